Source: an optimization exercise on an open RTL-to-GDS flow (aim: small area). Production flows keep margins and buffers that such runs may drop.
Where RTL was checked, it was by simulation tests only, not by an equivalence proof against the original.
The runs stand in the order in which they began. Some may have run side by side, so a run need not build on the results above it, and the first need not be the original design.
Not every run is shown, and edits may drop behaviour that the tests do not exercise.
Only the layout flow was run in runs 3 and 4; the RTL was not checked for function there.
No activity file was given, so power comes from the tool's default toggle rates.

==> design.v <==
`timescale 1ns / 1ps
module decoder_3_8(
    a,
    b,
    c,
    out
   );
   input a;
   input b;
   input c;
   output [7:0]out;
   reg[7:0]out;
   always@(*)begin
        case({a,b,c})
            3'b000:out=8'b11111110;
            3'b001:out=8'b11111101;
            3'b010:out=8'b11111011;
            3'b011:out=8'b11110111;
            3'b100:out=8'b11101111;
            3'b101:out=8'b11011111;
            3'b110:out=8'b10111111;
            3'b111:out=8'b01111111;
        endcase         
   end
endmodule
`timescale 1ns / 1ps
module hex8(
    Clk,
    Reset_n,
    Disp_Data,
    SEL,
    SEG
    );
    input Clk;
    input Reset_n;
    input [31:0]Disp_Data;
    output wire[7:0]SEL;
    output reg[7:0]SEG;
    reg [29:0]cnt;
    reg [2:0]cnt_sel;
    reg [3:0]data_temp;
    parameter MCNT=1-1;  
    parameter MCNT_sel=8-1;
    always@(posedge Clk or negedge Reset_n)
    if(!Reset_n)
        cnt<=0;
    else if(cnt==MCNT)
        cnt<=0;
    else 
        cnt<=cnt+1'b1;
    always@(posedge Clk or negedge Reset_n)
    if(!Reset_n)
        cnt_sel<=0;
    else if(cnt==MCNT)begin
        if(cnt_sel==MCNT_sel)
            cnt_sel<=0;
        else
            cnt_sel<=cnt_sel+1'b1;
        end
    decoder_3_8 decoder_3_8_inst(
    .a(cnt_sel[2]),
    .b(cnt_sel[1]),
    .c(cnt_sel[0]),
    .out(SEL)
   );
    always@(posedge Clk)
    case(data_temp)
        0:SEG<=8'b1100_0000;
        1:SEG<=8'b1111_1001;
        2:SEG<=8'b1010_0100;            
        3:SEG<=8'b1011_0000;
        4:SEG<=8'b1001_1001;
        5:SEG<=8'b1001_0010;
        6:SEG<=8'b1000_0010;
        7:SEG<=8'b1111_1000;
        8:SEG<=8'b1000_0000;
        9:SEG<=8'b1001_0000;
        10:SEG<=8'b1011_1111;
        11:SEG<=8'b1111_1111;
        default:SEG<=8'b0000_0000;
    endcase
    always@(*)
    case(cnt_sel)
        0:data_temp<=Disp_Data[3:0];
        1:data_temp<=Disp_Data[7:4];
        2:data_temp<=Disp_Data[11:8];
        3:data_temp<=Disp_Data[15:12];
        4:data_temp<=Disp_Data[19:16];
        5:data_temp<=Disp_Data[23:20];
        6:data_temp<=Disp_Data[27:24];
        7:data_temp<=Disp_Data[31:28];
    endcase
endmodule
`timescale 1ns / 1ps
module key_filter(
    Clk,
    Reset_n,
    Key,
    Key_P_flag,
    Key_R_flag
    );
    input Clk;
    input Reset_n;
    input Key;
    output reg Key_P_flag;
    output reg Key_R_flag;
    reg sync_d0_Key;
    reg sync_d1_Key;
    reg Key_r;
    reg [1:0]state;
    reg [29:0]cnt;
    wire Key_pedge;
    wire Key_nedge;
    wire timewait_20ms;
    parameter MCNT=20;  
    localparam IDLE=0;
    localparam P_FILTER=1;
    localparam WAIT_R=2;
    localparam R_FILTER=3;
    always@(posedge Clk)
        sync_d0_Key<=Key;
    always@(posedge Clk)
        sync_d1_Key<=sync_d0_Key;
    always@(posedge Clk)
        Key_r<=sync_d1_Key;
    assign Key_pedge=(Key_r==0)&&(sync_d1_Key==1);
    assign Key_nedge=(Key_r==1)&&(sync_d1_Key==0);
    always@(posedge Clk or negedge Reset_n)
    if(!Reset_n)
        cnt<=0;
    else if((state==P_FILTER)||(state==R_FILTER))
        cnt<=cnt+1'b1;
    else
        cnt<=0;
    assign timewait_20ms=cnt>=MCNT;
    always@(posedge Clk or negedge Reset_n)
    if(!Reset_n)begin
        state<=0;
        Key_P_flag<=0;
        Key_R_flag<=0;
    end
    else 
        case(state)
            IDLE:begin
                Key_R_flag<=0;
                if(Key_nedge==1)begin
                    state<=P_FILTER;
                end
            end
            P_FILTER:begin
                if(timewait_20ms)begin
                    Key_P_flag<=1;
                    state<=WAIT_R;
                end
                else if(Key_pedge==1)
                    state<=IDLE;
                else 
                    state<=state;
            end
            WAIT_R:begin
                Key_P_flag<=0;
                if(Key_pedge==1)begin
                    state<=R_FILTER;
                end
            end
            R_FILTER:begin
                if(timewait_20ms)begin
                    Key_R_flag<=1;
                    state<=IDLE;
                end
                else if(Key_nedge==1)
                    state<=WAIT_R;
                else 
                    state<=state;
            end
            endcase
endmodule
`timescale 1ns / 1ps
module calendar(
    Clk,
    Reset_n,
    cnt_inc,
    cnt_dec,
    full_flag,
    Data
    );
    input Clk;
    input Reset_n;
    input [2:0]cnt_inc;
    input [2:0]cnt_dec;
    input full_flag;
    output reg[31:0]Data;
    reg [3:0]cnt_0;
    reg [3:0]cnt_1;
    reg [3:0]cnt_2;
    reg [3:0]cnt_3;
    reg [3:0]cnt_4;
    reg [3:0]cnt_5;
    reg month_b; 
    reg leap_year; 
    reg year_full;
    reg month_full;
    reg day_full;
    always @(*) begin
        month_b=0;  
        if(cnt_3==0)
            case(cnt_2)
                1,3,5,7,8:month_b=1; 
                default:month_b=0; 
            endcase
        else if(cnt_3==1)
            case(cnt_2)
                0,2:month_b=1; 
                default:month_b=0; 
            endcase
    end
    always @(*) begin
        if((cnt_4+cnt_5*10)%4==0)
            leap_year=1; 
        else
            leap_year=0; 
    end
    always @(*) begin
        day_full=0;  
        if((cnt_5==9)&&(cnt_4==9))
            year_full=1;
        else
            year_full=0;
        if ((cnt_3==1)&&(cnt_2==2)) 
            month_full=1;
        else
            month_full=0;
        if(month_b==1) begin
            if((cnt_1==3)&&(cnt_0==1))
                day_full=1;
            else
                day_full=0;
        end
        else if((month_b==0)&&(cnt_2==2))begin
            if(leap_year==1) begin
                if(((cnt_1==2)&&(cnt_0==9))||(cnt_1==3))
                    day_full=1;
                else
                    day_full=0;
            end
            else if(leap_year==0) begin
                if(((cnt_1==2)&&(cnt_0>=8))||(cnt_1==3))
                    day_full=1;
                else
                    day_full=0;
            end
        end
        else if(month_b==0) begin
            if(cnt_1==3)
                day_full=1;
            else
                day_full=0;
        end
    end
    always @(posedge Clk or negedge Reset_n) begin
        if(!Reset_n)begin
            cnt_0<=4'b0001;
            cnt_1<=4'b0000;
            cnt_2<=4'b0001;
            cnt_3<=4'b0000;
            cnt_4<=4'b0000;
            cnt_5<=4'b0000;
        end
        else begin
            if (cnt_inc[0]==1)
                if(day_full==1) begin
                    cnt_0<=1;
                    cnt_1<=0;
                end
                else if(cnt_0==9) begin
                    cnt_0<=0;
                    cnt_1<=cnt_1+1;
                end
                else
                    cnt_0<=cnt_0+1;
            else if (cnt_dec[0]==1)
                if(cnt_0==1&&cnt_1==0) begin
                    if(month_b==1)begin
                        cnt_0<=1;
                        cnt_1<=3;
                    end
                    else if(month_b==0&&cnt_2==2) begin
                        if(leap_year==1) begin
                            cnt_0<=9;
                            cnt_1<=2;
                        end
                        else if(leap_year==0) begin
                            cnt_0<=8;
                            cnt_1<=2;
                        end
                    end
                    else begin
                        cnt_0<=0;
                        cnt_1<=3;
                    end
                end
                else if(cnt_0==0) begin
                    cnt_0<=9;
                    cnt_1<=cnt_1-1;
                end
                else
                    cnt_0<=cnt_0-1;
            if(cnt_inc[1]==1)
                if(month_full==1)begin
                    cnt_2<=1;
                    cnt_3<=0;
                end
                else if((cnt_2==9))begin
                    cnt_2<=0;
                    cnt_3<=cnt_3+1;
                end
                else
                    cnt_2<=cnt_2+1;
            else if(cnt_dec[1]==1)
                if(cnt_2==1&&cnt_3==0)begin
                    cnt_2<=2;
                    cnt_3<=1;
                end
                else if(cnt_2==0)begin
                    cnt_2<=9;
                    cnt_3<=cnt_3-1;
                end
                else
                    cnt_2<=cnt_2-1;
            if(cnt_inc[2]==1)
                if((year_full==1)) begin
                    cnt_4<=0;
                    cnt_5<=0;
                end
                else if((cnt_4==9))begin
                    cnt_4<=0;
                    cnt_5<=cnt_5+1;
                end
                else
                    cnt_4<=cnt_4+1;
            else if(cnt_dec[2]==1)
                if(cnt_4==0&&cnt_5==0)begin
                    cnt_4<=9;
                    cnt_5<=9;
                end
                else if(cnt_4==0)begin
                    cnt_4<=9;
                    cnt_5<=cnt_5-1;
                end
                else
                    cnt_4<=cnt_4-1;
            if(full_flag==1) begin
                if(day_full==1)begin
                    cnt_0<=1;
                    cnt_1<=0;
                    if(month_full==1)begin
                        cnt_2<=1;
                        cnt_3<=0;
                        if(year_full==1) begin
                            cnt_4<=0;
                            cnt_5<=0;
                        end
                        else if((cnt_4==9))begin
                            cnt_4<=0;
                            cnt_5<=cnt_5+1;
                        end
                        else
                            cnt_4<=cnt_4+1;
                    end
                    else if((cnt_2==9))begin
                        cnt_2<=0;
                        cnt_3<=cnt_3+1;
                    end
                    else
                        cnt_2<=cnt_2+1;
                end
                else if(cnt_0==9) begin
                    cnt_0<=0;
                    cnt_1<=cnt_1+1;
                end
                else
                    cnt_0<=cnt_0+1;
            end
        end
    end
    always@(posedge Clk)begin
        Data<={cnt_0,cnt_1,cnt_2,cnt_3,cnt_4,cnt_5,4'b0000,4'b0010};
    end
endmodule
`timescale 1ns / 1ps
module alarm(
    Clk,
    Reset_n,
    cnt_inc,
    cnt_dec,
    Data
    );
    input Clk;
    input Reset_n;
    input [2:0]cnt_inc;
    input [2:0]cnt_dec;
    output reg[31:0]Data;
    reg [3:0]cnt_0;
    reg [3:0]cnt_1;
    reg [3:0]cnt_2;
    reg [3:0]cnt_3;
    reg [3:0]cnt_4;
    reg [3:0]cnt_5;
    always @(posedge Clk or negedge Reset_n) begin
        if (!Reset_n) begin
            cnt_0 <= 0;
            cnt_1 <= 0;
            cnt_2 <= 0;
            cnt_3 <= 0;
            cnt_4 <= 0;
            cnt_5 <= 0;
        end else begin
            if(cnt_inc[0]==1)
                if(cnt_0==9)begin
                    cnt_0<=0;
                    if(cnt_1==5)begin
                        cnt_1<=0;
                    end
                    else
                        cnt_1<=cnt_1+1;
                end
                else
                    cnt_0<=cnt_0+1;
            else if(cnt_dec[0]==1)
                if(cnt_0==0)begin
                    cnt_0<=9;
                    if(cnt_1==0)begin
                        cnt_1<=5;
                    end
                    else
                        cnt_1<=cnt_1-1;
                end
                else
                    cnt_0<=cnt_0-1;
            if(cnt_inc[1]==1)
                if(cnt_2==9)begin
                    cnt_2<=0;
                    if(cnt_3==5)begin
                        cnt_3<=0;
                    end
                    else
                        cnt_3<=cnt_3+1;
                end
                else
                    cnt_2<=cnt_2+1;
            else if(cnt_dec[1]==1)
                if(cnt_2==0)begin
                    cnt_2<=9;
                    if(cnt_3==0)begin
                        cnt_3<=5;
                    end
                    else
                        cnt_3<=cnt_3-1;
                end
                else
                    cnt_2<=cnt_2-1;
            if(cnt_inc[2]==1)
                if(cnt_4==3&&cnt_5==2)begin
                    cnt_4<=0;
                    cnt_5<=0;
                end
                else if(cnt_4==9)begin
                    cnt_4<=0;
                    cnt_5<=cnt_5+1;
                end
                else
                    cnt_4<=cnt_4+1;
            else if(cnt_dec[2]==1)
                if(cnt_4==0)begin
                    if(cnt_5==0)begin
                        cnt_4<=3;
                        cnt_5<=2;
                    end
                    else begin
                        cnt_4<=9;
                        cnt_5<=cnt_5-1;
                    end
                end
                else
                    cnt_4<=cnt_4-1;
        end
    end
    always@(*) begin
        Data={cnt_0,cnt_1,4'hA,cnt_2,cnt_3,4'hA,cnt_4,cnt_5};
    end
endmodule
`timescale 1ns / 1ps
module counter_down(
    Clk,
    Reset_n,
    cnt_inc,
    cnt_dec,
    cnt_down,
    Data,
    start_flag,
    reset_flag
    );
    input Clk;
    input Reset_n;
    input [2:0] cnt_inc;
    input [2:0] cnt_dec;
    input cnt_down;
    input start_flag;
    input reset_flag;
    output reg [31:0] Data;
    reg [31:0] Data_last;
    reg start_flag_r;
    reg [3:0]cnt_0;
    reg [3:0]cnt_1;
    reg [3:0]cnt_2;
    reg [3:0]cnt_3;
    reg [3:0]cnt_4;
    reg [3:0]cnt_5;
    always @(posedge Clk or negedge Reset_n) begin
        if(!Reset_n)begin
            cnt_0 <= 4'd0;
            cnt_1 <= 4'd0;
            cnt_2 <= 4'd0;
            cnt_3 <= 4'd0;
            cnt_4 <= 4'd0;  
            cnt_5 <= 4'd0;
        end
        else if(reset_flag==1)begin
            cnt_0 <= Data_last[31:28];
            cnt_1 <= Data_last[27:24];
            cnt_2 <= Data_last[19:16];
            cnt_3 <= Data_last[15:12];
            cnt_4 <= Data_last[7:4];
            cnt_5 <= Data_last[3:0];
        end
        else begin
            if(cnt_inc[0]==1)begin
                if(cnt_0==9)begin
                    cnt_0<=0;
                    if(cnt_1==5)
                        cnt_1<=0;
                    else
                        cnt_1<=cnt_1+1;
                end
                else
                    cnt_0<=cnt_0+1;
            end
            else if(cnt_dec[0]==1)begin
                if(cnt_0==0)begin
                    cnt_0<=9;
                    if(cnt_1==0)
                        cnt_1<=5;
                    else
                        cnt_1<=cnt_1-1;
                end
                else
                    cnt_0<=cnt_0-1;
            end
            if(cnt_inc[1]==1)begin
                if(cnt_2==9)begin
                    cnt_2<=0;
                    if(cnt_3==5)
                        cnt_3<=0;
                    else
                        cnt_3<=cnt_3+1;
                end
                else
                    cnt_2<=cnt_2+1;
            end
            else if(cnt_dec[1]==1)begin
                if(cnt_2==0)begin
                    cnt_2<=9;
                    if(cnt_3==0)
                        cnt_3<=5;
                    else
                        cnt_3<=cnt_3-1;
                end
                else
                    cnt_2<=cnt_2-1;
            end
            if(cnt_inc[2]==1)begin
                if(cnt_4==3&&cnt_5==2)begin
                    cnt_4<=0;
                    cnt_5<=0;
                end
                else if(cnt_4==9)begin
                    cnt_4<=0;
                    cnt_5<=cnt_5+1;
                end
                else
                    cnt_4<=cnt_4+1;
            end
            else if(cnt_dec[2]==1)begin
                if(cnt_4==0)begin
                    if(cnt_5==0)begin
                        cnt_4<=3;
                        cnt_5<=2;
                    end
                    else begin
                            cnt_4<=9;
                            cnt_5<=cnt_5-1;
                        end
                end
                else
                    cnt_4<=cnt_4-1;
            end
            if(cnt_down==1)begin
                if(cnt_0==0)begin
                    cnt_0<=9;
                    if(cnt_1==0)begin
                        cnt_1<=5;
                        if(cnt_2==0)begin
                            cnt_2<=9;
                            if(cnt_3==0)begin
                                cnt_3<=5;
                                if(cnt_4==0)begin
                                    if(cnt_5==0)begin
                                        cnt_5<=2;
                                        cnt_4<=3;
                                    end
                                    else begin
                                        cnt_4<=9;
                                        cnt_5<=cnt_5-1;
                                    end
                                end
                                else
                                    cnt_4<=cnt_4-1;
                            end
                            else
                                cnt_3<=cnt_3-1;
                        end
                        else begin
                            cnt_2<=cnt_2-1;
                        end
                    end
                    else
                        cnt_1<=cnt_1-1;
                end
                else
                    cnt_0<=cnt_0-1;
            end
        end
    end
    always @(posedge Clk) begin
        start_flag_r<=start_flag;
    end
    always @(posedge Clk or negedge Reset_n) begin
        if(!Reset_n) begin
            Data<=0;
            Data_last<=0;
        end
        else if(start_flag_r==1) begin
            Data_last<={cnt_0,cnt_1,4'hA,cnt_2,cnt_3,4'hA,cnt_4,cnt_5};
        end
        else begin
            Data<={cnt_0,cnt_1,4'hA,cnt_2,cnt_3,4'hA,cnt_4,cnt_5};
        end
    end
endmodule
`timescale 1ns / 1ps
module electric_clock(
    Clk,
    Reset_n,
    Key,
    LED,
    SEL,
    SEG
    );
    input Clk;
    input Reset_n;
    input [3:0]Key;
    output [3:0]LED;
    reg LED_3;  
    output [7:0]SEL;
    output [7:0]SEG;
    reg [31:0]Data;
    wire [31:0]Data_clock;
    wire [31:0]Data_calendar;
    wire [31:0]Data_alarm;
    reg [31:0]Data_alarm_s1;
    reg [31:0]Data_alarm_s2;
    reg [31:0]Data_alarm_s3;
    wire [31:0]Data_counter_down;
    reg [2:0]state1;
    reg [2:0]state2;
    reg[1:0]key_state;
    reg[1:0]alarm_state;
    wire[3:0]Point;
    wire [3:0]Key_P_flag;
    wire [3:0]Key_R_flag;
    assign Point=4'hA;
    reg[29:0]cnt_s;
    reg[29:0]cnt_flash; 
    reg[29:0]cnt_key_time;
    reg[29:0]cnt_alarm_time;
    reg[29:0]cnt_counter_down_flash;
    reg[3:0]cnt_0;
    reg[3:0]cnt_1;
    reg[3:0]cnt_2;
    reg[3:0]cnt_3;
    reg[3:0]cnt_4;
    reg[3:0]cnt_5;
    reg[5:0]cnt_inc; 
    reg[5:0]cnt_dec; 
    reg[2:0]cnt_inc_c;
    reg[2:0]cnt_dec_c;
    reg[2:0]cnt_inc_a;
    reg[2:0]cnt_dec_a;
    reg[2:0]cnt_inc_d;
    reg[2:0]cnt_dec_d;
    reg f_clear;
    reg [2:0]alarm_set;
    reg [29:0]cnt_down;
    reg count_d;
    reg start_flag;
    reg reset_flag;
    parameter MCNT_F=500-1;  
    parameter MCNT_S=1000-1;
    parameter MCNT_2S =2000-1;
    parameter MCNT_5S =5000-1;
    parameter MCNT_10S=10000-1;
    localparam CLOCK=0;
    localparam CLOCK_C=1;
    localparam CALENDAR=2;
    localparam CALENDAR_C=3;
    localparam ALARM=4;
    localparam COUNTER_D_SET=5;
    localparam COUNTER_D_START=6;
    hex8 hex8_inst(
    .Clk(Clk),
    .Reset_n(Reset_n),
    .Disp_Data(Data),
    .SEL(SEL),
    .SEG(SEG)
    );
    key_filter key_filter_inst0( 
    .Clk(Clk),
    .Reset_n(Reset_n),
    .Key(Key[0]),
    .Key_P_flag(Key_P_flag[0]),
    .Key_R_flag(Key_R_flag[0])
    );
    key_filter key_filter_inst1( 
    .Clk(Clk),
    .Reset_n(Reset_n),
    .Key(Key[1]),
    .Key_P_flag(Key_P_flag[1]),
    .Key_R_flag(Key_R_flag[1])
    );
    key_filter key_filter_inst2( 
    .Clk(Clk),
    .Reset_n(Reset_n),
    .Key(Key[2]),
    .Key_P_flag(Key_P_flag[2]),
    .Key_R_flag(Key_R_flag[2])
    );
    key_filter key_filter_inst3( 
    .Clk(Clk),
    .Reset_n(Reset_n),
    .Key(Key[3]),
    .Key_P_flag(Key_P_flag[3]),
    .Key_R_flag(Key_R_flag[3])
    );
    always@(posedge Clk or negedge Reset_n)begin
        if(!Reset_n) begin
            cnt_s<=0;
            cnt_0<=0;
            cnt_1<=0;
            cnt_2<=0;
            cnt_3<=0;
            cnt_4<=0;
            cnt_5<=0;
            f_clear<=0;
            cnt_inc[1]<=0;
            cnt_inc[3]<=0;
            cnt_inc[5]<=0;
            cnt_dec[1]<=0;
            cnt_dec[3]<=0;
            cnt_dec[5]<=0;
        end
        else begin
            if(cnt_s==MCNT_S)
                cnt_s<=0;
            else 
                cnt_s<=cnt_s+1'b1;
            if(cnt_inc[0]==1)
                if(cnt_0==9)begin
                    cnt_0<=0;
                    cnt_inc[1]<=1;
                end
                else 
                    cnt_0<=cnt_0+1'b1;
            else if (cnt_dec[0]==1)
                if(cnt_0==0)begin
                    cnt_0<=9;
                    cnt_dec[1]<=1;
                end
                else 
                    cnt_0<=cnt_0-1'b1;
            else if (cnt_inc[1]==1)
                cnt_inc[1]<=0;
            else if (cnt_dec[1]==1)
                cnt_dec[1]<=0; 
            else if(cnt_s==MCNT_S)
                if(cnt_0==9)
                    cnt_0<=0;
                else
                    cnt_0<=cnt_0+1'b1;
            if(cnt_inc[1]==1)
                if(cnt_1==5)
                    cnt_1<=0;
                else
                    cnt_1<=cnt_1+1'b1;
            else if (cnt_dec[1]==1)
                if(cnt_1==0)
                    cnt_1<=5;
                else 
                    cnt_1<=cnt_1-1'b1;
            else if((cnt_0==9)&&(cnt_s==MCNT_S))begin
                if(cnt_1==5)
                    cnt_1<=0;
                else
                    cnt_1<=cnt_1+1'b1;
            end   
            if(cnt_inc[2]==1)
                if(cnt_2==9)begin
                    cnt_2<=0;
                    cnt_inc[3]<=1;
                end
                else 
                    cnt_2<=cnt_2+1'b1;
            else if (cnt_dec[2]==1)
                if(cnt_2==0)begin
                    cnt_2<=9;
                    cnt_dec[3]<=1;
                end
                else 
                    cnt_2<=cnt_2-1'b1;
            else if (cnt_dec[3]==1)
                cnt_dec[3]<=0; 
            else if (cnt_inc[3]==1)
                cnt_inc[3]<=0;  
            else if((cnt_1==5)&&(cnt_0==9)&&(cnt_s==MCNT_S))
                if(cnt_2==9)
                    cnt_2<=0;
                else
                    cnt_2<=cnt_2+1'b1;
            if(cnt_inc[3]==1)
                if(cnt_3==5)
                    cnt_3<=0;
                else
                    cnt_3<=cnt_3+1'b1;
            else if (cnt_dec[3]==1)
                if(cnt_3==0)
                    cnt_3<=5;
                else 
                    cnt_3<=cnt_3-1'b1;
            else if((cnt_1==5)&&(cnt_0==9)&&(cnt_s==MCNT_S)&&(cnt_2==9))
                if(cnt_3==5)
                    cnt_3<=0;
                else
                    cnt_3<=cnt_3+1'b1; 
            if(cnt_inc[4]==1)
                if((cnt_5==2)&&(cnt_4==3))begin
                    cnt_4<=0;
                    f_clear<=1;
                end
                else if(cnt_4==9)begin
                    cnt_4<=0;
                    cnt_inc[5]<=1;
                end
                else 
                    cnt_4<=cnt_4+1'b1;
            else if (cnt_dec[4]==1)
                if(cnt_4==0)begin
                    if(cnt_5==0)
                        cnt_4<=3;
                    else 
                        cnt_4<=9;
                    cnt_dec[5]<=1;
                end
                else 
                    cnt_4<=cnt_4-1'b1;
            else if (cnt_dec[5]==1)
                cnt_dec[5]<=0; 
            else if (cnt_inc[5]==1)
                cnt_inc[5]<=0;
            else if (f_clear==1)
                f_clear<=0;
            else if((cnt_1==5)&&(cnt_0==9)&&(cnt_s==MCNT_S)&&(cnt_2==9)&&(cnt_3==5)&&(cnt_4==3)&&(cnt_5==2))begin
                f_clear<=1;
                cnt_4<=0;
            end  
            else if((cnt_1==5)&&(cnt_0==9)&&(cnt_s==MCNT_S)&&(cnt_2==9)&&(cnt_3==5))
                if(cnt_4==9)
                    cnt_4<=0;
                else
                    cnt_4<=cnt_4+1'b1;
            if(f_clear==1)
                cnt_5<=0;
            else if(cnt_inc[5]==1)
                cnt_5<=cnt_5+1'b1;
            else if (cnt_dec[5]==1)
                if(cnt_5==0)
                    cnt_5<=2;
                else 
                    cnt_5<=cnt_5-1'b1;
            else if((cnt_1==5)&&(cnt_0==9)&&(cnt_s==MCNT_S)&&(cnt_2==9)&&(cnt_3==5)&&(cnt_4==9))
                    cnt_5<=cnt_5+1'b1;
        end
    end 
    calendar calendar_inst(
    .Clk(Clk),
    .Reset_n(Reset_n),
    .cnt_inc(cnt_inc_c),
    .cnt_dec(cnt_dec_c),
    .full_flag(f_clear),
    .Data(Data_calendar)
    );
    alarm alarm_inst1(
    .Clk(Clk),
    .Reset_n(Reset_n),
    .cnt_inc(cnt_inc_a),
    .cnt_dec(cnt_dec_a),
    .Data(Data_alarm)
    );
    counter_down counter_down_inst(
    .Clk(Clk),
    .Reset_n(Reset_n),
    .cnt_inc(cnt_inc_d),
    .cnt_dec(cnt_dec_d),
    .cnt_down(count_d),
    .start_flag(start_flag),
    .reset_flag(reset_flag),
    .Data(Data_counter_down)
    );
    always@(posedge Clk or negedge Reset_n)begin
    if(!Reset_n)begin
        state1<=0;
        state2<=0;
        alarm_set<=0;
        Data_alarm_s1<=32'hffff_ffff;
        Data_alarm_s2<=32'hffff_ffff;
        Data_alarm_s3<=32'hffff_ffff;
        count_d<=0;
        cnt_down<=0;
        start_flag<=0;
        reset_flag<=0;
        cnt_inc[0]<=0;
        cnt_inc[2]<=0;
        cnt_inc[4]<=0;
        cnt_dec[0]<=0;
        cnt_dec[2]<=0;
        cnt_dec[4]<=0;
        cnt_inc_c<=0;
        cnt_dec_c<=0;
        cnt_inc_a<=0;
        cnt_dec_a<=0;
        cnt_inc_d<=0;
        cnt_dec_d<=0;
        cnt_counter_down_flash<=0;
    end
    else if(cnt_inc[0]==1)
        cnt_inc[0]<=0;
    else if(cnt_inc[2]==1)
        cnt_inc[2]<=0;
    else if(cnt_inc[4]==1)
        cnt_inc[4]<=0;
    else if(cnt_dec[0]==1)
        cnt_dec[0]<=0;
    else if(cnt_dec[2]==1)
        cnt_dec[2]<=0;
    else if(cnt_dec[4]==1)
        cnt_dec[4]<=0;
    else if(cnt_inc_c[0]==1)
        cnt_inc_c[0]<=0;
    else if(cnt_inc_c[1]==1)
        cnt_inc_c[1]<=0;
    else if(cnt_inc_c[2]==1)
        cnt_inc_c[2]<=0;
    else if(cnt_dec_c[0]==1)
        cnt_dec_c[0]<=0;
    else if(cnt_dec_c[1]==1)
        cnt_dec_c[1]<=0;
    else if(cnt_dec_c[2]==1)
        cnt_dec_c[2]<=0;
    else if(cnt_inc_a[0]==1)
        cnt_inc_a[0]<=0;
    else if(cnt_inc_a[1]==1)
        cnt_inc_a[1]<=0;
    else if(cnt_inc_a[2]==1)
        cnt_inc_a[2]<=0;
    else if(cnt_dec_a[0]==1)
        cnt_dec_a[0]<=0;
    else if(cnt_dec_a[1]==1)
        cnt_dec_a[1]<=0;
    else if(cnt_dec_a[2]==1)
        cnt_dec_a[2]<=0;
    else if(cnt_inc_d[0]==1)
        cnt_inc_d[0]<=0;
    else if(cnt_inc_d[1]==1)
        cnt_inc_d[1]<=0;
    else if(cnt_inc_d[2]==1)
        cnt_inc_d[2]<=0;
    else if(cnt_dec_d[0]==1)
        cnt_dec_d[0]<=0;
    else if(cnt_dec_d[1]==1)
        cnt_dec_d[1]<=0;
    else if(cnt_dec_d[2]==1)
        cnt_dec_d[2]<=0;
    else case(state1)
            CLOCK:begin
                state2<=0;
                if(Key_P_flag[3]==1)
                    state1<=CLOCK_C;
            end
            CLOCK_C:begin
                if(Key_P_flag[3]==1)
                    state1<=CALENDAR;
                else if(cnt_s!=MCNT_S)
                    case(state2)
                        0:
                            if(Key_P_flag[2]==1)
                                state2<=1;
                            else if(Key_P_flag[1]==1)
                                cnt_inc[0]<=1; 
                            else if(Key_P_flag[0]==1)
                                cnt_dec[0]<=1; 
                        1:
                            if(Key_P_flag[2]==1)
                                state2<=2;
                            else if(Key_P_flag[1]==1)
                                cnt_inc[2]<=1;
                            else if(Key_P_flag[0]==1)
                                cnt_dec[2]<=1;
                        2:
                            if(Key_P_flag[2]==1)
                                state2<=0;
                            else if(Key_P_flag[1]==1)
                                cnt_inc[4]<=1;
                            else if(Key_P_flag[0]==1)   
                                cnt_dec[4]<=1;
                        default:
                            state2<=0;
                    endcase
            end
            CALENDAR:begin  
                state2<=0;
                if(Key_P_flag[3]==1)
                    state1<=CALENDAR_C;
            end
            CALENDAR_C:begin
                if(Key_P_flag[3]==1)
                    state1<=ALARM;
                else
                    case(state2)
                            0:
                                if(Key_P_flag[2]==1)
                                    state2<=1;
                                else if(Key_P_flag[1]==1)
                                    cnt_inc_c[0]<=1;
                                else if(Key_P_flag[0]==1)
                                    cnt_dec_c[0]<=1;
                            1:
                                if(Key_P_flag[2]==1)
                                    state2<=2;
                                else if(Key_P_flag[1]==1)
                                    cnt_inc_c[1]<=1;
                                else if(Key_P_flag[0]==1)
                                    cnt_dec_c[1]<=1;
                            2:
                                if(Key_P_flag[2]==1)
                                    state2<=0;
                                else if(Key_P_flag[1]==1)
                                    cnt_inc_c[2]<=1;
                                else if(Key_P_flag[0]==1)
                                    cnt_dec_c[2]<=1;
                            default:
                                state2<=0;
                endcase
            end
            ALARM:begin
                if(Key_P_flag[3]==1)begin
                    state1<=COUNTER_D_SET;
                    state2<=0;
                end
                else if(key_state==3)begin
                    if(alarm_set[0]==0)begin
                        alarm_set[0]<=1;
                        Data_alarm_s1<=Data_alarm;
                    end
                    else if(alarm_set[1]==0)begin
                        alarm_set[1]<=1;
                        Data_alarm_s2<=Data_alarm;
                    end
                    else if(alarm_set[2]==0)begin
                        alarm_set[2]<=1;
                        Data_alarm_s3<=Data_alarm;
                    end
                    else begin
                        Data_alarm_s1<=32'hffff_ffff;
                        Data_alarm_s2<=32'hffff_ffff;
                        Data_alarm_s3<=32'hffff_ffff;
                        alarm_set<=0;
                    end    
                end   
                else
                    case(state2)
                        0:
                            if(key_state==2)
                                state2<=1;
                            else if(Key_P_flag[1]==1)
                                cnt_inc_a[0]<=1;
                            else if(Key_P_flag[0]==1)
                                cnt_dec_a[0]<=1;
                        1:
                            if(key_state==2)
                                state2<=2;
                            else if(Key_P_flag[1]==1)
                                cnt_inc_a[1]<=1;
                            else if(Key_P_flag[0]==1)
                                cnt_dec_a[1]<=1;
                        2:
                            if(key_state==2)
                                state2<=0;
                            else if(Key_P_flag[1]==1)
                                cnt_inc_a[2]<=1;
                            else if(Key_P_flag[0]==1)   
                                cnt_dec_a[2]<=1;
                        default:
                            state2<=0;
                    endcase
            end
            COUNTER_D_SET:begin
                reset_flag<=0;
                if(Key_P_flag[3]==1)
                    state1<=CLOCK;
                else if(key_state==3)begin
                    state1<=COUNTER_D_START;
                    start_flag<=1;
                    state2<=0;
                end
                else
                    case(state2)
                        0:
                            if(key_state==2)
                                state2<=1;
                            else if(Key_P_flag[1]==1)
                                cnt_inc_d[0]<=1;
                            else if(Key_P_flag[0]==1)
                                cnt_dec_d[0]<=1;
                        1:
                            if(key_state==2)
                                state2<=2;
                            else if(Key_P_flag[1]==1)
                                cnt_inc_d[1]<=1;
                            else if(Key_P_flag[0]==1)
                                cnt_dec_d[1]<=1;
                        2:
                            if(key_state==2)
                                state2<=0;
                            else if(Key_P_flag[1]==1)
                                cnt_inc_d[2]<=1;
                            else if(Key_P_flag[0]==1)   
                                cnt_dec_d[2]<=1;
                        default:
                            state2<=0;
                    endcase
            end
            COUNTER_D_START:begin
                start_flag<=0;
                case(state2)
                    0:begin
                        if(key_state==2)begin
                            state2<=1;
                            cnt_down<=0;
                        end
                        else if(Key_P_flag[3]==1)begin
                            state1<=CLOCK;
                            state2<=0;
                            cnt_down<=0;
                        end
                        else if(Data_counter_down=={4'h0,4'h0,4'hA,4'h0,4'h0,4'hA,4'h0,4'h0})begin
                            count_d<=0;
                            cnt_down<=0;
                            state2<=2;
                        end
                        else if(cnt_down==MCNT_S)begin
                            cnt_down<=0;
                            count_d<=1;
                        end
                        else begin
                            count_d<=0;
                            cnt_down<=cnt_down+1'b1;
                        end
                    end
                    1:begin
                        count_d<=0;
                        if(key_state==2)
                            state2<=0;
                        else if(key_state==3)begin
                            reset_flag<=1;
                            cnt_down<=0;
                            state2<=0;
                            state1<=COUNTER_D_SET;
                        end
                        else if(Key_P_flag[3]==1)begin
                            state1<=CLOCK;
                            state2<=0;
                            cnt_down<=0;
                        end
                    end
                    2:begin
                        cnt_counter_down_flash<=cnt_counter_down_flash+1'b1;
                        if(cnt_counter_down_flash==MCNT_5S)begin
                            cnt_counter_down_flash<=0;
                            state2<=0;
                            state1<=CLOCK;
                        end
                        if(Key_P_flag[3]==1)begin
                            state1<=CLOCK;
                            state2<=0;
                            cnt_counter_down_flash<=0;
                        end
                    end
                    default:begin
                        state2<=0;
                        count_d<=0;
                    end
                endcase
            end
            default:
                state1<=CLOCK;
        endcase
    end
    always@(posedge Clk or negedge Reset_n)begin
        if(!Reset_n)begin
            key_state<=0;
            cnt_key_time<=0;
        end
        else begin
            case(key_state)
                0:
                    if(Key_P_flag[2]==1)begin
                        key_state<=1;
                        cnt_key_time<=0;
                    end
                1:
                    if(Key_R_flag[2]==1)begin
                        key_state<=2;
                        cnt_key_time<=0;
                    end
                    else if(cnt_key_time==MCNT_2S)begin
                        key_state<=3;
                        cnt_key_time<=0;
                    end
                    else begin
                        cnt_key_time<=cnt_key_time+1;
                    end
                default:
                    key_state<=0;
            endcase
        end
    end
    always@(posedge Clk or negedge Reset_n)begin
        if(!Reset_n)
            cnt_flash<=0;
        else
            if(cnt_flash==MCNT_F)
                cnt_flash<=0;
            else
                cnt_flash<=cnt_flash+1;
    end
    always@(posedge Clk)begin
        case(state1)
            CLOCK:
                Data<={cnt_0,cnt_1,Point,cnt_2,cnt_3,Point,cnt_4,cnt_5};
            CLOCK_C:
                if(cnt_flash<MCNT_F/2)
                    Data<={cnt_0,cnt_1,Point,cnt_2,cnt_3,Point,cnt_4,cnt_5};
                else if(state2==0)
                    Data<={4'hB,4'hB,Point,cnt_2,cnt_3,Point,cnt_4,cnt_5};
                else if(state2==1)
                    Data<={cnt_0,cnt_1,Point,4'hB,4'hB,Point,cnt_4,cnt_5};
                else if(state2==2)
                    Data<={cnt_0,cnt_1,Point,cnt_2,cnt_3,Point,4'hB,4'hB};
                else
                    Data<={cnt_0,cnt_1,Point,cnt_2,cnt_3,Point,cnt_4,cnt_5};
            CALENDAR:
                Data<=Data_calendar;
            CALENDAR_C:
                if(cnt_flash<MCNT_F/2)
                    Data<=Data_calendar;
                else if(state2==0)
                    Data<={4'hB,4'hB,Data_calendar[23:20],Data_calendar[19:16],Data_calendar[15:12],Data_calendar[11:8],Data_calendar[7:4],Data_calendar[3:0]};
                else if(state2==1)
                    Data<={Data_calendar[31:28],Data_calendar[27:24],4'hB,4'hB,Data_calendar[15:12],Data_calendar[11:8],Data_calendar[7:4],Data_calendar[3:0]};
                else if(state2==2)
                    Data<={Data_calendar[31:28],Data_calendar[27:24],Data_calendar[23:20],Data_calendar[19:16],4'hB,4'hB,4'hB,4'hB};
                else
                    Data<=Data_calendar;
            ALARM:
                if(cnt_flash<MCNT_F/2)
                    Data<=Data_alarm;
                else if(state2==0)
                    Data<={4'hB,4'hB,Data_alarm[23:20],Data_alarm[19:16],Data_alarm[15:12],Data_alarm[11:8],Data_alarm[7:4],Data_alarm[3:0]};
                else if(state2==1) 
                    Data<={Data_alarm[31:28],Data_alarm[27:24],Data_alarm[23:20],4'hB,4'hB,Data_alarm[11:8],Data_alarm[7:4],Data_alarm[3:0]};
                else if(state2==2)
                    Data<={Data_alarm[31:28],Data_alarm[27:24],Data_alarm[23:20],Data_alarm[19:16],Data_alarm[15:12],Data_alarm[11:8],4'hB,4'hB};
                else
                    Data<=Data_alarm;
            COUNTER_D_SET:
                if(cnt_flash<MCNT_F/2)
                    Data<=Data_counter_down;
                else if(state2==0)
                    Data<={4'hB,4'hB,Data_counter_down[23:20],Data_counter_down[19:16],Data_counter_down[15:12],Data_counter_down[11:8],Data_counter_down[7:4],Data_counter_down[3:0]};
                else if(state2==1) 
                    Data<={Data_counter_down[31:28],Data_counter_down[27:24],Data_counter_down[23:20],4'hB,4'hB,Data_counter_down[11:8],Data_counter_down[7:4],Data_counter_down[3:0]};
                else if(state2==2)
                    Data<={Data_counter_down[31:28],Data_counter_down[27:24],Data_counter_down[23:20],Data_counter_down[19:16],Data_counter_down[15:12],Data_counter_down[11:8],4'hB,4'hB};
                else
                    Data<=Data_counter_down;
            COUNTER_D_START:
                Data<=Data_counter_down;
            default:
                Data<={cnt_0,cnt_1,Point,cnt_2,cnt_3,Point,cnt_4,cnt_5};
        endcase
    end
    assign LED={LED_3,alarm_set};
    assign Data_clock={cnt_0,cnt_1,Point,cnt_2,cnt_3,Point,cnt_4,cnt_5};
    always@(posedge Clk or negedge Reset_n)begin
        if(!Reset_n)begin
            LED_3<=0;
            alarm_state<=0;
            cnt_alarm_time<=0;
        end
        else if(state1==COUNTER_D_START&&state2==2)
            if(cnt_flash<MCNT_F/2)
                LED_3<=1;
            else
                LED_3<=0;
        else
            case(alarm_state)
                0:begin
                    LED_3<=0;
                    cnt_alarm_time<=0;
                    if(Data_clock==Data_alarm_s1||Data_clock==Data_alarm_s2||Data_clock==Data_alarm_s3)
                        alarm_state<=1;
                end
                1:begin
                    cnt_alarm_time<=cnt_alarm_time+1'b1;
                    if(Key_P_flag[2]==1)
                        alarm_state<=0;
                    else if(cnt_alarm_time==MCNT_5S)begin
                        alarm_state<=2;
                        cnt_alarm_time<=0;
                    end
                    if(cnt_flash<MCNT_F/2)
                        LED_3<=1;
                    else
                        LED_3<=0;
                end
                2:begin
                    cnt_alarm_time<=cnt_alarm_time+1'b1;
                    if(Key_P_flag[2]==1)
                        alarm_state<=0;
                    else if(cnt_alarm_time==MCNT_10S)begin
                        alarm_state<=3;
                        cnt_alarm_time<=0;
                    end
                    LED_3<=0;
                end
                3:begin
                    cnt_alarm_time<=cnt_alarm_time+1'b1;
                    if(Key_P_flag[2]==1)
                        alarm_state<=0;
                    else if(cnt_alarm_time==MCNT_5S)begin
                        alarm_state<=0;
                        cnt_alarm_time<=0;
                    end
                    if(cnt_flash<MCNT_F/2)
                        LED_3<=1;
                    else
                        LED_3<=0;
                end
                default:
                    alarm_state<=0;
            endcase
    end
endmodule
==> run.sh <==
#!/bin/bash
# synth_recipe.tcl (not shown) runs the flow's synth.tcl, then flattens the netlist and writes it again
# the make line also repeats each setting of config.mk as NAME=value (left out here)
make -C /OpenROAD-flow-scripts/flow DESIGN_CONFIG=/design/flow/config.mk WORK_HOME=/design/flow/orfs CLKGATE_MAP_FILE= SYNTH_SCRIPT=/design/flow/synth_recipe.tcl finish
==> config.mk <==
export PLATFORM = sky130hd
export DESIGN_NAME = electric_clock
export DESIGN_NICKNAME = electric_clock
export VERILOG_FILES = /design/flow/design.v
export SDC_FILE = /design/flow/constraint.sdc
export NUM_CORES = 4
export LEC_CHECK = 0
export CAP_MARGIN = 20
export CORE_MARGIN = 2
export CORE_UTILIZATION = 40
export PLACE_DENSITY = 0.6
export SLEW_MARGIN = 20
==> constraint.sdc <==
create_clock -name core_clock -period 20.0 [get_ports {Clk}]
set_input_delay 4.0000 -clock core_clock [delete_from_list [all_inputs] [get_ports {Clk}]]
set_output_delay 4.0000 -clock core_clock [all_outputs]
set_load 0.01 [all_outputs]
==> results of run 1 <==
routing by layer:
layer  part of all wire  global-route usage  wire, um
met1               0.48               0.281     44700
met2               0.44               0.296     41000
met3              0.049              0.0313      4570
met4              0.026              0.0554      2450
met5                  0                   0         0
critical path, cell delays in order:
cell and delay [ps]:
buf_8 510, buf_12 550, buf_4 850, buf_4 820
cell usage after synthesis (10+ instances only):
| library cell | instances |
|---|---|
| inv_1 | 107 |
| nand2_1 | 353 |
| or4_1 | 17 |
| a22oi_1 | 31 |
| or2_2 | 14 |
| mux2_2 | 62 |
| xor2_1 | 157 |
| xnor2_1 | 216 |
| dfstp_2 | 77 |
| buf_2 | 37 |
| nand3b_1 | 12 |
| buf_1 | 16 |
| o22a_1 | 27 |
| nor3b_1 | 12 |
| nor2b_1 | 38 |
| nand3_1 | 188 |
| o21a_1 | 10 |
| and4_1 | 28 |
| or3_1 | 31 |
| o22ai_1 | 23 |
| nor4_1 | 105 |
| nand4_1 | 115 |
| a21o_1 | 12 |
| dfrtp_1 | 537 |
| nand2b_1 | 30 |
| a21boi_0 | 14 |
| and2_1 | 125 |
| dfxtp_1 | 77 |
| o31ai_1 | 51 |
| mux2i_1 | 49 |
| o21ai_0 | 264 |
| ha_1 | 62 |
| o211ai_1 | 19 |
| a22o_1 | 16 |
| a21oi_1 | 148 |
| nor4b_1 | 10 |
| nor3_1 | 107 |
| a31oi_1 | 41 |
| clkbuf_1 | 169 |
| o221ai_1 | 17 |
| nor2_1 | 385 |
| a221oi_1 | 10 |
| and3_1 | 57 |
| o32ai_1 | 14 |
final cells by class:
| class | instances | area (um^2) | share of cell area |
|---|---|---|---|
| multi-input combinational | 3027 | 19200 | 0.464 |
| sequential | 691 | 17000 | 0.412 |
| clock buffer | 122 | 2420 | 0.0586 |
| tap | 1254 | 1570 | 0.0380 |
| timing repair buffer | 50 | 477 | 0.0115 |
| inverter | 111 | 417 | 0.0101 |
| clock inverter | 22 | 263 | 0.00636 |
worst paths after layout:
check / endpoint / slack (ps) / cells past startpoint
worst max-delay path: cnt_dec_d[0]$_DFFE_PN0P_ / 13490 / 4
max in group core_clock: SEL[1] / 13620 / 4
worst max register to register: cnt_inc_d[2]$_DFFE_PN0P_ / 16500 / 7
worst min-delay path: key_filter_inst1.sync_d1_Key$_DFF_P_ / 340 / 0
worst min register to register: key_filter_inst1.sync_d1_Key$_DFF_P_ / 340 / 0
min in group asynchronous: cnt_s[16]$_DFF_PN0_ / 3390 / 1
state kept, by name, indices dropped and copies added (netlist names), 8 cells and up:
name / flops
Data_alarm_s3: 25
hex8_inst.SEG: 8
counter_down_inst.Data_last: 24
cnt_counter_down_flash: 30
cnt_key_time: 30
counter_down_inst.Data: 25
Data_alarm_s2: 25
key_filter_inst1.cnt: 30
cnt_down: 30
key_filter_inst2.cnt: 30
cnt_flash: 30
Data_alarm_s1: 25
calendar_inst.Data: 24
key_filter_inst0.cnt: 30
cnt_alarm_time: 30
Data: 32
key_filter_inst3.cnt: 30
cnt_s: 30
hex8_inst.cnt: 30
logic make-up (layout without fill, tap and decap cells):
family | count (synthesis) | in the layout | synth area share
and+or+nand+nor | 1676 | 1676 | 0.230
AOI/OAI and AO/OA | 804 | 804 | 0.140
DFF | 691 | 691 | 0.454
xor gates and xnor gates | 373 | 373 | 0.0872
buffers and inverters | 340 | 305 | 0.0358
muxes | 111 | 111 | 0.0317
adders and majority gates | 63 | 63 | 0.0210
report_power, final:
part	internal (mW)	switching, mW	total [mW]	leakage [nW]
Clock	0.898	0.592	1.49	1.32
Combinational	0.0361	0.0696	0.106	7.25
Sequential	1.41	0.0321	1.45	8.84
==> results.txt, run 1 <==
- sum of negative setup slack: 0 ps
- clock tree from TritonCTS: built
- cell at the root of the clock tree: clkbuf_16
- Worst Path Arrival: 7150 ps
- startpoint of the most critical setup path: Reset_n
- area of the core: 93000 um^2
- top achievable clock speed: 154 MHz
- Area after DPL: 38600 um^2
- leakage power: 17.4 nW
- Crit Reg-Reg Startpoint: state1[0]$_DFFE_PN0P_
- worst relative slew slack: 0.311
- largest area contributor in the netlist: dfrtp_1
- GRT Residual Overflow: 0
- setup ws final: 13490 ps
- gate count of the mapped netlist: 4058
- number of antenna violations at the first check in global routing: 0
- Fillers: 9079
- Post-Route WL: 92600 um
- worst min path class: flip-flop to flip-flop
- starting density of the core: 0.403
- run status: finished clean
- most common cell after layout, fill and taps aside: dfrtp_1
- total number of placement rows: 112
- CTS max path bufs: 3
- Max VDD drop: 0.0000523 V
- Post-synth top flop: dfrtp_1
- clock-pin transition on the worst setup and hold timing paths: 60 ps
- sum of net half-perimeters after detailed placement: 62400 um
- number of H-tree branching levels: 3
- first-pass GRT wire length: 152000 um
- Final Power: 3.04 mW
- worst hold start: key_filter_inst1.sync_d0_Key$_DFF_P_
- post-route cell area: 41300 um^2
- Num CTS Buffers: 80
- Maximum Capacitance Violations: 0
- Max FO, Critical Path: 155
- final hold slack: 345 ps
- Top-Level Pins: 26
- post-synth cell types: 105
- start-to-end type of the worst setup path: input pin to asynchronous set/reset pin
- Area contributors post-synth: dfrtp_1, dfstp_2, xnor2_1
- post-route minimum period: 6510 ps
- number of DRC markers in iteration 0: 2385
- post-route insts no fill: 5277
- pre-CTS setup slack: 12660 ps
- clock latency reported for the late side of the worst-skew pair: 650 ps
- antenna cells: 0
- antenna-violating nets left: 0
- first-pass detailed-route iteration total: 6
- max-slew violation count: 0
- pin count of the biggest net entering global routing: 156
- RSZ-0062 raised after global routing: false
- post-CTS sizing: 0
- count of endpoints failing hold in the final timing report: 0
- proportion of layout cells with a drive suffix above 1: 0.0887
- count of vias placed by the detailed router: 29400
- GP Congestion: 0.875
- Layout Area Growth over Synthesis: 10.3%
- synthesized area per cell: 9.23 um^2
- commonest non-fill, non-tap cells in the layout: dfrtp_1, nor2_1, nand2_1
- Synth Register Bits: 691
- synthesized net count: 4126
- Slew @ Worst Pin: 1030 ps
- number of nets in the layout: 4029
- Die Y: 310 um
- required time reported for the critical path endpoint: 20630 ps
- fraction of synthesis flops using an asynchronous set or reset pin: 0.889
- sinks on the clock net: 691
- share of the synthesized area in the top cell type: 0.359
- worst clock skew: 31.7 ps
- width of the die: 310 um
- Power per Cell Area: 73.6 nW/um^2
- global routing usage summed across all routing layers: 0.193
- EDFF count, synth: 0
- Worst setup EP type: asynchronous set/reset pin
- synth warn: 7
- DRC violation count after routing: 0
- proportion of synthesized chip area in sequential cells: 0.454
- Vias/cell: 5.58
- hold-fix buffers at CTS: 0
- Final setup viols: 0
- via count of the first global-routing pass: 27800
- IO Port Bufs: 25
- ratio of final minimum period to clock period: 0.326
- average wire per standard cell: 17.6 um
- cell area after technology mapping: 37500 um^2
- buffer count from post-CTS setup fixing: 0
- post-route core utilization: 0.444
- type of origin of the critical path: input pin
- die area: 96100 um^2
- number of instances in the placed design: 5132
==> inputs of run 2 (changes only) <==
==> design.v (replaced) <==
module key_filter #(parameter KF = 20) (
    input  Clk,
    input  Reset_n,
    input  Key,
    output P,
    output R
);
    reg s0, s1, kr;
    always @(posedge Clk) begin
        s0 <= Key;
        s1 <= s0;
        kr <= s1;
    end
    reg [1:0] st;
    reg [4:0] cnt;
    wire tw = (cnt & KF) == KF;
    wire abort = s1 ^ st[1];
    wire trig = st[1] ? (s1 & ~kr) : (kr & ~s1);
    always @(posedge Clk or negedge Reset_n)
        if (!Reset_n)
            st <= 2'b00;
        else if (st[0]) begin
            if (tw)
                st <= {~st[1], 1'b0};
            else if (abort)
                st <= {st[1], 1'b0};
        end else if (trig)
            st <= {st[1], 1'b1};
    always @(posedge Clk)
        cnt <= st[0] ? cnt + 1'b1 : 5'd0;
    wire done = (cnt & (KF + 1)) == (KF + 1);
    assign P = (st == 2'b10) & done;
    assign R = (st == 2'b00) & done;
endmodule
`timescale 1ns / 1ps
module electric_clock(
    Clk,
    Reset_n,
    Key,
    LED,
    SEL,
    SEG
    );
    input Clk;
    input Reset_n;
    input [3:0]Key;
    output [3:0]LED;
    output [7:0]SEL;
    output [7:0]SEG;
    localparam KF   = 20;
    localparam NF   = 500;
    localparam FH   = 249;
    localparam NS   = 1000;
    localparam N2S  = 2000;
    localparam N5S  = 5000;
    localparam N10S = 10000;
    localparam FW   = 9;      
    localparam FOFF = 7;      
    localparam CLOCK=0;
    localparam CLOCK_C=1;
    localparam CALENDAR=2;
    localparam CALENDAR_C=3;
    localparam ALARM=4;
    localparam COUNTER_D_SET=5;
    localparam COUNTER_D_START=6;
    wire [3:0] P;
    wire [3:0] R;
    key_filter #(.KF(KF)) key_filter_inst0(.Clk(Clk), .Reset_n(Reset_n), .Key(Key[0]), .P(P[0]), .R(R[0]));
    key_filter #(.KF(KF)) key_filter_inst1(.Clk(Clk), .Reset_n(Reset_n), .Key(Key[1]), .P(P[1]), .R(R[1]));
    key_filter #(.KF(KF)) key_filter_inst2(.Clk(Clk), .Reset_n(Reset_n), .Key(Key[2]), .P(P[2]), .R(R[2]));
    key_filter #(.KF(KF)) key_filter_inst3(.Clk(Clk), .Reset_n(Reset_n), .Key(Key[3]), .P(P[3]), .R(R[3]));
    reg half;
    reg [FW-1:0] cf;
    wire cf_end = (cf & (NF - 1 + FOFF)) == (NF - 1 + FOFF);
    wire tick = half & cf_end;
    wire flash_on = cf < (FH + FOFF);
    always @(posedge Clk or negedge Reset_n)
        if (!Reset_n) begin
            half <= 1'b0;
            cf <= FOFF;
        end else begin
            half <= half ^ cf_end;
            cf <= cf_end ? FOFF : cf + 1'b1;
        end
    reg [2:0] state1;
    reg [1:0] state2;
    reg [1:0] key_state;
    reg adj;             
    reg inc;             
    reg adj_d, inc_d;    
    reg [2:0] alarm_set;
    reg count_d, start_flag, reset_flag;
    reg start_flag_r, count_d_d, reset_flag_d;
    wire s2_0 = state2 == 2'd0;
    wire s2_1 = state2 == 2'd1;
    wire s2_2 = state2 == 2'd2;
    wire in_clock_c = state1 == CLOCK_C;
    wire in_cal_c   = state1 == CALENDAR_C;
    wire in_alarm   = state1 == ALARM;
    wire in_set     = state1 == COUNTER_D_SET;
    wire in_start   = state1 == COUNTER_D_START;
    wire ci0 = adj &  inc & in_clock_c & s2_0;
    wire cd0 = adj & ~inc & in_clock_c & s2_0;
    wire ci2 = adj &  inc & in_clock_c & s2_1;
    wire cd2 = adj & ~inc & in_clock_c & s2_1;
    wire ci4 = adj &  inc & in_clock_c & s2_2;
    wire cd4 = adj & ~inc & in_clock_c & s2_2;
    wire ai0 = adj &  inc & in_alarm & s2_0;
    wire ad0 = adj & ~inc & in_alarm & s2_0;
    wire ai1 = adj &  inc & in_alarm & s2_1;
    wire ad1 = adj & ~inc & in_alarm & s2_1;
    wire ai2 = adj &  inc & in_alarm & s2_2;
    wire ad2 = adj & ~inc & in_alarm & s2_2;
    wire ki0 = adj_d &  inc_d & in_cal_c & s2_0;
    wire kd0 = adj_d & ~inc_d & in_cal_c & s2_0;
    wire ki1 = adj_d &  inc_d & in_cal_c & s2_1;
    wire kd1 = adj_d & ~inc_d & in_cal_c & s2_1;
    wire ki2 = adj_d &  inc_d & in_cal_c & s2_2;
    wire kd2 = adj_d & ~inc_d & in_cal_c & s2_2;
    wire di0 = adj_d &  inc_d & in_set & s2_0;
    wire dd0 = adj_d & ~inc_d & in_set & s2_0;
    wire di1 = adj_d &  inc_d & in_set & s2_1;
    wire dd1 = adj_d & ~inc_d & in_set & s2_1;
    wire di2 = adj_d &  inc_d & in_set & s2_2;
    wire dd2 = adj_d & ~inc_d & in_set & s2_2;
    reg [3:0] c0;    
    reg [2:0] c1;
    reg [3:0] c2;    
    reg [2:0] c3;
    reg [3:0] c4;    
    reg [3:0] c5;
    reg ci1, cd1, ci3, cd3, ci5, cd5, f_clear;
    wire t1 = (c0 == 9) & tick;
    wire t2 = t1 & (c1 == 5);
    wire t3 = t2 & (c2 == 9);
    wire t4 = t3 & (c3 == 5);
    always @(posedge Clk or negedge Reset_n)
        if (!Reset_n) begin
            c0 <= 0; c1 <= 0; c2 <= 0; c3 <= 0; c4 <= 0; c5 <= 0;
            ci1 <= 0; cd1 <= 0; ci3 <= 0; cd3 <= 0; ci5 <= 0; cd5 <= 0;
            f_clear <= 0;
        end else begin
            if (ci0) begin
                if (c0 == 9) begin c0 <= 0; ci1 <= 1; end
                else c0 <= c0 + 1'b1;
            end else if (cd0) begin
                if (c0 == 0) begin c0 <= 9; cd1 <= 1; end
                else c0 <= c0 - 1'b1;
            end else if (ci1)
                ci1 <= 0;
            else if (cd1)
                cd1 <= 0;
            else if (tick)
                c0 <= (c0 == 9) ? 4'd0 : c0 + 1'b1;
            if (ci1)
                c1 <= (c1 == 5) ? 3'd0 : c1 + 1'b1;
            else if (cd1)
                c1 <= (c1 == 0) ? 3'd5 : c1 - 1'b1;
            else if (t1)
                c1 <= (c1 == 5) ? 3'd0 : c1 + 1'b1;
            if (ci2) begin
                if (c2 == 9) begin c2 <= 0; ci3 <= 1; end
                else c2 <= c2 + 1'b1;
            end else if (cd2) begin
                if (c2 == 0) begin c2 <= 9; cd3 <= 1; end
                else c2 <= c2 - 1'b1;
            end else if (cd3)
                cd3 <= 0;
            else if (ci3)
                ci3 <= 0;
            else if (t2)
                c2 <= (c2 == 9) ? 4'd0 : c2 + 1'b1;
            if (ci3)
                c3 <= (c3 == 5) ? 3'd0 : c3 + 1'b1;
            else if (cd3)
                c3 <= (c3 == 0) ? 3'd5 : c3 - 1'b1;
            else if (t3)
                c3 <= (c3 == 5) ? 3'd0 : c3 + 1'b1;
            if (ci4) begin
                if (c5 == 2 && c4 == 3) begin c4 <= 0; f_clear <= 1; end
                else if (c4 == 9) begin c4 <= 0; ci5 <= 1; end
                else c4 <= c4 + 1'b1;
            end else if (cd4) begin
                if (c4 == 0) begin
                    c4 <= (c5 == 0) ? 4'd3 : 4'd9;
                    cd5 <= 1;
                end else
                    c4 <= c4 - 1'b1;
            end else if (cd5)
                cd5 <= 0;
            else if (ci5)
                ci5 <= 0;
            else if (f_clear)
                f_clear <= 0;
            else if (t4 && c4 == 3 && c5 == 2) begin
                f_clear <= 1;
                c4 <= 0;
            end else if (t4)
                c4 <= (c4 == 9) ? 4'd0 : c4 + 1'b1;
            if (f_clear)
                c5 <= 0;
            else if (ci5)
                c5 <= c5 + 1'b1;
            else if (cd5)
                c5 <= (c5 == 0) ? 4'd2 : c5 - 1'b1;
            else if (t4 && c4 == 9)
                c5 <= c5 + 1'b1;
        end
    reg f_clear_d;
    reg [3:0] k0;    
    reg [1:0] k1;
    reg [3:0] k2;    
    reg       k3;
    reg [3:0] k4;    
    reg [3:0] k5;
    wire month_b = k3 ? (k2 == 0 || k2 == 2)
                      : (k2 == 1 || k2 == 3 || k2 == 5 || k2 == 7 || k2 == 8);
    wire leap_year = ~k4[0] & ~(k4[1] ^ k5[0]);
    wire year_full = (k5 == 9) && (k4 == 9);
    wire month_full = k3 && (k2 == 2);
    wire day_full = month_b ? (k1 == 3 && k0 == 1)
                  : (k2 == 2) ? ((k1 == 2 && (leap_year ? k0 == 9 : k0 >= 8)) || k1 == 3)
                  : (k1 == 3);
    always @(posedge Clk or negedge Reset_n)
        if (!Reset_n) begin
            k0 <= 1; k1 <= 0; k2 <= 1; k3 <= 0; k4 <= 0; k5 <= 0;
        end else begin
            if (ki0)
                if (day_full) begin k0 <= 1; k1 <= 0; end
                else if (k0 == 9) begin k0 <= 0; k1 <= k1 + 1'b1; end
                else k0 <= k0 + 1'b1;
            else if (kd0)
                if (k0 == 1 && k1 == 0) begin
                    if (month_b) begin k0 <= 1; k1 <= 3; end
                    else if (k2 == 2) begin k0 <= leap_year ? 4'd9 : 4'd8; k1 <= 2; end
                    else begin k0 <= 0; k1 <= 3; end
                end
                else if (k0 == 0) begin k0 <= 9; k1 <= k1 - 1'b1; end
                else k0 <= k0 - 1'b1;
            if (ki1)
                if (month_full) begin k2 <= 1; k3 <= 0; end
                else if (k2 == 9) begin k2 <= 0; k3 <= 1; end
                else k2 <= k2 + 1'b1;
            else if (kd1)
                if (k2 == 1 && k3 == 0) begin k2 <= 2; k3 <= 1; end
                else if (k2 == 0) begin k2 <= 9; k3 <= 0; end
                else k2 <= k2 - 1'b1;
            if (ki2)
                if (year_full) begin k4 <= 0; k5 <= 0; end
                else if (k4 == 9) begin k4 <= 0; k5 <= k5 + 1'b1; end
                else k4 <= k4 + 1'b1;
            else if (kd2)
                if (k4 == 0 && k5 == 0) begin k4 <= 9; k5 <= 9; end
                else if (k4 == 0) begin k4 <= 9; k5 <= k5 - 1'b1; end
                else k4 <= k4 - 1'b1;
            if (f_clear_d) begin
                if (day_full) begin
                    k0 <= 1; k1 <= 0;
                    if (month_full) begin
                        k2 <= 1; k3 <= 0;
                        if (year_full) begin k4 <= 0; k5 <= 0; end
                        else if (k4 == 9) begin k4 <= 0; k5 <= k5 + 1'b1; end
                        else k4 <= k4 + 1'b1;
                    end
                    else if (k2 == 9) begin k2 <= 0; k3 <= 1; end
                    else k2 <= k2 + 1'b1;
                end
                else if (k0 == 9) begin k0 <= 0; k1 <= k1 + 1'b1; end
                else k0 <= k0 + 1'b1;
            end
        end
    reg [3:0] a0;
    reg [2:0] a1;
    reg [3:0] a2;
    reg [2:0] a3;
    reg [3:0] a4;
    reg [1:0] a5;
    always @(posedge Clk or negedge Reset_n)
        if (!Reset_n) begin
            a0 <= 0; a1 <= 0; a2 <= 0; a3 <= 0; a4 <= 0; a5 <= 0;
        end else begin
            if (ai0)
                if (a0 == 9) begin a0 <= 0; a1 <= (a1 == 5) ? 3'd0 : a1 + 1'b1; end
                else a0 <= a0 + 1'b1;
            else if (ad0)
                if (a0 == 0) begin a0 <= 9; a1 <= (a1 == 0) ? 3'd5 : a1 - 1'b1; end
                else a0 <= a0 - 1'b1;
            if (ai1)
                if (a2 == 9) begin a2 <= 0; a3 <= (a3 == 5) ? 3'd0 : a3 + 1'b1; end
                else a2 <= a2 + 1'b1;
            else if (ad1)
                if (a2 == 0) begin a2 <= 9; a3 <= (a3 == 0) ? 3'd5 : a3 - 1'b1; end
                else a2 <= a2 - 1'b1;
            if (ai2)
                if (a4 == 3 && a5 == 2) begin a4 <= 0; a5 <= 0; end
                else if (a4 == 9) begin a4 <= 0; a5 <= a5 + 1'b1; end
                else a4 <= a4 + 1'b1;
            else if (ad2)
                if (a4 == 0) begin
                    if (a5 == 0) begin a4 <= 3; a5 <= 2; end
                    else begin a4 <= 9; a5 <= a5 - 1'b1; end
                end
                else a4 <= a4 - 1'b1;
        end
    reg [3:0] d0;
    reg [2:0] d1;
    reg [3:0] d2;
    reg [2:0] d3;
    reg [3:0] d4;
    reg [1:0] d5;
    reg [3:0] l0;    
    reg [2:0] l1;
    reg [3:0] l2;
    reg [2:0] l3;
    reg [3:0] l4;
    reg [1:0] l5;
    reg [3:0] n0;
    reg [2:0] n1;
    reg [3:0] n2;
    reg [2:0] n3;
    reg [3:0] n4;
    reg [1:0] n5;
    always @(*) begin
        n0 = d0; n1 = d1; n2 = d2; n3 = d3; n4 = d4; n5 = d5;
        if (reset_flag_d) begin
            n0 = l0; n1 = l1; n2 = l2; n3 = l3; n4 = l4; n5 = l5;
        end else begin
            if (di0)
                if (d0 == 9) begin n0 = 0; n1 = (d1 == 5) ? 3'd0 : d1 + 1'b1; end
                else n0 = d0 + 1'b1;
            else if (dd0)
                if (d0 == 0) begin n0 = 9; n1 = (d1 == 0) ? 3'd5 : d1 - 1'b1; end
                else n0 = d0 - 1'b1;
            if (di1)
                if (d2 == 9) begin n2 = 0; n3 = (d3 == 5) ? 3'd0 : d3 + 1'b1; end
                else n2 = d2 + 1'b1;
            else if (dd1)
                if (d2 == 0) begin n2 = 9; n3 = (d3 == 0) ? 3'd5 : d3 - 1'b1; end
                else n2 = d2 - 1'b1;
            if (di2)
                if (d4 == 3 && d5 == 2) begin n4 = 0; n5 = 0; end
                else if (d4 == 9) begin n4 = 0; n5 = d5 + 1'b1; end
                else n4 = d4 + 1'b1;
            else if (dd2)
                if (d4 == 0) begin
                    if (d5 == 0) begin n4 = 3; n5 = 2; end
                    else begin n4 = 9; n5 = d5 - 1'b1; end
                end
                else n4 = d4 - 1'b1;
            if (count_d_d) begin
                if (d0 == 0) begin
                    n0 = 9;
                    if (d1 == 0) begin
                        n1 = 5;
                        if (d2 == 0) begin
                            n2 = 9;
                            if (d3 == 0) begin
                                n3 = 5;
                                if (d4 == 0) begin
                                    if (d5 == 0) begin n5 = 2; n4 = 3; end
                                    else begin n4 = 9; n5 = d5 - 1'b1; end
                                end else
                                    n4 = d4 - 1'b1;
                            end else
                                n3 = d3 - 1'b1;
                        end else
                            n2 = d2 - 1'b1;
                    end else
                        n1 = d1 - 1'b1;
                end else
                    n0 = d0 - 1'b1;
            end
        end
    end
    wire hold = start_flag_r & in_start;
    always @(posedge Clk or negedge Reset_n)
        if (!Reset_n) begin
            d0 <= 0; d1 <= 0; d2 <= 0; d3 <= 0; d4 <= 0; d5 <= 0;
            count_d_d <= 0;
        end else if (!hold) begin
            d0 <= n0; d1 <= n1; d2 <= n2; d3 <= n3; d4 <= n4; d5 <= n5;
            count_d_d <= count_d;
        end
    always @(posedge Clk)
        if (start_flag_r) begin
            l0 <= n0; l1 <= n1; l2 <= n2; l3 <= n3; l4 <= n4; l5 <= n5;
        end
    wire cd_zero = (d0 == 0) && (d1 == 0) && (d2 == 0) && (d3 == 0) && (d4 == 0) && (d5 == 0);
    reg [10:0] ktime;
    always @(posedge Clk or negedge Reset_n)
        if (!Reset_n)
            key_state <= 0;
        else case (key_state)
            0: if (P[2]) key_state <= 1;
            1: if (R[2]) key_state <= 2;
               else if ((ktime & (N2S - 1)) == (N2S - 1)) key_state <= 3;
            default: key_state <= 0;
        endcase
    always @(posedge Clk)
        ktime <= (key_state == 1) ? ktime + 1'b1 : 11'd0;
    reg [12:0] tcnt;
    wire t_sec = (tcnt & (NS - 1)) == (NS - 1);
    wire t_5s  = (tcnt & (N5S - 1)) == (N5S - 1);
    always @(posedge Clk or negedge Reset_n)
        if (!Reset_n) begin
            state1 <= 0;
            state2 <= 0;
            alarm_set <= 0;
            count_d <= 0;
            start_flag <= 0;
            reset_flag <= 0;
            adj <= 0;
        end else if (adj)
            adj <= 0;
        else case (state1)
            CLOCK: begin
                state2 <= 0;
                if (P[3]) state1 <= CLOCK_C;
            end
            CLOCK_C: begin
                if (P[3])
                    state1 <= CALENDAR;
                else if (!tick) begin
                    if (P[2])
                        state2 <= s2_0 ? 2'd1 : s2_1 ? 2'd2 : 2'd0;
                    else if (P[1] | P[0])
                        adj <= 1;
                end
            end
            CALENDAR: begin
                state2 <= 0;
                if (P[3]) state1 <= CALENDAR_C;
            end
            CALENDAR_C: begin
                if (P[3])
                    state1 <= ALARM;
                else if (P[2])
                    state2 <= s2_0 ? 2'd1 : s2_1 ? 2'd2 : 2'd0;
                else if (P[1] | P[0])
                    adj <= 1;
            end
            ALARM: begin
                if (P[3]) begin
                    state1 <= COUNTER_D_SET;
                    state2 <= 0;
                end else if (key_state == 3) begin
                    if (!alarm_set[0]) alarm_set[0] <= 1;
                    else if (!alarm_set[1]) alarm_set[1] <= 1;
                    else if (!alarm_set[2]) alarm_set[2] <= 1;
                    else alarm_set <= 0;
                end else if (key_state == 2)
                    state2 <= s2_0 ? 2'd1 : s2_1 ? 2'd2 : 2'd0;
                else if (P[1] | P[0])
                    adj <= 1;
            end
            COUNTER_D_SET: begin
                reset_flag <= 0;
                if (P[3])
                    state1 <= CLOCK;
                else if (key_state == 3) begin
                    state1 <= COUNTER_D_START;
                    start_flag <= 1;
                    state2 <= 0;
                end else if (key_state == 2)
                    state2 <= s2_0 ? 2'd1 : s2_1 ? 2'd2 : 2'd0;
                else if (P[1] | P[0])
                    adj <= 1;
            end
            COUNTER_D_START: begin
                start_flag <= 0;
                case (state2)
                    0: begin
                        if (key_state == 2)
                            state2 <= 1;
                        else if (P[3]) begin
                            state1 <= CLOCK;
                            state2 <= 0;
                        end else if (cd_zero) begin
                            count_d <= 0;
                            state2 <= 2;
                        end else
                            count_d <= t_sec;
                    end
                    1: begin
                        count_d <= 0;
                        if (key_state == 2)
                            state2 <= 0;
                        else if (key_state == 3) begin
                            reset_flag <= 1;
                            state2 <= 0;
                            state1 <= COUNTER_D_SET;
                        end else if (P[3]) begin
                            state1 <= CLOCK;
                            state2 <= 0;
                        end
                    end
                    2: begin
                        if (t_5s || P[3]) begin
                            state2 <= 0;
                            state1 <= CLOCK;
                        end
                    end
                    default: begin
                        state2 <= 0;
                        count_d <= 0;
                    end
                endcase
            end
            default:
                state1 <= CLOCK;
        endcase
    always @(posedge Clk)
        inc <= P[1];
    always @(posedge Clk) begin
        adj_d <= adj;
        inc_d <= inc;
        f_clear_d <= f_clear;
        reset_flag_d <= reset_flag;
        start_flag_r <= start_flag;
    end
    always @(posedge Clk)
        if (in_start && state2 == 0 && !(key_state == 2) && !P[3] && !cd_zero && !t_sec)
            tcnt <= tcnt + 1'b1;
        else if (in_start && state2 == 2 && !t_5s && !P[3])
            tcnt <= tcnt + 1'b1;
        else
            tcnt <= 0;
    reg [3:0] s0_0, s1_0, s2_0r;
    reg [2:0] s0_1, s1_1, s2_1r;
    reg [3:0] s0_2, s1_2, s2_2r;
    reg [2:0] s0_3, s1_3, s2_3r;
    reg [3:0] s0_4, s1_4, s2_4r;
    reg [1:0] s0_5, s1_5, s2_5r;
    wire store = ~adj & in_alarm & ~P[3] & (key_state == 3);
    always @(posedge Clk) begin
        if (store & ~alarm_set[0]) begin
            s0_0 <= a0; s0_1 <= a1; s0_2 <= a2; s0_3 <= a3; s0_4 <= a4; s0_5 <= a5;
        end
        if (store & alarm_set[0] & ~alarm_set[1]) begin
            s1_0 <= a0; s1_1 <= a1; s1_2 <= a2; s1_3 <= a3; s1_4 <= a4; s1_5 <= a5;
        end
        if (store & alarm_set[0] & alarm_set[1] & ~alarm_set[2]) begin
            s2_0r <= a0; s2_1r <= a1; s2_2r <= a2; s2_3r <= a3; s2_4r <= a4; s2_5r <= a5;
        end
    end
    wire hh_ok = c5[3:2] == 2'b00;
    wire m0 = alarm_set[0] && hh_ok && c0 == s0_0 && c1 == s0_1 && c2 == s0_2 && c3 == s0_3 && c4 == s0_4 && c5[1:0] == s0_5;
    wire m1 = alarm_set[1] && hh_ok && c0 == s1_0 && c1 == s1_1 && c2 == s1_2 && c3 == s1_3 && c4 == s1_4 && c5[1:0] == s1_5;
    wire m2 = alarm_set[2] && hh_ok && c0 == s2_0r && c1 == s2_1r && c2 == s2_2r && c3 == s2_3r && c4 == s2_4r && c5[1:0] == s2_5r;
    wire alarm_hit = m0 | m1 | m2;
    reg LED_3;
    reg [1:0] alarm_state;
    reg [13:0] atime;
    wire a_5s  = (atime & (N5S - 1)) == (N5S - 1);
    wire a_10s = (atime & (N10S - 1)) == (N10S - 1);
    always @(posedge Clk or negedge Reset_n)
        if (!Reset_n) begin
            LED_3 <= 0;
            alarm_state <= 0;
        end else if (in_start && state2 == 2)
            LED_3 <= flash_on;
        else case (alarm_state)
            0: begin
                LED_3 <= 0;
                if (alarm_hit) alarm_state <= 1;
            end
            1: begin
                if (P[2]) alarm_state <= 0;
                else if (a_5s) alarm_state <= 2;
                LED_3 <= flash_on;
            end
            2: begin
                if (P[2]) alarm_state <= 0;
                else if (a_10s) alarm_state <= 3;
                LED_3 <= 0;
            end
            default: begin
                if (P[2]) alarm_state <= 0;
                else if (a_5s) alarm_state <= 0;
                LED_3 <= flash_on;
            end
        endcase
    always @(posedge Clk)
        if (in_start && state2 == 2)
            atime <= atime;
        else if (alarm_state == 0)
            atime <= 0;
        else if (!P[2] && ((alarm_state == 2) ? a_10s : a_5s))
            atime <= 0;
        else
            atime <= atime + 1'b1;
    assign LED = {LED_3, alarm_set};
    localparam [3:0] PT = 4'hA;
    localparam [3:0] BL = 4'hB;
    wire [31:0] dclk = {c0, 1'b0, c1, PT, c2, 1'b0, c3, PT, c4, c5};
    wire [31:0] dcal = {k0, 2'b00, k1, k2, 3'b000, k3, k4, k5, 4'h0, 4'h2};
    wire [31:0] dal  = {a0, 1'b0, a1, PT, a2, 1'b0, a3, PT, a4, 2'b00, a5};
    wire [31:0] dcd  = {d0, 1'b0, d1, PT, d2, 1'b0, d3, PT, d4, 2'b00, d5};
    reg [31:0] M;
    always @(*) begin
        case (state1)
            CLOCK_C:
                if (flash_on) M = dclk;
                else if (s2_0) M = {BL, BL, dclk[23:0]};
                else if (s2_1) M = {dclk[31:20], BL, BL, dclk[11:0]};
                else if (s2_2) M = {dclk[31:8], BL, BL};
                else M = dclk;
            CALENDAR:
                M = dcal;
            CALENDAR_C:
                if (flash_on) M = dcal;
                else if (s2_0) M = {BL, BL, dcal[23:0]};
                else if (s2_1) M = {dcal[31:24], BL, BL, dcal[15:0]};
                else if (s2_2) M = {dcal[31:16], BL, BL, BL, BL};
                else M = dcal;
            ALARM:
                if (flash_on) M = dal;
                else if (s2_0) M = {BL, BL, dal[23:0]};
                else if (s2_1) M = {dal[31:20], BL, BL, dal[11:0]};
                else if (s2_2) M = {dal[31:8], BL, BL};
                else M = dal;
            COUNTER_D_SET:
                if (flash_on) M = dcd;
                else if (s2_0) M = {BL, BL, dcd[23:0]};
                else if (s2_1) M = {dcd[31:20], BL, BL, dcd[11:0]};
                else if (s2_2) M = {dcd[31:8], BL, BL};
                else M = dcd;
            COUNTER_D_START:
                M = dcd;
            default:
                M = dclk;
        endcase
    end
    reg [2:0] cnt_sel;
    always @(posedge Clk or negedge Reset_n)
        if (!Reset_n) cnt_sel <= 0;
        else cnt_sel <= cnt_sel + 1'b1;
    reg [3:0] nib1, nib2;
    wire [2:0] nsel = cnt_sel + 1'b1;
    always @(posedge Clk or negedge Reset_n)
        if (!Reset_n) nib1 <= 0;
        else nib1 <= M[{nsel, 2'b00} +: 4];
    always @(posedge Clk)
        nib2 <= nib1;
    assign SEL = ~(8'b1 << cnt_sel);
    reg [7:0] seg_c;
    always @(*)
        case (nib2)
            0: seg_c = 8'b1100_0000;
            1: seg_c = 8'b1111_1001;
            2: seg_c = 8'b1010_0100;
            3: seg_c = 8'b1011_0000;
            4: seg_c = 8'b1001_1001;
            5: seg_c = 8'b1001_0010;
            6: seg_c = 8'b1000_0010;
            7: seg_c = 8'b1111_1000;
            8: seg_c = 8'b1000_0000;
            9: seg_c = 8'b1001_0000;
            10: seg_c = 8'b1011_1111;
            11: seg_c = 8'b1111_1111;
            default: seg_c = 8'b0000_0000;
        endcase
    assign SEG = seg_c;
endmodule
==> run 2 against run 1 <==
Effect of this change:
- cell area fell by 52%
- cell count shrank 52%
- synthesized cell count fell by 51%
- worst hold slack lost 18 ps
- count of clock-buffer cells in the layout down 73
- critical path type is now flip-flop to output port
==> results.txt, run 2 <==
- slowest CP cell: clkdlybuf4s50_1
- EDFF count, synth: 94, +94
- number of DRC markers in iteration 0: 1536, -36%
- CTS max path bufs: 3, unchanged
- ratio of final minimum period to clock period: 0.329, +0.00339
- via count of the first global-routing pass: 14500, -48%
- first-pass GRT wire length: 79600 um, -48%
- Slew @ Worst Pin: 1020 ps, -10.9 ps
- post-CTS sizing: 0, unchanged
- sum of negative setup slack: 0 ps, unchanged
- worst min path class: flip-flop to flip-flop
- first-pass detailed-route iteration total: 6, unchanged
- type of origin of the critical path: flip-flop
- worst path cell trace: buf_4, inv_1, ha_1, nand2_1, clkdlybuf4s50_1
- post-route insts no fill: 2544, -52%
- Die Y: 216 um, -30%
- required time reported for the critical path endpoint: 16000 ps, -4630 ps
- Worst setup EP type: output port
- die area: 46700 um^2, -51%
- Layout Area Growth over Synthesis: 9.75%
- Maximum Capacitance Violations: 0, unchanged
- post-route minimum period: 6580 ps, +67.7 ps
- largest area contributor in the netlist: dfrtp_1
- worst relative slew slack: 0.318, +0.00730
- Post-Route WL: 49600 um, -46%
- Fillers: 4277, -53%
- start-to-end type of the worst setup path: flip-flop to output port
- Top-Level Pins: 26, unchanged
- sinks on the clock net: 295, -57%
- starting density of the core: 0.406, +0.00304
- average wire per standard cell: 19.5 um, +11%
- width of the die: 216 um, -30%
- fraction of synthesis flops using an asynchronous set or reset pin: 0.444, -0.444
- share of the synthesized area in the top cell type: 0.175, -0.183
- hold-fix buffers at CTS: 0, unchanged
- cell at the root of the clock tree: clkbuf_16
- flip-flop count of the largest register, all copies and words added: 14, -56%
- post-synth cell types: 99, -5.7%
- proportion of synthesized chip area in sequential cells: 0.418, -0.0362
- Crit Reg-Reg Startpoint: state2[0]$_DFFE_PN0P_
- pin count of the biggest net entering global routing: 71, -54%
- total number of placement rows: 77, -31%
- count of endpoints failing hold in the final timing report: 0, unchanged
- count of vias placed by the detailed router: 15100, -49%
- RSZ-0062 raised after global routing: false
- CP delay by family, top: buffers and inverters
- most common cell after layout, fill and taps aside: nor2_1
- area of the multi-input gates: 9600 um^2, -50%
- Num CTS Buffers: 36, -55%
- synthesized area per cell: 9.04 um^2, -2.1%
- top achievable clock speed: 152 MHz, -1.0%
- Synth Register Bits: 295, -57%
- IO Port Bufs: 25, unchanged
- max-slew violation count: 0, unchanged
- Vias/cell: 5.92, +6.2%
- Reg2Reg Setup Slack: 16500 ps, about the same
- most frequent cell after synthesis: nor2_1
- clock-pin transition on the worst setup and hold timing paths: 60 ps, about the same
- buffer count from post-CTS setup fixing: 0, unchanged
- Max FO, Critical Path: 36, -77%
- gate count of the mapped netlist: 1990, -51%
- largest reg by FF count: atime
- worst hold start: key_filter_inst0.s0$_DFF_P_
- most common library cells after synthesis: nor2_1, nand2_1, o21ai_0
- worst clock skew: 24.3 ps, -7.37 ps
- total buffers and inverters traversed by the critical path: 3, -1
- area of the core: 44300 um^2, -52%
- global routing usage summed across all routing layers: 0.211, +0.0179
- total area of sequential cells: 7510 um^2, -56%
- cell area after technology mapping: 18000 um^2, -52%
- antenna cells: 0, unchanged
- clock tree from TritonCTS: built
- final hold slack: 327 ps, -17.6 ps
- Post-synth top flop: dfrtp_1
- GRT Residual Overflow: 0, unchanged
- synthesized net count: 2055, -50%
- antenna-violating nets left: 0, unchanged
- run status: finished clean
- number of antenna violations at the first check in global routing: 1, +1
- maximum cell stage delay along the critical path: 540 ps, -310 ps
- GP Congestion: 0.919, +5.1%
- Worst Path Arrival: 2580 ps, -4570 ps
- number of H-tree branching levels: 2, -1
- startpoint of the most critical setup path: cnt_sel[0]$_DFF_PN0_
- largest registers: atime: 14 flops, tcnt: 13 flops, ktime: 11 flops
- DRC violation count after routing: 0, unchanged
- number of instances in the placed design: 2478, -52%
- commonest non-fill, non-tap cells in the layout: nor2_1, nand2_1, o21ai_0
- Area contributors post-synth: dfrtp_1, edfxtp_1, dfxtp_1
- clock latency reported for the late side of the worst-skew pair: 570 ps, -80 ps
- Final setup viols: 0, unchanged
- number of nets in the layout: 1989, -51%
- sum of net half-perimeters after detailed placement: 34300 um, -45%
- proportion of layout cells with a drive suffix above 1: 0.0681, -0.0206
- synth warn: 2, -5
==> run 2: cell count changes after synthesis, sizes merged, moves of 100 or more <==
cell and change:
nand3 -100, nor2 -214, nand2 -185, o21ai -129, xnor2 -138, dfrtp -411
==> run 2: final cells by class <==
type | instances | area share
clock buffers | 49 | 0.0523
flip-flops and latches | 295 | 0.381
inverters | 73 | 0.0139
multi-input cells | 1481 | 0.487
well taps | 592 | 0.0375
repair buffers | 37 | 0.0173
clock inverters | 17 | 0.0115
==> run 2: final timing paths <==
path | depth (start not counted) | end
setup / recovery | 5 | SEL[6]
hold / removal | 0 | key_filter_inst0.s1$_DFF_P_
setup reg to reg | 8 | state2[1]$_DFFE_PN0P_
hold reg to reg | 0 | key_filter_inst0.s1$_DFF_P_
max in group asynchronous | 2 | alarm_set[2]$_DFFE_PN0P_
min in group asynchronous | 1 | key_filter_inst1.st[0]$_DFF_PN0_
==> run 2: cell families (layout without fill, tap and decap cells) <==
kind of cell / after synthesis / in the layout / share of synthesized area
adder cells (fa/ha/maj): 61 / 61 / 0.0422
AO/OA/AOI/OAI: 492 / 492 / 0.184
XOR/XNOR: 143 / 143 / 0.0697
buffers and inverters: 214 / 176 / 0.0482
multiplexers: 43 / 43 / 0.0256
flip-flops: 295 / 295 / 0.418
AND/OR/NAND/NOR: 742 / 742 / 0.213
==> run 2: metrics by stage <==
stage	instance area, um^2	worst slack [ps]	util
after floorplan	18000	14780	-
after global placement	18500	14100	0.417
after detailed placement	18500	14030	0.417
after CTS	19700	13410	0.445
after global routing	19700	13320	0.445
final	19700	13420	0.445
==> run 2: per-layer routing <==
layer | vias up | global-route usage | share of wire
met2 | 567 | 0.336 | 0.46
met4 | 2 | 0.0833 | 0.029
li1 | 7107 | - | -
met3 | 107 | 0.0313 | 0.070
met1 | 7284 | 0.289 | 0.44
met5 | - | 0 | 0.00026
Power of run 2 is not shown: the default activity estimate is doubtful for this run.
==> inputs of run 3 (changes only) <==
--- a/design.v
+++ b/design.v
@@ -1,4 +1,4 @@
-module key_filter #(parameter KF = 20) (
+module key_filter #(parameter TW = 5'd27, parameter DONE = 5'd22) (
     input  Clk,
     input  Reset_n,
     input  Key,
@@ -13,7 +13,7 @@
     end
     reg [1:0] st;
     reg [4:0] cnt;
-    wire tw = (cnt & KF) == KF;
+    wire tw = cnt == TW;
     wire abort = s1 ^ st[1];
     wire trig = st[1] ? (s1 & ~kr) : (kr & ~s1);
     always @(posedge Clk or negedge Reset_n)
@@ -27,8 +27,8 @@
         end else if (trig)
             st <= {st[1], 1'b1};
     always @(posedge Clk)
-        cnt <= st[0] ? cnt + 1'b1 : 5'd0;
-    wire done = (cnt & (KF + 1)) == (KF + 1);
+        cnt <= st[0] ? {cnt[3:0], ~(cnt[4] ^ cnt[2])} : 5'd0;
+    wire done = cnt == DONE;
     assign P = (st == 2'b10) & done;
     assign R = (st == 2'b00) & done;
 endmodule
@@ -47,7 +47,8 @@
     output [3:0]LED;
     output [7:0]SEL;
     output [7:0]SEG;
-    localparam KF   = 20;
+    localparam KTW  = 5'd27;    
+    localparam KDONE = 5'd22;
     localparam NF   = 500;
     localparam FH   = 249;
     localparam NS   = 1000;
@@ -56,6 +57,11 @@
     localparam N10S = 10000;
     localparam FW   = 9;      
     localparam FOFF = 7;      
+    localparam [10:0] K_2S  = 11'd1491;    
+    localparam [12:0] T_1S  = 13'd8168;    
+    localparam [12:0] T_5S  = 13'd1729;    
+    localparam [13:0] A_5S  = 14'd15875;   
+    localparam [13:0] A_10S = 14'd16371;   
     localparam CLOCK=0;
     localparam CLOCK_C=1;
     localparam CALENDAR=2;
@@ -65,10 +71,10 @@
     localparam COUNTER_D_START=6;
     wire [3:0] P;
     wire [3:0] R;
-    key_filter #(.KF(KF)) key_filter_inst0(.Clk(Clk), .Reset_n(Reset_n), .Key(Key[0]), .P(P[0]), .R(R[0]));
-    key_filter #(.KF(KF)) key_filter_inst1(.Clk(Clk), .Reset_n(Reset_n), .Key(Key[1]), .P(P[1]), .R(R[1]));
-    key_filter #(.KF(KF)) key_filter_inst2(.Clk(Clk), .Reset_n(Reset_n), .Key(Key[2]), .P(P[2]), .R(R[2]));
-    key_filter #(.KF(KF)) key_filter_inst3(.Clk(Clk), .Reset_n(Reset_n), .Key(Key[3]), .P(P[3]), .R(R[3]));
+    key_filter #(.TW(KTW), .DONE(KDONE)) key_filter_inst0(.Clk(Clk), .Reset_n(Reset_n), .Key(Key[0]), .P(P[0]), .R(R[0]));
+    key_filter #(.TW(KTW), .DONE(KDONE)) key_filter_inst1(.Clk(Clk), .Reset_n(Reset_n), .Key(Key[1]), .P(P[1]), .R(R[1]));
+    key_filter #(.TW(KTW), .DONE(KDONE)) key_filter_inst2(.Clk(Clk), .Reset_n(Reset_n), .Key(Key[2]), .P(P[2]), .R(R[2]));
+    key_filter #(.TW(KTW), .DONE(KDONE)) key_filter_inst3(.Clk(Clk), .Reset_n(Reset_n), .Key(Key[3]), .P(P[3]), .R(R[3]));
     reg half;
     reg [FW-1:0] cf;
     wire cf_end = (cf & (NF - 1 + FOFF)) == (NF - 1 + FOFF);
@@ -129,7 +135,13 @@
     reg [2:0] c3;
     reg [3:0] c4;    
     reg [3:0] c5;
-    reg ci1, cd1, ci3, cd3, ci5, cd5, f_clear;
+    reg cd5, f_clear;
+    wire clk_adj_d = adj_d & in_clock_c;
+    wire ci1 = clk_adj_d &  inc_d & s2_0 & (c0 == 0);
+    wire cd1 = clk_adj_d & ~inc_d & s2_0 & (c0 == 9);
+    wire ci3 = clk_adj_d &  inc_d & s2_1 & (c2 == 0);
+    wire cd3 = clk_adj_d & ~inc_d & s2_1 & (c2 == 9);
+    wire ci5 = clk_adj_d &  inc_d & s2_2 & (c4 == 0) & ~f_clear;
     wire t1 = (c0 == 9) & tick;
     wire t2 = t1 & (c1 == 5);
     wire t3 = t2 & (c2 == 9);
@@ -137,19 +149,17 @@
     always @(posedge Clk or negedge Reset_n)
         if (!Reset_n) begin
             c0 <= 0; c1 <= 0; c2 <= 0; c3 <= 0; c4 <= 0; c5 <= 0;
-            ci1 <= 0; cd1 <= 0; ci3 <= 0; cd3 <= 0; ci5 <= 0; cd5 <= 0;
+            cd5 <= 0;
             f_clear <= 0;
         end else begin
             if (ci0) begin
-                if (c0 == 9) begin c0 <= 0; ci1 <= 1; end
+                if (c0 == 9) c0 <= 0;
                 else c0 <= c0 + 1'b1;
             end else if (cd0) begin
-                if (c0 == 0) begin c0 <= 9; cd1 <= 1; end
+                if (c0 == 0) c0 <= 9;
                 else c0 <= c0 - 1'b1;
-            end else if (ci1)
-                ci1 <= 0;
-            else if (cd1)
-                cd1 <= 0;
+            end else if (ci1 | cd1)
+                ;
             else if (tick)
                 c0 <= (c0 == 9) ? 4'd0 : c0 + 1'b1;
             if (ci1)
@@ -159,15 +169,13 @@
             else if (t1)
                 c1 <= (c1 == 5) ? 3'd0 : c1 + 1'b1;
             if (ci2) begin
-                if (c2 == 9) begin c2 <= 0; ci3 <= 1; end
+                if (c2 == 9) c2 <= 0;
                 else c2 <= c2 + 1'b1;
             end else if (cd2) begin
-                if (c2 == 0) begin c2 <= 9; cd3 <= 1; end
+                if (c2 == 0) c2 <= 9;
                 else c2 <= c2 - 1'b1;
-            end else if (cd3)
-                cd3 <= 0;
-            else if (ci3)
-                ci3 <= 0;
+            end else if (cd3 | ci3)
+                ;
             else if (t2)
                 c2 <= (c2 == 9) ? 4'd0 : c2 + 1'b1;
             if (ci3)
@@ -178,7 +186,7 @@
                 c3 <= (c3 == 5) ? 3'd0 : c3 + 1'b1;
             if (ci4) begin
                 if (c5 == 2 && c4 == 3) begin c4 <= 0; f_clear <= 1; end
-                else if (c4 == 9) begin c4 <= 0; ci5 <= 1; end
+                else if (c4 == 9) c4 <= 0;
                 else c4 <= c4 + 1'b1;
             end else if (cd4) begin
                 if (c4 == 0) begin
@@ -189,7 +197,7 @@
             end else if (cd5)
                 cd5 <= 0;
             else if (ci5)
-                ci5 <= 0;
+                ;
             else if (f_clear)
                 f_clear <= 0;
             else if (t4 && c4 == 3 && c5 == 2) begin
@@ -393,14 +401,15 @@
         else case (key_state)
             0: if (P[2]) key_state <= 1;
             1: if (R[2]) key_state <= 2;
-               else if ((ktime & (N2S - 1)) == (N2S - 1)) key_state <= 3;
+               else if (ktime == K_2S) key_state <= 3;
             default: key_state <= 0;
         endcase
     always @(posedge Clk)
-        ktime <= (key_state == 1) ? ktime + 1'b1 : 11'd0;
+        ktime <= (key_state == 1) ? {ktime[9:0], ~(ktime[10] ^ ktime[8])} : 11'd0;
     reg [12:0] tcnt;
-    wire t_sec = (tcnt & (NS - 1)) == (NS - 1);
-    wire t_5s  = (tcnt & (N5S - 1)) == (N5S - 1);
+    wire t_sec = tcnt == T_1S;
+    wire t_5s  = tcnt == T_5S;
+    wire [12:0] tcnt_n = {tcnt[11:0], ~(tcnt[12] ^ tcnt[3] ^ tcnt[2] ^ tcnt[0])};
     always @(posedge Clk or negedge Reset_n)
         if (!Reset_n) begin
             state1 <= 0;
@@ -520,9 +529,9 @@
     end
     always @(posedge Clk)
         if (in_start && state2 == 0 && !(key_state == 2) && !P[3] && !cd_zero && !t_sec)
-            tcnt <= tcnt + 1'b1;
+            tcnt <= tcnt_n;
         else if (in_start && state2 == 2 && !t_5s && !P[3])
-            tcnt <= tcnt + 1'b1;
+            tcnt <= tcnt_n;
         else
             tcnt <= 0;
     reg [3:0] s0_0, s1_0, s2_0r;
@@ -551,8 +560,8 @@
     reg LED_3;
     reg [1:0] alarm_state;
     reg [13:0] atime;
-    wire a_5s  = (atime & (N5S - 1)) == (N5S - 1);
-    wire a_10s = (atime & (N10S - 1)) == (N10S - 1);
+    wire a_5s  = atime == A_5S;
+    wire a_10s = atime == A_10S;
     always @(posedge Clk or negedge Reset_n)
         if (!Reset_n) begin
             LED_3 <= 0;
@@ -588,7 +597,7 @@
         else if (!P[2] && ((alarm_state == 2) ? a_10s : a_5s))
             atime <= 0;
         else
-            atime <= atime + 1'b1;
+            atime <= {atime[12:0], ~(atime[13] ^ atime[4] ^ atime[2] ^ atime[0])};
     assign LED = {LED_3, alarm_set};
     localparam [3:0] PT = 4'hA;
     localparam [3:0] BL = 4'hB;
@@ -643,22 +652,17 @@
     always @(posedge Clk)
         nib2 <= nib1;
     assign SEL = ~(8'b1 << cnt_sel);
-    reg [7:0] seg_c;
-    always @(*)
-        case (nib2)
-            0: seg_c = 8'b1100_0000;
-            1: seg_c = 8'b1111_1001;
-            2: seg_c = 8'b1010_0100;
-            3: seg_c = 8'b1011_0000;
-            4: seg_c = 8'b1001_1001;
-            5: seg_c = 8'b1001_0010;
-            6: seg_c = 8'b1000_0010;
-            7: seg_c = 8'b1111_1000;
-            8: seg_c = 8'b1000_0000;
-            9: seg_c = 8'b1001_0000;
-            10: seg_c = 8'b1011_1111;
-            11: seg_c = 8'b1111_1111;
-            default: seg_c = 8'b0000_0000;
-        endcase
-    assign SEG = seg_c;
+    wire [3:0] n = nib2;
+    assign SEG = (n == 0)  ? 8'b1100_0000 :
+                 (n == 1)  ? 8'b1111_1001 :
+                 (n == 2)  ? 8'b1010_0100 :
+                 (n == 3)  ? 8'b1011_0000 :
+                 (n == 4)  ? 8'b1001_1001 :
+                 (n == 5)  ? 8'b1001_0010 :
+                 (n == 6)  ? 8'b1000_0010 :
+                 (n == 7)  ? 8'b1111_1000 :
+                 (n == 8)  ? 8'b1000_0000 :
+                 (n == 9)  ? 8'b1001_0000 :
+                 (n == 10) ? 8'b1011_1111 :
+                 (n == 11) ? 8'b1111_1111 : 8'b0000_0000;
 endmodule
==> flow/run.sh (new file) <==
#!/bin/bash
# The standard layout, except that the standard synthesis maps the
# combinational logic with an area-oriented ABC script (flow/abc_area.script)
# instead of ORFS's delay-oriented one. Registers are not touched.
set -euo pipefail
HERE=$(pwd)
{
  echo 'proc abc {args} {'
  echo '  set i [lsearch $args -script]'
  echo "  set args [lreplace \$args \$i [expr {\$i+1}] -script $HERE/flow/abc_area.script]"
  echo '  set j [lsearch $args -D]'
  echo '  if {$j >= 0} { set args [lreplace $args $j [expr {$j+1}]] }'
  echo '  yosys abc {*}$args'
  echo '}'
  cat synth_recipe.tcl
} > flow_synth.tcl
sed "s#SYNTH_SCRIPT=[^ ]*#SYNTH_SCRIPT=$HERE/flow_synth.tcl#" standard.sh > flow_standard.sh
bash flow_standard.sh > flow_make.log 2>&1
==> flow/abc_area.script (new file) <==
&get -n
&st
&dch -f
&nf -R 1000 -p
&st
&syn2
&dch -f
&nf -R 1000 -p
&st
&dch -f
&nf -R 1000 -p
&put
==> standard.sh (new file) <==
#!/bin/bash
# synth_recipe.tcl (not shown) runs the flow's synth.tcl, then flattens the netlist and writes it again
# the make line also repeats each setting of config.mk as NAME=value (left out here)
make -C /OpenROAD-flow-scripts/flow DESIGN_CONFIG=/design/flow/config.mk WORK_HOME=/design/flow/orfs CLKGATE_MAP_FILE= SYNTH_SCRIPT=/design/flow/synth_recipe.tcl "${@:-finish}"
removed: run.sh
==> run 3 against run 2 <==
Effect of this change:
- still clean on timing, DRC and antenna
- fmax decreased by 10%
- utilization increased by 1.1 points
- cell count decreased by 10%
- die area decreased by 13%
- setup slack got worse by 750 ps
- global-route usage increased by 0.60 points
- critical path type unchanged
- critical endpoint is now SEL[2]
- largest cell class unchanged
==> results.txt, run 3 <==
- Area contributors post-synth: dfrtp_1, edfxtp_1, dfxtp_1
- post-route core utilization: 0.457, +0.0114
- worst clock skew: 40.2 ps, +15.9 ps
- number of DRC markers in iteration 0: 1218, -21%
- count of vias placed by the detailed router: 13400, -11%
- Levels on crit path: 4, -1
- maximum cell stage delay along the critical path: 1030 ps, +490 ps
- end point of the critical path: SEL[2]
- buffer count from post-CTS setup fixing: 0, unchanged
- proportion of layout cells with a drive suffix above 1: 0.0426, -0.0255
- number of H-tree branching levels: 1, -1
- Synth Register Bits: 286, -3.1%
- total number of placement rows: 72, -6.5%
- gate count of the mapped netlist: 1665, -16%
- pin count of the biggest net entering global routing: 66, -7.0%
- most common library cells after synthesis: nand2_1, nor2_1, o21ai_0
- first-pass GRT wire length: 70500 um, -11%
- Post-synth top flop: dfrtp_1
- clock latency reported for the late side of the worst-skew pair: 610 ps, +40 ps
- Post-Route WL: 44500 um, -10%
- RSZ-0062 raised after global routing: false
- synthesized net count: 1719, -16%
- via count of the first global-routing pass: 12700, -12%
- hold-fix buffers at CTS: 0, unchanged
- Crit Reg-Reg Startpoint: state1[2]$_DFFE_PN0P_
- Maximum Capacitance Violations: 0, unchanged
- commonest non-fill, non-tap cells in the layout: nand2_1, nor2_1, o21ai_0
- Crit Reg-Reg Endpoint: a5[1]$_DFFE_PN0P_
- Die Y: 201 um, -7.0%
- required time reported for the critical path endpoint: 16000 ps, about the same
- pre-CTS setup slack: 13310 ps, -719 ps
- average wire per standard cell: 19.5 um, +0.23%
- most frequent cell after synthesis: nand2_1
- post-route minimum period: 7330 ps, +752 ps
- setup ws final: 12670 ps, -752 ps
- IO Port Bufs: 25, unchanged
- top achievable clock speed: 136 MHz, -10%
- flip-flop count of the largest register, all copies and words added: 14, unchanged
- fraction of synthesis flops using an asynchronous set or reset pin: 0.441, -0.00351
- largest registers: atime: 14 flops, tcnt: 13 flops, ktime: 11 flops
- Max FO, Critical Path: 28, -22%
- worst path cell trace: clkinv_1, ha_1, nand2_1, clkdlybuf4s50_1
- synth warn: 2, unchanged
- Final setup viols: 0, unchanged
- die area: 40400 um^2, -13%
- synthesized area per cell: 9.32 um^2, +3.2%
- GP Congestion: 0.927, +0.90%
- Worst setup EP type: output port
- cell area after technology mapping: 15500 um^2, -14%
- total buffers and inverters traversed by the critical path: 2, -1
- CTS max path bufs: 3, unchanged
- width of the die: 201 um, -7.0%
- count of endpoints failing hold in the final timing report: 0, unchanged
- Top-Level Pins: 26, unchanged
- largest reg by FF count: atime
- worst relative slew slack: 0.295, -0.0230
- length in cells of the worst reg-to-reg path: 10, +2
- DRC violation count after routing: 0, unchanged
- EDFF count, synth: 94, unchanged
- max-slew violation count: 0, unchanged
- CP delay by family, top: buffers and inverters
- number of nets in the layout: 1790, -10%
- sum of negative setup slack: 0 ps, unchanged
- antenna cells: 0, unchanged
- antenna-violating nets left: 0, unchanged
- sum of net half-perimeters after detailed placement: 31300 um, -8.5%
- run status: finished clean
- number of antenna violations at the first check in global routing: 0, -1
- first-pass detailed-route iteration total: 7, +1
- most common cell after layout, fill and taps aside: nand2_1
- Reg2Reg Setup Slack: 16260 ps, -240 ps
- worst min path class: flip-flop to flip-flop
- proportion of synthesized chip area in sequential cells: 0.471, +0.0530
- post-CTS sizing: 0, unchanged
- Worst Path Arrival: 3330 ps, +750 ps
- starting density of the core: 0.403, -0.00231
- cell at the root of the clock tree: clkbuf_16
- global routing usage summed across all routing layers: 0.217, +0.00599
- share of the synthesized area in the top cell type: 0.195, +0.0198
- largest area contributor in the netlist: dfrtp_1
- ratio of final minimum period to clock period: 0.367, +0.0376
- GRT Residual Overflow: 0, unchanged
- sinks on the clock net: 286, -3.1%
- Vias/cell: 5.88, -0.68%
- clock-pin transition on the worst setup and hold timing paths: 60 ps, about the same
- slowest CP cell: dfrtp_1
- Layout Area Growth over Synthesis: 13.2%
- Fillers: 3686, -14%
- area of the core: 38500 um^2, -13%
- start-to-end type of the worst setup path: flip-flop to output port
- clock tree from TritonCTS: built
- Slew @ Worst Pin: 1060 ps, +34.6 ps
- post-synth cell types: 68, -31%
- startpoint of the most critical setup path: cnt_sel[0]$_DFF_PN0_
- type of origin of the critical path: flip-flop
- Num CTS Buffers: 31, -14%
## run 3: cell types whose count changed after synthesis, sizes merged, moves of 28 or more
cell    before  now
and2        36   64
inv         73    0
nand3       90   62
clkbuf      98    0
xor2        65   31
xnor2       78   39
clkinv       0   93
buf         43    1
## run 3: per-layer routing
| layer | track usage | routed length (um) |
|---|---|---|
| met1 | 0.305 | 20200 |
| met2 | 0.340 | 19900 |
| met3 | 0.0381 | 3050 |
| met4 | 0.0706 | 1410 |
| met5 | 0 | 0 |
## run 3: how the worst min path moves through the flow
stage                           startpoint                          end  slack, ps  depth (start not counted)
2_1_floorplan  key_filter_inst0.s0$_DFF_P_  key_filter_inst0.s1$_DFF_P_        310                          0
4_1_cts        key_filter_inst2.s0$_DFF_P_  key_filter_inst2.s1$_DFF_P_        330                          0
6_report       key_filter_inst1.s0$_DFF_P_  key_filter_inst1.s1$_DFF_P_        320                          0
3_5_place_dp   key_filter_inst2.s0$_DFF_P_  key_filter_inst2.s1$_DFF_P_        310                          0
3_3_place_gp   key_filter_inst2.s0$_DFF_P_  key_filter_inst2.s1$_DFF_P_        310                          0
5_1_grt        key_filter_inst1.s0$_DFF_P_  key_filter_inst1.s1$_DFF_P_        330                          0
## run 3: cell families after synthesis
| kind of cell | Yosys count | synth area share |
|---|---|---|
| fa+ha+maj | 48 | 0.0387 |
| compound gates | 471 | 0.195 |
| mux | 29 | 0.0203 |
| simple gates | 667 | 0.213 |
| flops | 286 | 0.471 |
| buf+inv | 94 | 0.0230 |
| xor+xnor | 70 | 0.0395 |
## run 3: area by class of cell
class	count	area, um^2	area share
sequential	286	7300	0.416
clock inverter	10	115	0.00655
multi-input combinational	1285	7870	0.448
inverter	93	349	0.0199
timing repair buffer	39	357	0.0203
clock buffer	48	921	0.0524
tap	518	648	0.0369
## run 3: worst register-to-register path: stages (launching register included)
cell	delay (ps)
dfrtp_1	840
nand2b_1	560
nor2_1	270
buf_4	310
and3_1	450
nand2_1	130
a31o_1	230
a31oi_1	400
nor3b_1	170
o21ai_0	110
o21ai_0	100
## run 3: through the flow
stage | instance area [um^2] | hold slack, ps | std cells
2_1_floorplan | 15500 | 310 | 1665
3_3_place_gp | 16500 | 312 | 2221
3_5_place_dp | 16500 | 312 | 2221
4_1_cts | 17600 | 326 | 2279
5_1_grt | 17600 | 334 | 2279
6_report | 17600 | 324 | 2279
Power of run 3 is not shown: the default activity estimate is doubtful for this run.
==> inputs of run 4 (changes only) <==
==> config.mk (replaced) <==
export PLATFORM = sky130hd
export DESIGN_NAME = electric_clock
export DESIGN_NICKNAME = electric_clock
export VERILOG_FILES = /design/flow/design.v
export SDC_FILE = /design/flow/constraint.sdc
export NUM_CORES = 4
export LEC_CHECK = 0
export CAP_MARGIN = 0
export CORE_MARGIN = 2
export CORE_UTILIZATION = 60
export CTS_BUF_LIST = sky130_fd_sc_hd__clkbuf_4 sky130_fd_sc_hd__clkbuf_8
export PLACE_DENSITY = 0.75
export SLEW_MARGIN = 0
==> run 4 against run 3 <==
Effect of this change:
- synthesized cell count did not move
- utilization up 23 points
- largest cell class unchanged
- critical path depth is 1 higher
- non-clock buffer count fell by 3
- critical endpoint is now SEL[7]
==> results.txt, run 4 <==
- Top-Level Pins: 26, unchanged
- Final setup viols: 0, unchanged
- startpoint of the most critical setup path: cnt_sel[0]$_DFF_PN0_
- most frequent cell after synthesis: nand2_1
- Post-synth top flop: dfrtp_1
- count of endpoints failing hold in the final timing report: 0, unchanged
- Area contributors post-synth: dfrtp_1, edfxtp_1, dfxtp_1
- share of the synthesized area in the top cell type: 0.195, unchanged
- flip-flop count of the largest register, all copies and words added: 14, unchanged
- number of nets in the layout: 1804, +0.78%
- EDFF count, synth: 94, unchanged
- routed wire length on met3: 3960 um, +30%
- first-pass GRT wire length: 69400 um, -1.7%
- post-CTS sizing: 0, unchanged
- Max FO, Critical Path: 27, -3.6%
- worst clock skew: 29.6 ps, -10.6 ps
- Slew @ Worst Pin: 1070 ps, +14.8 ps
- synthesized area per cell: 9.32 um^2, unchanged
- via count of the first global-routing pass: 12900, +1.1%
- GP Congestion: 1.00, +7.9%
- most common library cells after synthesis: nand2_1, nor2_1, o21ai_0
- total number of placement rows: 58, -19%
- Crit Reg-Reg Startpoint: state1[2]$_DFFE_PN0P_
- area of the multi-input gates: 7870 um^2, unchanged
- sum of net half-perimeters after detailed placement: 30600 um, -2.4%
- Num CTS Buffers: 48, +55%
- worst relative slew slack: 0.284, -0.0108
- most common cell after layout, fill and taps aside: nand2_1
- synthesized net count: 1719, unchanged
- number of antenna violations at the first check in global routing: 0, unchanged
- IO Port Bufs: 25, unchanged
- DRC violation count after routing: 0, unchanged
- count of vias placed by the detailed router: 13600, +1.7%
- fraction of synthesis flops using an asynchronous set or reset pin: 0.441, unchanged
- CTS max path bufs: 3, unchanged
- starting density of the core: 0.614, +0.211
- area of the core: 25300 um^2, -34%
- end point of the critical path: SEL[7]
- largest registers: atime: 14 flops, tcnt: 13 flops, ktime: 11 flops
- width of the die: 165 um, -18%
- Crit Reg-Reg Endpoint: a1[1]$_DFFE_PN0P_
- die area: 27200 um^2, -33%
- clock latency reported for the late side of the worst-skew pair: 600 ps, about the same
- type of origin of the critical path: flip-flop
- first-pass detailed-route iteration total: 6, -1
- proportion of layout cells with a drive suffix above 1: 0.0609, +0.0183
- start-to-end type of the worst setup path: flip-flop to output port
- commonest non-fill, non-tap cells in the layout: nand2_1, nor2_1, o21ai_0
- clock-pin transition on the worst setup and hold timing paths: 60 ps, about the same
- post-synth cell types: 68, unchanged
- sinks on the clock net: 286, unchanged
- post-route minimum period: 6220 ps, -1110 ps
- clock tree from TritonCTS: built
- RSZ-0062 raised after global routing: false
- sum of negative setup slack: 0 ps, unchanged
- worst min path class: flip-flop to flip-flop
- post-route cell area: 17400 um^2, -0.89%
- number of H-tree branching levels: 2, +1
- Worst Path Arrival: 2220 ps, -1110 ps
- pin count of the biggest net entering global routing: 75, +14%
- M1 WL: 18600 um, -7.8%
- average wire per standard cell: 20.8 um, +6.2%
- run status: finished clean
- worst hold start: key_filter_inst3.s0$_DFF_P_
- global routing usage summed across all routing layers: 0.328, +0.111
- cell area after technology mapping: 15500 um^2, unchanged
- max-slew violation count: 0, unchanged
- cell at the root of the clock tree: clkbuf_8
- Vias/cell: 6.43, +9.3%
- Maximum Capacitance Violations: 0, unchanged
- buffer count from post-CTS setup fixing: 0, unchanged
- Synth Register Bits: 286, unchanged
- Fillers: 2023, -45%
- largest reg by FF count: atime
- met2 WL post-DR: 19800 um, -0.43%
- Layout Area Growth over Synthesis: 12.2%
- length in cells of the worst reg-to-reg path: 9, -1
- top metal layer carrying routed signals: met4
- GRT Residual Overflow: 0, unchanged
- Area after DPL: 16300 um^2, -1.5%
- antenna-violating nets left: 0, unchanged
- top achievable clock speed: 161 MHz, +18%
- required time reported for the critical path endpoint: 16000 ps, about the same
- largest area contributor in the netlist: dfrtp_1
- number of DRC markers in iteration 0: 1514, +24%
- gate count of the mapped netlist: 1665, unchanged
- Post-Route WL: 44000 um, -1.2%
- Worst setup EP type: output port
- Die Y: 165 um, -18%
- ratio of final minimum period to clock period: 0.311, -0.0555
- hold-fix buffers at CTS: 0, unchanged
- total area of sequential cells: 7300 um^2, about the same
- proportion of synthesized chip area in sequential cells: 0.471, unchanged
- Reg2Reg Setup Slack: 15960 ps, -300 ps
- synth warn: 2, unchanged
- antenna cells: 0, unchanged
run 4: cell counts after synthesis:
No cell type changed its count.
run 4: cells by family (layout without fill, tap and decap cells):
group,Yosys count,in the layout,synth area share
flip-flops,286,286,0.471
buffers and inverters,94,219,0.0230
AND/OR/NAND/NOR,667,667,0.213
AO/OA/AOI/OAI,471,471,0.195
XOR/XNOR,70,70,0.0395
adder cells (fa/ha/maj),48,48,0.0387
multiplexers,29,29,0.0203
run 4: final cells by class:
| type | instances | area share |
|---|---|---|
| Clock buffer | 74 | 0.0535 |
| Timing Repair Buffer | 36 | 0.0192 |
| Tap cell | 330 | 0.0237 |
| Clock inverter | 16 | 0.0119 |
| Multi-Input combinational cell | 1285 | 0.452 |
| Sequential cell | 286 | 0.420 |
| Inverter | 93 | 0.0201 |
run 4: per-layer routing:
layer  GRT usage  vias to the layer above
met1       0.449                     6481
met5           0                        -
met3      0.0693                      118
met2       0.512                      645
met4       0.130                        0
li1            -                     6391
run 4: critical path, cell delays in order, from the launching register on:
cell,delay (ps)
dfrtp_1,380
buf_4,240
ha_1,260
ha_1,200
clkinv_1,40
clkdlybuf4s50_1,520
run 4: per-stage QoR:
stage | util | setup WS, ps | cells | hold WS [ps]
CTS | 0.689 | 13770 | 2120 | 327
finish | 0.689 | 13780 | 2120 | 324
global route | 0.689 | 13700 | 2120 | 333
floorplan | - | 14420 | 1665 | 310
detailed placement | 0.644 | 14400 | 2030 | 312
global placement | 0.644 | 14430 | 2030 | 311
run 4: how the worst min path moves through the flow:
stage | end | slack [ps] | depth (start not counted)
after floorplan | key_filter_inst0.s1$_DFF_P_ | 310 | 0
after global routing | key_filter_inst1.s1$_DFF_P_ | 330 | 0
after global placement | key_filter_inst1.s1$_DFF_P_ | 310 | 0
after detailed placement | key_filter_inst2.s1$_DFF_P_ | 310 | 0
final | key_filter_inst3.s1$_DFF_P_ | 320 | 0
after CTS | key_filter_inst2.s1$_DFF_P_ | 330 | 0
Power of run 4 is not shown: the default activity estimate is doubtful for this run.
==> inputs of run 5 (changes only) <==
==> design.v (replaced) <==
module key_filter #(parameter TW = 5'd27, parameter DONE = 5'd22) (
    input  Clk,
    input  Reset_n,
    input  Key,
    output P,
    output R
);
    reg s0, s1, kr;
    always @(posedge Clk) begin
        s0 <= Key;
        s1 <= s0;
        kr <= s1;
    end
    reg [1:0] st;
    reg [4:0] cnt;
    wire tw = cnt == TW;
    wire abort = s1 ^ st[1];
    wire trig = st[1] ? (s1 & ~kr) : (kr & ~s1);
    always @(posedge Clk or negedge Reset_n)
        if (!Reset_n)
            st <= 2'b00;
        else if (st[0]) begin
            if (tw)
                st <= {~st[1], 1'b0};
            else if (abort)
                st <= {st[1], 1'b0};
        end else if (trig)
            st <= {st[1], 1'b1};
    always @(posedge Clk)
        cnt <= st[0] ? {cnt[3:0], ~(cnt[4] ^ cnt[2])} : 5'd0;
    wire done = cnt == DONE;
    assign P = (st == 2'b10) & done;
    assign R = (st == 2'b00) & done;
endmodule
`timescale 1ns / 1ps
module electric_clock(
    Clk,
    Reset_n,
    Key,
    LED,
    SEL,
    SEG
    );
    input Clk;
    input Reset_n;
    input [3:0]Key;
    output [3:0]LED;
    output [7:0]SEL;
    output [7:0]SEG;
    localparam KTW  = 5'd27;    
    localparam KDONE = 5'd22;
    localparam NF   = 500;
    localparam FH   = 249;
    localparam NS   = 1000;
    localparam N2S  = 2000;
    localparam N5S  = 5000;
    localparam N10S = 10000;
    localparam FW   = 9;      
    localparam FOFF = 7;      
    localparam [10:0] K_2S  = 11'd1491;    
    localparam [12:0] T_1S  = 13'd8168;    
    localparam [12:0] T_5S  = 13'd1729;    
    localparam [13:0] A_5S  = 14'd15875;   
    localparam [13:0] A_10S = 14'd16371;   
    localparam CLOCK=0;
    localparam CLOCK_C=1;
    localparam CALENDAR=2;
    localparam CALENDAR_C=3;
    localparam ALARM=4;
    localparam COUNTER_D_SET=5;
    localparam COUNTER_D_START=6;
    function [3:0] inc10;
        input [3:0] d;
        inc10 = (d[3] & d[0]) ? 4'd0 : d + 1'b1;
    endfunction
    function [3:0] dec10;
        input [3:0] d;
        dec10 = (d == 0) ? 4'd9 : d - 1'b1;
    endfunction
    function [2:0] inc6;
        input [2:0] d;
        inc6 = (d[2] & d[0]) ? 3'd0 : d + 1'b1;
    endfunction
    function [2:0] dec6;
        input [2:0] d;
        dec6 = (d == 0) ? 3'd5 : d - 1'b1;
    endfunction
    wire [3:0] P;
    wire [3:0] R;
    key_filter #(.TW(KTW), .DONE(KDONE)) key_filter_inst0(.Clk(Clk), .Reset_n(Reset_n), .Key(Key[0]), .P(P[0]), .R(R[0]));
    key_filter #(.TW(KTW), .DONE(KDONE)) key_filter_inst1(.Clk(Clk), .Reset_n(Reset_n), .Key(Key[1]), .P(P[1]), .R(R[1]));
    key_filter #(.TW(KTW), .DONE(KDONE)) key_filter_inst2(.Clk(Clk), .Reset_n(Reset_n), .Key(Key[2]), .P(P[2]), .R(R[2]));
    key_filter #(.TW(KTW), .DONE(KDONE)) key_filter_inst3(.Clk(Clk), .Reset_n(Reset_n), .Key(Key[3]), .P(P[3]), .R(R[3]));
    reg half;
    reg [FW-1:0] cf;
    wire cf_end = (cf & (NF - 1 + FOFF)) == (NF - 1 + FOFF);
    wire tick = half & cf_end;
    wire flash_on = cf < (FH + FOFF);
    always @(posedge Clk or negedge Reset_n)
        if (!Reset_n) begin
            half <= 1'b0;
            cf <= FOFF;
        end else begin
            half <= half ^ cf_end;
            cf <= cf_end ? FOFF : cf + 1'b1;
        end
    reg [2:0] state1;
    reg [1:0] state2;
    reg [1:0] key_state;
    reg adj;             
    reg inc;             
    reg adj_d, inc_d;    
    reg [2:0] alarm_set;
    reg count_d, start_flag, reset_flag;
    reg start_flag_r, count_d_d, reset_flag_d;
    wire s2_0 = state2 == 2'd0;
    wire s2_1 = state2 == 2'd1;
    wire s2_2 = state2 == 2'd2;
    wire in_clock_c = state1 == CLOCK_C;
    wire in_cal_c   = state1 == CALENDAR_C;
    wire in_alarm   = state1 == ALARM;
    wire in_set     = state1 == COUNTER_D_SET;
    wire in_start   = state1 == COUNTER_D_START;
    wire ci0 = adj &  inc & in_clock_c & s2_0;
    wire cd0 = adj & ~inc & in_clock_c & s2_0;
    wire ci2 = adj &  inc & in_clock_c & s2_1;
    wire cd2 = adj & ~inc & in_clock_c & s2_1;
    wire ci4 = adj &  inc & in_clock_c & s2_2;
    wire cd4 = adj & ~inc & in_clock_c & s2_2;
    wire ai0 = adj &  inc & in_alarm & s2_0;
    wire ad0 = adj & ~inc & in_alarm & s2_0;
    wire ai1 = adj &  inc & in_alarm & s2_1;
    wire ad1 = adj & ~inc & in_alarm & s2_1;
    wire ai2 = adj &  inc & in_alarm & s2_2;
    wire ad2 = adj & ~inc & in_alarm & s2_2;
    wire ki0 = adj_d &  inc_d & in_cal_c & s2_0;
    wire kd0 = adj_d & ~inc_d & in_cal_c & s2_0;
    wire ki1 = adj_d &  inc_d & in_cal_c & s2_1;
    wire kd1 = adj_d & ~inc_d & in_cal_c & s2_1;
    wire ki2 = adj_d &  inc_d & in_cal_c & s2_2;
    wire kd2 = adj_d & ~inc_d & in_cal_c & s2_2;
    wire di0 = adj_d &  inc_d & in_set & s2_0;
    wire dd0 = adj_d & ~inc_d & in_set & s2_0;
    wire di1 = adj_d &  inc_d & in_set & s2_1;
    wire dd1 = adj_d & ~inc_d & in_set & s2_1;
    wire di2 = adj_d &  inc_d & in_set & s2_2;
    wire dd2 = adj_d & ~inc_d & in_set & s2_2;
    reg [3:0] c0;    
    reg [2:0] c1;
    reg [3:0] c2;    
    reg [2:0] c3;
    reg [3:0] c4;    
    reg [3:0] c5;
    reg cd5, f_clear;
    wire clk_adj_d = adj_d & in_clock_c;
    wire ci1 = clk_adj_d &  inc_d & s2_0 & (c0 == 0);
    wire cd1 = clk_adj_d & ~inc_d & s2_0 & (c0 == 9);
    wire ci3 = clk_adj_d &  inc_d & s2_1 & (c2 == 0);
    wire cd3 = clk_adj_d & ~inc_d & s2_1 & (c2 == 9);
    wire ci5 = clk_adj_d &  inc_d & s2_2 & (c4 == 0) & ~f_clear;
    wire c0_9 = c0[3] & c0[0];
    wire c1_5 = c1[2] & c1[0];
    wire c2_9 = c2[3] & c2[0];
    wire c3_5 = c3[2] & c3[0];
    wire c4_9 = c4[3] & c4[0];
    wire c4_3 = ~c4[2] & c4[1] & c4[0];
    wire h23 = (c5 == 2) & c4_3;
    wire t1 = c0_9 & tick;
    wire t2 = t1 & c1_5;
    wire t3 = t2 & c2_9;
    wire t4 = t3 & c3_5;
    always @(posedge Clk or negedge Reset_n)
        if (!Reset_n) begin
            c0 <= 0; c1 <= 0; c2 <= 0; c3 <= 0; c4 <= 0; c5 <= 0;
        end else begin
            if (ci0) begin
                c0 <= inc10(c0);
            end else if (cd0) begin
                c0 <= dec10(c0);
            end else if (ci1 | cd1)
                ;
            else if (tick)
                c0 <= inc10(c0);
            if (ci1 | (t1 & ~cd1))
                c1 <= inc6(c1);
            else if (cd1)
                c1 <= dec6(c1);
            if (ci2) begin
                c2 <= inc10(c2);
            end else if (cd2) begin
                c2 <= dec10(c2);
            end else if (cd3 | ci3)
                ;
            else if (t2)
                c2 <= inc10(c2);
            if (ci3 | (t3 & ~cd3))
                c3 <= inc6(c3);
            else if (cd3)
                c3 <= dec6(c3);
            if (ci4) begin
                if (h23) c4 <= 0;
                else c4 <= inc10(c4);
            end else if (cd4) begin
                if (c4 == 0)
                    c4 <= (c5 == 0) ? 4'd3 : 4'd9;
                else
                    c4 <= c4 - 1'b1;
            end else if (cd5 | ci5 | f_clear)
                ;
            else if (t4 & h23)
                c4 <= 0;
            else if (t4)
                c4 <= inc10(c4);
            if (f_clear)
                c5 <= 0;
            else if (ci5)
                c5 <= c5 + 1'b1;
            else if (cd5)
                c5 <= (c5 == 0) ? 4'd2 : c5 - 1'b1;
            else if (t4 & c4_9)
                c5 <= c5 + 1'b1;
        end
    always @(posedge Clk) begin
        f_clear <= (ci4 & h23) | (~ci4 & ~cd4 & ~cd5 & ~ci5 & ~f_clear & t4 & h23);
        cd5 <= cd4 & (c4 == 0);
    end
    reg f_clear_d;
    reg [3:0] k0;    
    reg [1:0] k1;
    reg [3:0] k2;    
    reg       k3;
    reg [3:0] k4;    
    reg [3:0] k5;
    wire k0_9 = k0[3] & k0[0];
    wire k0_0 = k0 == 0;
    wire k0_1 = k0 == 1;
    wire k1_0 = k1 == 0;
    wire k1_2 = k1[1] & ~k1[0];
    wire k1_3 = k1[1] & k1[0];
    wire k2_9 = k2[3] & k2[0];
    wire k2_0 = k2 == 0;
    wire k2_1 = k2 == 1;
    wire k4_9 = k4[3] & k4[0];
    wire k4_0 = k4 == 0;
    wire k5_9 = k5[3] & k5[0];
    wire k5_0 = k5 == 0;
    wire month_b = k3 ? ~k2[0] : (k2[0] ^ k2[3]);       
    wire feb = ~k3 & k2[1] & ~k2[0] & ~k2[2];
    wire leap_year = ~k4[0] & ~(k4[1] ^ k5[0]);
    wire year_full = k5_9 & k4_9;
    wire month_full = k3 & k2[1];
    wire day_full = (k1_3 & (~month_b | k0[0])) | (feb & k1_2 & k0[3] & (~leap_year | k0[0]));
    wire day_inc = ki0 | f_clear_d;
    wire day_dec = kd0 & ~f_clear_d;
    wire mon_carry = f_clear_d & day_full;
    wire mon_inc = ki1 | mon_carry;
    wire mon_dec = kd1 & ~mon_carry;
    wire yr_carry = mon_carry & month_full;
    wire yr_inc = ki2 | yr_carry;
    wire yr_dec = kd2 & ~yr_carry;
    always @(posedge Clk or negedge Reset_n)
        if (!Reset_n) begin
            k0 <= 1; k1 <= 0; k2 <= 1; k3 <= 0; k4 <= 0; k5 <= 0;
        end else begin
            if (day_inc) begin
                if (day_full) begin k0 <= 1; k1 <= 0; end
                else if (k0_9) begin k0 <= 0; k1 <= k1 + 1'b1; end
                else k0 <= k0 + 1'b1;
            end else if (day_dec) begin
                if (k0_1 & k1_0) begin
                    if (month_b) begin k0 <= 1; k1 <= 3; end
                    else if (feb) begin k0 <= {3'b100, leap_year}; k1 <= 2; end
                    else begin k0 <= 0; k1 <= 3; end
                end
                else if (k0_0) begin k0 <= 9; k1 <= k1 - 1'b1; end
                else k0 <= k0 - 1'b1;
            end
            if (mon_inc) begin
                if (month_full) begin k2 <= 1; k3 <= 0; end
                else if (k2_9) begin k2 <= 0; k3 <= 1; end
                else k2 <= k2 + 1'b1;
            end else if (mon_dec) begin
                if (k2_1 & ~k3) begin k2 <= 2; k3 <= 1; end
                else if (k2_0) begin k2 <= 9; k3 <= 0; end
                else k2 <= k2 - 1'b1;
            end
            if (yr_inc) begin
                if (year_full) begin k4 <= 0; k5 <= 0; end
                else if (k4_9) begin k4 <= 0; k5 <= k5 + 1'b1; end
                else k4 <= k4 + 1'b1;
            end else if (yr_dec) begin
                if (k4_0 & k5_0) begin k4 <= 9; k5 <= 9; end
                else if (k4_0) begin k4 <= 9; k5 <= k5 - 1'b1; end
                else k4 <= k4 - 1'b1;
            end
        end
    reg [3:0] a0;
    reg [2:0] a1;
    reg [3:0] a2;
    reg [2:0] a3;
    reg [3:0] a4;
    reg [1:0] a5;
    always @(posedge Clk or negedge Reset_n)
        if (!Reset_n) begin
            a0 <= 0; a1 <= 0; a2 <= 0; a3 <= 0; a4 <= 0; a5 <= 0;
        end else begin
            if (ai0) begin
                a0 <= inc10(a0);
                if (a0[3] & a0[0]) a1 <= inc6(a1);
            end else if (ad0) begin
                a0 <= dec10(a0);
                if (a0 == 0) a1 <= dec6(a1);
            end
            if (ai1) begin
                a2 <= inc10(a2);
                if (a2[3] & a2[0]) a3 <= inc6(a3);
            end else if (ad1) begin
                a2 <= dec10(a2);
                if (a2 == 0) a3 <= dec6(a3);
            end
            if (ai2) begin
                if (a5[1] & a4[1] & a4[0]) begin a4 <= 0; a5 <= 0; end
                else begin
                    a4 <= inc10(a4);
                    if (a4[3] & a4[0]) a5 <= a5 + 1'b1;
                end
            end else if (ad2) begin
                if (a4 == 0 && a5 == 0) begin a4 <= 3; a5 <= 2; end
                else begin
                    a4 <= dec10(a4);
                    if (a4 == 0) a5 <= a5 - 1'b1;
                end
            end
        end
    reg [3:0] d0;
    reg [2:0] d1;
    reg [3:0] d2;
    reg [2:0] d3;
    reg [3:0] d4;
    reg [1:0] d5;
    reg [3:0] l0;    
    reg [2:0] l1;
    reg [3:0] l2;
    reg [2:0] l3;
    reg [3:0] l4;
    reg [1:0] l5;
    reg [3:0] n0;
    reg [2:0] n1;
    reg [3:0] n2;
    reg [2:0] n3;
    reg [3:0] n4;
    reg [1:0] n5;
    wire d0_z = d0 == 0;
    wire d1_z = d1 == 0;
    wire d2_z = d2 == 0;
    wire d3_z = d3 == 0;
    wire d4_z = d4 == 0;
    wire d5_z = d5 == 0;
    wire d0_9 = d0[3] & d0[0];
    wire d2_9 = d2[3] & d2[0];
    wire d4_9 = d4[3] & d4[0];
    wire d23 = d5[1] & d4[1] & d4[0];
    wire cdn = count_d_d & ~hold;
    wire b1 = cdn & d0_z;
    wire b2 = b1 & d1_z;
    wire b3 = b2 & d2_z;
    wire b4 = b3 & d3_z;
    wire hdn = b4 | dd2;
    always @(*) begin
        if (reset_flag_d) begin
            n0 = l0; n1 = l1; n2 = l2; n3 = l3; n4 = l4; n5 = l5;
        end else begin
            n0 = (cdn | dd0) ? dec10(d0) : di0 ? inc10(d0) : d0;
            n1 = (b1 | (dd0 & d0_z)) ? dec6(d1) : (di0 & d0_9) ? inc6(d1) : d1;
            n2 = (b2 | dd1) ? dec10(d2) : di1 ? inc10(d2) : d2;
            n3 = (b3 | (dd1 & d2_z)) ? dec6(d3) : (di1 & d2_9) ? inc6(d3) : d3;
            n4 = hdn ? ((d4_z & d5_z) ? 4'd3 : dec10(d4)) : di2 ? (d23 ? 4'd0 : inc10(d4)) : d4;
            n5 = (hdn & d4_z) ? (d5_z ? 2'd2 : d5 - 1'b1) : (di2 & d23) ? 2'd0 : (di2 & d4_9) ? d5 + 1'b1 : d5;
        end
    end
    wire hold = start_flag_r & in_start;
    reg hold_d;
    always @(posedge Clk or negedge Reset_n)
        if (!Reset_n) begin
            d0 <= 0; d1 <= 0; d2 <= 0; d3 <= 0; d4 <= 0; d5 <= 0;
        end else begin
            d0 <= n0; d1 <= n1; d2 <= n2; d3 <= n3; d4 <= n4; d5 <= n5;
        end
    always @(posedge Clk) begin
        if (!hold) count_d_d <= count_d;
        hold_d <= hold;
    end
    always @(posedge Clk)
        if ((start_flag_r & ~in_start) | hold_d) begin
            l0 <= n0; l1 <= n1; l2 <= n2; l3 <= n3; l4 <= n4; l5 <= n5;
        end
    wire cd_zero = d0_z & d1_z & d2_z & d3_z & d4_z & d5_z;
    reg [10:0] ktime;
    always @(posedge Clk or negedge Reset_n)
        if (!Reset_n)
            key_state <= 0;
        else case (key_state)
            0: if (P[2]) key_state <= 1;
            1: if (R[2]) key_state <= 2;
               else if (ktime == K_2S) key_state <= 3;
            default: key_state <= 0;
        endcase
    always @(posedge Clk)
        ktime <= (key_state == 1) ? {ktime[9:0], ~(ktime[10] ^ ktime[8])} : 11'd0;
    reg [12:0] tcnt;
    wire t_sec = tcnt == T_1S;
    wire t_5s  = tcnt == T_5S;
    wire [12:0] tcnt_n = {tcnt[11:0], ~(tcnt[12] ^ tcnt[3] ^ tcnt[2] ^ tcnt[0])};
    always @(posedge Clk or negedge Reset_n)
        if (!Reset_n) begin
            state1 <= 0;
            state2 <= 0;
            alarm_set <= 0;
            count_d <= 0;
        end else if (!adj) case (state1)
            CLOCK: begin
                state2 <= 0;
                if (P[3]) state1 <= CLOCK_C;
            end
            CLOCK_C: begin
                if (P[3])
                    state1 <= CALENDAR;
                else if (!tick) begin
                    if (P[2])
                        state2 <= s2_0 ? 2'd1 : s2_1 ? 2'd2 : 2'd0;
                    else if (P[1] | P[0])
                        ;
                end
            end
            CALENDAR: begin
                state2 <= 0;
                if (P[3]) state1 <= CALENDAR_C;
            end
            CALENDAR_C: begin
                if (P[3])
                    state1 <= ALARM;
                else if (P[2])
                    state2 <= s2_0 ? 2'd1 : s2_1 ? 2'd2 : 2'd0;
                else if (P[1] | P[0])
                    ;
            end
            ALARM: begin
                if (P[3]) begin
                    state1 <= COUNTER_D_SET;
                    state2 <= 0;
                end else if (key_state == 3) begin
                    if (!alarm_set[0]) alarm_set[0] <= 1;
                    else if (!alarm_set[1]) alarm_set[1] <= 1;
                    else if (!alarm_set[2]) alarm_set[2] <= 1;
                    else alarm_set <= 0;
                end else if (key_state == 2)
                    state2 <= s2_0 ? 2'd1 : s2_1 ? 2'd2 : 2'd0;
                else if (P[1] | P[0])
                    ;
            end
            COUNTER_D_SET: begin
                if (P[3])
                    state1 <= CLOCK;
                else if (key_state == 3) begin
                    state1 <= COUNTER_D_START;
                    state2 <= 0;
                end else if (key_state == 2)
                    state2 <= s2_0 ? 2'd1 : s2_1 ? 2'd2 : 2'd0;
                else if (P[1] | P[0])
                    ;
            end
            COUNTER_D_START: begin
                case (state2)
                    0: begin
                        if (key_state == 2)
                            state2 <= 1;
                        else if (P[3]) begin
                            state1 <= CLOCK;
                            state2 <= 0;
                        end else if (cd_zero) begin
                            count_d <= 0;
                            state2 <= 2;
                        end else
                            count_d <= t_sec;
                    end
                    1: begin
                        count_d <= 0;
                        if (key_state == 2)
                            state2 <= 0;
                        else if (key_state == 3) begin
                            state2 <= 0;
                            state1 <= COUNTER_D_SET;
                        end else if (P[3]) begin
                            state1 <= CLOCK;
                            state2 <= 0;
                        end
                    end
                    2: begin
                        if (t_5s || P[3]) begin
                            state2 <= 0;
                            state1 <= CLOCK;
                        end
                    end
                    default: begin
                        state2 <= 0;
                        count_d <= 0;
                    end
                endcase
            end
            default:
                state1 <= CLOCK;
        endcase
    wire pm = P[1] | P[0];
    always @(posedge Clk) begin
        adj <= ~adj & pm & ~P[3] & (
                 (in_clock_c & ~tick & ~P[2]) |
                 (in_cal_c & ~P[2]) |
                 ((in_alarm | in_set) & ~key_state[1]));
        start_flag <= ~adj & in_set & ~P[3] & (key_state == 3);
        reset_flag <= in_start & s2_1 & (key_state == 3);
    end
    always @(posedge Clk)
        inc <= P[1];
    always @(posedge Clk) begin
        adj_d <= adj;
        inc_d <= inc;
        f_clear_d <= f_clear;
        reset_flag_d <= reset_flag;
        start_flag_r <= start_flag;
    end
    always @(posedge Clk)
        if (in_start && state2 == 0 && !(key_state == 2) && !P[3] && !cd_zero && !t_sec)
            tcnt <= tcnt_n;
        else if (in_start && state2 == 2 && !t_5s && !P[3])
            tcnt <= tcnt_n;
        else
            tcnt <= 0;
    reg [3:0] s0_0, s1_0, s2_0r;
    reg [2:0] s0_1, s1_1, s2_1r;
    reg [3:0] s0_2, s1_2, s2_2r;
    reg [2:0] s0_3, s1_3, s2_3r;
    reg [3:0] s0_4, s1_4, s2_4r;
    reg [1:0] s0_5, s1_5, s2_5r;
    wire store = ~adj & in_alarm & ~P[3] & (key_state == 3);
    always @(posedge Clk) begin
        if (store & ~alarm_set[0]) begin
            s0_0 <= a0; s0_1 <= a1; s0_2 <= a2; s0_3 <= a3; s0_4 <= a4; s0_5 <= a5;
        end
        if (store & alarm_set[0] & ~alarm_set[1]) begin
            s1_0 <= a0; s1_1 <= a1; s1_2 <= a2; s1_3 <= a3; s1_4 <= a4; s1_5 <= a5;
        end
        if (store & alarm_set[0] & alarm_set[1] & ~alarm_set[2]) begin
            s2_0r <= a0; s2_1r <= a1; s2_2r <= a2; s2_3r <= a3; s2_4r <= a4; s2_5r <= a5;
        end
    end
    wire hh_ok = c5[3:2] == 2'b00;
    wire m0 = alarm_set[0] && hh_ok && c0 == s0_0 && c1 == s0_1 && c2 == s0_2 && c3 == s0_3 && c4 == s0_4 && c5[1:0] == s0_5;
    wire m1 = alarm_set[1] && hh_ok && c0 == s1_0 && c1 == s1_1 && c2 == s1_2 && c3 == s1_3 && c4 == s1_4 && c5[1:0] == s1_5;
    wire m2 = alarm_set[2] && hh_ok && c0 == s2_0r && c1 == s2_1r && c2 == s2_2r && c3 == s2_3r && c4 == s2_4r && c5[1:0] == s2_5r;
    wire alarm_hit = m0 | m1 | m2;
    reg LED_3;
    reg [1:0] alarm_state;
    reg [13:0] atime;
    wire a_5s  = atime == A_5S;
    wire a_10s = atime == A_10S;
    always @(posedge Clk or negedge Reset_n)
        if (!Reset_n)
            alarm_state <= 0;
        else if (!(in_start && state2 == 2)) case (alarm_state)
            0: if (alarm_hit) alarm_state <= 1;
            1: if (P[2]) alarm_state <= 0;
               else if (a_5s) alarm_state <= 2;
            2: if (P[2]) alarm_state <= 0;
               else if (a_10s) alarm_state <= 3;
            default: if (P[2] | a_5s) alarm_state <= 0;
        endcase
    always @(posedge Clk)
        LED_3 <= flash_on & ((in_start & s2_2) | alarm_state[0]);
    always @(posedge Clk)
        if (in_start && state2 == 2)
            atime <= atime;
        else if (alarm_state == 0)
            atime <= 0;
        else if (!P[2] && ((alarm_state == 2) ? a_10s : a_5s))
            atime <= 0;
        else
            atime <= {atime[12:0], ~(atime[13] ^ atime[4] ^ atime[2] ^ atime[0])};
    assign LED = {LED_3, alarm_set};
    localparam [3:0] PT = 4'hA;
    localparam [3:0] BL = 4'hB;
    reg [2:0] cnt_sel;
    always @(posedge Clk or negedge Reset_n)
        if (!Reset_n) cnt_sel <= 0;
        else cnt_sel <= cnt_sel + 1'b1;
    assign SEL = ~(8'b1 << cnt_sel);
    wire [2:0] p = cnt_sel + 1'b1;
    wire use_a = in_alarm;
    wire use_d = in_set | in_start;
    wire use_k = (state1 == CALENDAR) | in_cal_c;
    reg [3:0] cn, an, dn, kn;
    always @(*)
        case (p)
            7: cn = c0; 6: cn = {1'b0, c1}; 4: cn = c2; 3: cn = {1'b0, c3};
            1: cn = c4; 0: cn = c5; default: cn = PT;
        endcase
    always @(*)
        case (p)
            7: an = a0; 6: an = {1'b0, a1}; 4: an = a2; 3: an = {1'b0, a3};
            1: an = a4; 0: an = {2'b00, a5}; default: an = PT;
        endcase
    always @(*)
        case (p)
            7: dn = d0; 6: dn = {1'b0, d1}; 4: dn = d2; 3: dn = {1'b0, d3};
            1: dn = d4; 0: dn = {2'b00, d5}; default: dn = PT;
        endcase
    always @(*)
        case (p)
            7: kn = k0; 6: kn = {2'b00, k1}; 5: kn = k2; 4: kn = {3'b000, k3};
            3: kn = k4; 2: kn = k5; 1: kn = 4'h0; default: kn = 4'h2;
        endcase
    wire setting = in_clock_c | in_cal_c | in_alarm | in_set;
    wire bl_pos = use_k ? (s2_0 ? (p[2] & p[1]) : s2_1 ? (p == 5 || p == 4) : s2_2 ? ~p[2] : 1'b0)
                        : (s2_0 ? (p[2] & p[1]) : s2_1 ? (p == 4 || p == 3) : s2_2 ? (p[2:1] == 0) : 1'b0);
    wire blank = setting & ~flash_on & bl_pos;
    reg [3:0] nib1, nib2;
    always @(posedge Clk)
        nib1 <= blank ? BL : use_k ? kn : use_a ? an : use_d ? dn : cn;
    always @(posedge Clk)
        nib2 <= nib1;
    wire [3:0] n = nib2;
    assign SEG = (n == 0)  ? 8'b1100_0000 :
                 (n == 1)  ? 8'b1111_1001 :
                 (n == 2)  ? 8'b1010_0100 :
                 (n == 3)  ? 8'b1011_0000 :
                 (n == 4)  ? 8'b1001_1001 :
                 (n == 5)  ? 8'b1001_0010 :
                 (n == 6)  ? 8'b1000_0010 :
                 (n == 7)  ? 8'b1111_1000 :
                 (n == 8)  ? 8'b1000_0000 :
                 (n == 9)  ? 8'b1001_0000 :
                 (n == 10) ? 8'b1011_1111 :
                 (n == 11) ? 8'b1111_1111 : 8'b0000_0000;
endmodule
==> flow/run.sh (replaced) <==
#!/bin/bash
# The standard layout (standard.sh), with three changes:
#  * the standard synthesis maps the combinational logic with an
#    area-oriented ABC script (flow/abc_area.script) instead of ORFS's
#    delay-oriented one; registers are not touched;
#  * the clock tree uses the buffers and clustering in flow/cts_args and no
#    dummy loads;
#  * the port buffers are the smallest buffer cell.
# make's output goes to flow_make.log, ORFS's own logs stay in orfs/logs.
set -euo pipefail
HERE=$(pwd)
{
  echo 'proc abc {args} {'
  echo '  set i [lsearch $args -script]'
  echo "  set args [lreplace \$args \$i [expr {\$i+1}] -script $HERE/flow/abc_area.script]"
  echo '  set j [lsearch $args -D]'
  echo '  if {$j >= 0} { set args [lreplace $args $j [expr {$j+1}]] }'
  echo '  yosys abc {*}$args'
  echo '}'
  cat synth_recipe.tcl
} > flow_synth.tcl
sed "s#SYNTH_SCRIPT=[^ ]*#SYNTH_SCRIPT=$HERE/flow_synth.tcl#" standard.sh > flow_standard.sh
bash flow_standard.sh "CTS_ARGS=$(cat flow/cts_args)" "BUFFER_PORTS_ARGS=-buffer_cell sky130_fd_sc_hd__buf_1" finish > flow_make.log 2>&1
==> flow/abc_area.script (replaced) <==
&get -n
&st
&syn2
&dch -f
&nf -R 1000 -p
&st
&syn2
&dch -f
&nf -R 1000 -p
&st
&syn2
&dch -f
&nf -R 1000 -p
&st
&dch -f
&nf -R 1000 -p -F 8 -A 4
&put
==> flow/cts_args (new file) <==
-sink_clustering_enable -repair_clock_nets -dont_use_dummy_load -buf_list sky130_fd_sc_hd__clkbuf_16 -sink_clustering_size 26 -sink_clustering_max_diameter 100
--- a/config.mk
+++ b/config.mk
@@ -7,7 +7,6 @@
 export LEC_CHECK = 0
 export CAP_MARGIN = 0
 export CORE_MARGIN = 2
-export CORE_UTILIZATION = 60
-export CTS_BUF_LIST = sky130_fd_sc_hd__clkbuf_4 sky130_fd_sc_hd__clkbuf_8
-export PLACE_DENSITY = 0.75
+export CORE_UTILIZATION = 55
+export PLACE_DENSITY = 0.7
 export SLEW_MARGIN = 0
==> run 5 against run 4 <==
Effect of this change:
- register-to-register slack better by 660 ps
- still clean on timing, DRC and antenna
- die area up 4.2%
- cell count down 8.8%
- highest routed layer unchanged
- synthesized cell count down 7.4%
- clock skew up 5.6 ps
- critical path depth down 1
- via count down 11%
- utilization down 9.7 points
- sequential cell count up 1
==> results.txt, run 5 <==
- Area contributors post-synth: edfxtp_1, dfrtp_1, dfxtp_1
- Worst Path Arrival: 1670 ps, -550 ps
- clock-pin transition on the worst setup and hold timing paths: 90 ps, +30 ps
- ratio of final minimum period to clock period: 0.284, -0.0274
- adder and majority gate portion of the synthesized area: 0.0658, +0.0271
- Area after DPL: 15500 um^2, -5.0%
- largest registers: atime: 14 flops, tcnt: 13 flops, ktime: 11 flops
- worst hold start: key_filter_inst1.s0$_DFF_P_
- pin count of the biggest net entering global routing: 75, unchanged
- sum of negative setup slack: 0 ps, unchanged
- Crit Reg-Reg Endpoint: k1[0]$_DFFE_PN0P_
- Top-Level Pins: 26, unchanged
- Worst setup EP type: output port
- flip-flop count of the largest register, all copies and words added: 14, unchanged
- sinks on the clock net: 287, +0.35%
- Slew @ Worst Pin: 1240 ps, +167 ps
- Vias/cell: 6.30, -2.1%
- via count of the first global-routing pass: 11300, -12%
- Worst Hold Depth: 0, unchanged
- first-pass GRT wire length: 59400 um, -14%
- final hold slack: 334 ps, +9.89 ps
- required time reported for the critical path endpoint: 16000 ps, about the same
- die area: 28300 um^2, +4.2%
- cell at the root of the clock tree: clkbuf_16
- global routing usage summed across all routing layers: 0.259, -0.0685
- Compound-Gate Fraction of Synth Area: 0.193, -0.00200
- start-to-end type of the worst setup path: flip-flop to output port
- proportion of synthesized chip area in sequential cells: 0.491, +0.0200
- Crit Reg-Reg Startpoint: state2[0]$_DFFE_PN0P_
- number of DRC markers in iteration 0: 1236, -18%
- xor/xnor share of the synthesized area: 0.0283, -0.0112
- Post-synth top flop: dfrtp_1
- cell area after technology mapping: 14800 um^2, -4.4%
- GP Congestion: 0.933, -6.7%
- CTS max path bufs: 3, unchanged
- hold endpoint: key_filter_inst1.s1$_DFF_P_
- RSZ-0062 raised after global routing: false
- largest reg by FF count: atime
- commonest non-fill, non-tap cells in the layout: nand2_1, a21oi_1, clkinv_1
- worst clock skew: 35.2 ps, +5.62 ps
- share of the synthesized area in the top cell type: 0.192, -0.00282
- number of H-tree branching levels: 1, -1
- max-slew violation count: 0, unchanged
- worst min path class: flip-flop to flip-flop
- Fillers: 2316, +14%
- number of nets in the layout: 1679, -6.9%
- top metal layer carrying routed signals: met4
- total number of placement rows: 60, +3.4%
- buffer count from post-CTS setup fixing: 0, unchanged
- Num CTS Buffers: 15, -69%
- number of antenna violations at the first check in global routing: 0, unchanged
- largest family of logic cells by synthesized area: compound AO/OA/AOI/OAI gates
- post-route minimum period: 5670 ps, -548 ps
- width of the die: 168 um, +2.1%
- Final setup viols: 0, unchanged
- count of endpoints failing hold in the final timing report: 0, unchanged
- synthesized net count: 1625, -5.5%
- hold-fix buffers at CTS: 0, unchanged
- antenna-violating nets left: 0, unchanged
- first-pass detailed-route iteration total: 8, +2
- average wire per standard cell: 19.0 um, -8.4%
- synth warn: 2, unchanged
- post-CTS sizing: 0, unchanged
- most common cell after layout, fill and taps aside: nand2_1
- IO Port Bufs: 25, unchanged
- post-synth cell types: 66, -2.9%
- clock latency reported for the late side of the worst-skew pair: 510 ps, -90 ps
- area of the core: 26700 um^2, +5.8%
- M1 WL: 16500 um, -11%
- sum of net half-perimeters after detailed placement: 26000 um, -15%
- Max FO, Critical Path: 6, -78%
- run status: finished clean
- most frequent cell after synthesis: nand2_1
- top achievable clock speed: 176 MHz, +9.7%
- count of vias placed by the detailed router: 12200, -11%
- fraction of synthesis flops using an asynchronous set or reset pin: 0.401, -0.0399
- met2 WL post-DR: 16600 um, -16%
- routed wire length on met3: 2390 um, -40%
- synthesized area per cell: 9.63 um^2, +3.3%
- clock tree from TritonCTS: built
- length in cells of the worst reg-to-reg path: 11, +2
- Die Y: 168 um, +2.1%
- type of origin of the critical path: flip-flop
- most common library cells after synthesis: nand2_1, a21oi_1, clkinv_1
- fraction of synthesized area in multiplexers: 0.0105, -0.00986
- GRT Residual Overflow: 0, unchanged
- Layout Area Growth over Synthesis: 6.74%
- Synth Register Bits: 287, +0.35%
- worst relative slew slack: 0.167, -0.117
- largest area contributor in the netlist: edfxtp_1
- post-route cell area: 15800 um^2, -9.0%
- proportion of layout cells with a drive suffix above 1: 0.0226, -0.0383
- starting density of the core: 0.555, -0.0594
- DRC violation count after routing: 0, unchanged
- EDFF count, synth: 95, +1.1%
- antenna cells: 0, unchanged
- Reg2Reg Setup Slack: 16620 ps, +660 ps
- Post-Route WL: 36800 um, -16%
- gate count of the mapped netlist: 1541, -7.4%
- Maximum Capacitance Violations: 0, unchanged
- simple-gate share of the synthesized area: 0.181, -0.0319
==> run 5: changes by cell type in the layout (fill, tap and decap cells not counted), sizes merged, moves of 17 or more <==
cell,previous run,this run
clkdlybuf4s50,24,0
clkbuf,74,16
nand2,174,147
buf,12,37
nor2,150,116
clkinv,103,120
ha,48,78
==> run 5: cells by family (layout without fill, tap and decap cells) <==
logic type,after synthesis,in the layout
and+or+nand+nor,541,541
adders and majority gates,78,78
muxes,15,15
buffers and inverters,121,173
AOI/OAI and AO/OA,451,451
DFF,287,287
xor gates and xnor gates,48,48
==> run 5: final cells by class <==
cell class / count / area [um^2] / share of cell area
clock buffer: 15 / 375 / 0.0237
inverter: 120 / 450 / 0.0284
multi-input combinational: 1133 / 7110 / 0.449
sequential: 287 / 7280 / 0.460
tap: 341 / 427 / 0.0269
timing repair buffer: 38 / 195 / 0.0123
==> run 5: metrics by stage <==
step            util  setup slack [ps]  std cells
6_report       0.592             14330       1934
5_1_grt        0.592             14230       1934
4_1_cts        0.592             14350       1934
3_5_place_dp   0.578             14370       1919
3_3_place_gp   0.578             14400       1919
2_1_floorplan      -             14950       1541
==> run 5: worst max path at each step <==
stage / start / end
detailed placement: Reset_n / d4[1]$_DFF_PN0_
floorplan: nib2[2]$_DFF_P_ / SEG[3]
global route: cnt_sel[0]$_DFF_PN0_ / SEL[6]
finish: cnt_sel[0]$_DFF_PN0_ / SEL[0]
CTS: cnt_sel[0]$_DFF_PN0_ / SEL[4]
global placement: Reset_n / d4[1]$_DFF_PN0_
==> run 5: routing by layer <==
| metal | GRT usage | vias up |
|---|---|---|
| met4 | 0.0866 | 0 |
| li1 | - | 5802 |
| met2 | 0.417 | 460 |
| met3 | 0.0350 | 92 |
| met1 | 0.365 | 5821 |
| met5 | 0 | - |
==> run 5: worst max-delay path, stage by stage, from the launching register on <==
cell and delay, ps:
dfrtp_1 440, clkinv_1 180, ha_1 320, nand2_1 100, buf_1 150
Power of run 5 is not shown: the default activity estimate is doubtful for this run.
==> inputs of run 6 (changes only) <==
==> flow/cts_args (replaced) <==
-sink_clustering_enable -repair_clock_nets -dont_use_dummy_load -buf_list sky130_fd_sc_hd__clkbuf_8 -sink_clustering_size 14 -sink_clustering_max_diameter 100
==> run 6 against run 5 <==
Effect of this change:
- highest routed layer unchanged
- utilization fell by 0.17 points
- first-iteration DRC count fell by 10%
- critical path depth did not move
- cell count rose by 0.47%
==> results.txt, run 6 <==
- largest area contributor in the netlist: edfxtp_1
- type of origin of the critical path: flip-flop
- global routing usage summed across all routing layers: 0.260, +0.000358
- cell area after technology mapping: 14800 um^2, unchanged
- post-CTS sizing: 0, unchanged
- proportion of synthesized chip area in sequential cells: 0.491, unchanged
- run status: finished clean
- largest registers: atime: 14 flops, tcnt: 13 flops, ktime: 11 flops
- starting density of the core: 0.555, unchanged
- buffer count from post-CTS setup fixing: 0, unchanged
- first-pass detailed-route iteration total: 8, unchanged
- antenna cells: 0, unchanged
- Slew @ Worst Pin: 1200 ps, -35.3 ps
- proportion of layout cells with a drive suffix above 1: 0.0281, +0.00549
- area of the multi-input gates: 7110 um^2, unchanged
- Die Y: 168 um, unchanged
- cell at the root of the clock tree: clkbuf_8
- top achievable clock speed: 174 MHz, -1.5%
- antenna-violating nets left: 0, unchanged
- Post-Route WL: 36900 um, +0.25%
- clock tree from TritonCTS: built
- EDFF count, synth: 95, unchanged
- average wire per standard cell: 19.0 um, -0.21%
- worst clock skew: 45.4 ps, +10.2 ps
- number of DRC markers in iteration 0: 1112, -10%
- ratio of final minimum period to clock period: 0.288, +0.00423
- sum of net half-perimeters after detailed placement: 26000 um, unchanged
- via count of the first global-routing pass: 11300, +0.34%
- RSZ-0062 raised after global routing: false
- Area contributors post-synth: edfxtp_1, dfrtp_1, dfxtp_1
- IO Port Bufs: 25, unchanged
- synth warn: 2, unchanged
- width of the die: 168 um, unchanged
- required time reported for the critical path endpoint: 16000 ps, about the same
- Vias/cell: 6.26, -0.62%
- largest reg by FF count: atime
- die area: 28300 um^2, unchanged
- Worst setup EP type: output port
- most common cell after layout, fill and taps aside: nand2_1
- commonest non-fill, non-tap cells in the layout: nand2_1, a21oi_1, clkinv_1
- number of H-tree branching levels: 1, unchanged
- post-route minimum period: 5760 ps, +84.6 ps
- number of nets in the layout: 1688, +0.54%
- CTS max path bufs: 3, unchanged
- area of the core: 26700 um^2, unchanged
- post-route core utilization: 0.591, -0.00169
- share of the synthesized area in the top cell type: 0.192, unchanged
- first-pass GRT wire length: 59500 um, +0.16%
- post-synth cell types: 66, unchanged
- start-to-end type of the worst setup path: flip-flop to output port
- count of vias placed by the detailed router: 12200, -0.16%
- gate count of the mapped netlist: 1541, unchanged
- GP Congestion: 0.933, unchanged
- total number of placement rows: 60, unchanged
- sum of negative setup slack: 0 ps, unchanged
- GRT Residual Overflow: 0, unchanged
- Num CTS Buffers: 24, +9
- sinks on the clock net: 287, unchanged
- Worst Path Arrival: 1760 ps, +90 ps
- synthesized net count: 1625, unchanged
- flip-flop count of the largest register, all copies and words added: 14, unchanged
- pin count of the biggest net entering global routing: 75, unchanged
- most common library cells after synthesis: nand2_1, a21oi_1, clkinv_1
- hold-fix buffers at CTS: 0, unchanged
- Fillers: 2325, +0.39%
- Synth Register Bits: 287, unchanged
- max-slew violation count: 0, unchanged
- number of antenna violations at the first check in global routing: 0, unchanged
- count of endpoints failing hold in the final timing report: 0, unchanged
- fraction of synthesis flops using an asynchronous set or reset pin: 0.401, unchanged
- Maximum Capacitance Violations: 0, unchanged
- Max FO, Critical Path: 6, unchanged
- Top-Level Pins: 26, unchanged
- total area of sequential cells: 7280 um^2, unchanged
- worst relative slew slack: 0.191, +0.0237
- clock latency reported for the late side of the worst-skew pair: 570 ps, +60 ps
- Layout Area Growth over Synthesis: 6.44%
- Final setup viols: 0, unchanged
- synthesized area per cell: 9.63 um^2, unchanged
- clock-pin transition on the worst setup and hold timing paths: 90 ps, about the same
- DRC violation count after routing: 0, unchanged
- most frequent cell after synthesis: nand2_1
- worst min path class: flip-flop to flip-flop
- Post-synth top flop: dfrtp_1
[run 6: cell counts after synthesis]
Identical to the previous run, type by type.
[run 6: final timing paths]
path	start	to	slack (ps)	depth (start not counted)
min	key_filter_inst0.s0$_DFF_P_	key_filter_inst0.s1$_DFF_P_	330	0
min reg2reg	key_filter_inst0.s0$_DFF_P_	key_filter_inst0.s1$_DFF_P_	330	0
max reg2reg	state2[0]$_DFFE_PN0P_	k1[0]$_DFFE_PN0P_	16640	11
max in group asynchronous	Reset_n	d0[2]$_DFF_PN0_	15080	2
max	cnt_sel[0]$_DFF_PN0_	SEL[0]	14240	4
min in group asynchronous	Reset_n	c4[3]$_DFFE_PN0P_	3450	1
[run 6: logic make-up after synthesis]
group | Yosys count | synth area share
XOR/XNOR | 48 | 0.0283
adder cells (fa/ha/maj) | 78 | 0.0658
multiplexers | 15 | 0.0105
AO/OA/AOI/OAI | 451 | 0.193
AND/OR/NAND/NOR | 541 | 0.181
buffers and inverters | 121 | 0.0309
flip-flops | 287 | 0.491
[run 6: worst max-delay path, stage by stage (launching register included)]
cell      delay (ps)
dfrtp_1          440
clkinv_1         180
ha_1             320
nand2_1          100
buf_1            150
[run 6: area by class of cell]
cell class | instances | area share
Sequential cell | 287 | 0.461
Multi-Input combinational cell | 1133 | 0.450
Inverter | 120 | 0.0285
Tap cell | 341 | 0.0270
Clock buffer | 24 | 0.0209
Timing Repair Buffer | 38 | 0.0124
[run 6: layer usage]
metal / track usage / part of all wire / vias to the layer above
met5: 0 / 0 / -
li1: - / - / 5814
met4: 0.0926 / 0.038 / 0
met1: 0.366 / 0.45 / 5831
met2: 0.413 / 0.45 / 420
met3: 0.0367 / 0.065 / 91
[run 6: metrics by stage]
step	instance area [um^2]	cells	hold slack (ps)	setup WS, ps
after floorplan	14800	1541	310	14950
after global placement	15500	1919	313	14400
after detailed placement	15500	1919	312	14370
after CTS	15800	1943	328	14250
after global routing	15800	1943	337	14140
final	15800	1943	325	14240
Power of run 6 is not shown: the default activity estimate is doubtful for this run.
==> inputs of run 7 (changes only) <==
--- a/flow/run.sh
+++ b/flow/run.sh
@@ -1,15 +1,17 @@
 #!/bin/bash
-# The standard layout (standard.sh), with three changes:
-#  * the standard synthesis maps the combinational logic with an
-#    area-oriented ABC script (flow/abc_area.script) instead of ORFS's
-#    delay-oriented one; registers are not touched;
+# The standard layout (standard.sh), with these changes:
+#  * synthesis: ORFS's synthesis script unchanged, except that adders are
+#    not extracted into half/full-adder cells and the combinational logic
+#    is mapped with an area-oriented ABC script (flow/abc_area.script)
+#    instead of ORFS's delay-oriented one; registers are not touched;
 #  * the clock tree uses the buffers and clustering in flow/cts_args and no
 #    dummy loads;
 #  * the port buffers are the smallest buffer cell.
-# make's output goes to flow_make.log, ORFS's own logs stay in orfs/logs.
+# make's output goes to flow_make.log; ORFS's own logs are in orfs/logs.
 set -euo pipefail
 HERE=$(pwd)
 {
+  echo 'proc extract_fa {args} { puts "flow: extract_fa skipped" }'
   echo 'proc abc {args} {'
   echo '  set i [lsearch $args -script]'
   echo "  set args [lreplace \$args \$i [expr {\$i+1}] -script $HERE/flow/abc_area.script]"
==> flow/abc_area.script (replaced) <==
&get -n
&st
&dch -f
&nf -R 1000 -p
&st
&syn2
&dch -f
&nf -R 1000 -p
&st
&dch -f
&nf -R 1000 -p
&put
==> run 7 against run 6 <==
Effect of this change:
- still clean on timing, DRC and antenna
- cell area down 7.6%
- sequential share of layout area up 3.8 points
- fmax down 11%
- non-clock buffer count down 2
- synthesized cell count down 9.6%
- first-iteration DRC count up 5.5%
- cell count down 8.6%
- die area down 7.6%
- sequential cell count unchanged
- clock skew down 16 ps
- largest cell class unchanged
==> results.txt, run 7 <==
- number of nets in the layout: 1460, -14%
- clock latency reported for the late side of the worst-skew pair: 550 ps, -20 ps
- post-route minimum period: 6460 ps, +705 ps
- run status: finished clean
- worst relative slew slack: 0.336, +0.145
- GP Congestion: 0.967, +3.7%
- count of vias placed by the detailed router: 11400, -6.1%
- sinks on the clock net: 287, unchanged
- Num CTS Buffers: 24, unchanged
- DRC violation count after routing: 0, unchanged
- antenna-violating nets left: 0, unchanged
- IO Port Bufs: 25, unchanged
- post-CTS sizing: 0, unchanged
- global routing usage summed across all routing layers: 0.265, +0.00497
- largest reg by FF count: atime
- Vias/cell: 6.42, +2.7%
- clock-pin transition on the worst setup and hold timing paths: 90 ps, about the same
- pin count of the biggest net entering global routing: 65, -13%
- synth warn: 2, unchanged
- Post-synth top flop: dfrtp_1
- max-slew violation count: 0, unchanged
- largest registers: atime: 14 flops, tcnt: 13 flops, ktime: 11 flops
- starting density of the core: 0.561, +0.00558
- proportion of layout cells with a drive suffix above 1: 0.0296, +0.00152
- Fillers: 2150, -7.5%
- number of DRC markers in iteration 0: 1173, +5.5%
- Post-Route WL: 34800 um, -5.7%
- Max FO, Critical Path: 12, +6
- Synth Register Bits: 287, unchanged
- cell at the root of the clock tree: clkbuf_8
- Final setup viols: 0, unchanged
- post-synth cell types: 61, -7.6%
- synthesized net count: 1399, -14%
- clock tree from TritonCTS: built
- buffer count from post-CTS setup fixing: 0, unchanged
- number of H-tree branching levels: 1, unchanged
- count of endpoints failing hold in the final timing report: 0, unchanged
- type of origin of the critical path: flip-flop
- hold-fix buffers at CTS: 0, unchanged
- ratio of final minimum period to clock period: 0.323, +0.0353
- sum of negative setup slack: 0 ps, unchanged
- maximum cell stage delay along the critical path: 720 ps, +280 ps
- die area: 26100 um^2, -7.6%
- most common cell after layout, fill and taps aside: nor2_1
- Worst setup EP type: output port
- average wire per standard cell: 19.6 um, +3.1%
- antenna cells: 0, unchanged
- Slew @ Worst Pin: 992 ps, -212 ps
- worst min path class: flip-flop to flip-flop
- sum of net half-perimeters after detailed placement: 24600 um, -5.4%
- Die Y: 162 um, -3.9%
- GRT Residual Overflow: 0, unchanged
- top achievable clock speed: 155 MHz, -11%
- Layout Area Growth over Synthesis: 6.73%
- number of antenna violations at the first check in global routing: 0, unchanged
- slowest CP cell: nor2b_1
- synthesized area per cell: 9.82 um^2, +2.0%
- final hold slack: 328 ps, +3.37 ps
- RSZ-0062 raised after global routing: false
- worst path cell trace: nand2b_1, nor2b_1, clkinv_1, buf_1
- share of the synthesized area in the top cell type: 0.209, +0.0163
- worst clock skew: 29.0 ps, -16.4 ps
- most frequent cell after synthesis: nor2_1
- Top-Level Pins: 26, unchanged
- first-pass detailed-route iteration total: 5, -3
- fraction of synthesis flops using an asynchronous set or reset pin: 0.401, unchanged
- cell area after technology mapping: 13700 um^2, -7.8%
- commonest non-fill, non-tap cells in the layout: nor2_1, nand2_1, dfrtp_1
- flip-flop count of the largest register, all copies and words added: 14, unchanged
- required time reported for the critical path endpoint: 16000 ps, about the same
- Worst Path Arrival: 2460 ps, +700 ps
- start-to-end type of the worst setup path: flip-flop to output port
- width of the die: 162 um, -3.9%
- total number of placement rows: 57, -5.0%
- most common library cells after synthesis: nor2_1, nand2_1, dfrtp_1
- CTS max path bufs: 3, unchanged
- Maximum Capacitance Violations: 0, unchanged
- via count of the first global-routing pass: 10300, -8.9%
- EDFF count, synth: 95, unchanged
- largest area contributor in the netlist: edfxtp_1
- proportion of synthesized chip area in sequential cells: 0.532, +0.0416
- Area contributors post-synth: edfxtp_1, dfrtp_1, dfxtp_1
- area of the core: 24400 um^2, -8.7%
- gate count of the mapped netlist: 1393, -9.6%
- first-pass GRT wire length: 55200 um, -7.1%
[run 7: logic make-up (layout without fill, tap and decap cells)]
logic type      Yosys count  count (layout)  synth area share
flops                   287             287             0.532
buf+inv                  71             130            0.0198
simple gates            548             548             0.203
compound gates          416             416             0.198
xor+xnor                 61              61            0.0391
mux                      10              10           0.00796
[run 7: metrics by stage]
step	util	cell area, um^2	instances	setup WS [ps]
2_1_floorplan	-	13700	1393	14600
3_3_place_gp	0.585	14300	1752	14220
3_5_place_dp	0.585	14300	1752	14160
4_1_cts	0.598	14600	1776	13530
5_1_grt	0.598	14600	1776	13350
6_report	0.598	14600	1776	13540
[run 7: final cells by class]
cell class / instances / area (um^2) / share of cell area
tap: 324 / 405 / 0.0278
timing repair buffer: 36 / 180 / 0.0123
multi-input combinational: 1035 / 6140 / 0.421
inverter: 70 / 263 / 0.0180
clock buffer: 24 / 330 / 0.0226
sequential: 287 / 7280 / 0.499
[run 7: critical path: cells and delay by family, from the launching register on]
| kind | cells | cell delay (ps) |
|---|---|---|
| flops | 1 | 480 |
| buf+inv | 2 | 480 |
| simple gates | 2 | 950 |
[run 7: per-layer routing]
layer | track usage | share of wire | wire, um | vias to the layer above
li1 | - | - | - | 5370
met1 | 0.383 | 0.44 | 15300 | 5454
met2 | 0.402 | 0.44 | 15200 | 503
met3 | 0.0521 | 0.093 | 3220 | 82
met4 | 0.0925 | 0.031 | 1070 | 0
met5 | 0 | 0 | 0 | -
[run 7: path summary, 6_finish.rpt]
check / cells after the start / slack [ps] / end / startpoint
worst max-delay path: 4 / 13540 / SEL[5] / cnt_sel[1]$_DFF_PN0_
worst min-delay path: 0 / 330 / key_filter_inst0.s1$_DFF_P_ / key_filter_inst0.s0$_DFF_P_
worst max register to register: 11 / 16500 / c4[1]$_DFFE_PN0P_ / cf[1]$_DFF_PN1_
worst min register to register: 0 / 330 / key_filter_inst0.s1$_DFF_P_ / key_filter_inst0.s0$_DFF_P_
max in group asynchronous: 2 / 15120 / alarm_set[1]$_DFFE_PN0P_ / Reset_n
min in group asynchronous: 1 / 3520 / c2[3]$_DFFE_PN0P_ / Reset_n
Power of run 7 is not shown: the default activity estimate is doubtful for this run.
==> inputs of run 8 (changes only) <==
==> flow/abc_area.script (replaced) <==
&get -n
&st
&deepsyn -T 60 -I 4 -S 7
&dch -f
&nf -R 1000 -p
&put
==> run 8 against run 7 <==
Effect of this change:
- critical path depth unchanged
- worst hold slack got worse by 3.7 ps
- global-route usage about the same
- largest cell class unchanged
- clock skew increased by 18 ps
- setup slack got worse by 40 ps
- synthesized cell count decreased by 8.2%
- count of clock-buffer cells in the layout unchanged
- cell area decreased by 4.6%
- highest routed layer unchanged
- critical endpoint unchanged
==> results.txt, run 8 <==
- run status: finished clean
- worst min path class: flip-flop to flip-flop
- gate count of the mapped netlist: 1279, -8.2%
- commonest non-fill, non-tap cells in the layout: nor2_1, nand2_1, dfrtp_1
- clock tree from TritonCTS: built
- die area: 25000 um^2, -4.5%
- hold-fix buffers at CTS: 0, unchanged
- number of DRC markers in iteration 0: 1009, -14%
- pin count of the biggest net entering global routing: 63, -3.1%
- Area contributors post-synth: edfxtp_1, dfrtp_1, dfxtp_1
- share of the synthesized area in the top cell type: 0.219, +0.0101
- RSZ-0062 raised after global routing: false
- starting density of the core: 0.557, -0.00337
- post-route minimum period: 6500 ps, +39.8 ps
- proportion of synthesized chip area in sequential cells: 0.558, +0.0258
- IO Port Bufs: 25, unchanged
- total number of placement rows: 56, -1.8%
- worst relative slew slack: 0.366, +0.0297
- type of origin of the critical path: flip-flop
- largest reg by FF count: atime
- DRC violation count after routing: 0, unchanged
- most frequent cell after synthesis: nor2_1
- Die Y: 158 um, -2.3%
- Worst setup EP type: output port
- Final setup viols: 0, unchanged
- cell area after technology mapping: 13000 um^2, -4.6%
- first-pass detailed-route iteration total: 6, +1
- fraction of synthesis flops using an asynchronous set or reset pin: 0.401, unchanged
- global routing usage summed across all routing layers: 0.265, about the same
- Synth Register Bits: 287, unchanged
- Area after DPL: 13600 um^2, -4.7%
- width of the die: 158 um, -2.3%
- top achievable clock speed: 154 MHz, -0.61%
- Post-synth top flop: dfrtp_1
- Vias/cell: 6.18, -3.7%
- area of the core: 23400 um^2, -4.1%
- clock-pin transition on the worst setup and hold timing paths: 90 ps, about the same
- sum of net half-perimeters after detailed placement: 22900 um, -6.9%
- post-CTS sizing: 0, unchanged
- setup ws final: 13500 ps, -39.8 ps
- GRT Residual Overflow: 0, unchanged
- antenna-violating nets left: 0, unchanged
- CTS max path bufs: 3, unchanged
- Num CTS Buffers: 24, unchanged
- worst clock skew: 47.3 ps, +18.3 ps
- flip-flop count of the largest register, all copies and words added: 14, unchanged
- largest registers: atime: 14 flops, tcnt: 13 flops, ktime: 11 flops
- proportion of layout cells with a drive suffix above 1: 0.0292, -0.000423
- Max FO, Critical Path: 11, -1
- Reg2Reg Setup Slack: 16130 ps, -370 ps
- first-pass GRT wire length: 51100 um, -7.4%
- cell at the root of the clock tree: clkbuf_8
- most common cell after layout, fill and taps aside: nor2_1
- Layout Area Growth over Synthesis: 6.80%, about the same
- sinks on the clock net: 287, unchanged
- number of antenna violations at the first check in global routing: 0, unchanged
- synthesized net count: 1285, -8.1%
- average wire per standard cell: 19.5 um, -0.45%
- max-slew violation count: 0, unchanged
- largest area contributor in the netlist: edfxtp_1
- count of endpoints failing hold in the final timing report: 0, unchanged
- most common library cells after synthesis: nor2_1, nand2_1, dfrtp_1
- Post-Route WL: 32300 um, -7.2%
- number of H-tree branching levels: 1, unchanged
- pre-CTS setup slack: 14140 ps, -24.5 ps
- EDFF count, synth: 95, unchanged
- start-to-end type of the worst setup path: flip-flop to output port
- antenna cells: 0, unchanged
- post-route insts no fill: 1655, -6.8%
- post-route cell area: 13900 um^2, -4.6%
- number of nets in the layout: 1344, -7.9%
- sum of negative setup slack: 0 ps, unchanged
- required time reported for the critical path endpoint: 16000 ps, about the same
- synthesized area per cell: 10.2 um^2, +3.9%
- Worst Path Arrival: 2500 ps, +40 ps
- number of instances in the placed design: 1631, -6.9%
- Slew @ Worst Pin: 951 ps, -40.9 ps
- Maximum Capacitance Violations: 0, unchanged
- count of vias placed by the detailed router: 10200, -10%
- GP Congestion: 0.962, -0.52%
- clock latency reported for the late side of the worst-skew pair: 570 ps, +20 ps
- buffer count from post-CTS setup fixing: 0, unchanged
- synth warn: 2, unchanged
- post-synth cell types: 64, +4.9%
- Top-Level Pins: 26, unchanged
- via count of the first global-routing pass: 9409, -8.6%
- ratio of final minimum period to clock period: 0.325, +0.00199
## run 8: layout make-up
cell class	count	area (um^2)
repair buffers	34	165
multi-input cells	924	5500
inverters	67	251
clock buffers	24	330
well taps	319	399
fillers	2060	9470
flip-flops and latches	287	7280
## run 8: routing by layer
layer / vias to the layer above / part of all wire / GRT usage
met5: - / 0 / 0
met1: 4900 / 0.44 / 0.385
met3: 66 / 0.094 / 0.0586
li1: 4815 / - / -
met4: 0 / 0.027 / 0.0742
met2: 453 / 0.44 / 0.401
## run 8: cells by family (layout without fill, tap and decap cells)
family                    count (synthesis)  after routing  share of synthesized area
and+or+nand+nor                         507            507                      0.197
AOI/OAI and AO/OA                       334            334                      0.168
DFF                                     287            287                      0.558
xor gates and xnor gates                 76             76                     0.0510
buffers and inverters                    68            125                     0.0199
muxes                                     7              7                    0.00604
## run 8: metrics by stage
stage	util	hold slack [ps]
final	0.595	325
after global routing	0.595	330
after CTS	0.595	327
after detailed placement	0.581	312
after global placement	0.581	312
after floorplan	-	310
## run 8: final timing paths
check / startpoint / to / cells past startpoint
hold reg to reg: key_filter_inst1.s0$_DFF_P_ / key_filter_inst1.s1$_DFF_P_ / 0
min in group asynchronous: Reset_n / alarm_set[1]$_DFFE_PN0P_ / 1
hold / removal: key_filter_inst1.s0$_DFF_P_ / key_filter_inst1.s1$_DFF_P_ / 0
setup reg to reg: state1[0]$_DFFE_PN0P_ / k1[1]$_DFFE_PN0P_ / 11
setup / recovery: cnt_sel[0]$_DFF_PN0_ / SEL[5] / 4
max in group asynchronous: Reset_n / a5[0]$_DFFE_PN0P_ / 2
## run 8: critical path, cell delays in order (launching register included)
cell and delay (ps):
dfrtp_1 510, nand2_1 290, nor2_1 660, clkinv_1 290, buf_1 190
Power of run 8 is not shown: the default activity estimate is doubtful for this run.
==> inputs of run 9 (changes only) <==
==> flow/abc_area.script (replaced) <==
&get -n
&st
&dch -f
&nf -R 1000 -p
&st
&syn2
&dch -f
&nf -R 1000 -p
&st
&dch -f
&nf -R 1000 -p
&put
--- a/config.mk
+++ b/config.mk
@@ -8,5 +8,7 @@
 export CAP_MARGIN = 0
 export CORE_MARGIN = 2
 export CORE_UTILIZATION = 55
+export GPL_ROUTABILITY_DRIVEN = 0
+export GPL_TIMING_DRIVEN = 0
 export PLACE_DENSITY = 0.7
 export SLEW_MARGIN = 0
==> run 9 against run 8 <==
Effect of this change:
- sequential cell count unchanged
- first-iteration DRC count rose by 15%
- count of clock-buffer cells in the layout stayed put
- via count grew 10%
- cell area grew 4.9%
- critical path type unchanged
- area after synthesis is 4.9% higher
- critical path depth unchanged
- highest routed layer unchanged
- worst hold slack gained 8.9 ps
- fmax down 3.6%
- global-route usage is 0.55 points lower
==> results.txt, run 9 <==
- run status: finished clean
- worst path cell trace: nand2_1, nor2_1, clkinv_1, buf_1
- post-synth cell types: 61, -4.7%
- antenna cells: 0, unchanged
- flip-flop count of the largest register, all copies and words added: 14, unchanged
- routed wire length on met3: 2610 um, -14%
- post-route minimum period: 6740 ps, +240 ps
- pin count of the biggest net entering global routing: 37, -41%
- M1 WL: 14700 um, +2.7%
- IO Port Bufs: 25, unchanged
- worst relative slew slack: 0.166, -0.200
- die area: 26100 um^2, +4.7%
- Synth Register Bits: 287, unchanged
- most common library cells after synthesis: nor2_1, nand2_1, dfrtp_1
- via count of the first global-routing pass: 10400, +11%
- met2 WL post-DR: 15000 um, +6.9%
- proportion of synthesized chip area in sequential cells: 0.532, -0.0258
- top metal layer carrying routed signals: met4
- first-pass GRT wire length: 54700 um, +7.1%
- max-slew violation count: 0, unchanged
- largest registers: atime: 14 flops, tcnt: 13 flops, ktime: 11 flops
- Maximum Capacitance Violations: 0, unchanged
- most common cell after layout, fill and taps aside: nor2_1
- Slew @ Worst Pin: 1250 ps, +298 ps
- Post-Route WL: 33700 um, +4.5%
- top achievable clock speed: 148 MHz, -3.6%
- start-to-end type of the worst setup path: flip-flop to output port
- cell at the root of the clock tree: clkbuf_8
- Area contributors post-synth: edfxtp_1, dfrtp_1, dfxtp_1
- synthesized net count: 1399, +8.9%
- Die Y: 162 um, +2.3%
- largest reg by FF count: atime
- worst clock skew: 58.3 ps, +11.0 ps
- total area of sequential cells: 7280 um^2, unchanged
- Num CTS Buffers: 24, unchanged
- width of the die: 162 um, +2.3%
- EDFF count, synth: 95, unchanged
- count of vias placed by the detailed router: 11300, +10%
- clock-pin transition on the worst setup and hold timing paths: 90 ps, about the same
- number of nets in the layout: 1455, +8.3%
- worst min path class: flip-flop to flip-flop
- starting density of the core: 0.561, +0.00337
- count of endpoints failing hold in the final timing report: 0, unchanged
- synthesized area per cell: 9.82 um^2, -3.7%
- Vias/cell: 6.37, +3.1%
- fraction of synthesis flops using an asynchronous set or reset pin: 0.401, unchanged
- sum of net half-perimeters after detailed placement: 23900 um, +4.5%
- synth warn: 2, unchanged
- hold-fix buffers at CTS: 0, unchanged
- total number of placement rows: 57, +1.8%
- cell area after technology mapping: 13700 um^2, +4.9%
- gate count of the mapped netlist: 1393, +8.9%
- Max FO, Critical Path: 14, +3
- commonest non-fill, non-tap cells in the layout: nor2_1, nand2_1, dfrtp_1
- buffer count from post-CTS setup fixing: 0, unchanged
- number of antenna violations at the first check in global routing: 0, unchanged
- DRC violation count after routing: 0, unchanged
- first-pass detailed-route iteration total: 6, unchanged
- area of the core: 24400 um^2, +4.2%
- Layout Area Growth over Synthesis: 6.81%, about the same
- total buffers and inverters traversed by the critical path: 2, unchanged
- Final setup viols: 0, unchanged
- number of DRC markers in iteration 0: 1165, +15%
- CP delay by family, top: simple AND/OR/NAND/NOR gates
- required time reported for the critical path endpoint: 16000 ps, about the same
- average wire per standard cell: 19.0 um, -2.4%
- clock latency reported for the late side of the worst-skew pair: 590 ps, +20 ps
- Fillers: 2165, +5.1%
- largest area contributor in the netlist: edfxtp_1
- Worst Path Arrival: 2740 ps, +240 ps
- sum of negative setup slack: 0 ps, unchanged
- GRT Residual Overflow: 0, unchanged
- slowest CP cell: nor2_1
- Post-synth top flop: dfrtp_1
- post-CTS sizing: 0, unchanged
- sinks on the clock net: 287, unchanged
- global routing usage summed across all routing layers: 0.259, -0.00555
- antenna-violating nets left: 0, unchanged
- CTS max path bufs: 3, unchanged
- type of origin of the critical path: flip-flop
- maximum cell stage delay along the critical path: 910 ps, +250 ps
- ratio of final minimum period to clock period: 0.337, +0.0120
- share of the synthesized area in the top cell type: 0.209, -0.0101
- area of the multi-input gates: 6150 um^2, +12%
- Worst setup EP type: output port
- clock tree from TritonCTS: built
- Top-Level Pins: 26, unchanged
- RSZ-0062 raised after global routing: false
- number of H-tree branching levels: 1, unchanged
- proportion of layout cells with a drive suffix above 1: 0.0283, -0.000857
- most frequent cell after synthesis: nor2_1
-- run 9: cell count changes in the layout (fill, tap and decap cells not counted), sizes merged, moves of 10 or more --
cell   delta
a21oi    +24
xnor2    -10
and2     +12
nor4     +15
o21ai    +15
a22oi    +11
nor2     +14
nor2b    -28
a31oi    +11
-- run 9: cells by family (layout without fill, tap and decap cells) --
| logic type | count (synthesis) | in the layout | synth area share |
|---|---|---|---|
| buffers and inverters | 71 | 125 | 0.0198 |
| AOI/OAI and AO/OA | 416 | 416 | 0.198 |
| DFF | 287 | 287 | 0.532 |
| muxes | 10 | 10 | 0.00796 |
| xor gates and xnor gates | 61 | 61 | 0.0391 |
| and+or+nand+nor | 548 | 548 | 0.203 |
-- run 9: final cells by class --
class,instances,share of cell area
plain buffers,1,0.000514
repair buffers,30,0.0119
flip-flops and latches,287,0.498
well taps,324,0.0278
multi-input cells,1035,0.421
inverters,70,0.0180
clock buffers,24,0.0226
-- run 9: metal layers --
metal | up-vias | global-route usage
met5 | - | 0
met4 | 0 | 0.0969
met2 | 483 | 0.406
met3 | 101 | 0.0401
li1 | 5357 | -
met1 | 5347 | 0.368
-- run 9: stage by stage --
| step | instances | util | area (um^2) | hold slack (ps) | setup WS, ps |
|---|---|---|---|---|---|
| 6_report | 1771 | 0.599 | 14600 | 334 | 13260 |
| 5_1_grt | 1771 | 0.599 | 14600 | 338 | 13100 |
| 4_1_cts | 1771 | 0.599 | 14600 | 335 | 13320 |
| 3_5_place_dp | 1747 | 0.585 | 14300 | 313 | 13910 |
| 3_3_place_gp | 1742 | 0.581 | 14200 | 311 | 9250 |
| 2_1_floorplan | 1393 | - | 13700 | 310 | 14600 |
-- run 9: worst paths after layout --
path | start | to | slack, ps | cells past startpoint
worst max-delay path | cnt_sel[1]$_DFF_PN0_ | SEL[3] | 13260 | 4
worst min-delay path | reset_flag$_DFF_P_ | reset_flag_d$_DFF_P_ | 330 | 0
worst max register to register | state2[1]$_DFFE_PN0P_ | state1[1]$_DFFE_PN0P_ | 16360 | 7
worst min register to register | reset_flag$_DFF_P_ | reset_flag_d$_DFF_P_ | 330 | 0
max in group asynchronous | Reset_n | state2[0]$_DFFE_PN0P_ | 15780 | 3
min in group asynchronous | Reset_n | c5[2]$_DFFE_PN0P_ | 3390 | 1
Power of run 9 is not shown: the default activity estimate is doubtful for this run.
==> inputs of run 10 (changes only) <==
==> flow/abc_area.script (replaced) <==
&get -n
&st
&deepsyn -T 60 -I 4 -S 7
&dch -f
&nf -R 1000 -p
&put
==> flow/cts_args (replaced) <==
-sink_clustering_enable -repair_clock_nets -dont_use_dummy_load -buf_list sky130_fd_sc_hd__clkbuf_8 -sink_clustering_size 16 -sink_clustering_max_diameter 100
--- a/config.mk
+++ b/config.mk
@@ -8,7 +8,5 @@
 export CAP_MARGIN = 0
 export CORE_MARGIN = 2
 export CORE_UTILIZATION = 55
-export GPL_ROUTABILITY_DRIVEN = 0
-export GPL_TIMING_DRIVEN = 0
 export PLACE_DENSITY = 0.7
 export SLEW_MARGIN = 0
==> run 10 against run 9 <==
Effect of this change:
- still clean on timing, DRC and antenna
- via count shrank 9.6%
- first-iteration DRC count decreased by 8.7%
- cell area fell by 4.9%
- critical path depth stayed put
- die area is 4.5% lower
- worst hold slack worse by 1.2 ps
- wire length is 4.7% lower
- synthesized cell count is 8.2% lower
- count of clock-buffer cells in the layout fell by 3
- non-clock buffer count increased by 3
- setup slack improved by 160 ps
- register-to-register slack lost 260 ps
- critical path type unchanged
- highest routed layer unchanged
==> results.txt, run 10 <==
- commonest non-fill, non-tap cells in the layout: nor2_1, nand2_1, dfrtp_1
- Worst Hold Depth: 0, unchanged
- Num CTS Buffers: 21, -13%
- max-slew violation count: 0, unchanged
- Compound-Gate Fraction of Synth Area: 0.168, -0.0306
- Crit Reg-Reg Startpoint: state1[0]$_DFFE_PN0P_
- fraction of synthesized area in multiplexers: 0.00604, -0.00192
- most frequent cell after synthesis: nor2_1
- Reg2Reg Setup Slack: 16100 ps, -260 ps
- Vias/cell: 6.17, -3.1%
- Post-Route WL: 32100 um, -4.7%
- Worst Path Arrival: 2590 ps, -150 ps
- average wire per standard cell: 19.4 um, +2.2%
- Max FO, Critical Path: 12, -2
- pre-CTS setup slack: 14140 ps, +224 ps
- synthesized net count: 1285, -8.1%
- flip-flop count of the largest register, all copies and words added: 14, unchanged
- total number of placement rows: 56, -1.8%
- cell at the root of the clock tree: clkbuf_8
- count of vias placed by the detailed router: 10200, -9.6%
- start-to-end type of the worst setup path: flip-flop to output port
- Area contributors post-synth: edfxtp_1, dfrtp_1, dfxtp_1
- top achievable clock speed: 152 MHz, +2.4%
- number of DRC markers in iteration 0: 1064, -8.7%
- worst clock skew: 51.9 ps, -6.38 ps
- number of H-tree branching levels: 1, unchanged
- CP delay by family, top: simple AND/OR/NAND/NOR gates
- length in cells of the worst reg-to-reg path: 11, +4
- worst path cell trace: or2_0, nor2_1, clkinv_1, buf_1
- count of endpoints failing hold in the final timing report: 0, unchanged
- ratio of final minimum period to clock period: 0.329, -0.00778
- maximum cell stage delay along the critical path: 560 ps, -350 ps
- clock latency reported for the late side of the worst-skew pair: 560 ps, -30 ps
- post-synth cell types: 64, +4.9%
- required time reported for the critical path endpoint: 16000 ps, about the same
- final hold slack: 332 ps, -1.20 ps
- sum of net half-perimeters after detailed placement: 22900 um, -4.3%
- Maximum Capacitance Violations: 0, unchanged
- number of nets in the layout: 1341, -7.8%
- hold-fix buffers at CTS: 0, unchanged
- post-CTS sizing: 0, unchanged
- Post-synth top flop: dfrtp_1
- Slew @ Worst Pin: 952 ps, -297 ps
- synth warn: 2, unchanged
- first-pass GRT wire length: 50900 um, -7.0%
- routed wire length on met3: 3140 um, +20%
- Final setup viols: 0, unchanged
- proportion of layout cells with a drive suffix above 1: 0.0270, -0.00133
- Synth Register Bits: 287, unchanged
- largest reg by FF count: atime
- share of the synthesized area in the top cell type: 0.219, +0.0101
- Worst setup EP type: output port
- EDFF count, synth: 95, unchanged
- Crit Reg-Reg Endpoint: k1[1]$_DFFE_PN0P_
- top metal layer carrying routed signals: met4
- cell area after technology mapping: 13000 um^2, -4.6%
- DRC violation count after routing: 0, unchanged
- antenna cells: 0, unchanged
- clock tree from TritonCTS: built
- total buffers and inverters traversed by the critical path: 2, unchanged
- number of antenna violations at the first check in global routing: 0, unchanged
- Die Y: 158 um, -2.3%
- largest family of logic cells by synthesized area: simple AND/OR/NAND/NOR gates
- fraction of synthesis flops using an asynchronous set or reset pin: 0.401, unchanged
- post-route minimum period: 6590 ps, -155 ps
- met2 WL post-DR: 14000 um, -6.5%
- gate count of the mapped netlist: 1279, -8.2%
- sinks on the clock net: 287, unchanged
- Fillers: 2066, -4.6%
- most common library cells after synthesis: nor2_1, nand2_1, dfrtp_1
- type of origin of the critical path: flip-flop
- largest registers: atime: 14 flops, tcnt: 13 flops, ktime: 11 flops
- worst min path class: flip-flop to flip-flop
- slowest CP cell: nor2_1
- worst hold start: key_filter_inst1.s0$_DFF_P_
- GP Congestion: 0.962
- via count of the first global-routing pass: 9353, -10%
- largest area contributor in the netlist: edfxtp_1
- Top-Level Pins: 26, unchanged
- RSZ-0062 raised after global routing: false
- proportion of synthesized chip area in sequential cells: 0.558, +0.0258
- startpoint of the most critical setup path: cnt_sel[0]$_DFF_PN0_
- M1 WL: 14200 um, -3.8%
- Layout Area Growth over Synthesis: 6.49%
- CTS max path bufs: 3, unchanged
- simple-gate share of the synthesized area: 0.197, -0.00542
- width of the die: 158 um, -2.3%
- clock-pin transition on the worst setup and hold timing paths: 110 ps, +20 ps
- area of the core: 23400 um^2, -4.1%
- xor/xnor share of the synthesized area: 0.0510, +0.0120
- most common cell after layout, fill and taps aside: nor2_1
- first-pass detailed-route iteration total: 8, +2
- antenna-violating nets left: 0, unchanged
- worst relative slew slack: 0.365, +0.199
- pin count of the biggest net entering global routing: 63, +70%
- sum of negative setup slack: 0 ps, unchanged
- run status: finished clean
- buffer count from post-CTS setup fixing: 0, unchanged
- synthesized area per cell: 10.2 um^2, +3.9%
- hold endpoint: key_filter_inst1.s1$_DFF_P_
- IO Port Bufs: 25, unchanged
- setup ws final: 13410 ps, +155 ps
- adder and majority gate portion of the synthesized area: 0, unchanged
- die area: 25000 um^2, -4.5%
- starting density of the core: 0.557, -0.00337
- global routing usage summed across all routing layers: 0.263, +0.00398
- GRT Residual Overflow: 0, unchanged
==> run 10: changes by cell type after synthesis, sizes merged, moves of 11 or more <==
cell	before	now
a31oi	29	18
nor4	32	17
nor2	133	119
a22oi	22	11
and2	62	50
nor2b	15	43
a21oi	101	77
o21ai	89	74
==> run 10: area by class of cell <==
class                      count  area (um^2)  area share
multi-input combinational    924         5500       0.396
clock buffer                  21          289      0.0208
inverter                      67          251      0.0181
tap                          319          399      0.0287
sequential                   287         7280       0.524
timing repair buffer          34          165      0.0119
==> run 10: per-stage QoR <==
stage,instance area (um^2),cells,util
floorplan,13000,1279,-
finish,13900,1652,0.593
global placement,13600,1631,0.581
global route,13900,1652,0.593
CTS,13900,1652,0.593
detailed placement,13600,1631,0.581
==> run 10: worst max path at each step <==
stage / endpoint / slack [ps] / depth (start not counted)
6_report: SEL[0] / 13410 / 4
5_1_grt: SEL[0] / 13300 / 4
4_1_cts: SEL[2] / 13490 / 4
3_5_place_dp: SEL[2] / 14140 / 4
3_3_place_gp: SEL[2] / 14200 / 4
2_1_floorplan: SEL[2] / 14590 / 3
==> run 10: layer usage <==
metal / vias up / global-route usage
li1: 4804 / -
met1: 4875 / 0.385
met2: 458 / 0.398
met3: 64 / 0.0591
met4: 0 / 0.0704
met5: - / 0
==> run 10: logic make-up (layout without fill, tap and decap cells) <==
| group | after synthesis | in the layout |
|---|---|---|
| simple gates | 507 | 507 |
| buf+inv | 68 | 122 |
| compound gates | 334 | 334 |
| xor+xnor | 76 | 76 |
| flops | 287 | 287 |
| mux | 7 | 7 |
Power of run 10 is not shown: the default activity estimate is doubtful for this run.
==> inputs of run 11 (changes only) <==
--- a/design.v
+++ b/design.v
@@ -250,23 +250,15 @@
     wire year_full = k5_9 & k4_9;
     wire month_full = k3 & k2[1];
     wire day_full = (k1_3 & (~month_b | k0[0])) | (feb & k1_2 & k0[3] & (~leap_year | k0[0]));
-    wire day_inc = ki0 | f_clear_d;
-    wire day_dec = kd0 & ~f_clear_d;
-    wire mon_carry = f_clear_d & day_full;
-    wire mon_inc = ki1 | mon_carry;
-    wire mon_dec = kd1 & ~mon_carry;
-    wire yr_carry = mon_carry & month_full;
-    wire yr_inc = ki2 | yr_carry;
-    wire yr_dec = kd2 & ~yr_carry;
     always @(posedge Clk or negedge Reset_n)
         if (!Reset_n) begin
             k0 <= 1; k1 <= 0; k2 <= 1; k3 <= 0; k4 <= 0; k5 <= 0;
         end else begin
-            if (day_inc) begin
+            if (ki0) begin
                 if (day_full) begin k0 <= 1; k1 <= 0; end
                 else if (k0_9) begin k0 <= 0; k1 <= k1 + 1'b1; end
                 else k0 <= k0 + 1'b1;
-            end else if (day_dec) begin
+            end else if (kd0) begin
                 if (k0_1 & k1_0) begin
                     if (month_b) begin k0 <= 1; k1 <= 3; end
                     else if (feb) begin k0 <= {3'b100, leap_year}; k1 <= 2; end
@@ -275,24 +267,39 @@
                 else if (k0_0) begin k0 <= 9; k1 <= k1 - 1'b1; end
                 else k0 <= k0 - 1'b1;
             end
-            if (mon_inc) begin
+            if (ki1) begin
                 if (month_full) begin k2 <= 1; k3 <= 0; end
                 else if (k2_9) begin k2 <= 0; k3 <= 1; end
                 else k2 <= k2 + 1'b1;
-            end else if (mon_dec) begin
+            end else if (kd1) begin
                 if (k2_1 & ~k3) begin k2 <= 2; k3 <= 1; end
                 else if (k2_0) begin k2 <= 9; k3 <= 0; end
                 else k2 <= k2 - 1'b1;
             end
-            if (yr_inc) begin
+            if (ki2) begin
                 if (year_full) begin k4 <= 0; k5 <= 0; end
                 else if (k4_9) begin k4 <= 0; k5 <= k5 + 1'b1; end
                 else k4 <= k4 + 1'b1;
-            end else if (yr_dec) begin
+            end else if (kd2) begin
                 if (k4_0 & k5_0) begin k4 <= 9; k5 <= 9; end
                 else if (k4_0) begin k4 <= 9; k5 <= k5 - 1'b1; end
                 else k4 <= k4 - 1'b1;
             end
+            if (f_clear_d) begin
+                if (day_full) begin
+                    k0 <= 1; k1 <= 0;
+                    if (month_full) begin
+                        k2 <= 1; k3 <= 0;
+                        if (year_full) begin k4 <= 0; k5 <= 0; end
+                        else if (k4_9) begin k4 <= 0; k5 <= k5 + 1'b1; end
+                        else k4 <= k4 + 1'b1;
+                    end
+                    else if (k2_9) begin k2 <= 0; k3 <= 1; end
+                    else k2 <= k2 + 1'b1;
+                end
+                else if (k0_9) begin k0 <= 0; k1 <= k1 + 1'b1; end
+                else k0 <= k0 + 1'b1;
+            end
         end
     reg [3:0] a0;
     reg [2:0] a1;
==> run 11 against run 10 <==
Effect of this change:
- worst hold slack got worse by 34 ps
- sequential cell count stayed put
- cell area about the same
- via count increased by 2.2%
- fmax grew 2.7%
- clock skew fell by 14 ps
- still clean on timing, DRC and antenna
- utilization is essentially flat
- non-clock buffer count decreased by 4
- global-route usage up 0.27 points
- cell count is 0.79% higher
- synthesized cell count grew 1.3%
==> results.txt, run 11 <==
- share of the synthesized area in the top cell type: 0.218, -0.000335
- Area contributors post-synth: edfxtp_1, dfrtp_1, dfxtp_1
- largest reg by FF count: atime
- Fillers: 2042, -1.2%
- count of endpoints failing hold in the final timing report: 0, unchanged
- largest registers: atime: 14 flops, tcnt: 13 flops, ktime: 11 flops
- Levels on crit path: 4, unchanged
- count of vias placed by the detailed router: 10400, +2.2%
- number of antenna violations at the first check in global routing: 0, unchanged
- sum of negative setup slack: 0 ps, unchanged
- Post-synth top flop: dfrtp_1
- proportion of synthesized chip area in sequential cells: 0.557, -0.000855
- CP delay by family, top: simple AND/OR/NAND/NOR gates
- GP Congestion: 0.931, -3.2%
- EDFF count, synth: 95, unchanged
- type of origin of the critical path: flip-flop
- number of nets in the layout: 1354, +0.97%
- width of the die: 158 um, about the same
- GRT Residual Overflow: 0, unchanged
- synth warn: 2, unchanged
- DRC violation count after routing: 0, unchanged
- clock latency reported for the late side of the worst-skew pair: 580 ps, +20 ps
- max-slew violation count: 0, unchanged
- area of the core: 23400 um^2, unchanged
- adder and majority gate portion of the synthesized area: 0, unchanged
- CTS max path bufs: 3, unchanged
- xor/xnor share of the synthesized area: 0.0409, -0.0101
- most frequent cell after synthesis: nand2_1
- Post-Route WL: 32500 um, +1.2%
- worst clock skew: 38.1 ps, -13.9 ps
- pin count of the biggest net entering global routing: 61, -3.2%
- first-pass GRT wire length: 51700 um, +1.5%
- IO Port Bufs: 25, unchanged
- largest family of logic cells by synthesized area: simple AND/OR/NAND/NOR gates
- clock-pin transition on the worst setup and hold timing paths: 120 ps, about the same
- cell area after technology mapping: 13100 um^2, +0.15%
- starting density of the core: 0.558, +0.000855
- required time reported for the critical path endpoint: 16000 ps, about the same
- largest area contributor in the netlist: edfxtp_1
- pre-CTS setup slack: 14260 ps, +129 ps
- Compound-Gate Fraction of Synth Area: 0.170, +0.00185
- fraction of synthesized area in multiplexers: 0.00575, -0.000297
- Max FO, Critical Path: 11, -1
- flip-flop count of the largest register, all copies and words added: 14, unchanged
- setup ws final: 13590 ps, +176 ps
- worst min path class: flip-flop to flip-flop
- number of DRC markers in iteration 0: 1249, +17%
- Slew @ Worst Pin: 945 ps, -7.00 ps
- total number of placement rows: 56, unchanged
- Vias/cell: 6.26, +1.4%
- worst relative slew slack: 0.369, +0.00381
- Num CTS Buffers: 21, unchanged
- Worst Path Arrival: 2410 ps, -180 ps
- Final setup viols: 0, unchanged
- number of H-tree branching levels: 1, unchanged
- post-CTS sizing: 0, unchanged
- global routing usage summed across all routing layers: 0.266, +0.00274
- top achievable clock speed: 156 MHz, +2.7%
- total buffers and inverters traversed by the critical path: 2, unchanged
- antenna cells: 0, unchanged
- post-route cell area: 13900 um^2, about the same
- simple-gate share of the synthesized area: 0.207, +0.0100
- post-route minimum period: 6410 ps, -176 ps
- synthesized area per cell: 10.1 um^2, -1.2%
- Maximum Capacitance Violations: 0, unchanged
- hold-fix buffers at CTS: 0, unchanged
- buffer count from post-CTS setup fixing: 0, unchanged
- sinks on the clock net: 287, unchanged
- Top-Level Pins: 26, unchanged
- slowest CP cell: nor2_1
- fraction of synthesis flops using an asynchronous set or reset pin: 0.401, unchanged
- most common library cells after synthesis: nand2_1, nor2_1, dfrtp_1
- Die Y: 158 um, about the same
- Worst setup EP type: output port
- ratio of final minimum period to clock period: 0.321, -0.00879
- Layout Area Growth over Synthesis: 6.28%
- maximum cell stage delay along the critical path: 590 ps, +30 ps
- start-to-end type of the worst setup path: flip-flop to output port
- Worst Hold Depth: 0, unchanged
- commonest non-fill, non-tap cells in the layout: nand2_1, nor2_1, dfrtp_1
- cell at the root of the clock tree: clkbuf_8
- Area after DPL: 13600 um^2, about the same
- average wire per standard cell: 19.5 um, +0.43%
- post-synth cell types: 64, unchanged
- synthesized net count: 1302, +1.3%
- gate count of the mapped netlist: 1296, +1.3%
- first-pass detailed-route iteration total: 5, -3
- worst path cell trace: nand2_1, nor2_1, clkinv_1, buf_1
- proportion of layout cells with a drive suffix above 1: 0.0245, -0.00249
- Synth Register Bits: 287, unchanged
- antenna-violating nets left: 0, unchanged
- run status: finished clean
- most common cell after layout, fill and taps aside: nand2_1
- sum of net half-perimeters after detailed placement: 23300 um, +1.8%
- die area: 25000 um^2, +0.15%
- via count of the first global-routing pass: 9587, +2.5%
- length in cells of the worst reg-to-reg path: 12, +1
- clock tree from TritonCTS: built
- RSZ-0062 raised after global routing: false
run 11: stage by stage:
| step | util | instances | hold slack [ps] |
|---|---|---|---|
| floorplan | - | 1296 | 310 |
| global placement | 0.581 | 1644 | 311 |
| detailed placement | 0.581 | 1644 | 312 |
| CTS | 0.593 | 1665 | 324 |
| global route | 0.593 | 1665 | 336 |
| finish | 0.593 | 1665 | 298 |
run 11: final timing paths:
path	slack [ps]	to	startpoint
min in group asynchronous	3550	c4[1]$_DFFE_PN0P_	Reset_n
max in group asynchronous	15120	half$_DFF_PN0_	Reset_n
hold reg to reg	300	reset_flag_d$_DFF_P_	reset_flag$_DFF_P_
setup / recovery	13590	SEL[5]	cnt_sel[0]$_DFF_PN0_
setup reg to reg	16460	c4[2]$_DFFE_PN0P_	cf[1]$_DFF_PN1_
hold / removal	300	reset_flag_d$_DFF_P_	reset_flag$_DFF_P_
run 11: kinds of logic after synthesis:
group,after synthesis
AND/OR/NAND/NOR,542
AO/OA/AOI/OAI,333
multiplexers,7
buffers and inverters,66
XOR/XNOR,61
flip-flops,287
run 11: layer usage:
layer | share of wire | track usage | up-vias
met1 | 0.43 | 0.387 | 4991
met4 | 0.040 | 0.0961 | 0
met3 | 0.078 | 0.0359 | 88
met5 | 0 | 0 | -
li1 | - | - | 4896
met2 | 0.45 | 0.408 | 455
run 11: cell type report:
cell class	count	area (um^2)	share of cell area
clock buffers	21	289	0.0208
multi-input cells	943	5540	0.399
well taps	319	399	0.0288
flip-flops and latches	287	7280	0.524
inverters	65	244	0.0176
repair buffers	30	135	0.00973
Power of run 11 is not shown: the default activity estimate is doubtful for this run.
==> inputs of run 12 (changes only) <==
==> flow/cts_args (replaced) <==
-sink_clustering_enable -repair_clock_nets -dont_use_dummy_load -buf_list sky130_fd_sc_hd__clkbuf_8 -sink_clustering_size 14 -sink_clustering_max_diameter 100
==> run 12 against run 11 <==
Effect of this change:
- global-route usage grew 0.10 points
- setup slack gained 6.7 ps
- non-clock buffer count is the same
- cell count grew 0.18%
- clock skew shrank 3.6 ps
- area after synthesis is the same
==> results.txt, run 12 <==
- count of endpoints failing hold in the final timing report: 0, unchanged
- top achievable clock speed: 156 MHz, +0.10%
- GRT Residual Overflow: 0, unchanged
- sum of net half-perimeters after detailed placement: 23300 um, unchanged
- Vias/cell: 6.17, -1.5%
- worst clock skew: 34.4 ps, -3.62 ps
- post-route minimum period: 6400 ps, -6.70 ps
- cell area after technology mapping: 13100 um^2, unchanged
- largest registers: atime: 14 flops, tcnt: 13 flops, ktime: 11 flops
- post-synth cell types: 64, unchanged
- start-to-end type of the worst setup path: flip-flop to output port
- gate count of the mapped netlist: 1296, unchanged
- synthesized net count: 1302, unchanged
- Maximum Capacitance Violations: 0, unchanged
- area of the core: 23400 um^2, unchanged
- length in cells of the worst reg-to-reg path: 12, unchanged
- worst path cell trace: nand2_1, nor2_1, clkinv_1, buf_1
- flip-flop count of the largest register, all copies and words added: 14, unchanged
- Top-Level Pins: 26, unchanged
- starting density of the core: 0.558, unchanged
- antenna-violating nets left: 0, unchanged
- clock tree from TritonCTS: built
- Slew @ Worst Pin: 992 ps, +46.9 ps
- Max FO, Critical Path: 11, unchanged
- Area contributors post-synth: edfxtp_1, dfrtp_1, dfxtp_1
- width of the die: 158 um, unchanged
- Num CTS Buffers: 24, +14%
- type of origin of the critical path: flip-flop
- buffer count from post-CTS setup fixing: 0, unchanged
- proportion of layout cells with a drive suffix above 1: 0.0267, +0.00217
- number of antenna violations at the first check in global routing: 1, +1
- EDFF count, synth: 95, unchanged
- antenna cells: 0, unchanged
- average wire per standard cell: 19.5 um, about the same
- synth warn: 2, unchanged
- CTS max path bufs: 3, unchanged
- worst hold start: key_filter_inst2.s0$_DFF_P_
- commonest non-fill, non-tap cells in the layout: nand2_1, nor2_1, dfrtp_1
- post-CTS sizing: 0, unchanged
- max-slew violation count: 0, unchanged
- most common library cells after synthesis: nand2_1, nor2_1, dfrtp_1
- number of DRC markers in iteration 0: 1268, +1.5%
- global routing usage summed across all routing layers: 0.267, +0.00101
- Post-synth top flop: dfrtp_1
- count of vias placed by the detailed router: 10300, -1.3%
- largest area contributor in the netlist: edfxtp_1
- Layout Area Growth over Synthesis: 6.60%
- required time reported for the critical path endpoint: 16000 ps, about the same
- sum of negative setup slack: 0 ps, unchanged
- IO Port Bufs: 25, unchanged
- sinks on the clock net: 287, unchanged
- run status: finished clean
- RSZ-0062 raised after global routing: false
- post-route cell area: 13900 um^2, +0.30%
- total number of placement rows: 56, unchanged
- Crit Reg-Reg Endpoint: c4[2]$_DFFE_PN0P_
- maximum cell stage delay along the critical path: 590 ps, about the same
- DRC violation count after routing: 0, unchanged
- met2 WL post-DR: 14500 um, -0.63%
- Area after DPL: 13600 um^2, unchanged
- M1 WL: 14100 um, +0.54%
- routed wire length on met3: 2620 um, +2.9%
- share of the synthesized area in the top cell type: 0.218, unchanged
- die area: 25000 um^2, unchanged
- post-route insts no fill: 1668, +0.18%
- proportion of synthesized chip area in sequential cells: 0.557, unchanged
- number of instances in the placed design: 1644, unchanged
- Synth Register Bits: 287, unchanged
- cell at the root of the clock tree: clkbuf_8
- hold endpoint: key_filter_inst2.s1$_DFF_P_
- via count of the first global-routing pass: 9596, +0.094%
- Worst Hold Depth: 0, unchanged
- number of nets in the layout: 1357, +0.22%
- first-pass GRT wire length: 51900 um, +0.31%
- most common cell after layout, fill and taps aside: nand2_1
- Worst setup EP type: output port
- clock latency reported for the late side of the worst-skew pair: 560 ps, -20 ps
- Reg2Reg Setup Slack: 16460 ps, about the same
- Final setup viols: 0, unchanged
- GP Congestion: 0.931, unchanged
- top metal layer carrying routed signals: met5
- Worst Path Arrival: 2400 ps, about the same
- number of H-tree branching levels: 1, unchanged
- worst relative slew slack: 0.338, -0.0313
- largest reg by FF count: atime
- ratio of final minimum period to clock period: 0.320, -0.000335
- post-route core utilization: 0.595, +0.00176
- worst min path class: flip-flop to flip-flop
- synthesized area per cell: 10.1 um^2, unchanged
- slowest CP cell: nor2_1
- Post-Route WL: 32500 um, about the same
- pin count of the biggest net entering global routing: 61, unchanged
- first-pass detailed-route iteration total: 9, +4
- Crit Reg-Reg Startpoint: cf[1]$_DFF_PN1_
- hold-fix buffers at CTS: 0, unchanged
- clock-pin transition on the worst setup and hold timing paths: 110 ps, about the same
- Die Y: 158 um, unchanged
- most frequent cell after synthesis: nand2_1
- fraction of synthesis flops using an asynchronous set or reset pin: 0.401, unchanged
==> run 12: cell counts after synthesis <==
Identical to the previous run, type by type.
==> run 12: final cells by class <==
class / instances / area (um^2)
Clock buffer: 24 / 330
Timing Repair Buffer: 30 / 135
Multi-Input combinational cell: 943 / 5540
Inverter: 65 / 244
Fill cell: 2040 / 9480
Tap cell: 319 / 399
Sequential cell: 287 / 7280
==> run 12: cells by family after synthesis <==
logic type      count (synthesis)  share of synthesized area
compound gates                333                      0.170
xor+xnor                       61                     0.0409
buf+inv                        66                     0.0193
flops                         287                      0.557
mux                             7                    0.00575
simple gates                  542                      0.207
==> run 12: per-layer routing <==
layer	up-vias	GRT usage
met1	4877	0.387
met2	428	0.410
met5	-	0
met4	2	0.0978
li1	4901	-
met3	87	0.0375
==> run 12: how the worst max path moves through the flow <==
| stage | startpoint | end | slack, ps | cells after the start |
|---|---|---|---|---|
| 6_report | cnt_sel[0]$_DFF_PN0_ | SEL[5] | 13600 | 4 |
| 5_1_grt | cnt_sel[2]$_DFF_PN0_ | SEL[0] | 13450 | 5 |
| 4_1_cts | cnt_sel[0]$_DFF_PN0_ | SEL[5] | 13610 | 4 |
| 3_5_place_dp | cnt_sel[0]$_DFF_PN0_ | SEL[5] | 14260 | 4 |
| 3_3_place_gp | cnt_sel[0]$_DFF_PN0_ | SEL[5] | 14240 | 4 |
| 2_1_floorplan | nib2[0]$_DFF_P_ | SEG[4] | 14470 | 7 |
==> run 12: through the flow <==
step	setup WS [ps]	hold WS (ps)
2_1_floorplan	14470	310
3_3_place_gp	14240	311
3_5_place_dp	14260	312
4_1_cts	13610	333
5_1_grt	13450	338
6_report	13600	332
==> run 12: critical path, delay by kind of cell, from the launching register on <==
kind / cells / cell delay (ps)
flops: 1 / 570
buf+inv: 2 / 480
simple gates: 2 / 780
Power of run 12 is not shown: the default activity estimate is doubtful for this run.
==> inputs of run 13 (changes only) <==
==> flow/abc_area.script (replaced) <==
&get -n
&st
&deepsyn -T 90 -I 6 -S 7
&dch -f
&nf -R 1000 -p
&put
==> flow/cts_args (replaced) <==
-sink_clustering_enable -repair_clock_nets -dont_use_dummy_load -buf_list sky130_fd_sc_hd__clkbuf_8 -sink_clustering_size 16 -sink_clustering_max_diameter 100
==> run 13 against run 12 <==
Effect of this change:
- cell count down 1.6%
- clock skew increased by 19 ps
- cell area decreased by 0.91%
- via count grew 0.31%
- worst hold slack lost 46 ps
- sequential share of layout area grew 0.48 points
- critical path depth unchanged
- non-clock buffer count is 2 higher
- synthesized cell count shrank 1.9%
- die area shrank 0.79%
==> results.txt, run 13 <==
- clock-pin transition on the worst setup and hold timing paths: 110 ps, about the same
- proportion of synthesized chip area in sequential cells: 0.562, +0.00452
- Top-Level Pins: 26, unchanged
- IO Port Bufs: 25, unchanged
- worst min path class: flip-flop to flip-flop
- max-slew violation count: 0, unchanged
- maximum cell stage delay along the critical path: 700 ps, +110 ps
- flip-flop count of the largest register, all copies and words added: 14, unchanged
- cell area after technology mapping: 13000 um^2, -0.80%
- CTS max path bufs: 3, unchanged
- CP delay by family, top: simple AND/OR/NAND/NOR gates
- clock latency reported for the late side of the worst-skew pair: 570 ps, about the same
- number of H-tree branching levels: 1, unchanged
- synthesized area per cell: 10.2 um^2, +1.1%
- top achievable clock speed: 150 MHz, -3.9%
- total number of placement rows: 56, unchanged
- post-synth cell types: 65, +1.6%
- sum of negative setup slack: 0 ps, unchanged
- Post-synth top flop: dfrtp_1
- synthesized net count: 1277, -1.9%
- type of origin of the critical path: flip-flop
- fraction of synthesis flops using an asynchronous set or reset pin: 0.401, unchanged
- Die Y: 157 um, -0.40%
- largest registers: atime: 14 flops, tcnt: 13 flops, ktime: 11 flops
- run status: finished clean
- Num CTS Buffers: 21, -13%
- commonest non-fill, non-tap cells in the layout: nor2_1, nand2_1, dfrtp_1
- GRT Residual Overflow: 0, unchanged
- hold-fix buffers at CTS: 0, unchanged
- worst clock skew: 53.7 ps, +19.2 ps
- slowest CP cell: and2_0
- most frequent cell after synthesis: nor2_1
- count of endpoints failing hold in the final timing report: 0, unchanged
- clock tree from TritonCTS: built
- Max FO, Critical Path: 12, +1
- pin count of the biggest net entering global routing: 75, +23%
- antenna cells: 0, unchanged
- largest area contributor in the netlist: edfxtp_1
- sum of net half-perimeters after detailed placement: 23300 um, about the same
- EDFF count, synth: 95, unchanged
- start-to-end type of the worst setup path: flip-flop to output port
- count of vias placed by the detailed router: 10300, +0.31%
- average wire per standard cell: 20.0 um, +2.7%
- sinks on the clock net: 287, unchanged
- Vias/cell: 6.29, +1.9%
- number of antenna violations at the first check in global routing: 0, -1
- most common cell after layout, fill and taps aside: nor2_1
- Slew @ Worst Pin: 1010 ps, +21.0 ps
- final hold slack: 286 ps, -46.1 ps
- via count of the first global-routing pass: 9516, -0.83%
- number of nets in the layout: 1331, -1.9%
- Final setup viols: 0, unchanged
- gate count of the mapped netlist: 1271, -1.9%
- share of the synthesized area in the top cell type: 0.220, +0.00177
- global routing usage summed across all routing layers: 0.270, +0.00350
- cell at the root of the clock tree: clkbuf_8
- Layout Area Growth over Synthesis: 6.49%
- proportion of layout cells with a drive suffix above 1: 0.0272, +0.000524
- Post-Route WL: 32900 um, +1.1%
- Worst setup EP type: output port
- post-CTS sizing: 0, unchanged
- Synth Register Bits: 287, unchanged
- starting density of the core: 0.555, -0.00283
- worst path cell trace: nor2b_1, and2_0, clkinv_1, buf_1
- most common library cells after synthesis: nor2_1, nand2_1, dfrtp_1
- antenna-violating nets left: 0, unchanged
- synth warn: 2, unchanged
- Maximum Capacitance Violations: 0, unchanged
- ratio of final minimum period to clock period: 0.333, +0.0130
- required time reported for the critical path endpoint: 16000 ps, about the same
- DRC violation count after routing: 0, unchanged
- total buffers and inverters traversed by the critical path: 2, unchanged
- buffer count from post-CTS setup fixing: 0, unchanged
- number of DRC markers in iteration 0: 1341, +5.8%
- worst relative slew slack: 0.319, -0.0193
- RSZ-0062 raised after global routing: false
- area of the core: 23300 um^2, -0.30%
- post-route minimum period: 6670 ps, +261 ps
- first-pass detailed-route iteration total: 6, -3
- Area contributors post-synth: edfxtp_1, dfrtp_1, dfxtp_1
- first-pass GRT wire length: 52200 um, +0.73%
- width of the die: 157 um, -0.40%
- GP Congestion: 0.958, +2.8%
- Worst Path Arrival: 2670 ps, +270 ps
- largest reg by FF count: atime
- die area: 24800 um^2, -0.79%
## run 13: stage by stage
stage / instances / area [um^2] / setup WS, ps / util
floorplan: 1271 / 13000 / 14390 / -
global placement: 1621 / 13500 / 14060 / 0.579
detailed placement: 1621 / 13500 / 13990 / 0.579
CTS: 1642 / 13800 / 13400 / 0.591
global route: 1642 / 13800 / 13230 / 0.591
finish: 1642 / 13800 / 13330 / 0.591
## run 13: layout make-up
cell class,count,area [um^2]
Fill cell,2035,9540
Multi-Input combinational cell,911,5410
Timing Repair Buffer,32,150
Tap cell,319,399
Clock buffer,21,289
Sequential cell,287,7280
Inverter,72,270
## run 13: final timing paths
kind / from / end / slack, ps / cells past startpoint
worst max-delay path: cnt_sel[2]$_DFF_PN0_ / SEL[6] / 13330 / 4
worst min-delay path: reset_flag$_DFF_P_ / reset_flag_d$_DFF_P_ / 290 / 0
worst max register to register: cf[1]$_DFF_PN1_ / c5[2]$_DFFE_PN0P_ / 16120 / 11
worst min register to register: reset_flag$_DFF_P_ / reset_flag_d$_DFF_P_ / 290 / 0
max in group asynchronous: Reset_n / d0[1]$_DFF_PN0_ / 15090 / 2
min in group asynchronous: Reset_n / alarm_set[2]$_DFFE_PN0P_ / 3450 / 1
## run 13: cells by family (layout without fill, tap and decap cells)
logic type      after synthesis  count (layout)  share of synthesized area
mux                           5               5                    0.00415
flops                       287             287                      0.562
xor+xnor                     65              65                     0.0439
buf+inv                      73             125                     0.0214
simple gates                510             510                      0.198
compound gates              331             331                      0.170
## run 13: per-layer routing
layer,part of all wire,track usage,vias to the layer above
li1,-,-,4809
met4,0.020,0.0680,0
met3,0.088,0.0430,62
met5,0,0,-
met2,0.45,0.423,460
met1,0.44,0.395,4996
## run 13: worst reg2reg max path, cell delays in order (launching register included)
cell and delay [ps]:
dfstp_2 590, nand3_1 100, nor3_1 650, nand2_1 260, or4_1 580, nor4_1 370
nand3_1 120, and2_0 220, nor2_1 200, mux2_1 400, a221oi_1 260, o21a_1 160
Power of run 13 is not shown: the default activity estimate is doubtful for this run.

separate check: timing with driven ports:
The flow's constraints put no driver on any port. The routed layouts listed below were extracted and timed again, unchanged, in two steps. Step 1 assumes that a clkbuf_16 drives the clock port and a buf_2 every other input. Step 2 moves the port delays by t, midway between the first and last clock arrival at a register: inputs arrive t later, outputs are due t later. That takes back most of the time a late clock gives input paths. Slacks: ideal / step 1 / step 2; pairs: ideal / step 1.
run	shift t [ns]	setup WS [ns]	slew at the worst register clock pin (ns)
run 1	0.696	13.489 / 13.500 / 12.804	0.07 / 0.07
run 2	0.612	13.421 / 13.365 / 13.977	0.07 / 0.07
run 3	0.647	12.669 / 12.615 / 13.262	0.07 / 0.07
run 4	0.630	13.779 / 13.733 / 14.363	0.08 / 0.08
run 5	0.542	14.327 / 14.278 / 14.469	0.11 / 0.11
run 6	0.597	14.243 / 14.197 / 14.506	0.11 / 0.11
run 7	0.581	13.537 / 13.494 / 14.075	0.10 / 0.10
run 8	0.593	13.497 / 13.453 / 14.046	0.10 / 0.10
run 9	0.605	13.257 / 13.211 / 13.816	0.10 / 0.10
run 10	0.582	13.413 / 13.369 / 13.951	0.11 / 0.11
run 11	0.597	13.589 / 13.548 / 14.145	0.12 / 0.12
run 12	0.594	13.595 / 13.551 / 14.145	0.11 / 0.11
run 13	0.589	13.334 / 13.290 / 13.879	0.12 / 0.12
After both steps setup and hold are still met in every run listed. For run 1, which loses most, drivers alone change the setup slack by +0.011 ns; drivers and shift together by -0.685 ns. The worst setup slack also covers recovery checks on asynchronous resets.
